Context: an optimization exercise on an open-source flow, tuned for small area, a short achievable clock period and few clock cycles per item. The choices shown serve that exercise and are no tape-out recipe.
Where RTL was checked, it was by simulation tests only, not by an equivalence proof against the original.
Runs are listed by start time; runs that overlapped did not see each other's results, and the first one shown may already differ from the original design.
Not every run is shown, and edits may drop behaviour that the tests do not exercise.
The RTL of runs 4, 5, 9 to 16 and 18 to 23 was laid out without a check of its function.
Power and IR drop assume default switching activity.

==> flow/design.v <==
`timescale 1ns / 1ps
module simon2share(clk, data_ina, data_inb, data_rdy, cipher_out, Done, Trig);
input clk;
input data_ina, data_inb;
input [1:0] data_rdy;
output [127:0] cipher_out;
output reg Done, Trig;
reg [7:0] counter;
wire [63:0] keya, keyb;
always@(posedge clk)
begin
	if(data_rdy==0) begin
		counter <= 0;
	end
	else if(data_rdy ==3) begin			
		counter <= counter + 1;
	end
end
always @(posedge clk) begin
	if (counter == 1)  
		Trig <= 1;
	else
		Trig <= 0;
	if(data_rdy == 3 && (counter == 135))
		Done <= 1;			
	else
		Done <= 0;
end
p_datapath mydatapath(.clk(clk), .counter(counter), 
							 .data_ina(data_ina), .data_inb(data_inb),
							 .data_rdy(data_rdy), 
							 .key_ina(keya), .key_inb(keyb), 
							 .cipher_out(cipher_out));
p_keysch10 mykeysch_a(.clk(clk), .counter(counter), 
							 .data_in(data_ina), .data_rdy(data_rdy), .key_out(keya));
p_keysch11 mykeysch_b(.clk(clk), .counter(counter), 
							 .data_in(data_inb), .data_rdy(data_rdy), .key_out(keyb));						 
endmodule
module p_datapath
	(clk, counter, data_ina, data_inb, data_rdy,key_ina, key_inb, cipher_out);
input clk, data_ina, data_inb;
input [1:0] data_rdy;
input [7:0] counter;
input [63:0] key_ina, key_inb;	
output [127:0] cipher_out;
wire [63:0] Xout_a, Xout_b, Yout_a, Yout_b;
data_share2 share_a(.clk(clk), .data_rdy(data_rdy), .counter(counter[0]), .data_in(data_ina), 
						 .key_in(key_ina), .X_out(Xout_a), .Y_out(Yout_a), .Y_in(Yout_b));				 
data_share2 share_b(.clk(clk), .data_rdy(data_rdy), .counter(counter[0]), .data_in(data_inb), 
						 .key_in(key_inb), .X_out(Xout_b), .Y_out(Yout_b), .Y_in(Yout_a));
wire [127:0] res1, res2;
reg sel1, sel2;
always @(*) begin
	if (counter == 136) begin
		sel1 <= 1;
		sel2 <= 1;
	end
	else begin		
		sel1 <= 0;
		sel2 <= 0;
	end
end
quick_mux_128 SHARE_A_OUT_MUX_128( .in1({Xout_a, Yout_a}), .in2(128'd0), .out(res1), .sel(sel1) );
quick_mux_128 SHARE_B_OUT_MUX_128( .in1({Xout_b, Yout_b}), .in2(128'd0), .out(res2), .sel(sel2) );
assign cipher_out = res1 ^ res2;
endmodule  
module data_share2(clk, data_rdy, counter, data_in,key_in, X_out, Y_out, Y_in);
input clk, counter, data_in;
input [63:0] key_in;
input [1:0] data_rdy;	
input [63:0] Y_in;
output [63:0] X_out, Y_out;
reg [63:0] X, Y;
wire [63:0] XL1_1, XL2_1, XL8_1;
assign XL1_1 = {X[62:0], X[63]}; 
assign XL2_1 = {X[61:0], X[63:62]}; 
assign XL8_1 = {X[55:0], X[63:56]}; 
wire [63:0] YL1_1, YL8_2;
assign YL1_1 = {Y[62:0], Y[63]}; 
assign YL8_2 = {Y_in[55:0], Y_in[63:56]}; 
wire [63:0] sout1, sout2;
sub1 s1(Y, XL2_1, XL8_1, XL1_1, sout1);
sub1 s2(X, key_in, YL1_1, YL8_2, sout2);
always@(posedge clk)
begin
   if(data_rdy ==1) begin
		{X, Y} <= {data_in, X, Y[63:1]};
	end
	else if(data_rdy ==3) begin			
		if (counter == 1'b0) begin							
			X <= sout1 ;
			Y <= X;
		end
		else begin
			X <= sout2;
		end
	end
end
assign X_out = X;
assign Y_out = Y;
endmodule
module quick_mux_128(in1, in2, out, sel);
input [127:0] in1,in2;
input sel;
output [127:0] out;
assign out = sel?(in1):in2;
endmodule	
module p_keysch10(clk, counter, data_in, data_rdy, key_out);
input clk, data_in;
input [1:0] data_rdy;
input [7:0] counter;
output [63:0] key_out;
reg [63:0] KX, KY;
wire [0:127] Z = {68'b10101111011100000011010010011000101000010001111110010110110011101011, 60'd0};
wire [63:0] c = 64'hfffffffffffffffc;
always@(posedge clk)
begin
	if(data_rdy == 2) begin
		{KX, KY} <= {data_in, KX, KY[63:1]};
	end
	else if(data_rdy == 3) begin
		if(counter[0] == 1'b1) begin
			KX <= c ^ Z[counter[7:1]] ^ KY ^ {KX[2:0],KX[63:3]} ^ {KX[3:0],KX[63:4]};
			KY <= KX;
		end
	end
end
assign key_out = KY ;
endmodule
module p_keysch11(clk, counter, data_in, data_rdy, key_out);
input clk, data_in;
input [1:0] data_rdy;
input [7:0] counter;
output [63:0] key_out;
reg [63:0] KX, KY;
always@(posedge clk)
begin
	if(data_rdy ==2) begin
		{KX, KY} <= {data_in, KX, KY[63:1]};
	end
	else if(data_rdy ==3) begin
		if(counter[0] == 1'b1) begin
			KX <= KY ^ {KX[2:0],KX[63:3]} ^ {KX[3:0],KX[63:4]};
			KY <= KX;
		end
	end
end
assign key_out = KY ;
endmodule
module sub1(i1, i2, i3, i4, o1);
input [63:0] i1, i2, i3, i4;
output [63:0] o1;
wire [63:0] andout;
and4 a1(i3[3:0], i4[3:0], andout[3:0]);
and4 a2(i3[7:4], i4[7:4], andout[7:4]);
and4 a3(i3[11:8], i4[11:8], andout[11:8]);
and4 a4(i3[15:12], i4[15:12], andout[15:12]);
and4 a5(i3[19:16], i4[19:16], andout[19:16]);
and4 a6(i3[23:20], i4[23:20], andout[23:20]);
and4 a7(i3[27:24], i4[27:24], andout[27:24]);
and4 a8(i3[31:28], i4[31:28], andout[31:28]);
and4 a9(i3[35:32], i4[35:32], andout[35:32]);
and4 a10(i3[39:36], i4[39:36], andout[39:36]);
and4 a11(i3[43:40], i4[43:40], andout[43:40]);
and4 a12(i3[47:44], i4[47:44], andout[47:44]);
and4 a13(i3[51:48], i4[51:48], andout[51:48]);
and4 a14(i3[55:52], i4[55:52], andout[55:52]);
and4 a15(i3[59:56], i4[59:56], andout[59:56]);
and4 a16(i3[63:60], i4[63:60], andout[63:60]);
assign o1 = i1 ^ i2 ^ andout;
endmodule
module and4(a1, a2, andout);
input [3:0] a1,a2;
output [3:0] andout;
assign andout = a1 & a2;
endmodule
==> flow/run.sh <==
#!/bin/bash
# synth_recipe.tcl (not shown) runs the flow's synth.tcl, then flattens the netlist and writes it again
# the make line also repeats each setting of config.mk as NAME=value (left out here)
make -C /OpenROAD-flow-scripts/flow DESIGN_CONFIG=/design/flow/config.mk WORK_HOME=/design/flow/orfs CLKGATE_MAP_FILE= SYNTH_SCRIPT=/design/flow/synth_recipe.tcl finish
==> flow/config.mk <==
export PLATFORM = sky130hd
export DESIGN_NAME = simon2share
export DESIGN_NICKNAME = simon2share
export VERILOG_FILES = /design/flow/design.v
export SDC_FILE = /design/flow/constraint.sdc
export NUM_CORES = 4
export LEC_CHECK = 0
export CAP_MARGIN = 20
export CORE_MARGIN = 2
export CORE_UTILIZATION = 45
export SLEW_MARGIN = 20
==> flow/constraint.sdc <==
create_clock -name core_clock -period 4.2 [get_ports {clk}]
set_input_delay 0.8400 -clock core_clock [delete_from_list [all_inputs] [get_ports {clk}]]
set_output_delay 0.8400 -clock core_clock [all_outputs]
set_load 0.01 [all_outputs]
==> results of run 1 <==
[state kept, by name, summed over array words and instances (netlist names)]
signal                count
mydatapath.share_a.X     64
mydatapath.share_a.Y     64
mydatapath.share_b.X     64
mydatapath.share_b.Y     64
mykeysch_a.KX            64
mykeysch_a.KY            64
mykeysch_b.KX            64
mykeysch_b.KY            64
counter                   8
Done                      1
Trig                      1
[per-stage QoR]
| stage | TNS [ps] | total power (W) | cell area, sq um |
|---|---|---|---|
| global placement | 0 | 0.0196 | 35000 |
| floorplan | -510260 | 0.0172 | 33100 |
| finish | 0 | 0.0250 | 37000 |
| global route | 0 | 0.0266 | 37000 |
| detailed placement | 0 | 0.0197 | 35000 |
| CTS | 0 | 0.0251 | 37000 |
[worst min path at each step]
stage,start,endpoint,slack (ps),cells after the start
2_1_floorplan,counter[6],counter[6],520,2
3_3_place_gp,counter[6],counter[6],580,2
3_5_place_dp,counter[6],counter[6],580,2
4_1_cts,counter[6],counter[6],590,2
5_1_grt,counter[6],counter[6],610,2
6_report,counter[6],counter[6],590,2
[per-layer routing]
| metal | track usage | part of all wire | vias to the layer above |
|---|---|---|---|
| met5 | 0 | 0 | - |
| met4 | 0.0620 | 0.025 | 0 |
| met3 | 0.0279 | 0.063 | 134 |
| met2 | 0.380 | 0.47 | 778 |
| met1 | 0.342 | 0.44 | 11320 |
| li1 | - | - | 11220 |
[Yosys cell counts (2+ instances only)]
master and count:
nand3_1 7, a211o_1 2, nor2b_1 3, buf_1 6, and4_1 2, clkbuf_1 211
a32o_1 5, a21oi_1 192, dfxtp_1 10, nand4_1 8, mux2_2 128, o21ai_0 199
nand2b_1 4, xnor2_1 701, nand2_1 841, xor2_1 193, ha_1 10, nor2_4 10
edfxtp_1 512, a31o_2 2, buf_6 13, a31oi_1 2, buf_2 50, mux2i_1 3
inv_1 6, a21boi_0 2, nor2_1 312
[cells by family after synthesis]
group | Yosys count | synth area share
AND/OR/NAND/NOR | 1193 | 0.140
XOR/XNOR | 895 | 0.238
flip-flops | 522 | 0.472
AO/OA/AOI/OAI | 410 | 0.0641
buffers and inverters | 287 | 0.0378
multiplexers | 131 | 0.0446
adder cells (fa/ha/maj) | 10 | 0.00379
[where the power goes]
group | switching, W | internal (W) | leakage [nW]
registers | 0.00317 | 0.00787 | 4.98
clock network | 0.00223 | 0.00316 | 0.985
logic | 0.00395 | 0.00468 | 7.02
[cells in the final DEF, fill, tap and decap left out, types with 7 or more instances in the layout]
cell type          n
dfxtp_1            9
edfxtp_1         512
nand4_1            8
clkbuf_16         60
nor2_4            10
clkbuf_1           9
buf_4             34
nand3_1            7
clkinv_1          12
o21ai_0          199
clkbuf_8           7
ha_1              10
bufinv_16          7
xnor2_1          701
clkinv_2          13
clkdlybuf4s50_1  133
buf_12            18
nand2_1          841
xor2_1           193
nor2_1           312
a21oi_1          192
mux2_2           128
[critical path, stage by stage, from the launching register on]
cell             delay [ps]
dfxtp_1                 430
or3_4                   460
nor2_2                  110
nand4_1                 130
buf_4                   340
nor2_1                  220
clkdlybuf4s50_1         550
[cell type report]
type | instances | area, sq um
Clock inverter | 36 | 362
Timing Repair Buffer | 186 | 1960
Fill cell | 6703 | 35800
Sequential cell | 522 | 15600
Clock buffer | 76 | 1630
Inverter | 6 | 22.5
Multi-Input combinational cell | 2639 | 16200
Tap cell | 959 | 1200
==> results.json, run 1 <==
{
  "outcome": "timing/DRC/antenna clean",
  "fmax_mhz": 262,
  "syn_inst": 3448,
  "detail_route.wirelength_um": 89500,
  "place.port_buffers": 134,
  "worstReg2RegEnd": "mydatapath.share_a.X[34]",
  "clock-skew-final_ps": 12.6,
  "synth_fp_nets": 3463,
  "first_global_vias": 21941,
  "remaining_drc_errors": 0,
  "regToRegStartpoint": "counter[0]",
  "postLayoutSetupSlackWorst_ps": 390,
  "timing.final.max_slew_violations": 0,
  "tritoncts": "yes",
  "cts_buffer_count": 59,
  "post_synth.cell_area_avg_sq_um": 9.58,
  "first_pass_iters": 5,
  "yosysTopAreaCellShare": 0.466,
  "cp.required_ps": 3360,
  "layout.core_utilization": 0.508,
  "max-vdd-ir-drop_mv": 0.374,
  "die_x_um": 275,
  "crit_arrival_ps": 2970,
  "area_delta_synth_final_pct": 12.0,
  "detailedPlacementHpwl_um": 62700,
  "power_leakage_nw": 13.0,
  "die_y_um": 275,
  "total_routing_resource_utilization_after_global_routing": 0.237,
  "setup_violations": 0,
  "critical_path.endpoint_type": "output pin",
  "postCtsSetupBuffers": 0,
  "drv.max_cap_violation_count": 0,
  "grt_overflow": 0,
  "die-area_sq_um": 75600,
  "maximum_number_of_pins_on_one_net_before_global_route_repair": 93,
  "timing.final.crit_share": 0.907,
  "final_net_count": 3429,
  "grt_pass1_wl_um": 138000,
  "wl_per_cell_um": 20.2,
  "timing.hold.worst.class": "reg2reg",
  "start_util": 0.453,
  "hold_buffers": 0,
  "cts-resized-gates": 0,
  "detailroute.via_count": 23452,
  "power_per_cell_area_nw_per_um2": 677,
  "synth-seq-cells": 522,
  "io_pins": 135,
  "hold_violations": 0,
  "synth.cell_area_sq_um": 33000,
  "post-synth-top-area-cell": "edfxtp_1",
  "ffs_w_async_s_r_synth": 0,
  "unrepaired_setup_endpoints_after_global_routing": "no",
  "dr.first_iter.drc_count": 2246,
  "depth_of_the_worst_register_to_register_path": 4,
  "cts.sink_count": 522,
  "number_of_buffers_on_the_longest_clock_path": 3,
  "ys_types": 41,
  "final-instance-count-excl-fill": 4424,
  "fin_worst_hold_slack_ps": 586,
  "clock_tree.htree_level_count": 2,
  "post_drt_via_cell_ratio": 5.30,
  "critical_setup_path_kind": "reg2out",
  "antenna_found_initial": 0,
  "path_clk_slew_ps": 70,
  "yosys_warnings": 5,
  "netlist_top_cells_area": "edfxtp_1 (47%), xnor2_1 (19%), nand2_1 (9.6%)",
  "clock-root-buffer": "clkbuf_16",
  "tightest_slew_ps": 970,
  "ant_nets": 0,
  "rows": 99,
  "synth_enable_flop_cells": 512,
  "worst-path-max-fanout": 61,
  "sequential_element_share_of_the_synthesized_area": 0.472,
  "final_period_minus_worst_setup_slack_ps": 3810,
  "placed_cells": 4312,
  "worst_reg2reg_setup_slack_ps": 1680,
  "dp_worst_setup_slack_ps": 1020,
  "final_layout_size_suffix_gt1_frac": 0.0843,
  "yosys_most_used_dff": "edfxtp_1",
  "num_antenna_cells": 0,
  "core_area_sq_um": 72800,
  "setup.worst_path.start": "counter[4]",
  "gp_congestion": 0.834,
  "max_slew_margin": 0.352,
  "clock_latency_reported_for_the_late_side_of_the_worst_skew_pair_ps": 630,
  "timing.critical_path.to": "cipher_out[30]",
  "timing.critical_path.from_type": "flop"
}
Testbench counts, summed over its fixed seeds: cycles 201,728, encryptions 512.
==> inputs of run 2 (changes only) <==
==> flow/design.v (replaced) <==
`timescale 1ns / 1ps
module simon2share(clk, data_ina, data_inb, data_rdy, cipher_out, Done, Trig);
input clk;
input data_ina, data_inb;
input [1:0] data_rdy;
output [127:0] cipher_out;
output reg Done, Trig;
reg [7:0] counter;     
reg [6:0] ptcnt;       
wire idle  = (data_rdy == 2'd0);
wire ld_pt = (data_rdy == 2'd1);
wire ld_k  = (data_rdy == 2'd2);
wire run   = (data_rdy == 2'd3);
wire ph    = counter[0];
always @(posedge clk) begin
	if (idle)
		counter <= 8'd0;
	else if (run)
		counter <= counter + 8'd1;
end
always @(posedge clk) begin
	if (ld_k)
		ptcnt <= 7'd0;
	else if (ld_pt)
		ptcnt <= ptcnt + 7'd1;
end
always @(posedge clk) begin
	Trig <= (counter == 8'd1);
	Done <= run && (counter == 8'd135);
end
reg [63:0] Xa, Ya, Xb, Yb;
wire [63:0] Xa1 = {Xa[62:0], Xa[63]};
wire [63:0] Xa2 = {Xa[61:0], Xa[63:62]};
wire [63:0] Xa8 = {Xa[55:0], Xa[63:56]};
wire [63:0] Xb1 = {Xb[62:0], Xb[63]};
wire [63:0] Xb2 = {Xb[61:0], Xb[63:62]};
wire [63:0] Xb8 = {Xb[55:0], Xb[63:56]};
wire [63:0] Ya1 = {Ya[62:0], Ya[63]};
wire [63:0] Ya8 = {Ya[55:0], Ya[63:56]};
wire [63:0] Yb1 = {Yb[62:0], Yb[63]};
wire [63:0] Yb8 = {Yb[55:0], Yb[63:56]};
wire [63:0] KYa, KYb;
wire [63:0] sa1 = Ya ^ Xa2 ^ (Xa1 & Xa8);
wire [63:0] sb1 = Yb ^ Xb2 ^ (Xb1 & Xb8);
wire [63:0] sa2 = Xa ^ KYa ^ (Ya1 & Yb8);
wire [63:0] sb2 = Xb ^ KYb ^ (Yb1 & Ya8);
wire y_load = ld_pt && (ptcnt[6] == 1'b0 || ptcnt[5:0] == 6'd0);
always @(posedge clk) begin
	if (run) begin
		if (ph == 1'b0) begin
			Xa <= sa1;
			Xb <= sb1;
		end
		else begin
			Xa <= sa2;
			Xb <= sb2;
		end
	end
	else if (ld_pt) begin
		Xa <= {data_ina, Xa[63:1]};
		Xb <= {data_inb, Xb[63:1]};
	end
	if ((run && ph == 1'b0) || y_load) begin
		Ya <= Xa;
		Yb <= Xb;
	end
end
reg [63:0] KXa, KXb;
reg [63:0] KYa_r, KYb_r;
assign KYa = KYa_r;
assign KYb = KYb_r;
wire [0:127] Z = {68'b10101111011100000011010010011000101000010001111110010110110011101011, 60'd0};
wire [63:0] c = 64'hfffffffffffffffc;
always @(posedge clk) begin
	if (ld_k) begin
		{KXa, KYa_r} <= {data_ina, KXa, KYa_r[63:1]};
		{KXb, KYb_r} <= {data_inb, KXb, KYb_r[63:1]};
	end
	else if (run && ph == 1'b1) begin
		KXa <= c ^ Z[counter[7:1]] ^ KYa_r ^ {KXa[2:0], KXa[63:3]} ^ {KXa[3:0], KXa[63:4]};
		KYa_r <= KXa;
		KXb <= KYb_r ^ {KXb[2:0], KXb[63:3]} ^ {KXb[3:0], KXb[63:4]};
		KYb_r <= KXb;
	end
end
wire [127:0] res_a = Done ? {Xa, Ya} : 128'd0;
wire [127:0] res_b = Done ? {Xb, Yb} : 128'd0;
assign cipher_out = res_a ^ res_b;
endmodule
==> run 2 against run 1 <==
Compared with the run above: sequential cell count increased by 7; setup slack improved by 620 ps; global-route usage down 0.32 points; largest power group unchanged; die area fell by 3.1%; clock-buffer cell count shrank 1; sequential power shrank about 20%; non-clock buffer count fell by 24; still clean on timing, DRC and antenna; synthesized cell count down 3.0%; sequential share of layout area rose by 1.9 points.
==> results.json, run 2 <==
{
  "outcome": "timing/DRC/antenna clean",
  "area_delta_synth_final_pct": 11.7,
  "layout.cell_area.non_filler_sq_um": 35700,
  "final-instance-count-excl-fill": 4288,
  "hold_buffers": 0,
  "grt_overflow": 0,
  "worstReg2RegEnd": "KXa[0]",
  "cp.required_ps": 3360,
  "die_y_um": 271,
  "wl_per_cell_um": 20.2,
  "worst-path-max-fanout": 68,
  "synth.cell_area_sq_um": 32000,
  "detailroute.via_count": 22441,
  "postPlaceCellArea_sq_um": 33900,
  "detailedPlacementHpwl_um": 60100,
  "netlist_top_cells_area": "edfxtp_1 (48%), xnor2_1 (16%), nand2_1 (12%)",
  "first_global_vias": 21593,
  "critical_path.endpoint_type": "output pin",
  "yosys_most_used_dff": "edfxtp_1",
  "setup_total_negative_slack_ps": 0,
  "first_pass_iters": 5,
  "total_routing_resource_utilization_after_global_routing": 0.234,
  "ffs_w_async_s_r_synth": 0,
  "most_frequent_standard_cell_in_the_layout_excluding_fill_and_tap_cells": "nand2_1",
  "dr.first_iter.drc_count": 2127,
  "hold_path.startpoint": "ptcnt[1]",
  "num-fill-cells": 6470,
  "depth_of_the_worst_register_to_register_path": 6,
  "final_net_count": 3319,
  "critical_setup_path_kind": "reg2out",
  "syn_inst": 3346,
  "final_period_minus_worst_setup_slack_ps": 3190,
  "power_per_cell_area_nw_per_um2": 538,
  "die-area_sq_um": 73200,
  "antenna_found_initial": 0,
  "post-synth-top-area-cell": "edfxtp_1",
  "drv.max_cap_violation_count": 0,
  "io_pins": 135,
  "start_util": 0.456,
  "synth.most_common_cell": "nand2_1",
  "min_delay_path_depth": 1,
  "detail_route.wirelength_um": 86600,
  "clock-skew-final_ps": 15.3,
  "die_x_um": 271,
  "ant_nets": 0,
  "yosysTopAreaCellShare": 0.481,
  "synth_commonest_cells": "nand2_1 (980), xnor2_1 (575), edfxtp_1 (512)",
  "timing.critical_path.from_type": "flop",
  "maximum_number_of_pins_on_one_net_before_global_route_repair": 136,
  "grt_pass1_wl_um": 133000,
  "sequential_element_share_of_the_synthesized_area": 0.491,
  "setup_violations": 0,
  "timing.final.crit_share": 0.759,
  "timing.hold.worst.class": "reg2reg",
  "num_antenna_cells": 0,
  "gp_congestion": 0.897,
  "fmax_mhz": 314,
  "clock_tree.htree_level_count": 2,
  "synth_enable_flop_cells": 512,
  "regToRegStartpoint": "counter[2]",
  "unrepaired_setup_endpoints_after_global_routing": "no",
  "yosys_warnings": 1,
  "crit_arrival_ps": 2350,
  "remaining_drc_errors": 0,
  "timing.final.max_slew_violations": 0,
  "cts-resized-gates": 0,
  "max-vdd-ir-drop_mv": 0.331,
  "worst_reg2reg_setup_slack_ps": 2050,
  "path_clk_slew_ps": 60,
  "synth_fp_nets": 3362,
  "tritoncts": "yes",
  "synth-seq-cells": 529,
  "worst_hold_path.endpoint": "ptcnt[1]",
  "max_slew_margin": 0.333,
  "placed_cells": 4181,
  "hold_violations": 0,
  "power_leakage_nw": 13.0,
  "ys_types": 42,
  "cts.sink_count": 529,
  "cts_buffer_count": 59,
  "layout_common_cells": "nand2_1 (978), xnor2_1 (575), edfxtp_1 (512)",
  "core_area_sq_um": 70100,
  "number_of_buffers_on_the_longest_clock_path": 3,
  "post_drt_via_cell_ratio": 5.23,
  "tightest_slew_ps": 1000,
  "postCtsSetupBuffers": 0,
  "post_synth.cell_area_avg_sq_um": 9.56,
  "final_layout_size_suffix_gt1_frac": 0.0355,
  "place.port_buffers": 134,
  "clock_latency_reported_for_the_late_side_of_the_worst_skew_pair_ps": 630,
  "rows": 97,
  "clock-root-buffer": "clkbuf_16"
}
[run 2: changes by cell type after synthesis, sizes merged, moves of 6 or more]
cell    previous run  this run
nor2             323        73
nand2            841       980
o21ai            199       331
and2               0       128
xor2             193       321
mux2             128         1
xnor2            701       575
a21oi            192        68
clkbuf           211       202
dfxtp             10        17
buf               70        64
[run 2: critical path: stages (launching register included)]
cell	delay [ps]
dfxtp_4	670
buf_12	270
and2_1	180
clkdlybuf4s50_1	540
[run 2: kinds of logic after synthesis]
logic type | count (synthesis) | share of synthesized area
buf+inv | 273 | 0.0345
fa+ha+maj | 11 | 0.00430
flops | 529 | 0.491
compound gates | 420 | 0.0680
xor+xnor | 896 | 0.245
mux | 5 | 0.00160
simple gates | 1212 | 0.155
[run 2: cell type report]
class                   count  area [sq um]  share of cell area
flip-flops and latches    529         15700               0.440
multi-input cells        2544         15200               0.426
repair buffers            162          1740              0.0487
clock buffers              75          1540              0.0430
well taps                 940          1180              0.0329
clock inverters            31           327             0.00914
inverters                   7          26.3            0.000735
[run 2: how the worst max path moves through the flow]
stage,from,endpoint,slack [ps],cells past startpoint
finish,Done,cipher_out[17],1010,3
global route,Done,cipher_out[80],830,3
CTS,Done,cipher_out[17],800,2
detailed placement,data_rdy[1],KXb[39],890,5
global placement,data_rdy[1],KXb[1],990,5
floorplan,data_rdy[0],Ya[0],110,4
[run 2: through the flow]
step                      power (W)   util  hold WS [ps]  setup WS, ps
after floorplan              0.0126      -           424           107
after global placement       0.0140  0.483           518           992
after detailed placement     0.0141  0.483           546           889
after CTS                    0.0193  0.509           561           795
after global routing         0.0202  0.509           601           826
final                        0.0192  0.509           565          1010
[run 2: power by group]
part	internal [W]	leakage (nW)	switching (W)
Sequential	0.00717	5.10	0.00169
Combinational	0.00253	6.99	0.00263
Clock	0.00299	0.902	0.00221
[run 2: per-layer routing]
| layer | vias to the layer above | global-route usage | part of all wire |
|---|---|---|---|
| met3 | 121 | 0.0239 | 0.058 |
| met4 | 0 | 0.0631 | 0.024 |
| met1 | 10793 | 0.336 | 0.45 |
| li1 | 10785 | - | - |
| met2 | 742 | 0.379 | 0.47 |
| met5 | - | 0 | 0 |
Testbench counts for the RTL of run 2, summed over its fixed seeds: cycles 201,728, encryptions 512.
==> inputs of run 3 (changes only) <==
--- a/flow/config.mk
+++ b/flow/config.mk
@@ -5,7 +5,9 @@
 export SDC_FILE = /design/flow/constraint.sdc
 export NUM_CORES = 4
 export LEC_CHECK = 0
+export ABC_CLOCK_PERIOD_IN_PS = 2300
 export CAP_MARGIN = 20
 export CORE_MARGIN = 2
 export CORE_UTILIZATION = 45
+export SETUP_SLACK_MARGIN = 1.9
 export SLEW_MARGIN = 20
==> run 3 against run 2 <==
Compared with the run above: clock-buffer cell count down 2; sequential power down 5.6%; synthesized area unchanged; clock skew up 11 ps; largest power group unchanged; critical path type unchanged; register-to-register slack about the same.
==> results.json, run 3 <==
{
  "first_global_vias": 23004,
  "detailedPlacementHpwl_um": 59700,
  "number_of_buffers_on_the_longest_clock_path": 3,
  "fmax_mhz": 389,
  "synth_enable_flop_cells": 512,
  "hold_path.startpoint": "ptcnt[1]",
  "min_delay_path_depth": 1,
  "io_pins": 135,
  "timing.critical_path.from_type": "flop",
  "synth.cell_area_sq_um": 32000,
  "detail_route.wirelength_um": 99500,
  "num-fill-cells": 6178,
  "worst_hold_path.endpoint": "ptcnt[1]",
  "gp_congestion": 0.914,
  "path_clk_slew_ps": 60,
  "netlist_top_cells_area": "edfxtp_1 (48%), xnor2_1 (16%), nand2_1 (12%)",
  "worst-path-max-fanout": 4,
  "cp.required_ps": 3360,
  "antenna_found_initial": 1,
  "total_routing_resource_utilization_after_global_routing": 0.258,
  "hold_buffers": 0,
  "start_util": 0.456,
  "unrepaired_setup_endpoints_after_global_routing": "yes",
  "post_drt_via_cell_ratio": 5.30,
  "timing.hold.worst.class": "reg2reg",
  "core_area_sq_um": 70100,
  "cts_buffer_count": 60,
  "yosys_most_used_dff": "edfxtp_1",
  "tritoncts": "yes",
  "place.port_buffers": 134,
  "regToRegStartpoint": "counter[2]",
  "wl_per_cell_um": 21.6,
  "layout_common_cells": "nand2_1 (976), xnor2_1 (575), edfxtp_1 (512)",
  "syn_inst": 3346,
  "dr.first_iter.drc_count": 2860,
  "ys_types": 42,
  "hold_violations": 0,
  "cts.sink_count": 529,
  "tightest_slew_ps": 1030,
  "power_per_cell_area_nw_per_um2": 510,
  "crit_arrival_ps": 1730,
  "die_y_um": 271,
  "critical_path.endpoint_type": "output pin",
  "final_layout_size_suffix_gt1_frac": 0.195,
  "max_slew_margin": 0.313,
  "synth.most_common_cell": "nand2_1",
  "setup_violations": 0,
  "post-synth-top-area-cell": "edfxtp_1",
  "most_frequent_standard_cell_in_the_layout_excluding_fill_and_tap_cells": "nand2_1",
  "die-area_sq_um": 73200,
  "depth_of_the_worst_register_to_register_path": 6,
  "yosysTopAreaCellShare": 0.481,
  "drv.max_cap_violation_count": 0,
  "max-vdd-ir-drop_mv": 0.300,
  "sequential_element_share_of_the_synthesized_area": 0.491,
  "critical_setup_path_kind": "reg2out",
  "power_leakage_nw": 15.2,
  "yosys_warnings": 1,
  "critPathMostFrequentCell": "buf_6",
  "clock-root-buffer": "clkbuf_16",
  "cp_cell_sequence": "buf_8 -> buf_12 -> buf_6 -> buf_6 -> and2_1 -> buf_2",
  "clock_tree.htree_level_count": 2,
  "clock_latency_reported_for_the_late_side_of_the_worst_skew_pair_ps": 640,
  "timing.critical_path.slowest_cell_delay_ps": 370,
  "rows": 97,
  "grt_overflow": 0,
  "final_net_count": 3634,
  "maximum_number_of_pins_on_one_net_before_global_route_repair": 147,
  "die_x_um": 271,
  "setup_total_negative_slack_ps": 0,
  "ffs_w_async_s_r_synth": 0,
  "detailroute.via_count": 24429,
  "clock-skew-final_ps": 25.8,
  "synth_fp_nets": 3362,
  "timing.final.crit_share": 0.612,
  "first_pass_iters": 6,
  "area_delta_synth_final_pct": 22.1,
  "cp_slowest_cell": "dfxtp_4",
  "cpLargestDelayFamily": "buffers and inverters",
  "post_synth.cell_area_avg_sq_um": 9.56,
  "synth-seq-cells": 529,
  "remaining_drc_errors": 0,
  "timing.final.max_slew_violations": 0,
  "grt_pass1_wl_um": 145000,
  "synth_commonest_cells": "nand2_1 (980), xnor2_1 (575), edfxtp_1 (512)",
  "outcome": "timing/DRC/antenna clean",
  "worstReg2RegEnd": "KXa[0]",
  "timing.critical_path.buf_inv": 5,
  "final_period_minus_worst_setup_slack_ps": 2570,
  "ant_nets": 0,
  "post-layout-total-power_w": 0.0199,
  "worst_reg2reg_setup_slack_ps": 2040
}
[run 3: kinds of logic after synthesis]
group / after synthesis / share of synthesized area
AOI/OAI and AO/OA: 420 / 0.0680
muxes: 5 / 0.00160
adders and majority gates: 11 / 0.00430
and+or+nand+nor: 1212 / 0.155
DFF: 529 / 0.491
xor gates and xnor gates: 896 / 0.245
buffers and inverters: 273 / 0.0345
[run 3: metrics by stage]
step / area, sq um / cells / worst slack, ps / utilization / hold WS [ps]
detailed placement: 33900 / 4183 / 990 / 0.483 / 526
global placement: 33900 / 4183 / 1070 / 0.483 / 519
finish: 39000 / 4605 / 1630 / 0.557 / 540
global route: 39000 / 4605 / 1570 / 0.557 / 580
CTS: 37900 / 4549 / 1300 / 0.541 / 541
floorplan: 32100 / 3346 / 305 / - / 424
[run 3: metal layers]
metal  global-route usage  share of wire  vias to the layer above
li1                     -              -                    11358
met2                0.407           0.45                     1077
met3               0.0348          0.086                      174
met4               0.0820          0.038                        0
met5                    0              0                        -
met1                0.369           0.42                    11820
[run 3: final cells by class]
type	count	area (sq um)	area share
multi-input combinational	2545	15900	0.408
sequential	529	15700	0.403
timing repair buffer	475	4330	0.111
clock buffer	73	1570	0.0403
tap	940	1180	0.0301
clock inverter	35	294	0.00753
inverter	7	28.8	0.000737
antenna	1	2.50	0.0000641
[run 3: worst max path at each step]
stage | startpoint | cells past startpoint | slack (ps) | endpoint
floorplan | data_rdy[1] | 5 | 300 | Ya[0]
global placement | data_rdy[1] | 5 | 1070 | KXa[38]
detailed placement | data_rdy[1] | 6 | 990 | KXb[37]
CTS | Done | 3 | 1300 | cipher_out[103]
global route | Done | 5 | 1570 | cipher_out[38]
finish | Done | 6 | 1630 | cipher_out[115]
[run 3: repair_timing]
item	4_1_cts	5_1_grt
resized for setup	272	412
pin swaps	110	60
setup endpoints to repair	724	280
setup buffers	258	42
cloned	0	13
[run 3: worst reg2reg max path, cell delays in order (launching register included)]
cell	delay (ps)
dfxtp_1	540
inv_1	200
ha_1	240
or4_1	390
a31o_1	240
o311a_1	330
nand3_1	80
[run 3: power by group]
part / internal [W] / total [W] / switching (W)
Combinational: 0.00299 / 0.00642 / 0.00343
Clock: 0.00294 / 0.00516 / 0.00222
Sequential: 0.00716 / 0.00835 / 0.00120
==> inputs of run 4 (changes only) <==
--- a/flow/design.v
+++ b/flow/design.v
@@ -24,9 +24,13 @@
 	else if (ld_pt)
 		ptcnt <= ptcnt + 7'd1;
 end
+reg [2:0] oe;
 always @(posedge clk) begin
 	Trig <= (counter == 8'd1);
-	Done <= run && (counter == 8'd135);
+	Done  <= run && (counter == 8'd135);
+	oe[0] <= run && counter[0] && (counter[7:1] == 7'd67);
+	oe[1] <= run && (counter[3:0] == 4'd7) && (counter[7:4] == 4'd8);
+	oe[2] <= run && (counter[1:0] == 2'd3) && (counter[7:2] == 6'd33);
 end
 reg [63:0] Xa, Ya, Xb, Yb;
 wire [63:0] Xa1 = {Xa[62:0], Xa[63]};
@@ -83,7 +87,8 @@
 		KYb_r <= KXb;
 	end
 end
-wire [127:0] res_a = Done ? {Xa, Ya} : 128'd0;
-wire [127:0] res_b = Done ? {Xb, Yb} : 128'd0;
-assign cipher_out = res_a ^ res_b;
+wire [127:0] xy_a = {Xa, Ya};
+wire [127:0] xy_b = {Xb, Yb};
+wire [127:0] gate = {{32{oe[2]}}, {32{oe[1]}}, {32{oe[0]}}, {32{Done}}};
+assign cipher_out = (xy_a & gate) ^ (xy_b & gate);
 endmodule
--- a/flow/config.mk
+++ b/flow/config.mk
@@ -5,9 +5,11 @@
 export SDC_FILE = /design/flow/constraint.sdc
 export NUM_CORES = 4
 export LEC_CHECK = 0
-export ABC_CLOCK_PERIOD_IN_PS = 2300
+export ABC_AREA = 1
 export CAP_MARGIN = 20
 export CORE_MARGIN = 2
 export CORE_UTILIZATION = 45
+export CTS_CLUSTER_DIAMETER = 80
+export CTS_CLUSTER_SIZE = 24
 export SETUP_SLACK_MARGIN = 1.9
 export SLEW_MARGIN = 20
==> run 4 against run 3 <==
Compared with the run above: power down 27%; sequential power is 11% lower; synthesized area down 2.0%; clock-buffer cell count shrank 37; final cell count rose by 2.5%; largest power group unchanged; setup slack got worse by 120 ps; clock skew about the same; first-iteration DRC count increased by 15%; register-to-register slack improved by 60 ps; critical endpoint is now cipher_out[69]; fmax shrank 4.6%; die area shrank 2.0%.
==> results.json, run 4 <==
{
  "dr.first_iter.drc_count": 3278,
  "detail_route.wirelength_um": 105000,
  "final-instance-count-excl-fill": 4722,
  "io_pins": 135,
  "yosys_warnings": 1,
  "setup_violations": 0,
  "synth.most_common_cell": "nand2_1",
  "power_per_cell_area_nw_per_um2": 387,
  "clock_tree.htree_level_count": 1,
  "timing.critical_path.slowest_cell_delay_ps": 480,
  "area_delta_synth_final_pct": 20.5,
  "ant_nets": 0,
  "timing.final.crit_share": 0.642,
  "post_drt_via_cell_ratio": 5.68,
  "num-fill-cells": 6210,
  "cts_buffer_count": 31,
  "die_x_um": 268,
  "post-synth-top-area-cell": "edfxtp_1",
  "fmax_mhz": 371,
  "critical_setup_path_kind": "reg2out",
  "antenna_found_initial": 0,
  "tightest_slew_ps": 910,
  "maximum_number_of_pins_on_one_net_before_global_route_repair": 136,
  "final_net_count": 3783,
  "final_period_minus_worst_setup_slack_ps": 2700,
  "rows": 96,
  "first_pass_iters": 8,
  "tritoncts": "yes",
  "start_util": 0.455,
  "max_slew_margin": 0.394,
  "ffs_w_async_s_r_synth": 0,
  "drv.max_cap_violation_count": 0,
  "cts.sink_count": 532,
  "worstReg2RegEnd": "Yb[19]",
  "core_area_sq_um": 68800,
  "cpLargestDelayFamily": "buffers and inverters",
  "power_leakage_nw": 15.0,
  "detailroute.via_count": 26831,
  "max-vdd-ir-drop_mv": 0.301,
  "path_clk_slew_ps": 90,
  "synth_commonest_cells": "nand2_1 (794), edfxtp_1 (512), a21oi_1 (333)",
  "synth-seq-cells": 532,
  "netlist_top_cells_area": "edfxtp_1 (49%), nand2_1 (9.5%), xor2_1 (8.0%)",
  "layout_common_cells": "nand2_1 (790), edfxtp_1 (512), buf_4 (289)",
  "yosys_most_used_dff": "edfxtp_1",
  "worst_reg2reg_setup_slack_ps": 2100,
  "remaining_drc_errors": 0,
  "clock-root-buffer": "clkbuf_16",
  "setup_total_negative_slack_ps": 0,
  "post_synth.cell_area_avg_sq_um": 8.97,
  "min_delay_path_depth": 2,
  "sequential_element_share_of_the_synthesized_area": 0.503,
  "clock-skew-final_ps": 25.7,
  "hold_path.startpoint": "ptcnt[2]",
  "clock_latency_reported_for_the_late_side_of_the_worst_skew_pair_ps": 640,
  "detailedPlacementHpwl_um": 62800,
  "yosysTopAreaCellShare": 0.491,
  "total_routing_resource_utilization_after_global_routing": 0.280,
  "grt_pass1_wl_um": 152000,
  "synth_fp_nets": 3510,
  "timing.critical_path.from_type": "flop",
  "timing.critical_path.buf_inv": 4,
  "syn_inst": 3495,
  "outcome": "timing/DRC/antenna clean",
  "worst_hold_path.endpoint": "ptcnt[2]",
  "worst-path-max-fanout": 6,
  "gp_congestion": 0.858,
  "final_layout_size_suffix_gt1_frac": 0.191,
  "timing.final.max_slew_violations": 0,
  "regToRegStartpoint": "ptcnt[1]",
  "most_frequent_standard_cell_in_the_layout_excluding_fill_and_tap_cells": "nand2_1",
  "wl_per_cell_um": 22.3,
  "place.port_buffers": 134,
  "hold_violations": 0,
  "unrepaired_setup_endpoints_after_global_routing": "yes",
  "critical_path.endpoint_type": "output pin",
  "path_depth": 6,
  "first_global_vias": 23901,
  "cp_cell_sequence": "buf_12 -> buf_16 -> buf_6 -> o21ai_2 -> a21oi_2 -> buf_2",
  "placed_cells": 4329,
  "timing.hold.worst.class": "reg2reg",
  "die-area_sq_um": 71800,
  "number_of_buffers_on_the_longest_clock_path": 3,
  "cp.required_ps": 3360,
  "crit_arrival_ps": 1860,
  "cp_slowest_cell": "dfxtp_4",
  "ys_types": 30,
  "grt_overflow": 0,
  "synth.cell_area_sq_um": 31300,
  "synth_enable_flop_cells": 512,
  "depth_of_the_worst_register_to_register_path": 7,
  "die_y_um": 268
}
[run 4: changes by cell type after synthesis, moves of 33 or more]
cell,change
a21oi_1,+265
a31oi_1,+130
and2_1,-128
inv_1,+204
nand2_1,-186
nand3_1,+34
nor2_1,+147
o21ai_0,+125
o21ai_1,-153
o221ai_1,+35
o22ai_1,+69
xnor2_1,-330
xor2_1,-33
[run 4: how the worst max path moves through the flow]
stage               slack, ps        endpoint        start
global route             1470  cipher_out[69]        oe[1]
finish                   1500  cipher_out[69]        oe[1]
CTS                      1500  cipher_out[55]        oe[0]
global placement          930       KYb_r[29]  data_rdy[1]
detailed placement        920         KXb[54]  data_rdy[1]
floorplan                1450          KXa[0]  data_rdy[1]
[run 4: what timing repair did]
action	4_1_cts	5_1_grt
endpoints found under the setup margin	572	179
buffers inserted	287	36
pin swaps	1	0
resized for setup	573	295
hold buffers	0	0
cloned	11	3
[run 4: tightest hold or removal path: cells and delay by family, from the launching register on]
family           cells  cell delay [ps]
flip-flops           1              320
AO/OA/AOI/OAI        1               50
AND/OR/NAND/NOR      1               60
[run 4: kinds of logic (layout without fill, tap and decap cells)]
group           count (synthesis)  in the layout  share of synthesized area
simple gates                 1074           1076                      0.132
buf+inv                       467            760                     0.0585
compound gates                879            879                      0.153
other cells                     0              1                          0
fa+ha+maj                      10             10                    0.00399
flops                         532            532                      0.503
xor+xnor                      533            533                      0.149
[run 4: metrics by stage]
step | cell area [sq um] | util | total power [W] | worst slack [ps] | hold slack (ps)
after global placement | 33200 | 0.482 | 0.0104 | 926 | 455
after global routing | 37800 | 0.549 | 0.0153 | 1470 | 487
after CTS | 36800 | 0.535 | 0.0145 | 1500 | 469
after floorplan | 31400 | - | 0.00953 | 1450 | 424
after detailed placement | 33200 | 0.482 | 0.0104 | 918 | 456
final | 37800 | 0.549 | 0.0146 | 1500 | 468
[run 4: final cells by class]
| cell class | count | area, sq um | share of cell area |
|---|---|---|---|
| clock buffers | 36 | 795 | 0.0210 |
| inverters | 213 | 831 | 0.0220 |
| clock inverters | 19 | 294 | 0.00779 |
| repair buffers | 492 | 4260 | 0.113 |
| flip-flops and latches | 532 | 15800 | 0.418 |
| multi-input cells | 2498 | 14600 | 0.387 |
| well taps | 931 | 1160 | 0.0308 |
| diodes | 1 | 2.50 | 0.0000663 |
[run 4: power by group]
part / total (W) / switching [W] / internal (W)
clock network: 0.00371 / 0.00199 / 0.00173
registers: 0.00746 / 0.000880 / 0.00658
logic: 0.00345 / 0.00197 / 0.00148
[run 4: layer usage]
layer | vias up | part of all wire | GRT usage
li1 | 12430 | - | -
met4 | 0 | 0.038 | 0.101
met5 | - | 0 | 0
met3 | 192 | 0.085 | 0.0329
met2 | 1315 | 0.46 | 0.448
met1 | 12894 | 0.41 | 0.393
==> inputs of run 5 (changes only) <==
--- a/flow/config.mk
+++ b/flow/config.mk
@@ -9,7 +9,5 @@
 export CAP_MARGIN = 20
 export CORE_MARGIN = 2
 export CORE_UTILIZATION = 45
-export CTS_CLUSTER_DIAMETER = 80
-export CTS_CLUSTER_SIZE = 24
 export SETUP_SLACK_MARGIN = 1.9
 export SLEW_MARGIN = 20
==> run 5 against run 4 <==
Compared with the run above: still clean on timing, DRC and antenna; synthesized area did not move; synthesized cell count is the same; routed wire length grew 0.78%; clock skew fell by 1.5 ps; final cell count rose by 0.28%.
==> results.json, run 5 <==
{
  "outcome": "timing/DRC/antenna clean",
  "setup_violations": 0,
  "timing.final.max_slew_violations": 0,
  "first_global_vias": 23923,
  "layout_common_cells": "nand2_1 (791), edfxtp_1 (512), xor2_1 (288)",
  "cp_cell_sequence": "clkbuf_16 -> buf_4 -> o21ai_2 -> a21oi_2 -> buf_2",
  "sequential_element_share_of_the_synthesized_area": 0.503,
  "most_frequent_standard_cell_in_the_layout_excluding_fill_and_tap_cells": "nand2_1",
  "ffs_w_async_s_r_synth": 0,
  "clock-skew-final_ps": 24.2,
  "synth.most_common_cell": "nand2_1",
  "tritoncts": "yes",
  "synth.cell_area_sq_um": 31300,
  "final_layout_size_suffix_gt1_frac": 0.191,
  "multi_input_comb_area_sq_um": 14600,
  "globalRouteMet1Util": 0.389,
  "power_per_cell_area_nw_per_um2": 422,
  "min_delay_path_depth": 2,
  "crit_arrival_ps": 1830,
  "depth_of_the_worst_register_to_register_path": 7,
  "global_route.peak_usage_layer": "met2",
  "wl_per_cell_um": 22.4,
  "timing.critical_path.from_type": "flop",
  "yosys_most_used_dff": "edfxtp_1",
  "critical_path.endpoint_type": "output pin",
  "hold_buffers": 0,
  "start_util": 0.455,
  "post-layout-total-power_w": 0.0161,
  "remaining_drc_errors": 0,
  "cp.required_ps": 3360,
  "yosysTopAreaCellShare": 0.491,
  "yosys_warnings": 1,
  "regToRegStartpoint": "ptcnt[1]",
  "post_drt_via_cell_ratio": 5.68,
  "netlist_top_cells_area": "edfxtp_1 (49%), nand2_1 (9.5%), xor2_1 (8.0%)",
  "die_y_um": 268,
  "fin_worst_hold_slack_ps": 462,
  "max_slew_margin": 0.393,
  "critical_setup_path_kind": "reg2out",
  "hold_violations": 0,
  "cts.sink_count": 532,
  "grtUsageMet3": 0.0422,
  "die-area_sq_um": 71800,
  "maximum_number_of_pins_on_one_net_before_global_route_repair": 136,
  "worst-path-max-fanout": 8,
  "timing.critical_path.slowest_cell_delay_ps": 480,
  "rows": 96,
  "synth_commonest_cells": "nand2_1 (794), edfxtp_1 (512), a21oi_1 (333)",
  "grt_pass1_wl_um": 152000,
  "final-instance-count-excl-fill": 4735,
  "unrepaired_setup_endpoints_after_global_routing": "yes",
  "detail_route.wirelength_um": 106000,
  "synth_enable_flop_cells": 512,
  "clock_tree.htree_level_count": 2,
  "grt_overflow": 0,
  "detailedPlacementHpwl_um": 62800,
  "clock_latency_reported_for_the_late_side_of_the_worst_skew_pair_ps": 630,
  "area.sequential_sq_um": 15800,
  "antenna_found_initial": 0,
  "hold_path.startpoint": "ptcnt[6]",
  "total_routing_resource_utilization_after_global_routing": 0.281,
  "synth-seq-cells": 532,
  "gp_congestion": 0.858,
  "syn_inst": 3495,
  "met2_usage": 0.444,
  "core_area_sq_um": 68800,
  "final_net_count": 3772,
  "synth_fp_nets": 3510,
  "post-synth-top-area-cell": "edfxtp_1",
  "max-vdd-ir-drop_mv": 0.294,
  "worst_reg2reg_setup_slack_ps": 2090,
  "io_pins": 135,
  "cts_buffer_count": 59,
  "first_pass_iters": 9,
  "area_delta_synth_final_pct": 21.8,
  "dr.first_iter.drc_count": 3436,
  "place.port_buffers": 134,
  "tightest_slew_ps": 910,
  "ys_types": 30,
  "timing.final.crit_share": 0.636,
  "power_leakage_nw": 15.2,
  "placed_cells": 4329,
  "post_synth.cell_area_avg_sq_um": 8.97,
  "path_clk_slew_ps": 60,
  "worst_hold_path.endpoint": "ptcnt[6]",
  "detailroute.via_count": 26900,
  "num-fill-cells": 6200,
  "fmax_mhz": 374,
  "drv.max_cap_violation_count": 0,
  "setup_total_negative_slack_ps": 0,
  "final_period_minus_worst_setup_slack_ps": 2670,
  "num_antenna_cells": 0,
  "worstReg2RegEnd": "Ya[36]",
  "cp_slowest_cell": "dfxtp_4",
  "number_of_buffers_on_the_longest_clock_path": 3,
  "ant_nets": 0,
  "clock-root-buffer": "clkbuf_16",
  "die_x_um": 268,
  "timing.hold.worst.class": "reg2reg"
}
==> run 5: cells by family (layout without fill, tap and decap cells) <==
family / after synthesis / in the layout / share of synthesized area
AND/OR/NAND/NOR: 1074 / 1076 / 0.132
buffers and inverters: 467 / 774 / 0.0585
XOR/XNOR: 533 / 533 / 0.149
AO/OA/AOI/OAI: 879 / 879 / 0.153
adder cells (fa/ha/maj): 10 / 10 / 0.00399
flip-flops: 532 / 532 / 0.503
==> run 5: cell type report <==
cell class | count | area share
flip-flops and latches | 532 | 0.414
multi-input cells | 2498 | 0.383
repair buffers | 453 | 0.101
clock buffers | 69 | 0.0397
well taps | 931 | 0.0305
inverters | 213 | 0.0218
clock inverters | 39 | 0.00980
==> run 5: repair_timing <==
item	CTS	global route
setup endpoints to repair	593	133
setup buffers	234	47
cloned	11	6
endpoints found under the hold margin	0	0
resized for setup	471	411
pin swaps	2	0
==> run 5: metrics by stage <==
stage | cell area (sq um) | setup slack [ps] | utilization
finish | 38200 | 1530 | 0.555
global route | 38200 | 1480 | 0.555
CTS | 37300 | 1490 | 0.541
detailed placement | 33200 | 918 | 0.482
global placement | 33200 | 926 | 0.482
floorplan | 31400 | 1450 | -
==> run 5: power by group <==
| part | total, W | internal, W | switching (W) |
|---|---|---|---|
| Combinational | 0.00334 | 0.00144 | 0.00191 |
| Sequential | 0.00752 | 0.00660 | 0.000928 |
| Clock | 0.00525 | 0.00299 | 0.00226 |
| Total | 0.0161 | 0.0110 | 0.00509 |
==> run 5: worst max-delay path by stage <==
| stage | start | to | slack, ps | depth (start not counted) |
|---|---|---|---|---|
| CTS | oe[0] | cipher_out[55] | 1490 | 4 |
| global route | oe[1] | cipher_out[68] | 1480 | 6 |
| detailed placement | data_rdy[1] | KXb[54] | 920 | 8 |
| floorplan | data_rdy[1] | KXa[0] | 1450 | 6 |
| finish | oe[0] | cipher_out[61] | 1530 | 5 |
| global placement | data_rdy[1] | KYb_r[29] | 930 | 6 |
==> run 5: routing by layer <==
| metal | share of wire | vias up | wire length (um) |
|---|---|---|---|
| li1 | - | 12460 | - |
| met4 | 0.048 | 0 | 5080 |
| met1 | 0.41 | 12838 | 43500 |
| met3 | 0.087 | 246 | 9210 |
| met2 | 0.46 | 1356 | 48400 |
| met5 | 0 | - | 0 |
==> run 5: critical path, delay by kind of cell, from the launching register on <==
kind                   cells  cell delay [ps]
buffers and inverters      3              520
DFF                        1              480
AOI/OAI and AO/OA          2              210
==> inputs of run 6 (changes only) <==
--- a/flow/design.v
+++ b/flow/design.v
@@ -24,13 +24,9 @@
 	else if (ld_pt)
 		ptcnt <= ptcnt + 7'd1;
 end
-reg [2:0] oe;
 always @(posedge clk) begin
 	Trig <= (counter == 8'd1);
-	Done  <= run && (counter == 8'd135);
-	oe[0] <= run && counter[0] && (counter[7:1] == 7'd67);
-	oe[1] <= run && (counter[3:0] == 4'd7) && (counter[7:4] == 4'd8);
-	oe[2] <= run && (counter[1:0] == 2'd3) && (counter[7:2] == 6'd33);
+	Done <= run && (counter == 8'd135);
 end
 reg [63:0] Xa, Ya, Xb, Yb;
 wire [63:0] Xa1 = {Xa[62:0], Xa[63]};
@@ -87,8 +83,7 @@
 		KYb_r <= KXb;
 	end
 end
-wire [127:0] xy_a = {Xa, Ya};
-wire [127:0] xy_b = {Xb, Yb};
-wire [127:0] gate = {{32{oe[2]}}, {32{oe[1]}}, {32{oe[0]}}, {32{Done}}};
-assign cipher_out = (xy_a & gate) ^ (xy_b & gate);
+wire [127:0] res_a = Done ? {Xa, Ya} : 128'd0;
+wire [127:0] res_b = Done ? {Xb, Yb} : 128'd0;
+assign cipher_out = res_a ^ res_b;
 endmodule
==> run 6 against run 5 <==
Compared with the run above: largest cell class unchanged; critical path type unchanged; still clean; clock-buffer cell count rose by 14; sequential power rose by 2%; register-to-register slack got worse by 30 ps; sequential share of layout area rose by 2.1 points; critical endpoint is now cipher_out[64]; highest routed layer unchanged; combinational power fell by 14%.
==> results.json, run 6 <==
{
  "setup_total_negative_slack_ps": 0,
  "most_frequent_standard_cell_in_the_layout_excluding_fill_and_tap_cells": "nand2_1",
  "post-synth-top-area-cell": "edfxtp_1",
  "gp_congestion": 0.854,
  "sequential_element_share_of_the_synthesized_area": 0.502,
  "place.port_buffers": 134,
  "multi_input_comb_area_sq_um": 14200,
  "fmax_mhz": 372,
  "unrepaired_setup_endpoints_after_global_routing": "yes",
  "area_delta_synth_final_pct": 15.6,
  "final_period_minus_worst_setup_slack_ps": 2690,
  "core_area_sq_um": 68700,
  "timing.critical_path.slowest_cell_delay_ps": 390,
  "detail_route.wirelength_um": 97000,
  "final_net_count": 3580,
  "worst_reg2reg_setup_slack_ps": 2060,
  "timing.critical_path.from_type": "flop",
  "fin_worst_hold_slack_ps": 474,
  "power_leakage_nw": 14.3,
  "syn_inst": 3481,
  "critical_setup_path_kind": "reg2out",
  "maximum_number_of_pins_on_one_net_before_global_route_repair": 136,
  "timing.final.max_slew_violations": 0,
  "cp.required_ps": 3360,
  "detailroute.via_count": 25457,
  "drv.max_cap_violation_count": 0,
  "dr.first_iter.drc_count": 3105,
  "synth.most_common_cell": "nand2_1",
  "timing.hold.worst.class": "reg2reg",
  "tritoncts": "yes",
  "cp_slowest_cell": "dfxtp_4",
  "start_util": 0.455,
  "timing.critical_path.buf_inv": 4,
  "die-area_sq_um": 71700,
  "detailedPlacementHpwl_um": 62200,
  "max_slew_margin": 0.346,
  "ant_nets": 0,
  "max-vdd-ir-drop_mv": 0.246,
  "placed_cells": 4311,
  "timing.final.crit_share": 0.640,
  "postPlaceCellArea_sq_um": 33100,
  "num_antenna_cells": 0,
  "post_synth.cell_area_avg_sq_um": 8.99,
  "setup_violations": 0,
  "area.sequential_sq_um": 15700,
  "num-fill-cells": 6408,
  "io_pins": 135,
  "antenna_found_initial": 0,
  "first_global_vias": 22909,
  "final-instance-count-excl-fill": 4541,
  "yosys_most_used_dff": "edfxtp_1",
  "power_per_cell_area_nw_per_um2": 441,
  "clock_latency_reported_for_the_late_side_of_the_worst_skew_pair_ps": 600,
  "cp_cell_sequence": "buf_12 -> buf_16 -> buf_12 -> o21ai_4 -> a21oi_2 -> buf_2",
  "number_of_buffers_on_the_longest_clock_path": 3,
  "netlist_top_cells_area": "edfxtp_1 (49%), nand2_1 (9.3%), xor2_1 (7.8%)",
  "synth.cell_area_sq_um": 31300,
  "synth_enable_flop_cells": 512,
  "yosysTopAreaCellShare": 0.491,
  "yosys_warnings": 1,
  "layout.cell_area.non_filler_sq_um": 36200,
  "critical_path.endpoint_type": "output pin",
  "critPathMostFrequentCell": "buf_12",
  "clock_tree.htree_level_count": 3,
  "grt_pass1_wl_um": 142000,
  "crit_arrival_ps": 1850,
  "outcome": "timing/DRC/antenna clean",
  "postLayoutSetupSlackWorst_ps": 1510,
  "clock-root-buffer": "clkbuf_16",
  "clock-skew-final_ps": 24.4,
  "first_pass_iters": 7,
  "synth-seq-cells": 529,
  "layout_common_cells": "nand2_1 (774), edfxtp_1 (512), a21oi_1 (283)",
  "total_routing_resource_utilization_after_global_routing": 0.262,
  "remaining_drc_errors": 0,
  "worst-path-max-fanout": 7,
  "ffs_w_async_s_r_synth": 0,
  "cpLargestDelayFamily": "buffers and inverters",
  "final_layout_size_suffix_gt1_frac": 0.131,
  "grt_overflow": 0,
  "synth_commonest_cells": "nand2_1 (776), edfxtp_1 (512), a21oi_1 (326)",
  "wl_per_cell_um": 21.4,
  "cts_buffer_count": 66,
  "dp_worst_setup_slack_ps": 990,
  "tightest_slew_ps": 981,
  "post_drt_via_cell_ratio": 5.61,
  "hold_violations": 0,
  "rows": 96,
  "path_clk_slew_ps": 60,
  "die_x_um": 268,
  "ys_types": 28,
  "die_y_um": 268,
  "synth_fp_nets": 3497,
  "cts.sink_count": 529
}
## run 6: cell count changes in the layout (fill, tap and decap cells not counted), moves of 10 or more
cell / delta
nand2_1: -17
buf_4: -170
o21ai_2: -24
buf_12: -10
a21oi_1: +25
o21ai_0: +46
a21oi_2: -31
nand3_1: +17
o21ai_4: -15
## run 6: final cells by class
cell class              instances  share of cell area
repair buffers                271              0.0632
clock inverters                31             0.00664
inverters                     216              0.0230
flip-flops and latches        529               0.434
clock buffers                  83              0.0480
well taps                     931              0.0322
multi-input cells            2480               0.392
## run 6: routing by layer
metal	GRT usage	vias up	part of all wire
met5	0	-	0
met4	0.0839	0	0.024
met3	0.0396	146	0.075
met2	0.424	1091	0.47
met1	0.363	12170	0.43
li1	-	12050	-
## run 6: final timing paths
check	from	endpoint	depth (start not counted)
worst max-delay path	Done	cipher_out[64]	6
worst min-delay path	ptcnt[6]	ptcnt[6]	2
worst max register to register	ptcnt[0]	Yb[32]	7
worst min register to register	ptcnt[6]	ptcnt[6]	2
## run 6: timing repair
item | 4_1_cts | 5_1_grt
hold buffers | 0 | 0
pin swaps | 2 | 0
endpoints found under the setup margin | 612 | 160
gates cloned | 7 | 4
resized for setup | 549 | 180
setup buffers | 31 | 74
## run 6: where the power goes
group          switching, W  total [W]  internal [W]  leakage [nW]
Combinational       0.00160    0.00286       0.00126          8.28
Sequential          0.00109    0.00767       0.00657          5.02
Clock               0.00231    0.00542       0.00311         0.964
Total               0.00500     0.0159        0.0109          14.3
## run 6: kinds of logic after synthesis
group,count (synthesis),synth area share
buf+inv,473,0.0601
compound gates,873,0.153
xor+xnor,533,0.149
simple gates,1062,0.131
flops,529,0.502
fa+ha+maj,11,0.00440
## run 6: stage by stage
| step | utilization | total power (W) |
|---|---|---|
| floorplan | - | 0.00952 |
| global placement | 0.482 | 0.0104 |
| detailed placement | 0.482 | 0.0104 |
| CTS | 0.516 | 0.0159 |
| global route | 0.527 | 0.0166 |
| finish | 0.527 | 0.0159 |
## run 6: worst register-to-register path, cell delays in order, from the launching register on
cell and delay (ps):
dfxtp_1 370, inv_1 60, ha_1 180, nand3_1 70
nor3_1 40, o21ai_0 470, nand2_8 270, buf_12 290
Testbench counts for the RTL of run 6, summed over its fixed seeds: cycles 201,728, encryptions 512.
==> inputs of run 7 (changes only) <==
--- a/flow/config.mk
+++ b/flow/config.mk
@@ -8,6 +8,6 @@
 export ABC_AREA = 1
 export CAP_MARGIN = 20
 export CORE_MARGIN = 2
-export CORE_UTILIZATION = 45
-export SETUP_SLACK_MARGIN = 1.9
+export CORE_UTILIZATION = 60
+export SETUP_SLACK_MARGIN = 1.7
 export SLEW_MARGIN = 20
==> run 7 against run 6 <==
Compared with the run above: die area is 25% lower; setup slack worse by 130 ps; largest power group unchanged; sequential share of layout area is 0.076 points lower; highest routed layer unchanged.
==> results.json, run 7 <==
{
  "multi_input_comb_area_sq_um": 14400,
  "timing.critical_path.slowest_cell_delay_ps": 390,
  "timing.critical_path.buf_inv": 5,
  "synth_fp_nets": 3497,
  "syn_inst": 3481,
  "pwr-share-comb": 0.185,
  "grtUsageMet3": 0.0708,
  "power.clock.fraction": 0.338,
  "core_area_sq_um": 51400,
  "tightest_slew_ps": 1010,
  "maximum_number_of_pins_on_one_net_before_global_route_repair": 220,
  "cts_buffer_count": 57,
  "remaining_drc_errors": 0,
  "area_delta_synth_final_pct": 15.9,
  "timing.critical_path.from_type": "flop",
  "num-fill-cells": 3970,
  "timing.hold.worst.class": "reg2reg",
  "synth-seq-cells": 529,
  "ys_types": 28,
  "critPathMostFrequentCell": "buf_12",
  "dr.first_iter.drc_count": 3614,
  "synth_commonest_cells": "nand2_1 (776), edfxtp_1 (512), a21oi_1 (326)",
  "post-layout-total-power_w": 0.0160,
  "detailedPlacementHpwl_um": 61900,
  "hold_buffers": 0,
  "wl_per_cell_um": 23.6,
  "synth.most_common_cell": "nand2_1",
  "sw_frac_of_total": 0.313,
  "timing.final.crit_share": 0.670,
  "first_pass_iters": 6,
  "synth.cell_area_sq_um": 31300,
  "place.port_buffers": 134,
  "final_net_count": 3577,
  "number_of_buffers_on_the_longest_clock_path": 3,
  "die_y_um": 232,
  "cts.sink_count": 529,
  "yosys_most_used_dff": "edfxtp_1",
  "p_switching_w": 0.00503,
  "unrepaired_setup_endpoints_after_global_routing": "yes",
  "io_pins": 135,
  "cpLargestDelayFamily": "buffers and inverters",
  "yosysTopAreaCellShare": 0.491,
  "start_util": 0.609,
  "yosys_warnings": 1,
  "detail_route.wirelength_um": 101000,
  "most_frequent_standard_cell_in_the_layout_excluding_fill_and_tap_cells": "nand2_1",
  "antenna_found_initial": 0,
  "path_clk_slew_ps": 60,
  "first_global_vias": 24302,
  "global_route.peak_usage_layer": "met2",
  "setup_total_negative_slack_ps": 0,
  "worst-path-max-fanout": 8,
  "power_frac_seq": 0.476,
  "die-area_sq_um": 54000,
  "critical_path.endpoint_type": "output pin",
  "cp.required_ps": 3360,
  "clock_latency_reported_for_the_late_side_of_the_worst_skew_pair_ps": 630,
  "power_per_cell_area_nw_per_um2": 443,
  "grt_overflow": 0,
  "die_x_um": 232,
  "sequential_element_share_of_the_synthesized_area": 0.502,
  "critical_setup_path_kind": "reg2out",
  "met2_usage": 0.557,
  "max_slew_margin": 0.325,
  "clock_tree.htree_level_count": 2,
  "post_synth.cell_area_avg_sq_um": 8.99,
  "power_leakage_nw": 14.4,
  "grt_pass1_wl_um": 146000,
  "rows": 83,
  "total_routing_resource_utilization_after_global_routing": 0.357,
  "clock-root-buffer": "clkbuf_16",
  "outcome": "timing/DRC/antenna clean",
  "post_drt_via_cell_ratio": 6.22,
  "max-vdd-ir-drop_mv": 0.361,
  "setup_violations": 0,
  "timing.final.max_slew_violations": 0,
  "hold_violations": 0,
  "drv.max_cap_violation_count": 0,
  "crit_arrival_ps": 1980,
  "layout_common_cells": "nand2_1 (774), edfxtp_1 (512), xor2_1 (279)",
  "gp_congestion": 0.904,
  "area.sequential_sq_um": 15700,
  "synth_enable_flop_cells": 512,
  "ant_nets": 0,
  "final_layout_size_suffix_gt1_frac": 0.141,
  "netlist_top_cells_area": "edfxtp_1 (49%), nand2_1 (9.3%), xor2_1 (7.8%)",
  "final_period_minus_worst_setup_slack_ps": 2820,
  "fmax_mhz": 355,
  "cp_slowest_cell": "dfxtp_4",
  "tritoncts": "yes",
  "ffs_w_async_s_r_synth": 0,
  "globalRouteMet1Util": 0.494,
  "detailroute.via_count": 26705,
  "cp_cell_sequence": "buf_6 -> buf_12 -> buf_12 -> buf_16 -> o21ai_1 -> a21oi_1 -> buf_2",
  "clock-skew-final_ps": 26.3,
  "post-synth-top-area-cell": "edfxtp_1",
  "internal-power_w": 0.0110
}
run 7: worst paths after layout:
| kind | start | endpoint | slack, ps | cells past startpoint |
|---|---|---|---|---|
| worst max-delay path | Done | cipher_out[73] | 1380 | 7 |
| worst max register to register | ptcnt[0] | Yb[30] | 1870 | 7 |
| worst min-delay path | ptcnt[6] | ptcnt[6] | 490 | 2 |
| worst min register to register | ptcnt[6] | ptcnt[6] | 490 | 2 |
run 7: timing repair:
action | in CTS | in global routing
setup buffers | 78 | 24
cloned | 11 | 8
pin swaps | 1 | 2
gates resized for setup | 579 | 221
endpoints found under the setup margin | 195 | 342
run 7: metal layers:
layer | wire length, um | vias up
met3 | 11000 | 278
met2 | 46200 | 1681
met1 | 39900 | 12713
met5 | 0 | -
met4 | 4370 | 0
li1 | - | 12033
run 7: worst reg2reg max path, cell delays in order, from the launching register on:
cell and delay (ps):
dfxtp_1 380, inv_1 60, ha_1 190, nand3_1 80
nor3_1 50, o21ai_1 620, nand2_8 310, buf_12 300
run 7: stage by stage:
step | cell area [sq um] | worst slack [ps] | hold WS [ps] | utilization | instances
after floorplan | 31400 | 1410 | 424 | - | 3481
after global placement | 32800 | 1020 | 462 | 0.638 | 4061
after detailed placement | 32800 | 939 | 478 | 0.638 | 4061
after CTS | 35500 | 1420 | 488 | 0.691 | 4256
after global routing | 36200 | 1340 | 517 | 0.705 | 4288
final | 36200 | 1380 | 494 | 0.705 | 4290
run 7: final cells by class:
| cell class | count | share of cell area |
|---|---|---|
| inverter | 216 | 0.0234 |
| clock inverter | 35 | 0.0116 |
| multi-input combinational | 2482 | 0.396 |
| tap | 680 | 0.0235 |
| timing repair inverter | 1 | 0.000311 |
| clock buffer | 71 | 0.0425 |
| sequential | 529 | 0.434 |
| antenna | 2 | 0.000138 |
| timing repair buffer | 274 | 0.0684 |
run 7: kinds of logic after synthesis:
kind of cell,Yosys count,share of synthesized area
fa+ha+maj,11,0.00440
xor+xnor,533,0.149
buf+inv,473,0.0601
compound gates,873,0.153
simple gates,1062,0.131
flops,529,0.502
run 7: power by group through the flow:
stage	combinational (W)	clock, W	sequential (W)
2_1_floorplan	0.00248	0	0.00704
3_3_place_gp	0.00257	0	0.00772
3_5_place_dp	0.00268	0	0.00772
4_1_cts	0.00286	0.00542	0.00756
5_1_grt	0.00329	0.00561	0.00769
6_report	0.00297	0.00543	0.00764
==> inputs of run 8 (changes only) <==
==> flow/flow/run.sh (new file) <==
#!/bin/bash
# Standard ORFS layout (standard.sh, standard synthesis unchanged) with three changes:
#  - port buffers are plain buf_2 cells instead of the delay cells buffer_ports picks by default;
#  - timing repair may change a cell's footprint (so it can resize those port buffers);
#  - before the placement-stage repair_design, a max fanout of 16 is set so that high-fanout
#    nets get a balanced buffer tree.
set -uo pipefail
here=$(pwd)
bash standard.sh \
  MATCH_CELL_FOOTPRINT=0 \
  "BUFFER_PORTS_ARGS=-buffer_cell sky130_fd_sc_hd__buf_2" \
  PRE_RESIZE_TCL=$here/flow/pre_resize.tcl \
  finish > standard.log 2>&1
status=$?
cp -r orfs/logs orfs_logs 2>/dev/null
exit $status
==> flow/flow/pre_resize.tcl (new file) <==
# Guide repair_design: split high-fanout nets into buffer trees.
set_max_fanout 16 [current_design]
==> flow/standard.sh (new file) <==
#!/bin/bash
# synth_recipe.tcl (not shown) runs the flow's synth.tcl, then flattens the netlist and writes it again
# the make line also repeats each setting of config.mk as NAME=value (left out here)
make -C /OpenROAD-flow-scripts/flow DESIGN_CONFIG=/design/flow/config.mk WORK_HOME=/design/flow/orfs CLKGATE_MAP_FILE= SYNTH_SCRIPT=/design/flow/synth_recipe.tcl "${@:-finish}"
--- a/flow/config.mk
+++ b/flow/config.mk
@@ -8,6 +8,6 @@
 export ABC_AREA = 1
 export CAP_MARGIN = 20
 export CORE_MARGIN = 2
-export CORE_UTILIZATION = 60
-export SETUP_SLACK_MARGIN = 1.7
+export CORE_UTILIZATION = 45
+export SETUP_SLACK_MARGIN = 1.9
 export SLEW_MARGIN = 20
removed: flow/run.sh
==> run 8 against run 7 <==
Compared with the run above: fmax is 1.1% lower; setup slack got worse by 32 ps; sequential cell count is the same; critical path type unchanged.
==> results.json, run 8 <==
{
  "layout_common_cells": "nand2_1 (773), edfxtp_1 (512), xor2_1 (279)",
  "clock_tree.htree_level_count": 2,
  "grt_overflow": 0,
  "outcome": "timing/DRC/antenna clean",
  "synth-seq-cells": 529,
  "final_net_count": 3626,
  "post-synth-top-area-cell": "edfxtp_1",
  "layout.core_utilization": 0.541,
  "fmax_mhz": 351,
  "core_area_sq_um": 68700,
  "post_synth.cell_area_avg_sq_um": 8.99,
  "hold_violations": 0,
  "synth_enable_flop_cells": 512,
  "number_of_buffers_on_the_longest_clock_path": 3,
  "post_drt_via_cell_ratio": 5.67,
  "crit_arrival_ps": 2010,
  "synth_commonest_cells": "nand2_1 (776), edfxtp_1 (512), a21oi_1 (326)",
  "timing.hold.worst.class": "in2reg",
  "die_x_um": 268,
  "clock-skew-final_ps": 17.8,
  "gp_congestion": 0.857,
  "worst-path-max-fanout": 16,
  "num_antenna_cells": 0,
  "die-area_sq_um": 71700,
  "io_pins": 135,
  "remaining_drc_errors": 0,
  "synth_fp_nets": 3497,
  "timing.final.max_slew_violations": 0,
  "path_clk_slew_ps": 60,
  "tritoncts": "yes",
  "synth.area.mux_share": 0,
  "final_layout_size_suffix_gt1_frac": 0.156,
  "critical_path.endpoint_type": "output pin",
  "cts.sink_count": 529,
  "unrepaired_setup_endpoints_after_global_routing": "yes",
  "final-instance-count-excl-fill": 4587,
  "synth.most_common_cell": "nand2_1",
  "cp.required_ps": 3360,
  "netlist_top_cells_area": "edfxtp_1 (49%), nand2_1 (9.3%), xor2_1 (7.8%)",
  "postPlaceCellArea_sq_um": 33700,
  "cp_cell_sequence": "buf_12 -> buf_12 -> buf_12 -> buf_8 -> o21ai_0 -> a21oi_1 -> buf_2",
  "combinational_family_with_the_most_area_after_synthesis": "compound AO/OA/AOI/OAI gates",
  "maximum_number_of_pins_on_one_net_before_global_route_repair": 17,
  "critical_setup_path_kind": "reg2out",
  "total_routing_resource_utilization_after_global_routing": 0.279,
  "num-fill-cells": 6240,
  "timing.critical_path.from_type": "flop",
  "tightest_slew_ps": 870,
  "drv.max_cap_violation_count": 0,
  "max-vdd-ir-drop_mv": 0.361,
  "yosys_warnings": 1,
  "sequential_element_share_of_the_synthesized_area": 0.502,
  "setup_violations": 0,
  "detailedPlacementHpwl_um": 72800,
  "yosysTopAreaCellShare": 0.491,
  "power_leakage_nw": 14.7,
  "area_delta_synth_final_pct": 18.7,
  "syn_inst": 3481,
  "antenna_found_initial": 0,
  "wl_per_cell_um": 22.3,
  "first_pass_iters": 6,
  "timing.critical_path.slowest_cell_delay_ps": 390,
  "max_slew_margin": 0.418,
  "layout.cell_area.non_filler_sq_um": 37100,
  "synth_area_in_xor_xnor": 0.149,
  "cts_buffer_count": 60,
  "synth_compound_area_frac": 0.153,
  "final_period_minus_worst_setup_slack_ps": 2850,
  "placed_cells": 4438,
  "rows": 96,
  "ys_types": 28,
  "grt_pass1_wl_um": 150000,
  "start_util": 0.455,
  "timing.final.crit_share": 0.678,
  "power_per_cell_area_nw_per_um2": 439,
  "clock_latency_reported_for_the_late_side_of_the_worst_skew_pair_ps": 640,
  "place.port_buffers": 134,
  "ffs_w_async_s_r_synth": 0,
  "detailroute.via_count": 25989,
  "most_frequent_standard_cell_in_the_layout_excluding_fill_and_tap_cells": "nand2_1",
  "post_synth_fa_ha_maj_area_fraction": 0.00440,
  "critPathMostFrequentCell": "buf_12",
  "first_global_vias": 23646,
  "ant_nets": 0,
  "yosys_most_used_dff": "edfxtp_1",
  "cp_slowest_cell": "dfxtp_4",
  "postLayoutSetupSlackWorst_ps": 1350,
  "detail_route.wirelength_um": 102000,
  "clock-root-buffer": "clkbuf_16",
  "synth.cell_area_sq_um": 31300,
  "synth_simple_gate_area_frac": 0.131,
  "dr.first_iter.drc_count": 3333,
  "die_y_um": 268,
  "post-layout-total-power_w": 0.0163,
  "dp_worst_setup_slack_ps": -4980
}
[run 8: worst max-delay path, delay by kind of cell (launching register included)]
family	cells	cell delay, ps
buffers and inverters	5	670
flip-flops	1	390
AO/OA/AOI/OAI	2	310
[run 8: cells by family after synthesis]
| kind of cell | after synthesis |
|---|---|
| AO/OA/AOI/OAI | 873 |
| buffers and inverters | 473 |
| flip-flops | 529 |
| adder cells (fa/ha/maj) | 11 |
| AND/OR/NAND/NOR | 1062 |
| XOR/XNOR | 533 |
[run 8: where the power goes]
group	switching [W]	internal [W]	leakage [nW]
Sequential	0.00118	0.00657	5.02
Combinational	0.00166	0.00130	8.72
Clock	0.00225	0.00334	0.996
Total	0.00509	0.0112	14.7
[run 8: timing repair]
item,CTS,global route
gates resized for setup,460,309
pin swaps,1,1
hold buffers,0,0
setup endpoints to repair,1024,602
gates cloned,3,3
setup buffers,17,18
[run 8: cell type report]
| cell class | count | area [sq um] | area share |
|---|---|---|---|
| tap | 931 | 1160 | 0.0314 |
| inverter | 216 | 833 | 0.0224 |
| timing repair buffer | 324 | 2770 | 0.0746 |
| clock buffer | 72 | 1590 | 0.0427 |
| multi-input combinational | 2479 | 14600 | 0.393 |
| clock inverter | 36 | 458 | 0.0123 |
| sequential | 529 | 15700 | 0.423 |
[run 8: worst paths after layout]
check / start / endpoint / slack, ps / cells past startpoint
worst max register to register: counter[0] / Ya[45] / 1950 / 7
worst max-delay path: Done / cipher_out[72] / 1350 / 7
worst min-delay path: data_rdy[0] / Xb[1] / 470 / 1
worst min register to register: ptcnt[2] / ptcnt[2] / 490 / 1
[run 8: metrics by stage]
| stage | TNS (ps) | hold WS, ps |
|---|---|---|
| finish | 0 | 467 |
| global route | 0 | 452 |
| CTS | 0 | 442 |
| detailed placement | -1443130 | 478 |
| global placement | 0 | 474 |
| floorplan | 0 | 424 |
[run 8: routing by layer]
layer,vias to the layer above,wire (um),GRT usage
li1,12155,-,-
met1,12450,43100,0.391
met2,1213,47700,0.447
met3,171,8300,0.0391
met4,0,3200,0.0865
met5,-,0,0
==> inputs of run 9 (changes only) <==
--- a/flow/design.v
+++ b/flow/design.v
@@ -24,9 +24,13 @@
 	else if (ld_pt)
 		ptcnt <= ptcnt + 7'd1;
 end
+reg [2:0] oe;
 always @(posedge clk) begin
 	Trig <= (counter == 8'd1);
-	Done <= run && (counter == 8'd135);
+	Done  <= run && (counter == 8'd135);
+	oe[0] <= run && counter[0] && (counter[7:1] == 7'd67);
+	oe[1] <= run && (counter[3:0] == 4'd7) && (counter[7:4] == 4'd8);
+	oe[2] <= run && (counter[1:0] == 2'd3) && (counter[7:2] == 6'd33);
 end
 reg [63:0] Xa, Ya, Xb, Yb;
 wire [63:0] Xa1 = {Xa[62:0], Xa[63]};
@@ -83,7 +87,8 @@
 		KYb_r <= KXb;
 	end
 end
-wire [127:0] res_a = Done ? {Xa, Ya} : 128'd0;
-wire [127:0] res_b = Done ? {Xb, Yb} : 128'd0;
-assign cipher_out = res_a ^ res_b;
+wire [127:0] xy_a = {Xa, Ya};
+wire [127:0] xy_b = {Xb, Yb};
+wire [127:0] gate = {{32{oe[2]}}, {32{oe[1]}}, {32{oe[0]}}, {32{Done}}};
+assign cipher_out = (xy_a & gate) ^ (xy_b & gate);
 endmodule
==> run 9 against run 8 <==
Compared with the run above: sequential share of layout area down 0.46 points; final area up 1.5%; clock skew is 2.8 ps lower; clock power fell by 4.3%; synthesized area is 0.14% higher; setup slack improved by 170 ps; die area is 0.14% higher; utilization grew 0.71 points; power decreased by 0.70%; highest routed layer unchanged.
==> results.json, run 9 <==
{
  "synth_simple_gate_area_frac": 0.132,
  "path_clk_slew_ps": 60,
  "yosysTopAreaCellShare": 0.491,
  "multi_input_comb_area_sq_um": 14500,
  "timing.hold.worst.class": "reg2reg",
  "num-fill-cells": 6095,
  "core_area_sq_um": 68800,
  "yosys_most_used_dff": "edfxtp_1",
  "timing.final.max_slew_violations": 0,
  "layout_common_cells": "nand2_1 (790), edfxtp_1 (512), xor2_1 (288)",
  "area.sequential_sq_um": 15800,
  "sequential_element_share_of_the_synthesized_area": 0.503,
  "final_net_count": 3718,
  "max_slew_margin": 0.356,
  "timing.critical_path.buf_inv": 5,
  "combinational_family_with_the_most_area_after_synthesis": "compound AO/OA/AOI/OAI gates",
  "clock_tree.htree_level_count": 2,
  "max-vdd-ir-drop_mv": 0.299,
  "io_pins": 135,
  "synth-seq-cells": 532,
  "place.port_buffers": 134,
  "final_layout_size_suffix_gt1_frac": 0.170,
  "yosys_warnings": 1,
  "post-synth-top-area-cell": "edfxtp_1",
  "clock_latency_reported_for_the_late_side_of_the_worst_skew_pair_ps": 630,
  "most_frequent_standard_cell_in_the_layout_excluding_fill_and_tap_cells": "nand2_1",
  "power_leakage_nw": 15.1,
  "dp_worst_setup_slack_ps": -5120,
  "synth_commonest_cells": "nand2_1 (794), edfxtp_1 (512), a21oi_1 (333)",
  "hold_buffers": 0,
  "hold_violations": 0,
  "synth.area.mux_share": 0,
  "setup_total_negative_slack_ps": 0,
  "post_drt_via_cell_ratio": 5.67,
  "unrepaired_setup_endpoints_after_global_routing": "yes",
  "postLayoutSetupSlackWorst_ps": 1520,
  "ffs_w_async_s_r_synth": 0,
  "cpLargestDelayFamily": "buffers and inverters",
  "setup.worst_path.start": "oe[0]",
  "grt_pass1_wl_um": 152000,
  "first_global_vias": 23655,
  "clock-skew-final_ps": 15.0,
  "die-area_sq_um": 71800,
  "syn_inst": 3495,
  "post_synth.cell_area_avg_sq_um": 8.97,
  "setup_violations": 0,
  "critical_path.endpoint_type": "output pin",
  "layout.cell_area.non_filler_sq_um": 37700,
  "postPlaceCellArea_sq_um": 33700,
  "clock-root-buffer": "clkbuf_16",
  "min_delay_path_depth": 2,
  "start_util": 0.455,
  "worst_hold_path.endpoint": "ptcnt[6]",
  "power_per_cell_area_nw_per_um2": 429,
  "post_synth_fa_ha_maj_area_fraction": 0.00399,
  "cts_buffer_count": 59,
  "gp_congestion": 0.863,
  "outcome": "timing/DRC/antenna clean",
  "number_of_buffers_on_the_longest_clock_path": 3,
  "detailroute.via_count": 26545,
  "ant_nets": 0,
  "cp.required_ps": 3360,
  "timing.critical_path.from_type": "flop",
  "grt_overflow": 0,
  "maximum_number_of_pins_on_one_net_before_global_route_repair": 17,
  "synth_area_in_xor_xnor": 0.149,
  "worst-path-max-fanout": 8,
  "detail_route.wirelength_um": 105000,
  "final_period_minus_worst_setup_slack_ps": 2680,
  "regToRegStartpoint": "counter[0]",
  "cp_slowest_cell": "dfxtp_2",
  "antenna_found_initial": 4,
  "worst_reg2reg_setup_slack_ps": 1970,
  "synth.most_common_cell": "nand2_1",
  "remaining_drc_errors": 0,
  "tightest_slew_ps": 964,
  "synth.cell_area_sq_um": 31300,
  "depth_of_the_worst_register_to_register_path": 7,
  "rows": 96,
  "wl_per_cell_um": 22.4,
  "tritoncts": "yes",
  "hold_path.startpoint": "ptcnt[6]",
  "dr.first_iter.drc_count": 3345,
  "worstReg2RegEnd": "Xa[50]",
  "critical_setup_path_kind": "reg2out",
  "layout.core_utilization": 0.548,
  "crit_arrival_ps": 1840,
  "ys_types": 30,
  "detailedPlacementHpwl_um": 73200,
  "area_delta_synth_final_pct": 20.3,
  "netlist_top_cells_area": "edfxtp_1 (49%), nand2_1 (9.5%), xor2_1 (8.0%)",
  "cts.sink_count": 532,
  "drv.max_cap_violation_count": 0,
  "timing.critical_path.slowest_cell_delay_ps": 320,
  "total_routing_resource_utilization_after_global_routing": 0.282,
  "cp_cell_sequence": "buf_6 -> buf_12 -> buf_12 -> buf_6 -> o21ai_2 -> a21oi_1 -> buf_2",
  "synth_enable_flop_cells": 512,
  "fmax_mhz": 373,
  "die_y_um": 268,
  "timing.final.crit_share": 0.638,
  "die_x_um": 268,
  "synth_compound_area_frac": 0.153,
  "first_pass_iters": 6,
  "synth_fp_nets": 3510
}
-- run 9: cell count changes after synthesis, moves of 9 or more --
cell	before	now
nand2_1	776	794
nand3_1	57	40
o21ai_0	293	303
xor2_1	279	288
buf_2	79	64
o21ai_1	13	0
xnor2_1	254	245
clkbuf_1	167	187
-- run 9: cell type report --
cell class,instances,share of cell area
tap,931,0.0309
clock buffer,64,0.0408
timing repair buffer,401,0.0925
inverter,213,0.0218
antenna,2,0.000133
clock inverter,46,0.0106
sequential,532,0.419
multi-input combinational,2496,0.385
-- run 9: worst max-delay path by stage --
stage	endpoint	slack (ps)	cells past startpoint
after global routing	cipher_out[34]	1510	7
final	cipher_out[34]	1520	7
after global placement	KXb[59]	1200	7
after CTS	cipher_out[48]	1540	6
after floorplan	KXa[0]	1450	6
after detailed placement	KXa[15]	-5120	12
-- run 9: worst min-delay path, delay by kind of cell (launching register included) --
family	cells	cell delay, ps
buf+inv	1	60
flops	1	310
compound gates	1	50
-- run 9: kinds of logic (layout without fill, tap and decap cells) --
family,count (synthesis),after routing
xor+xnor,533,533
other cells,0,2
fa+ha+maj,10,10
simple gates,1074,1074
flops,532,532
buf+inv,467,724
compound gates,879,879
-- run 9: layer usage --
metal  track usage  vias to the layer above  wire length, um
li1              -                    12361                -
met1         0.395                    12670            43300
met2         0.452                     1312            49000
met3        0.0378                      202             9100
met4        0.0953                        0             3560
met5             0                        -                0
-- run 9: power by group --
part | internal [W] | total [W] | leakage [nW] | switching, W
Sequential | 0.00660 | 0.00774 | 5.04 | 0.00114
Clock | 0.00305 | 0.00535 | 0.946 | 0.00229
Combinational | 0.00140 | 0.00311 | 9.11 | 0.00170
Total | 0.0111 | 0.0162 | 15.1 | 0.00514
-- run 9: stage by stage --
stage               hold WS [ps]  std cells  power, W
finish                       462       4685    0.0162
CTS                          465       4575    0.0159
detailed placement           458       4449    0.0106
global route                 490       4684    0.0168
floorplan                    424       3495   0.00953
global placement             453       4327    0.0104
-- run 9: what timing repair did --
action | in CTS | in global routing
buffers inserted | 13 | 101
endpoints found under the setup margin | 1025 | 577
cloned | 3 | 7
pin swaps | 0 | 2
gates resized for setup | 486 | 358
==> inputs of run 10 (changes only) <==
--- a/flow/design.v
+++ b/flow/design.v
@@ -24,13 +24,20 @@
 	else if (ld_pt)
 		ptcnt <= ptcnt + 7'd1;
 end
-reg [2:0] oe;
 always @(posedge clk) begin
 	Trig <= (counter == 8'd1);
-	Done  <= run && (counter == 8'd135);
-	oe[0] <= run && counter[0] && (counter[7:1] == 7'd67);
-	oe[1] <= run && (counter[3:0] == 4'd7) && (counter[7:4] == 4'd8);
+	Done <= run && (counter == 8'd135);
+end
+reg [7:0] oe;
+always @(posedge clk) begin
+	oe[0] <= run && (counter == 8'd135);
+	oe[1] <= run && (counter[0:0] == 1'd1) && (counter[7:1] == 7'd67);
 	oe[2] <= run && (counter[1:0] == 2'd3) && (counter[7:2] == 6'd33);
+	oe[3] <= run && (counter[2:0] == 3'd7) && (counter[7:3] == 5'd16);
+	oe[4] <= run && (counter[3:0] == 4'd7) && (counter[7:4] == 4'd8);
+	oe[5] <= run && (counter[4:0] == 5'd7) && (counter[7:5] == 3'd4);
+	oe[6] <= run && (counter[5:0] == 6'd7) && (counter[7:6] == 2'd2);
+	oe[7] <= run && (counter[6:0] == 7'd7) && (counter[7:7] == 1'd1);
 end
 reg [63:0] Xa, Ya, Xb, Yb;
 wire [63:0] Xa1 = {Xa[62:0], Xa[63]};
@@ -89,6 +96,7 @@
 end
 wire [127:0] xy_a = {Xa, Ya};
 wire [127:0] xy_b = {Xb, Yb};
-wire [127:0] gate = {{32{oe[2]}}, {32{oe[1]}}, {32{oe[0]}}, {32{Done}}};
+wire [127:0] gate = {{16{oe[7]}}, {16{oe[6]}}, {16{oe[5]}}, {16{oe[4]}},
+                     {16{oe[3]}}, {16{oe[2]}}, {16{oe[1]}}, {16{oe[0]}}};
 assign cipher_out = (xy_a & gate) ^ (xy_b & gate);
 endmodule
==> flow/run.sh (new file) <==
#!/bin/bash
# synth_recipe.tcl (not shown) runs the flow's synth.tcl, then flattens the netlist and writes it again
# the make line also repeats each setting of config.mk as NAME=value (left out here)
make -C /OpenROAD-flow-scripts/flow DESIGN_CONFIG=/design/flow/config.mk WORK_HOME=/design/flow/orfs CLKGATE_MAP_FILE= SYNTH_SCRIPT=/design/flow/synth_recipe.tcl finish
removed: flow/flow/run.sh
removed: flow/flow/pre_resize.tcl
removed: flow/standard.sh
==> run 10 against run 9 <==
Compared with the run above: still clean on timing, DRC and antenna; worst hold slack improved by 12 ps; power grew 2.8%; clock power is essentially flat; final area grew 4.6%; register-to-register slack improved by 90 ps; clock skew increased by 4.7 ps; global-route usage increased by 0.98 points; final cell count grew 6.1%; sequential cell count grew 4; setup slack gained 120 ps; fmax increased by 4.8%.
==> results.json, run 10 <==
{
  "tightest_slew_ps": 954,
  "timing.critical_path.from_type": "flop",
  "die_y_um": 268,
  "detailedPlacementHpwl_um": 65100,
  "clock-root-buffer": "clkbuf_16",
  "worst-path-max-fanout": 6,
  "clock_tree.htree_level_count": 2,
  "cts.sink_count": 536,
  "hold_buffers": 0,
  "max_slew_margin": 0.364,
  "synth-seq-cells": 536,
  "final_net_count": 4008,
  "ffs_w_async_s_r_synth": 0,
  "first_global_vias": 25522,
  "setup_violations": 0,
  "drv.max_cap_violation_count": 0,
  "die_x_um": 268,
  "timing.hold.worst.class": "reg2reg",
  "clock-skew-final_ps": 19.7,
  "outcome": "timing/DRC/antenna clean",
  "synth_commonest_cells": "nand2_1 (798), edfxtp_1 (512), a21oi_1 (376)",
  "max-vdd-ir-drop_mv": 0.327,
  "power_per_cell_area_nw_per_um2": 422,
  "area_delta_synth_final_pct": 26.0,
  "post-synth-top-area-cell": "edfxtp_1",
  "syn_inst": 3496,
  "final_layout_size_suffix_gt1_frac": 0.232,
  "grt_pass1_wl_um": 159000,
  "cp.required_ps": 3360,
  "min_delay_path_depth": 2,
  "rows": 96,
  "dr.first_iter.drc_count": 3147,
  "path_clk_slew_ps": 60,
  "power_leakage_nw": 16.2,
  "yosysTopAreaCellShare": 0.491,
  "crit_arrival_ps": 1720,
  "maximum_number_of_pins_on_one_net_before_global_route_repair": 141,
  "synth_enable_flop_cells": 512,
  "unrepaired_setup_endpoints_after_global_routing": "yes",
  "worstReg2RegEnd": "KYb_r[35]",
  "fmax_mhz": 391,
  "yosys_most_used_dff": "edfxtp_1",
  "regToRegStartpoint": "counter[0]",
  "timing.final.crit_share": 0.608,
  "final_period_minus_worst_setup_slack_ps": 2560,
  "timing.final.max_slew_violations": 0,
  "hold_violations": 0,
  "die-area_sq_um": 71700,
  "cts_buffer_count": 58,
  "number_of_buffers_on_the_longest_clock_path": 3,
  "grt_overflow": 0,
  "synth_fp_nets": 3513,
  "sequential_element_share_of_the_synthesized_area": 0.506,
  "post_drt_via_cell_ratio": 5.63,
  "antenna_found_initial": 2,
  "first_pass_iters": 6,
  "worst_hold_path.endpoint": "ptcnt[2]",
  "ys_types": 31,
  "fin_worst_hold_slack_ps": 474,
  "start_util": 0.456,
  "place.port_buffers": 134,
  "yosys_warnings": 1,
  "remaining_drc_errors": 0,
  "depth_of_the_worst_register_to_register_path": 3,
  "detail_route.wirelength_um": 108000,
  "synth.cell_area_sq_um": 31300,
  "critical_path.endpoint_type": "output pin",
  "core_area_sq_um": 68700,
  "hold_path.startpoint": "ptcnt[2]",
  "critical_setup_path_kind": "reg2out",
  "post-layout-total-power_w": 0.0166,
  "detailroute.via_count": 27988,
  "layout_common_cells": "nand2_1 (797), edfxtp_1 (512), buf_4 (492)",
  "clock_latency_reported_for_the_late_side_of_the_worst_skew_pair_ps": 630,
  "tritoncts": "yes",
  "io_pins": 135,
  "wl_per_cell_um": 21.6,
  "synth.most_common_cell": "nand2_1",
  "netlist_top_cells_area": "edfxtp_1 (49%), nand2_1 (9.6%), xor2_1 (8.8%)",
  "ant_nets": 0,
  "worst_reg2reg_setup_slack_ps": 2060,
  "total_routing_resource_utilization_after_global_routing": 0.292,
  "post_synth.cell_area_avg_sq_um": 8.95,
  "most_frequent_standard_cell_in_the_layout_excluding_fill_and_tap_cells": "nand2_1",
  "gp_congestion": 0.860,
  "num_antenna_cells": 0
}
[run 10: cell count changes after synthesis, moves of 22 or more]
cell,before,now
xnor2_1,245,201
a21oi_1,333,376
o22ai_1,70,116
o221ai_1,35,8
nor2_1,220,267
inv_1,209,165
o21ai_0,303,270
xor2_1,288,314
nand3_1,40,18
[run 10: worst max-delay path by stage]
stage                                 end  slack (ps)  cells after the start   startpoint
after CTS                  cipher_out[14]        1680                      4        oe[0]
after detailed placement          KXb[10]         890                      8  data_rdy[1]
after global placement            KXb[16]         970                      8  data_rdy[1]
after floorplan                    KXa[0]       -1280                      1  data_rdy[0]
final                     cipher_out[103]        1640                      4        oe[6]
after global routing      cipher_out[103]        1630                      4        oe[6]
[run 10: cells by family after synthesis]
| group | count (synthesis) | synth area share |
|---|---|---|
| AOI/OAI and AO/OA | 908 | 0.156 |
| buffers and inverters | 422 | 0.0532 |
| and+or+nand+nor | 1103 | 0.135 |
| xor gates and xnor gates | 515 | 0.144 |
| adders and majority gates | 12 | 0.00480 |
| DFF | 536 | 0.506 |
[run 10: critical path, stage by stage, from the launching register on]
cell and delay (ps):
dfxtp_4 450, clkbuf_16 190, o21ai_0 100, a21oi_1 180
buf_2 160
[run 10: power by group]
group | leakage [nW] | switching [W] | total [W] | internal, W
logic | 10.2 | 0.00214 | 0.00381 | 0.00167
clock network | 0.950 | 0.00228 | 0.00538 | 0.00310
registers | 5.08 | 0.000808 | 0.00745 | 0.00664
total | 16.2 | 0.00523 | 0.0166 | 0.0114
[run 10: final cells by class]
type	count	area, sq um
inverter	171	672
clock buffer	75	1590
fill	6046	29300
clock inverter	35	369
timing repair buffer	685	5290
timing repair inverter	1	8.76
multi-input combinational	2538	14500
sequential	536	15900
tap	931	1160
[run 10: timing repair]
| action | 4_1_cts | 5_1_grt |
|---|---|---|
| pin swaps | 47 | 24 |
| setup buffers | 480 | 45 |
| gates cloned | 2 | 1 |
| setup endpoints to repair | 297 | 386 |
| endpoints found under the hold margin | 0 | 0 |
| resized for setup | 679 | 188 |
[run 10: metrics by stage]
| step | cells | utilization | TNS [ps] | worst slack [ps] | cell area [sq um] |
|---|---|---|---|---|---|
| 6_report | 4972 | 0.574 | 0 | 1640 | 39400 |
| 3_5_place_dp | 4334 | 0.483 | 0 | 893 | 33200 |
| 3_3_place_gp | 4334 | 0.483 | 0 | 967 | 33200 |
| 2_1_floorplan | 3496 | - | -326480 | -1280 | 31400 |
| 4_1_cts | 4926 | 0.560 | 0 | 1680 | 38500 |
| 5_1_grt | 4972 | 0.574 | 0 | 1630 | 39400 |
[run 10: metal layers]
layer | vias to the layer above | global-route usage | wire, um
met5 | - | 0 | 0
met4 | 0 | 0.0987 | 4040
met3 | 267 | 0.0470 | 9510
met2 | 1337 | 0.458 | 48700
met1 | 13424 | 0.412 | 45300
li1 | 12960 | - | -
==> inputs of run 11 (changes only) <==
--- a/flow/config.mk
+++ b/flow/config.mk
@@ -5,7 +5,6 @@
 export SDC_FILE = /design/flow/constraint.sdc
 export NUM_CORES = 4
 export LEC_CHECK = 0
-export ABC_AREA = 1
 export CAP_MARGIN = 20
 export CORE_MARGIN = 2
 export CORE_UTILIZATION = 45
==> run 11 against run 10 <==
Compared with the run above: worst hold slack better by 53 ps; final area down 2.5%; synthesized area up 2.7%; via count down 11%; global-route usage down 2.7 points; critical endpoint is now cipher_out[83]; largest cell class unchanged; highest routed layer unchanged.
==> results.json, run 11 <==
{
  "outcome": "timing/DRC/antenna clean",
  "num_antenna_cells": 0,
  "yosysTopAreaCellShare": 0.478,
  "drv.max_cap_violation_count": 0,
  "start_util": 0.457,
  "fin_worst_hold_slack_ps": 528,
  "detailroute.via_count": 24921,
  "post-synth-top-area-cell": "edfxtp_1",
  "power.clock.fraction": 0.289,
  "ant_nets": 0,
  "synth-seq-cells": 536,
  "critical_setup_path_kind": "reg2out",
  "die_x_um": 271,
  "hold_path.startpoint": "ptcnt[1]",
  "layout_common_cells": "nand2_1 (980), xnor2_1 (575), edfxtp_1 (512)",
  "syn_inst": 3354,
  "depth_of_the_worst_register_to_register_path": 7,
  "clock_tree.htree_level_count": 3,
  "worst_hold_path.endpoint": "ptcnt[1]",
  "clock_latency_reported_for_the_late_side_of_the_worst_skew_pair_ps": 620,
  "clock-root-buffer": "clkbuf_16",
  "detailedPlacementHpwl_um": 62100,
  "grt_pass1_wl_um": 148000,
  "remaining_drc_errors": 0,
  "critical_path.endpoint_type": "output pin",
  "post_synth.cell_area_avg_sq_um": 9.58,
  "worst_reg2reg_setup_slack_ps": 1990,
  "hold_buffers": 0,
  "final_period_minus_worst_setup_slack_ps": 2500,
  "power_per_cell_area_nw_per_um2": 541,
  "worstReg2RegEnd": "KXa[0]",
  "ffs_w_async_s_r_synth": 0,
  "timing.final.max_slew_violations": 0,
  "timing.critical_path.from_type": "flop",
  "sequential_element_share_of_the_synthesized_area": 0.493,
  "unrepaired_setup_endpoints_after_global_routing": "yes",
  "synth.cell_area_sq_um": 32100,
  "sw_frac_of_total": 0.336,
  "min_delay_path_depth": 1,
  "setup_total_negative_slack_ps": 0,
  "most_frequent_standard_cell_in_the_layout_excluding_fill_and_tap_cells": "nand2_1",
  "worst-path-max-fanout": 2,
  "grt_overflow": 0,
  "first_pass_iters": 6,
  "cp.required_ps": 3360,
  "synth_commonest_cells": "nand2_1 (984), xnor2_1 (575), edfxtp_1 (512)",
  "dr.first_iter.drc_count": 2638,
  "gp_congestion": 0.899,
  "number_of_buffers_on_the_longest_clock_path": 3,
  "synth_fp_nets": 3371,
  "timing.final.crit_share": 0.595,
  "setup_violations": 0,
  "layout.core_utilization": 0.546,
  "yosys_warnings": 1,
  "tritoncts": "yes",
  "internal-power_w": 0.0138,
  "maximum_number_of_pins_on_one_net_before_global_route_repair": 209,
  "pwr-share-comb": 0.306,
  "place.port_buffers": 134,
  "p_switching_w": 0.00699,
  "die-area_sq_um": 73600,
  "synth.most_common_cell": "nand2_1",
  "rows": 97,
  "clock-skew-final_ps": 22.5,
  "hold_violations": 0,
  "power_leakage_nw": 15.2,
  "final_net_count": 3657,
  "post-layout-total-power_w": 0.0208,
  "core_area_sq_um": 70400,
  "crit_arrival_ps": 1660,
  "io_pins": 135,
  "antenna_found_initial": 5,
  "max_slew_margin": 0.321,
  "area_delta_synth_final_pct": 19.7,
  "ys_types": 48,
  "fmax_mhz": 400,
  "max-vdd-ir-drop_mv": 0.280,
  "cts_buffer_count": 66,
  "post_drt_via_cell_ratio": 5.38,
  "tightest_slew_ps": 1020,
  "first_global_vias": 23320,
  "cts.sink_count": 536,
  "path_clk_slew_ps": 60,
  "total_routing_resource_utilization_after_global_routing": 0.265,
  "netlist_top_cells_area": "edfxtp_1 (48%), xnor2_1 (16%), nand2_1 (11%)",
  "die_y_um": 271,
  "yosys_most_used_dff": "edfxtp_1",
  "regToRegStartpoint": "counter[1]",
  "final_layout_size_suffix_gt1_frac": 0.174,
  "num-fill-cells": 6257,
  "wl_per_cell_um": 21.9,
  "detail_route.wirelength_um": 102000,
  "timing.hold.worst.class": "reg2reg",
  "power_frac_seq": 0.405,
  "synth_enable_flop_cells": 512
}
run 11: cell count changes after synthesis, sizes merged, moves of 15 or more:
cell / change
xnor2: +374
a21oi: -309
clkbuf: +33
a31oi: -131
nor2: -194
nand2: +186
o21ai: +57
inv: -161
o22ai: -115
and2: +129
nand3: -15
buf: -24
run 11: how the worst max path moves through the flow:
stage / endpoint / start / slack, ps
after floorplan: Ya[0] / data_rdy[1] / 350
after global placement: KXb[27] / data_rdy[1] / 900
after CTS: cipher_out[64] / Xb[0] / 1700
after detailed placement: KXb[19] / data_rdy[1] / 810
final: cipher_out[83] / Xb[19] / 1700
after global routing: cipher_out[81] / Xb[17] / 1640
run 11: area by class of cell:
type                            instances  area [sq um]  share of cell area
Clock buffer                           86          1870              0.0487
Timing Repair Buffer                  477          3540              0.0920
Clock inverter                         34           374             0.00973
Inverter                                9          41.3             0.00107
Sequential cell                       536         15900               0.413
Tap cell                              940          1180              0.0306
Multi-Input combinational cell       2550         15600               0.405
run 11: worst max-delay path, stage by stage (launching register included):
cell and delay, ps:
edfxtp_1 540, xor2_1 210, and2_1 190, buf_6 120
run 11: power by group through the flow:
stage                     clock, W  sequential (W)  combinational [W]
after floorplan                  0         0.00806            0.00445
after global routing       0.00627         0.00854            0.00695
final                      0.00601         0.00842            0.00638
after CTS                  0.00606         0.00839            0.00611
after detailed placement         0         0.00905            0.00491
after global placement           0         0.00903            0.00481
run 11: cells by family (layout without fill, tap and decap cells):
family / count (synthesis) / after routing / synth area share
mux: 5 / 5 / 0.00164
flops: 536 / 536 / 0.493
fa+ha+maj: 12 / 12 / 0.00467
simple gates: 1218 / 1218 / 0.155
buf+inv: 269 / 606 / 0.0337
compound gates: 418 / 419 / 0.0677
xor+xnor: 896 / 896 / 0.244
run 11: metal layers:
metal,global-route usage,wire [um],part of all wire
met1,0.369,42300,0.42
met2,0.410,45200,0.45
met3,0.0522,10500,0.10
met4,0.0969,3530,0.035
met5,0,0,0
run 11: through the flow:
stage	instances	cell area (sq um)	worst slack [ps]
finish	4632	38500	1700
global route	4632	38500	1640
CTS	4574	37900	1700
detailed placement	4190	34000	809
global placement	4190	34000	903
floorplan	3354	32200	355
run 11: repair_timing:
| item | 4_1_cts | 5_1_grt |
|---|---|---|
| setup buffers | 264 | 55 |
| cloned | 0 | 3 |
| resized for setup | 572 | 28 |
| pin swaps | 192 | 65 |
| setup endpoints to repair | 768 | 245 |
==> inputs of run 12 (changes only) <==
--- a/flow/config.mk
+++ b/flow/config.mk
@@ -8,5 +8,6 @@
 export CAP_MARGIN = 20
 export CORE_MARGIN = 2
 export CORE_UTILIZATION = 45
+export PLACE_DENSITY = 0.47
 export SETUP_SLACK_MARGIN = 1.9
 export SLEW_MARGIN = 20
==> run 12 against run 11 <==
Compared with the run above: final area fell by 0.65%; sequential share of layout area increased by 0.24 points; first-iteration DRC count fell by 7.8%; clock-buffer cell count down 4; utilization down 0.35 points; power is 1.5% lower; clock skew is 3.0 ps higher; die area unchanged; register-to-register slack improved by 80 ps; synthesized area is the same; combinational power shrank 2%; setup slack improved by 4.7 ps; largest cell class unchanged; highest routed layer unchanged.
==> results.json, run 12 <==
{
  "ys_types": 48,
  "worst-path-max-fanout": 2,
  "timing.final.crit_share": 0.594,
  "final_layout_size_suffix_gt1_frac": 0.170,
  "final_period_minus_worst_setup_slack_ps": 2500,
  "clock-skew-final_ps": 25.6,
  "synth_fp_nets": 3371,
  "clock-root-buffer": "clkbuf_16",
  "detail_route.wirelength_um": 104000,
  "post-synth-top-area-cell": "edfxtp_1",
  "antenna_found_initial": 0,
  "io_pins": 135,
  "cts.sink_count": 536,
  "p_switching_w": 0.00696,
  "yosys_warnings": 1,
  "hold_path.startpoint": "ptcnt[1]",
  "cp.required_ps": 3360,
  "syn_inst": 3354,
  "pwr-share-comb": 0.306,
  "area_delta_synth_final_pct": 18.9,
  "most_frequent_standard_cell_in_the_layout_excluding_fill_and_tap_cells": "nand2_1",
  "final_net_count": 3649,
  "grt_overflow": 0,
  "post_synth.cell_area_avg_sq_um": 9.58,
  "timing.critical_path.from_type": "flop",
  "max_slew_margin": 0.320,
  "cts_buffer_count": 67,
  "sw_frac_of_total": 0.340,
  "timing.critical_path.slowest_cell_delay_ps": 500,
  "critical_path.endpoint_type": "output pin",
  "total_routing_resource_utilization_after_global_routing": 0.277,
  "cp_slowest_cell": "edfxtp_1",
  "synth.most_common_cell": "nand2_1",
  "grt_pass1_wl_um": 153000,
  "setup_total_negative_slack_ps": 0,
  "path_clk_slew_ps": 60,
  "synth_enable_flop_cells": 512,
  "maximum_number_of_pins_on_one_net_before_global_route_repair": 147,
  "depth_of_the_worst_register_to_register_path": 7,
  "min_delay_path_depth": 1,
  "crit_arrival_ps": 1660,
  "synth-seq-cells": 536,
  "hold_violations": 0,
  "outcome": "timing/DRC/antenna clean",
  "layout_common_cells": "nand2_1 (980), xnor2_1 (575), edfxtp_1 (512)",
  "post_drt_via_cell_ratio": 5.24,
  "synth_commonest_cells": "nand2_1 (984), xnor2_1 (575), edfxtp_1 (512)",
  "tightest_slew_ps": 1020,
  "clock_latency_reported_for_the_late_side_of_the_worst_skew_pair_ps": 610,
  "synth.cell_area_sq_um": 32100,
  "power_per_cell_area_nw_per_um2": 536,
  "number_of_buffers_on_the_longest_clock_path": 3,
  "die-area_sq_um": 73600,
  "tritoncts": "yes",
  "power_leakage_nw": 15.1,
  "first_global_vias": 23101,
  "power.clock.fraction": 0.282,
  "die_y_um": 271,
  "clock_tree.htree_level_count": 3,
  "internal-power_w": 0.0135,
  "num_antenna_cells": 0,
  "ffs_w_async_s_r_synth": 0,
  "detailroute.via_count": 24212,
  "worstReg2RegEnd": "KXa[0]",
  "dr.first_iter.drc_count": 2431,
  "netlist_top_cells_area": "edfxtp_1 (48%), xnor2_1 (16%), nand2_1 (11%)",
  "cp_cell_sequence": "xor2_1 -> and2_1 -> buf_2",
  "start_util": 0.457,
  "wl_per_cell_um": 22.4,
  "yosysTopAreaCellShare": 0.478,
  "sequential_element_share_of_the_synthesized_area": 0.493,
  "fmax_mhz": 401,
  "drv.max_cap_violation_count": 0,
  "layout.core_utilization": 0.543,
  "critical_setup_path_kind": "reg2out",
  "first_pass_iters": 7,
  "power_frac_seq": 0.412,
  "rows": 97,
  "regToRegStartpoint": "counter[1]",
  "setup_violations": 0,
  "core_area_sq_um": 70400,
  "max-vdd-ir-drop_mv": 0.336,
  "timing.final.max_slew_violations": 0,
  "ant_nets": 0,
  "detailedPlacementHpwl_um": 64300,
  "worst_reg2reg_setup_slack_ps": 2070,
  "timing.hold.worst.class": "reg2reg",
  "unrepaired_setup_endpoints_after_global_routing": "yes",
  "place.port_buffers": 134,
  "die_x_um": 271,
  "gp_congestion": 0.854,
  "worst_hold_path.endpoint": "ptcnt[1]",
  "remaining_drc_errors": 0,
  "yosys_most_used_dff": "edfxtp_1",
  "hold_buffers": 0
}
-- run 12: cell count changes in the layout (fill, tap and decap cells not counted), sizes merged --
cell      change
buf           -7
bufinv        -3
clkbuf        -5
clkinv        +5
clkinvlp      +3
o21a          -1
-- run 12: critical path, delay by kind of cell, from the launching register on --
family	cells	cell delay (ps)
xor+xnor	1	270
buf+inv	1	120
flops	1	500
simple gates	1	160
-- run 12: layer usage --
layer	vias to the layer above	part of all wire	track usage
li1	11437	-	-
met1	11731	0.44	0.397
met2	864	0.45	0.436
met3	180	0.067	0.0318
met4	0	0.038	0.0979
met5	-	0	0
-- run 12: power groups by stage --
stage                     Sequential (W)  Clock, W  Combinational [W]
after floorplan                  0.00806         0            0.00445
after global placement           0.00911         0            0.00487
after detailed placement         0.00910         0            0.00495
after CTS                        0.00844   0.00588            0.00615
after global routing             0.00856   0.00607            0.00692
final                            0.00845   0.00578            0.00626
-- run 12: final cells by class --
type | count | area (sq um)
inverter | 9 | 41.3
timing repair buffer | 469 | 3450
multi-input combinational | 2549 | 15500
fill | 6455 | 32200
sequential | 536 | 15900
clock inverter | 39 | 354
tap | 940 | 1180
clock buffer | 82 | 1800
-- run 12: worst max path at each step --
stage / endpoint / startpoint
2_1_floorplan: Ya[0] / data_rdy[1]
3_3_place_gp: Yb[30] / data_rdy[1]
3_5_place_dp: Yb[28] / data_rdy[1]
4_1_cts: cipher_out[68] / Xb[4]
5_1_grt: cipher_out[72] / Xb[8]
6_report: cipher_out[69] / Xb[5]
-- run 12: cell families after synthesis --
kind of cell | after synthesis | synth area share
DFF | 536 | 0.493
xor gates and xnor gates | 896 | 0.244
adders and majority gates | 12 | 0.00467
buffers and inverters | 269 | 0.0337
muxes | 5 | 0.00164
and+or+nand+nor | 1218 | 0.155
AOI/OAI and AO/OA | 418 | 0.0677
-- run 12: what timing repair did --
| action | CTS | global route |
|---|---|---|
| setup endpoints to repair | 682 | 161 |
| gates resized for setup | 557 | 22 |
| pin swaps | 160 | 74 |
| endpoints found under the hold margin | 0 | 0 |
| gates cloned | 0 | 1 |
| setup buffers | 261 | 47 |
-- run 12: through the flow --
stage / setup WS [ps] / instance area (sq um) / instances / hold slack, ps / power [W]
after global routing: 1670 / 38200 / 4624 / 569 / 0.0216
after detailed placement: 602 / 34000 / 4194 / 523 / 0.0140
final: 1700 / 38200 / 4624 / 540 / 0.0205
after CTS: 1680 / 37700 / 4576 / 540 / 0.0205
after floorplan: 355 / 32200 / 3354 / 424 / 0.0125
after global placement: 686 / 34000 / 4194 / 517 / 0.0140
==> inputs of run 13 (changes only) <==
--- a/flow/config.mk
+++ b/flow/config.mk
@@ -7,7 +7,7 @@
 export LEC_CHECK = 0
 export CAP_MARGIN = 20
 export CORE_MARGIN = 2
-export CORE_UTILIZATION = 45
-export PLACE_DENSITY = 0.47
+export CORE_UTILIZATION = 65
+export PLACE_DENSITY = 0.72
 export SETUP_SLACK_MARGIN = 1.9
 export SLEW_MARGIN = 20
==> run 13 against run 12 <==
Compared with the run above: power decreased by 2.8%; clock-buffer cell count fell by 12; critical path depth did not move; final area is 0.90% lower; critical path type unchanged.
==> results.json, run 13 <==
{
  "outcome": "timing/DRC/antenna clean",
  "cp_cell_sequence": "xor2_1 -> and2_1 -> buf_2",
  "drv.max_cap_violation_count": 0,
  "placed_cells": 3917,
  "detail_route.wirelength_um": 97000,
  "synth_enable_flop_cells": 512,
  "total_routing_resource_utilization_after_global_routing": 0.372,
  "yosysTopAreaCellShare": 0.478,
  "synth-seq-cells": 536,
  "post_synth_fa_ha_maj_area_fraction": 0.00467,
  "most_frequent_standard_cell_in_the_layout_excluding_fill_and_tap_cells": "nand2_1",
  "first_global_vias": 23401,
  "synth.most_common_cell": "nand2_1",
  "io_pins": 135,
  "sequential_element_share_of_the_synthesized_area": 0.493,
  "tightest_slew_ps": 879,
  "dr.first_iter.drc_count": 3364,
  "fin_worst_hold_slack_ps": 563,
  "ant_nets": 0,
  "timing.hold.worst.class": "reg2reg",
  "syn_inst": 3354,
  "cts_buffer_count": 56,
  "final_period_minus_worst_setup_slack_ps": 2490,
  "grt_pass1_wl_um": 142000,
  "die_y_um": 226,
  "max_slew_margin": 0.414,
  "hold_violations": 0,
  "maximum_number_of_pins_on_one_net_before_global_route_repair": 131,
  "rows": 81,
  "yosys_warnings": 1,
  "die_x_um": 226,
  "timing.critical_path.slowest_cell_delay_ps": 530,
  "gp_congestion": 0.922,
  "crit_arrival_ps": 1650,
  "area_delta_synth_final_pct": 17.8,
  "clock_tree.htree_level_count": 2,
  "critical_path.endpoint_type": "output pin",
  "netlist_top_cells_area": "edfxtp_1 (48%), xnor2_1 (16%), nand2_1 (11%)",
  "cts.sink_count": 536,
  "layout_common_cells": "nand2_1 (980), xnor2_1 (575), edfxtp_1 (512)",
  "critical_setup_path_kind": "reg2out",
  "tritoncts": "yes",
  "synth_simple_gate_area_frac": 0.155,
  "antenna_found_initial": 1,
  "remaining_drc_errors": 0,
  "die-area_sq_um": 51200,
  "timing.critical_path.from_type": "flop",
  "path_clk_slew_ps": 60,
  "yosys_most_used_dff": "edfxtp_1",
  "final_net_count": 3673,
  "number_of_buffers_on_the_longest_clock_path": 3,
  "synth_fp_nets": 3371,
  "timing.final.max_slew_violations": 0,
  "setup_violations": 0,
  "max-vdd-ir-drop_mv": 0.420,
  "post_synth.cell_area_avg_sq_um": 9.58,
  "hold_buffers": 0,
  "clock-root-buffer": "clkbuf_16",
  "synth_compound_area_frac": 0.0677,
  "start_util": 0.658,
  "clock_latency_reported_for_the_late_side_of_the_worst_skew_pair_ps": 610,
  "final-instance-count-excl-fill": 4367,
  "detailroute.via_count": 25343,
  "postLayoutSetupSlackWorst_ps": 1710,
  "first_pass_iters": 6,
  "wl_per_cell_um": 22.2,
  "worst-path-max-fanout": 2,
  "timing.final.crit_share": 0.592,
  "cp_slowest_cell": "edfxtp_1",
  "dp_worst_setup_slack_ps": 1180,
  "synth.cell_area_sq_um": 32100,
  "unrepaired_setup_endpoints_after_global_routing": "yes",
  "synth_area_in_xor_xnor": 0.244,
  "post_drt_via_cell_ratio": 5.80,
  "clock-skew-final_ps": 18.0,
  "synth_commonest_cells": "nand2_1 (984), xnor2_1 (575), edfxtp_1 (512)",
  "synth.area.mux_share": 0.00164,
  "cp.required_ps": 3360,
  "detailedPlacementHpwl_um": 57600,
  "core_area_sq_um": 48800,
  "num-fill-cells": 3288,
  "power_leakage_nw": 15.1,
  "grt_overflow": 0,
  "ys_types": 48,
  "fmax_mhz": 402,
  "ffs_w_async_s_r_synth": 0,
  "post-synth-top-area-cell": "edfxtp_1",
  "setup_total_negative_slack_ps": 0,
  "combinational_family_with_the_most_area_after_synthesis": "XOR/XNOR gates",
  "final_layout_size_suffix_gt1_frac": 0.175,
  "power_per_cell_area_nw_per_um2": 526,
  "place.port_buffers": 134
}
-- run 13: cell count changes in the layout (fill, tap and decap cells not counted), sizes merged, moves of 2 or more --
cell      delta
clkbuf      -12
buf         +34
clkinv       -3
clkinvlp     -2
-- run 13: through the flow --
stage / util / instance area (sq um) / total power [W]
floorplan: - / 32200 / 0.0125
global placement: 0.690 / 33700 / 0.0137
detailed placement: 0.690 / 33700 / 0.0139
CTS: 0.759 / 37100 / 0.0195
global route: 0.775 / 37900 / 0.0207
finish: 0.775 / 37900 / 0.0199
-- run 13: worst max-delay path, delay by kind of cell (launching register included) --
family | cells | cell delay [ps]
buffers and inverters | 1 | 130
DFF | 1 | 530
xor gates and xnor gates | 1 | 200
and+or+nand+nor | 1 | 170
-- run 13: final timing paths --
path               from               to  slack [ps]  depth (start not counted)
max reg2reg  counter[2]           KXa[0]        1940                          7
max              Xa[38]  cipher_out[102]        1710                          3
min reg2reg    ptcnt[1]         ptcnt[1]         560                          1
min            ptcnt[1]         ptcnt[1]         560                          1
-- run 13: logic make-up (layout without fill, tap and decap cells) --
| kind of cell | count (synthesis) | after routing |
|---|---|---|
| simple gates | 1218 | 1218 |
| xor+xnor | 896 | 896 |
| flops | 536 | 536 |
| compound gates | 418 | 419 |
| buf+inv | 269 | 616 |
| fa+ha+maj | 12 | 12 |
| mux | 5 | 5 |
| other cells | 0 | 1 |
-- run 13: repair_timing --
item                       CTS  global route
gates resized for setup    546            37
pin swaps                  167            88
setup endpoints to repair  394           266
gates cloned                 2             0
setup buffers              265            78
hold endpoints to repair     0             0
-- run 13: area by class of cell --
cell class	instances	area (sq um)	share of cell area
timing repair buffer	503	3790	0.100
clock buffer	70	1520	0.0401
multi-input combinational	2550	15500	0.409
sequential	536	15900	0.420
inverter	9	45.0	0.00119
tap	664	831	0.0219
clock inverter	34	319	0.00843
antenna	1	2.50	0.0000661
-- run 13: routing by layer --
layer  track usage  wire [um]  share of wire
met1         0.511      37000           0.38
met2         0.578      43800           0.45
met3        0.0793      11800           0.12
met4         0.150       4460          0.046
met5             0          0              0
-- run 13: report_power, final --
group | leakage (nW) | switching, W | internal (W)
logic | 9.06 | 0.00341 | 0.00299
clock network | 0.905 | 0.00217 | 0.00292
registers | 5.16 | 0.00120 | 0.00722
==> inputs of run 14 (changes only) <==
==> flow/flow/run.sh (new file) <==
#!/bin/bash
# Standard ORFS layout (standard.sh, standard synthesis unchanged) with two changes:
#  - port buffers are plain buf_4 cells instead of the delay cells buffer_ports picks by default;
#  - timing repair after CTS may change a cell's footprint (so it can resize those buffers).
# The make output goes to standard.log; each ORFS step keeps its own log under orfs/logs.
set -uo pipefail
bash standard.sh \
  MATCH_CELL_FOOTPRINT=0 \
  "BUFFER_PORTS_ARGS=-buffer_cell sky130_fd_sc_hd__buf_4" \
  finish > standard.log 2>&1
==> flow/standard.sh (new file) <==
#!/bin/bash
# synth_recipe.tcl (not shown) runs the flow's synth.tcl, then flattens the netlist and writes it again
# the make line also repeats each setting of config.mk as NAME=value (left out here)
make -C /OpenROAD-flow-scripts/flow DESIGN_CONFIG=/design/flow/config.mk WORK_HOME=/design/flow/orfs CLKGATE_MAP_FILE= SYNTH_SCRIPT=/design/flow/synth_recipe.tcl "${@:-finish}"
--- a/flow/config.mk
+++ b/flow/config.mk
@@ -7,7 +7,9 @@
 export LEC_CHECK = 0
 export CAP_MARGIN = 20
 export CORE_MARGIN = 2
-export CORE_UTILIZATION = 65
-export PLACE_DENSITY = 0.72
+export CORE_UTILIZATION = 45
+export CTS_CLUSTER_DIAMETER = 80
+export CTS_CLUSTER_SIZE = 24
+export PLACE_DENSITY = 0.47
 export SETUP_SLACK_MARGIN = 1.9
 export SLEW_MARGIN = 20
removed: flow/run.sh
==> run 14 against run 13 <==
Compared with the run above: via count decreased by 5.5%; die area increased by 44%; worst hold slack got worse by 15 ps; sequential power about the same; still clean on timing, DRC and antenna; critical path depth unchanged; setup slack got worse by 30 ps; clock-buffer cell count decreased by 30; clock power decreased by 22%; non-clock buffer count decreased by 29; synthesized area unchanged; sequential share of layout area decreased by 0.20 points; largest power group unchanged; global-route usage decreased by 9.8 points.
==> results.json, run 14 <==
{
  "outcome": "timing/DRC/antenna clean",
  "first_global_vias": 23004,
  "die_y_um": 271,
  "synth.most_common_cell": "nand2_1",
  "clock-skew-final_ps": 26.1,
  "critical_path.endpoint_type": "output pin",
  "io_pins": 135,
  "cp.required_ps": 3360,
  "synth-seq-cells": 536,
  "unrepaired_setup_endpoints_after_global_routing": "yes",
  "clock-root-buffer": "clkbuf_16",
  "maximum_number_of_pins_on_one_net_before_global_route_repair": 134,
  "placed_cells": 4196,
  "dr.first_iter.drc_count": 2259,
  "power_frac_seq": 0.451,
  "synth.cell_area_sq_um": 32100,
  "ffs_w_async_s_r_synth": 0,
  "final_period_minus_worst_setup_slack_ps": 2520,
  "sw_frac_of_total": 0.361,
  "p_switching_w": 0.00674,
  "synth_fp_nets": 3371,
  "post-synth-top-area-cell": "edfxtp_1",
  "timing.final.max_slew_violations": 0,
  "setup_total_negative_slack_ps": 0,
  "timing.hold.worst.class": "reg2reg",
  "timing.critical_path.from_type": "flop",
  "layout_common_cells": "nand2_1 (980), xnor2_1 (575), edfxtp_1 (512)",
  "yosys_most_used_dff": "edfxtp_1",
  "cp_cell_sequence": "xor2_2 -> and2_4 -> buf_6",
  "ant_nets": 0,
  "power_leakage_nw": 14.7,
  "area.sequential_sq_um": 15900,
  "detail_route.wirelength_um": 102000,
  "cp_slowest_cell": "edfxtp_1",
  "wl_per_cell_um": 22.3,
  "first_pass_iters": 5,
  "power.clock.fraction": 0.213,
  "setup_violations": 0,
  "clock_tree.htree_level_count": 2,
  "syn_inst": 3354,
  "die_x_um": 271,
  "critical_setup_path_kind": "reg2out",
  "clock_latency_reported_for_the_late_side_of_the_worst_skew_pair_ps": 590,
  "max_slew_margin": 0.387,
  "yosys_warnings": 1,
  "fmax_mhz": 397,
  "most_frequent_standard_cell_in_the_layout_excluding_fill_and_tap_cells": "nand2_1",
  "final_net_count": 3625,
  "cts.sink_count": 536,
  "place.port_buffers": 134,
  "ys_types": 48,
  "drv.max_cap_violation_count": 0,
  "post-layout-total-power_w": 0.0187,
  "max-vdd-ir-drop_mv": 0.345,
  "rows": 97,
  "final_layout_size_suffix_gt1_frac": 0.178,
  "area_delta_synth_final_pct": 18.4,
  "number_of_buffers_on_the_longest_clock_path": 3,
  "antenna_found_initial": 1,
  "yosysTopAreaCellShare": 0.478,
  "pwr-share-comb": 0.337,
  "worst-path-max-fanout": 2,
  "hold_violations": 0,
  "grt_pass1_wl_um": 152000,
  "timing.final.crit_share": 0.599,
  "post_drt_via_cell_ratio": 5.23,
  "total_routing_resource_utilization_after_global_routing": 0.274,
  "post_synth.cell_area_avg_sq_um": 9.58,
  "timing.critical_path.slowest_cell_delay_ps": 510,
  "tightest_slew_ps": 920,
  "path_clk_slew_ps": 90,
  "internal-power_w": 0.0120,
  "num-fill-cells": 6533,
  "tritoncts": "yes",
  "remaining_drc_errors": 0,
  "grt_overflow": 0,
  "gp_congestion": 0.883,
  "multi_input_comb_area_sq_um": 15700,
  "power_per_cell_area_nw_per_um2": 491,
  "synth_commonest_cells": "nand2_1 (984), xnor2_1 (575), edfxtp_1 (512)",
  "sequential_element_share_of_the_synthesized_area": 0.493,
  "final-instance-count-excl-fill": 4575,
  "synth_enable_flop_cells": 512,
  "detailroute.via_count": 23947,
  "crit_arrival_ps": 1680,
  "start_util": 0.457,
  "core_area_sq_um": 70400,
  "detailedPlacementHpwl_um": 65000,
  "netlist_top_cells_area": "edfxtp_1 (48%), xnor2_1 (16%), nand2_1 (11%)",
  "die-area_sq_um": 73600,
  "cts_buffer_count": 37
}
-- run 14: worst paths after layout --
check	startpoint	end	slack, ps	depth (start not counted)
max	Xb[9]	cipher_out[73]	1680	3
min	ptcnt[1]	ptcnt[1]	550	1
min reg2reg	ptcnt[1]	ptcnt[1]	550	1
max reg2reg	counter[2]	KXa[0]	2020	7
-- run 14: routing by layer --
| metal | global-route usage | vias to the layer above | part of all wire |
|---|---|---|---|
| li1 | - | 11364 | - |
| met1 | 0.392 | 11650 | 0.45 |
| met2 | 0.434 | 792 | 0.46 |
| met3 | 0.0402 | 139 | 0.068 |
| met4 | 0.0737 | 2 | 0.028 |
| met5 | 0 | - | 0.00012 |
-- run 14: power groups by stage --
stage / Clock [W] / Sequential (W) / Combinational (W)
global placement: 0 / 0.00907 / 0.00493
floorplan: 0 / 0.00806 / 0.00445
CTS: 0.00407 / 0.00841 / 0.00616
detailed placement: 0 / 0.00908 / 0.00498
finish: 0.00397 / 0.00842 / 0.00629
global route: 0.00422 / 0.00854 / 0.00695
-- run 14: cell families after synthesis --
kind of cell    after synthesis  synth area share
compound gates              418            0.0677
flops                       536             0.493
simple gates               1218             0.155
fa+ha+maj                    12           0.00467
buf+inv                     269            0.0337
xor+xnor                    896             0.244
mux                           5           0.00164
-- run 14: stage by stage --
step / worst slack [ps] / utilization / cell area (sq um) / hold WS (ps)
2_1_floorplan: 355 / - / 32200 / 424
5_1_grt: 1640 / 0.541 / 38100 / 571
6_report: 1680 / 0.541 / 38100 / 547
4_1_cts: 1690 / 0.531 / 37400 / 541
3_5_place_dp: 1470 / 0.479 / 33700 / 529
3_3_place_gp: 1480 / 0.479 / 33700 / 520
-- run 14: cell type report --
class | instances | share of cell area
Antenna cell | 1 | 0.0000658
Clock buffer | 40 | 0.0249
Clock inverter | 25 | 0.00658
Inverter | 9 | 0.00102
Multi-Input combinational cell | 2550 | 0.412
Sequential cell | 536 | 0.418
Tap cell | 940 | 0.0309
Timing Repair Buffer | 474 | 0.107
-- run 14: worst max-delay path: cells and delay by family, from the launching register on --
family | cells | cell delay, ps
xor gates and xnor gates | 1 | 290
buffers and inverters | 1 | 100
DFF | 1 | 510
and+or+nand+nor | 1 | 190
-- run 14: timing repair --
action	in CTS	in global routing
buffers inserted	257	55
pin swaps	78	48
resized for setup	126	63
endpoints found under the setup margin	130	242
cloned	0	1
hold buffers	0	0
==> inputs of run 15 (changes only) <==
==> flow/run.sh (new file) <==
#!/bin/bash
# synth_recipe.tcl (not shown) runs the flow's synth.tcl, then flattens the netlist and writes it again
# the make line also repeats each setting of config.mk as NAME=value (left out here)
make -C /OpenROAD-flow-scripts/flow DESIGN_CONFIG=/design/flow/config.mk WORK_HOME=/design/flow/orfs CLKGATE_MAP_FILE= SYNTH_SCRIPT=/design/flow/synth_recipe.tcl finish
==> flow/config.mk (replaced) <==
export PLATFORM = sky130hd
export DESIGN_NAME = simon2share
export DESIGN_NICKNAME = simon2share
export VERILOG_FILES = /design/flow/design.v
export SDC_FILE = /design/flow/constraint.sdc
export NUM_CORES = 4
export LEC_CHECK = 0
export CAP_MARGIN = 20
export CORE_ASPECT_RATIO = 0.3
export CORE_MARGIN = 2
export CORE_UTILIZATION = 55
export SETUP_SLACK_MARGIN = 1.9
export SLEW_MARGIN = 20
removed: flow/flow/run.sh
removed: flow/standard.sh
==> run 15 against run 14 <==
Compared with the run above: first-iteration DRC count increased by 74%; power up 4.1%; synthesized area unchanged; sequential share of layout area grew 0.62 points; worst hold slack improved by 17 ps; sequential cell count stayed put; fmax grew 1.6%; critical path depth unchanged; still clean on timing, DRC and antenna; final area shrank 1.5%; final cell count decreased by 3.0%; die area shrank 17%.
==> results.json, run 15 <==
{
  "ys_types": 48,
  "dr.first_iter.drc_count": 3930,
  "timing.final.crit_share": 0.589,
  "post_drt_via_cell_ratio": 5.62,
  "power_leakage_nw": 14.8,
  "layout_common_cells": "nand2_1 (980), xnor2_1 (575), edfxtp_1 (512)",
  "yosys_most_used_dff": "edfxtp_1",
  "first_global_vias": 21995,
  "power_per_cell_area_nw_per_um2": 519,
  "grt_pass1_wl_um": 152000,
  "timing.critical_path.from_type": "flop",
  "max-vdd-ir-drop_mv": 0.327,
  "outcome": "timing/DRC/antenna clean",
  "crit_arrival_ps": 1640,
  "num-fill-cells": 4755,
  "tightest_slew_ps": 1040,
  "final_period_minus_worst_setup_slack_ps": 2480,
  "post-synth-top-area-cell": "edfxtp_1",
  "cts_buffer_count": 45,
  "timing.final.max_slew_violations": 0,
  "first_pass_iters": 5,
  "syn_inst": 3354,
  "timing.hold.worst.class": "reg2reg",
  "synth_enable_flop_cells": 512,
  "start_util": 0.559,
  "layout.core_utilization": 0.652,
  "tritoncts": "yes",
  "unrepaired_setup_endpoints_after_global_routing": "yes",
  "detailroute.via_count": 24940,
  "netlist_top_cells_area": "edfxtp_1 (48%), xnor2_1 (16%), nand2_1 (11%)",
  "remaining_drc_errors": 0,
  "setup.worst_path.start": "Xa[45]",
  "die_x_um": 445,
  "antenna_found_initial": 4,
  "final_net_count": 3641,
  "post-layout-total-power_w": 0.0195,
  "core_area_sq_um": 57500,
  "sequential_element_share_of_the_synthesized_area": 0.493,
  "postPlaceCellArea_sq_um": 33900,
  "cp.required_ps": 3360,
  "gp_congestion": 0.937,
  "fmax_mhz": 404,
  "cts.sink_count": 536,
  "hold_buffers": 0,
  "synth.most_common_cell": "nand2_1",
  "post_synth.cell_area_avg_sq_um": 9.58,
  "most_frequent_standard_cell_in_the_layout_excluding_fill_and_tap_cells": "nand2_1",
  "synth.cell_area_sq_um": 32100,
  "synth_fp_nets": 3371,
  "io_pins": 135,
  "setup_total_negative_slack_ps": 0,
  "layout.cell_area.non_filler_sq_um": 37500,
  "rows": 48,
  "clock-skew-final_ps": 25.2,
  "area.sequential_sq_um": 15900,
  "worst-path-max-fanout": 2,
  "clock_tree.htree_level_count": 2,
  "hold_path.startpoint": "ptcnt[0]",
  "die_y_um": 136,
  "grt_overflow": 0,
  "setup_violations": 0,
  "drv.max_cap_violation_count": 0,
  "wl_per_cell_um": 24.0,
  "critical_path.endpoint_type": "output pin",
  "hold_violations": 0,
  "ant_nets": 0,
  "clock-root-buffer": "clkbuf_16",
  "final_layout_size_suffix_gt1_frac": 0.165,
  "total_routing_resource_utilization_after_global_routing": 0.350,
  "synth-seq-cells": 536,
  "number_of_buffers_on_the_longest_clock_path": 3,
  "maximum_number_of_pins_on_one_net_before_global_route_repair": 155,
  "synth_commonest_cells": "nand2_1 (984), xnor2_1 (575), edfxtp_1 (512)",
  "placed_cells": 4045,
  "multi_input_comb_area_sq_um": 15500,
  "yosys_warnings": 1,
  "place.port_buffers": 134,
  "max_slew_margin": 0.309,
  "clock_latency_reported_for_the_late_side_of_the_worst_skew_pair_ps": 610,
  "regToRegStartpoint": "counter[4]",
  "path_clk_slew_ps": 70,
  "ffs_w_async_s_r_synth": 0,
  "final-instance-count-excl-fill": 4437,
  "detailedPlacementHpwl_um": 69100,
  "yosysTopAreaCellShare": 0.478,
  "detail_route.wirelength_um": 107000,
  "area_delta_synth_final_pct": 16.6,
  "die-area_sq_um": 60700,
  "critical_setup_path_kind": "reg2out"
}
-- run 15: cell count changes in the layout (fill, tap and decap cells not counted), moves of 10 or more --
cell / change
clkbuf_16: +10
xor2_1: +14
xor2_2: -14
and2_1: +36
clkinv_1: +11
buf_4: -48
buf_6: -56
buf_2: +108
and2_4: -36
-- run 15: final timing paths --
| check | to | slack [ps] | cells after the start |
|---|---|---|---|
| worst max-delay path | cipher_out[109] | 1720 | 3 |
| worst min register to register | ptcnt[0] | 560 | 1 |
| worst max register to register | KXa[0] | 2020 | 5 |
| worst min-delay path | ptcnt[0] | 560 | 1 |
-- run 15: per-layer routing --
layer | up-vias | GRT usage | wire, um
met4 | 4 | 0.0416 | 1010
met1 | 11944 | 0.561 | 49500
met2 | 1487 | 0.394 | 36300
met5 | - | 0.0254 | 198
met3 | 84 | 0.191 | 19600
li1 | 11421 | - | -
-- run 15: logic make-up (layout without fill, tap and decap cells) --
logic type,Yosys count,in the layout,share of synthesized area
xor+xnor,896,896,0.244
mux,5,5,0.00164
other cells,0,3,0
flops,536,536,0.493
buf+inv,269,573,0.0337
compound gates,418,419,0.0677
simple gates,1218,1218,0.155
fa+ha+maj,12,12,0.00467
-- run 15: through the flow --
stage	setup slack, ps	hold WS, ps
after global placement	1280	516
after detailed placement	1250	548
after global routing	1670	603
after CTS	1700	564
final	1720	565
after floorplan	355	424
-- run 15: report_power, final --
group / leakage, nW / switching [W] / total (W) / internal, W
sequential: 5.16 / 0.00128 / 0.00849 / 0.00721
combinational: 8.94 / 0.00358 / 0.00654 / 0.00296
clock: 0.706 / 0.00214 / 0.00443 / 0.00229
-- run 15: final cells by class --
class,instances,share of cell area
sequential,536,0.424
tap,775,0.0259
inverter,9,0.00120
clock inverter,29,0.00638
clock buffer,53,0.0320
timing repair buffer,482,0.0973
multi-input combinational,2550,0.413
antenna,3,0.000200
-- run 15: critical path, stage by stage (launching register included) --
cell and delay (ps):
edfxtp_1 490, xor2_2 220, and2_1 170, buf_2 140
-- run 15: timing repair --
action | CTS | global route
resized for setup | 585 | 22
buffers inserted | 260 | 46
setup endpoints to repair | 149 | 549
pin swaps | 129 | 58
cloned | 1 | 0
==> inputs of run 16 (changes only) <==
--- a/flow/design.v
+++ b/flow/design.v
@@ -56,25 +56,16 @@
 wire [63:0] sa2 = Xa ^ KYa ^ (Ya1 & Yb8);
 wire [63:0] sb2 = Xb ^ KYb ^ (Yb1 & Ya8);
 wire y_load = ld_pt && (ptcnt[6] == 1'b0 || ptcnt[5:0] == 6'd0);
+wire selA = run && (ph == 1'b0);
+wire selB = run && (ph == 1'b1);
+wire selS = ld_pt;
+wire selH = !(run || ld_pt);
+wire y_hold = !selA && !y_load;
 always @(posedge clk) begin
-	if (run) begin
-		if (ph == 1'b0) begin
-			Xa <= sa1;
-			Xb <= sb1;
-		end
-		else begin
-			Xa <= sa2;
-			Xb <= sb2;
-		end
-	end
-	else if (ld_pt) begin
-		Xa <= {data_ina, Xa[63:1]};
-		Xb <= {data_inb, Xb[63:1]};
-	end
-	if ((run && ph == 1'b0) || y_load) begin
-		Ya <= Xa;
-		Yb <= Xb;
-	end
+	Xa <= ({64{selA}} & sa1) | ({64{selB}} & sa2) | ({64{selS}} & {data_ina, Xa[63:1]}) | ({64{selH}} & Xa);
+	Xb <= ({64{selA}} & sb1) | ({64{selB}} & sb2) | ({64{selS}} & {data_inb, Xb[63:1]}) | ({64{selH}} & Xb);
+	Ya <= ({64{selA}} & Xa) | ({64{y_load}} & Xa) | ({64{y_hold}} & Ya);
+	Yb <= ({64{selA}} & Xb) | ({64{y_load}} & Xb) | ({64{y_hold}} & Yb);
 end
 reg [63:0] KXa, KXb;
 reg [63:0] KYa_r, KYb_r;
--- a/flow/config.mk
+++ b/flow/config.mk
@@ -6,8 +6,10 @@
 export NUM_CORES = 4
 export LEC_CHECK = 0
 export CAP_MARGIN = 20
-export CORE_ASPECT_RATIO = 0.3
 export CORE_MARGIN = 2
-export CORE_UTILIZATION = 55
+export CORE_UTILIZATION = 65
+export CTS_CLUSTER_DIAMETER = 80
+export CTS_CLUSTER_SIZE = 24
+export PLACE_DENSITY = 0.72
 export SETUP_SLACK_MARGIN = 1.9
 export SLEW_MARGIN = 20
==> run 16 against run 15 <==
Compared with the run above: still clean on timing, DRC and antenna; critical path depth rose by 1; sequential share of layout area decreased by 4.9 points; first-iteration DRC count is 5.4% lower; final area grew 1.5%; non-clock buffer count decreased by 61; fmax grew 6.8%; combinational power is 140% higher; worst hold slack lost 43 ps; largest power group is now combinational cells; highest routed layer unchanged.
==> results.json, run 16 <==
{
  "place.port_buffers": 134,
  "yosys_most_used_dff": "dfxtp_1",
  "first_global_vias": 25956,
  "postLayoutSetupSlackWorst_ps": 1880,
  "final_layout_size_suffix_gt1_frac": 0.266,
  "post_synth.cell_area_avg_sq_um": 9.14,
  "gp_congestion": 0.919,
  "post_drt_via_cell_ratio": 6.30,
  "maximum_number_of_pins_on_one_net_before_global_route_repair": 147,
  "sequential_element_share_of_the_synthesized_area": 0.411,
  "yosysTopAreaCellShare": 0.238,
  "most_frequent_standard_cell_in_the_layout_excluding_fill_and_tap_cells": "nand2_1",
  "setup_violations": 0,
  "remaining_drc_errors": 0,
  "wl_per_cell_um": 24.1,
  "unrepaired_setup_endpoints_after_global_routing": "yes",
  "ant_nets": 0,
  "setup_total_negative_slack_ps": 0,
  "final_net_count": 3709,
  "layout_common_cells": "nand2_1 (729), xnor2_1 (576), a21oi_1 (319)",
  "synth_enable_flop_cells": 256,
  "combinational_family_with_the_most_area_after_synthesis": "XOR/XNOR gates",
  "area_delta_synth_final_pct": 17.8,
  "synth.most_common_cell": "nand2_1",
  "post-layout-total-power_w": 0.0302,
  "ffs_w_async_s_r_synth": 0,
  "clock-skew-final_ps": 26.1,
  "tightest_slew_ps": 993,
  "max_slew_margin": 0.338,
  "synth.cell_area_sq_um": 32300,
  "tritoncts": "yes",
  "netlist_top_cells_area": "edfxtp_1 (24%), dfxtp_1 (17%), xnor2_1 (16%)",
  "grt_pass1_wl_um": 157000,
  "cts_buffer_count": 35,
  "hold_path.startpoint": "ptcnt[0]",
  "clock_latency_reported_for_the_late_side_of_the_worst_skew_pair_ps": 600,
  "total_routing_resource_utilization_after_global_routing": 0.401,
  "final-instance-count-excl-fill": 4383,
  "synth_commonest_cells": "nand2_1 (731), xnor2_1 (576), a21oi_1 (319)",
  "fmax_mhz": 431,
  "synth.area.mux_share": 0.0596,
  "core_area_sq_um": 49000,
  "die_x_um": 227,
  "syn_inst": 3535,
  "synth_area_in_xor_xnor": 0.209,
  "clock-root-buffer": "clkbuf_16",
  "dr.first_iter.drc_count": 3716,
  "max-vdd-ir-drop_mv": 0.390,
  "final_period_minus_worst_setup_slack_ps": 2320,
  "number_of_buffers_on_the_longest_clock_path": 3,
  "ys_types": 50,
  "antenna_found_initial": 2,
  "critical_path.endpoint_type": "output pin",
  "sw_frac_of_total": 0.416,
  "power_leakage_nw": 15.7,
  "path_clk_slew_ps": 90,
  "timing.final.max_slew_violations": 0,
  "cp_cell_sequence": "buf_6 -> xor2_1 -> and2_1 -> buf_2",
  "crit_arrival_ps": 1480,
  "detail_route.wirelength_um": 105000,
  "rows": 81,
  "synth_fp_nets": 3552,
  "cp.required_ps": 3360,
  "min_delay_path_depth": 2,
  "num-fill-cells": 3255,
  "synth-seq-cells": 536,
  "io_pins": 135,
  "detailedPlacementHpwl_um": 60700,
  "critical_setup_path_kind": "reg2out",
  "worst_reg2reg_setup_slack_ps": 2010,
  "outcome": "timing/DRC/antenna clean",
  "timing.hold.worst.class": "reg2reg",
  "drv.max_cap_violation_count": 0,
  "cpLargestDelayFamily": "flip-flops",
  "timing.final.crit_share": 0.552,
  "worst-path-max-fanout": 2,
  "post-synth-top-area-cell": "edfxtp_1",
  "start_util": 0.660,
  "placed_cells": 4052,
  "hold_violations": 0,
  "p_switching_w": 0.0126,
  "regToRegStartpoint": "counter[1]",
  "power_frac_seq": 0.343,
  "dp_worst_setup_slack_ps": 649,
  "die_y_um": 227,
  "worst_hold_path.endpoint": "ptcnt[0]",
  "synth_compound_area_frac": 0.131,
  "power_per_cell_area_nw_per_um2": 793,
  "cts.sink_count": 536,
  "timing.critical_path.slowest_cell_delay_ps": 310,
  "power.clock.fraction": 0.132,
  "yosys_warnings": 1,
  "cp_slowest_cell": "dfxtp_1",
  "depth_of_the_worst_register_to_register_path": 6,
  "first_pass_iters": 6,
  "pwr-share-comb": 0.525,
  "internal-power_w": 0.0176,
  "detailroute.via_count": 27591,
  "grt_overflow": 0,
  "post_synth_fa_ha_maj_area_fraction": 0.00465,
  "timing.critical_path.buf_inv": 2,
  "die-area_sq_um": 51500,
  "timing.critical_path.from_type": "flop",
  "worstReg2RegEnd": "KXa[0]",
  "clock_tree.htree_level_count": 2,
  "synth_simple_gate_area_frac": 0.140
}
-- run 16: cell types whose count changed after synthesis, sizes merged, moves of 126 or more --
cell | before | now
edfxtp | 512 | 256
mux2 | 2 | 130
xor2 | 321 | 194
o21ai | 328 | 83
nor2 | 75 | 203
o211a | 0 | 126
o22ai | 1 | 127
nand2 | 984 | 732
dfxtp | 24 | 280
a21oi | 67 | 319
-- run 16: worst min-delay path, stage by stage (launching register included) --
cell and delay (ps):
dfxtp_1 350, nand2_1 60, o21ai_0 60
-- run 16: worst max path at each step --
| stage | from | depth (start not counted) | endpoint |
|---|---|---|---|
| 6_report | Xa[58] | 4 | cipher_out[122] |
| 5_1_grt | Xa[47] | 3 | cipher_out[111] |
| 3_5_place_dp | data_rdy[1] | 4 | KXb[48] |
| 2_1_floorplan | data_rdy[0] | 6 | KXa[0] |
| 3_3_place_gp | data_rdy[1] | 4 | KXb[48] |
| 4_1_cts | Xa[47] | 3 | cipher_out[111] |
-- run 16: power groups by stage --
stage	Combinational [W]	Sequential [W]	Clock, W
finish	0.0158	0.0104	0.00399
detailed placement	0.00997	0.0114	0
global placement	0.00968	0.0114	0
CTS	0.0150	0.0101	0.00396
global route	0.0167	0.0105	0.00415
floorplan	0.0100	0.00857	0
-- run 16: through the flow --
stage	util	instance area (sq um)	hold slack, ps
6_report	0.778	38100	522
2_1_floorplan	-	32400	478
5_1_grt	0.778	38100	548
3_3_place_gp	0.683	33400	502
4_1_cts	0.771	37700	527
3_5_place_dp	0.683	33400	511
-- run 16: cells by family after synthesis --
logic type                 Yosys count
AOI/OAI and AO/OA                  675
DFF                                536
buffers and inverters              313
and+or+nand+nor                   1098
muxes                              131
adders and majority gates           12
xor gates and xnor gates           770
-- run 16: layout make-up --
class	count	area, sq um	share of cell area
clock inverter	21	249	0.00654
inverter	12	55.1	0.00145
multi-input combinational	2686	18500	0.485
clock buffer	42	997	0.0262
antenna	1	2.50	0.0000657
sequential	536	14300	0.375
timing repair buffer	421	3190	0.0837
tap	664	831	0.0218
-- run 16: metal layers --
layer  vias up  track usage  wire, um  part of all wire
met3       468       0.0771     11800              0.11
met1     13186        0.543     40500              0.38
met4         2        0.187      6380             0.061
li1      12060            -         -                 -
met2      1875        0.622     46800              0.44
met5         -            0        11           0.00010
-- run 16: what timing repair did --
action	4_1_cts	5_1_grt
endpoints found under the hold margin	0	0
setup buffers	261	3
setup endpoints to repair	831	328
pin swaps	53	58
gates resized for setup	1132	50
gates cloned	1	2
hold buffers	0	0
==> inputs of run 17 (changes only) <==
--- a/flow/design.v
+++ b/flow/design.v
@@ -5,19 +5,24 @@
 input [1:0] data_rdy;
 output [127:0] cipher_out;
 output reg Done, Trig;
+reg [1:0] rdy_r;       
+reg ina_r, inb_r;      
 reg [7:0] counter;     
 reg [6:0] ptcnt;       
-wire idle  = (data_rdy == 2'd0);
-wire ld_pt = (data_rdy == 2'd1);
-wire ld_k  = (data_rdy == 2'd2);
-wire run   = (data_rdy == 2'd3);
+always @(posedge clk) begin
+	rdy_r <= data_rdy;
+	ina_r <= data_ina;
+	inb_r <= data_inb;
+end
+wire idle  = (rdy_r == 2'd0);
+wire ld_pt = (rdy_r == 2'd1);
+wire ld_k  = (rdy_r == 2'd2);
+wire run   = (rdy_r == 2'd3);
 wire ph    = counter[0];
-always @(posedge clk) begin
-	if (idle)
-		counter <= 8'd0;
-	else if (run)
-		counter <= counter + 8'd1;
-end
+wire run_now = (data_rdy == 2'd3);
+wire [7:0] counter_next = idle ? 8'd0 : (run ? counter + 8'd1 : counter);
+always @(posedge clk)
+	counter <= counter_next;
 always @(posedge clk) begin
 	if (ld_k)
 		ptcnt <= 7'd0;
@@ -25,19 +30,19 @@
 		ptcnt <= ptcnt + 7'd1;
 end
 always @(posedge clk) begin
-	Trig <= (counter == 8'd1);
-	Done <= run && (counter == 8'd135);
+	Trig <= (counter_next == 8'd1);
+	Done <= run_now && run && (counter == 8'd135);
 end
 reg [7:0] oe;
 always @(posedge clk) begin
-	oe[0] <= run && (counter == 8'd135);
-	oe[1] <= run && (counter[0:0] == 1'd1) && (counter[7:1] == 7'd67);
-	oe[2] <= run && (counter[1:0] == 2'd3) && (counter[7:2] == 6'd33);
-	oe[3] <= run && (counter[2:0] == 3'd7) && (counter[7:3] == 5'd16);
-	oe[4] <= run && (counter[3:0] == 4'd7) && (counter[7:4] == 4'd8);
-	oe[5] <= run && (counter[4:0] == 5'd7) && (counter[7:5] == 3'd4);
-	oe[6] <= run && (counter[5:0] == 6'd7) && (counter[7:6] == 2'd2);
-	oe[7] <= run && (counter[6:0] == 7'd7) && (counter[7:7] == 1'd1);
+	oe[0] <= run_now && run && (counter == 8'd135);
+	oe[1] <= run_now && run && (counter[0:0] == 1'd1) && (counter[7:1] == 7'd67);
+	oe[2] <= run_now && run && (counter[1:0] == 2'd3) && (counter[7:2] == 6'd33);
+	oe[3] <= run_now && run && (counter[2:0] == 3'd7) && (counter[7:3] == 5'd16);
+	oe[4] <= run_now && run && (counter[3:0] == 4'd7) && (counter[7:4] == 4'd8);
+	oe[5] <= run_now && run && (counter[4:0] == 5'd7) && (counter[7:5] == 3'd4);
+	oe[6] <= run_now && run && (counter[5:0] == 6'd7) && (counter[7:6] == 2'd2);
+	oe[7] <= run_now && run && (counter[6:0] == 7'd7) && (counter[7:7] == 1'd1);
 end
 reg [63:0] Xa, Ya, Xb, Yb;
 wire [63:0] Xa1 = {Xa[62:0], Xa[63]};
@@ -62,8 +67,8 @@
 wire selH = !(run || ld_pt);
 wire y_hold = !selA && !y_load;
 always @(posedge clk) begin
-	Xa <= ({64{selA}} & sa1) | ({64{selB}} & sa2) | ({64{selS}} & {data_ina, Xa[63:1]}) | ({64{selH}} & Xa);
-	Xb <= ({64{selA}} & sb1) | ({64{selB}} & sb2) | ({64{selS}} & {data_inb, Xb[63:1]}) | ({64{selH}} & Xb);
+	Xa <= ({64{selA}} & sa1) | ({64{selB}} & sa2) | ({64{selS}} & {ina_r, Xa[63:1]}) | ({64{selH}} & Xa);
+	Xb <= ({64{selA}} & sb1) | ({64{selB}} & sb2) | ({64{selS}} & {inb_r, Xb[63:1]}) | ({64{selH}} & Xb);
 	Ya <= ({64{selA}} & Xa) | ({64{y_load}} & Xa) | ({64{y_hold}} & Ya);
 	Yb <= ({64{selA}} & Xb) | ({64{y_load}} & Xb) | ({64{y_hold}} & Yb);
 end
@@ -75,8 +80,8 @@
 wire [63:0] c = 64'hfffffffffffffffc;
 always @(posedge clk) begin
 	if (ld_k) begin
-		{KXa, KYa_r} <= {data_ina, KXa, KYa_r[63:1]};
-		{KXb, KYb_r} <= {data_inb, KXb, KYb_r[63:1]};
+		{KXa, KYa_r} <= {ina_r, KXa, KYa_r[63:1]};
+		{KXb, KYb_r} <= {inb_r, KXb, KYb_r[63:1]};
 	end
 	else if (run && ph == 1'b1) begin
 		KXa <= c ^ Z[counter[7:1]] ^ KYa_r ^ {KXa[2:0], KXa[63:3]} ^ {KXa[3:0], KXa[63:4]};
==> run 17 against run 16 <==
Compared with the run above: sequential share of layout area grew 1.5 points; largest cell class unchanged; clock skew shrank 5.4 ps; still clean on timing, DRC and antenna; sequential cell count grew 4; largest power group unchanged.
==> results.json, run 17 <==
{
  "clock_tree.htree_level_count": 2,
  "die-area_sq_um": 49700,
  "setup_violations": 0,
  "fin_worst_hold_slack_ps": 521,
  "syn_inst": 3374,
  "clock_latency_reported_for_the_late_side_of_the_worst_skew_pair_ps": 590,
  "grt_overflow": 0,
  "hold_path.startpoint": "ptcnt[5]",
  "power_per_cell_area_nw_per_um2": 724,
  "tightest_slew_ps": 876,
  "worst_reg2reg_setup_slack_ps": 1950,
  "yosys_most_used_dff": "dfxtp_1",
  "most_frequent_standard_cell_in_the_layout_excluding_fill_and_tap_cells": "nand2_1",
  "hold_violations": 0,
  "tritoncts": "yes",
  "multi_input_comb_area_sq_um": 17400,
  "num-fill-cells": 3195,
  "power_leakage_nw": 15.4,
  "antenna_found_initial": 0,
  "rows": 80,
  "netlist_top_cells_area": "edfxtp_1 (25%), dfxtp_1 (18%), xor2_1 (13%)",
  "final_net_count": 3569,
  "setup.worst_path.start": "Ya[19]",
  "synth_area_in_xor_xnor": 0.252,
  "critical_setup_path_kind": "reg2out",
  "critical_path.endpoint_type": "output pin",
  "area.sequential_sq_um": 14400,
  "synth.cell_area_sq_um": 31200,
  "maximum_number_of_pins_on_one_net_before_global_route_repair": 193,
  "die_x_um": 223,
  "path_clk_slew_ps": 100,
  "cts.sink_count": 540,
  "synth.most_common_cell": "nand2_1",
  "ant_nets": 0,
  "post_synth.cell_area_avg_sq_um": 9.24,
  "detailedPlacementHpwl_um": 56800,
  "drv.max_cap_violation_count": 0,
  "core_area_sq_um": 47500,
  "num_antenna_cells": 0,
  "yosys_warnings": 1,
  "outcome": "timing/DRC/antenna clean",
  "worst-path-max-fanout": 2,
  "post_synth_fa_ha_maj_area_fraction": 0.00522,
  "gp_congestion": 0.915,
  "clock-skew-final_ps": 20.6,
  "final_layout_size_suffix_gt1_frac": 0.268,
  "area_delta_synth_final_pct": 17.9,
  "place.port_buffers": 134,
  "first_global_vias": 24784,
  "unrepaired_setup_endpoints_after_global_routing": "yes",
  "wl_per_cell_um": 22.8,
  "yosysTopAreaCellShare": 0.246,
  "ys_types": 43,
  "detailroute.via_count": 25497,
  "dr.first_iter.drc_count": 3988,
  "max-vdd-ir-drop_mv": 0.404,
  "regToRegStartpoint": "rdy_r[0]",
  "cp.required_ps": 3360,
  "synth_commonest_cells": "nand2_1 (974), xor2_1 (451), xnor2_1 (447)",
  "number_of_buffers_on_the_longest_clock_path": 3,
  "timing.final.crit_share": 0.545,
  "cts_buffer_count": 35,
  "start_util": 0.656,
  "total_routing_resource_utilization_after_global_routing": 0.379,
  "remaining_drc_errors": 0,
  "combinational_family_with_the_most_area_after_synthesis": "XOR/XNOR gates",
  "timing.critical_path.from_type": "flop",
  "crit_arrival_ps": 1450,
  "grt_pass1_wl_um": 146000,
  "io_pins": 135,
  "clock-root-buffer": "clkbuf_16",
  "first_pass_iters": 13,
  "synth.area.mux_share": 0.0487,
  "synth_fp_nets": 3392,
  "sequential_element_share_of_the_synthesized_area": 0.429,
  "post-synth-top-area-cell": "edfxtp_1",
  "final_period_minus_worst_setup_slack_ps": 2290,
  "timing.final.max_slew_violations": 0,
  "ffs_w_async_s_r_synth": 0,
  "fmax_mhz": 437,
  "synth_simple_gate_area_frac": 0.160,
  "synth_enable_flop_cells": 256,
  "synth_compound_area_frac": 0.0688,
  "post_drt_via_cell_ratio": 6.08,
  "setup_total_negative_slack_ps": 0,
  "synth-seq-cells": 540,
  "detail_route.wirelength_um": 95500,
  "layout_common_cells": "nand2_1 (973), xnor2_1 (447), xor2_1 (377)",
  "max_slew_margin": 0.416,
  "die_y_um": 223,
  "timing.hold.worst.class": "reg2reg"
}
[run 17: cell count changes in the layout (fill, tap and decap cells not counted), moves of 9 or more]
cell / before / now
nand2_1: 729 / 973
mux2_2: 9 / 129
xor2_1: 107 / 377
and2_4: 15 / 5
xnor2_1: 576 / 447
nor2_1: 202 / 69
o22ai_1: 127 / 2
a222oi_1: 0 / 128
a21oi_1: 319 / 69
and2_1: 113 / 124
o211a_1: 126 / 0
buf_2: 117 / 126
mux2_4: 120 / 1
[run 17: cells by family (layout without fill, tap and decap cells)]
| group | Yosys count | count (layout) |
|---|---|---|
| and+or+nand+nor | 1217 | 1217 |
| xor gates and xnor gates | 898 | 898 |
| DFF | 540 | 540 |
| AOI/OAI and AO/OA | 289 | 289 |
| buffers and inverters | 282 | 485 |
| muxes | 135 | 135 |
| adders and majority gates | 13 | 13 |
[run 17: per-stage QoR]
stage / cells / instance area (sq um) / total power (W) / setup slack [ps] / util
6_report: 4192 / 36800 / 0.0266 / 1910 / 0.773
5_1_grt: 4192 / 36800 / 0.0277 / 1890 / 0.773
4_1_cts: 4188 / 36600 / 0.0259 / 1830 / 0.769
3_5_place_dp: 3866 / 32500 / 0.0190 / 1330 / 0.684
3_3_place_gp: 3866 / 32500 / 0.0187 / 1410 / 0.684
2_1_floorplan: 3374 / 31200 / 0.0165 / 775 / -
[run 17: critical path, cell delays in order, from the launching register on]
cell and delay (ps):
dfxtp_4 380, xor2_2 190, and2_1 160, buf_2 130
[run 17: area by class of cell]
type                            count  area share
Clock inverter                     22     0.00623
Timing Repair Buffer              415      0.0821
Sequential cell                   540       0.391
Tap cell                          615      0.0209
Inverter                            7    0.000783
Clock buffer                       41      0.0264
Multi-Input combinational cell   2552       0.473
[run 17: metal layers]
metal | up-vias | track usage | share of wire
li1 | 11390 | - | -
met2 | 1582 | 0.594 | 0.45
met4 | 0 | 0.178 | 0.050
met5 | - | 0 | 0
met3 | 284 | 0.0715 | 0.11
met1 | 12241 | 0.512 | 0.38
[run 17: path summary, 6_finish.rpt]
check / to / depth (start not counted)
hold / removal: ptcnt[5] / 2
hold reg to reg: ptcnt[5] / 2
setup reg to reg: Xa[1] / 5
setup / recovery: cipher_out[19] / 3
[run 17: repair_timing]
action | CTS | global route
resized for setup | 1113 | 21
endpoints found under the setup margin | 698 | 154
hold endpoints to repair | 0 | 0
hold buffers | 0 | 0
gates cloned | 1 | 0
pin swaps | 50 | 19
buffers inserted | 258 | 4
[run 17: power breakdown]
| part | total, W | internal (W) | switching (W) | leakage (nW) |
|---|---|---|---|---|
| Combinational | 0.0128 | 0.00606 | 0.00673 | 9.88 |
| Clock | 0.00389 | 0.00181 | 0.00208 | 0.590 |
| Sequential | 0.00996 | 0.00796 | 0.00200 | 4.95 |
Testbench counts for the RTL of run 17, summed over its fixed seeds: cycles 202,240, encryptions 512.
==> inputs of run 18 (changes only) <==
==> flow/design.v (replaced) <==
`timescale 1ns / 1ps
module simon2share(clk, data_ina, data_inb, data_rdy, cipher_out, Done, Trig);
input clk;
input data_ina, data_inb;
input [1:0] data_rdy;
output [127:0] cipher_out;
output reg Done, Trig;
reg [1:0] rdy_r;       
reg ina_r, inb_r;      
reg [7:0] counter;     
reg [6:0] ptcnt;       
always @(posedge clk) begin
	rdy_r <= data_rdy;
	ina_r <= data_ina;
	inb_r <= data_inb;
end
wire idle  = (rdy_r == 2'd0);
wire ld_pt = (rdy_r == 2'd1);
wire ld_k  = (rdy_r == 2'd2);
wire run   = (rdy_r == 2'd3);
wire [7:0] counter_next = idle ? 8'd0 : (run ? counter + 8'd1 : counter);
wire [6:0] ptcnt_next   = ld_k ? 7'd0 : (ld_pt ? ptcnt + 7'd1 : ptcnt);
always @(posedge clk) begin
	counter <= counter_next;
	ptcnt   <= ptcnt_next;
end
wire n_pt  = (data_rdy == 2'd1);
wire n_k   = (data_rdy == 2'd2);
wire n_run = (data_rdy == 2'd3);
wire n_ph  = counter_next[0];
wire n_A   = n_run && !n_ph;                        
wire n_B   = n_run && n_ph;                         
wire n_H   = !(n_run || n_pt);                      
wire n_yl  = n_pt && (ptcnt_next[6] == 1'b0 || ptcnt_next[5:0] == 6'd0);   
wire n_YE  = n_A || n_yl;                           
wire n_KE  = n_k || n_B;                            
reg sA_a, sB_a, sS_a, sH_a, yE_a, yH_a, kE_a, kS_a;        
reg sA_bn, sB_bn, sS_bn, sH_bn, yE_bn, yH_bn, kE_bn, kS_bn;  
always @(posedge clk) begin
	sA_a <= n_A;   sB_a <= n_B;   sS_a <= n_pt;  sH_a <= n_H;
	yE_a <= n_YE;  yH_a <= !n_YE; kE_a <= n_KE;  kS_a <= n_k;
	sA_bn <= !n_A;  sB_bn <= !n_B;  sS_bn <= !n_pt; sH_bn <= !n_H;
	yE_bn <= !n_YE; yH_bn <= n_YE;  kE_bn <= !n_KE; kS_bn <= !n_k;
end
wire [0:127] Z = {68'b10101111011100000011010010011000101000010001111110010110110011101011, 60'd0};
reg zr;
always @(posedge clk)
	zr <= Z[counter_next[7:1]];
always @(posedge clk) begin
	Trig <= (counter_next == 8'd1);
	Done <= n_run && run && (counter == 8'd135);
end
reg [7:0] oe;
always @(posedge clk) begin
	oe[0] <= n_run && run && (counter == 8'd135);
	oe[1] <= n_run && run && (counter[0:0] == 1'd1) && (counter[7:1] == 7'd67);
	oe[2] <= n_run && run && (counter[1:0] == 2'd3) && (counter[7:2] == 6'd33);
	oe[3] <= n_run && run && (counter[2:0] == 3'd7) && (counter[7:3] == 5'd16);
	oe[4] <= n_run && run && (counter[3:0] == 4'd7) && (counter[7:4] == 4'd8);
	oe[5] <= n_run && run && (counter[4:0] == 5'd7) && (counter[7:5] == 3'd4);
	oe[6] <= n_run && run && (counter[5:0] == 6'd7) && (counter[7:6] == 2'd2);
	oe[7] <= n_run && run && (counter[6:0] == 7'd7) && (counter[7:7] == 1'd1);
end
reg [63:0] Xa, Ya, Xb, Yb;
wire [63:0] Xa1 = {Xa[62:0], Xa[63]};
wire [63:0] Xa2 = {Xa[61:0], Xa[63:62]};
wire [63:0] Xa8 = {Xa[55:0], Xa[63:56]};
wire [63:0] Xb1 = {Xb[62:0], Xb[63]};
wire [63:0] Xb2 = {Xb[61:0], Xb[63:62]};
wire [63:0] Xb8 = {Xb[55:0], Xb[63:56]};
wire [63:0] Ya1 = {Ya[62:0], Ya[63]};
wire [63:0] Ya8 = {Ya[55:0], Ya[63:56]};
wire [63:0] Yb1 = {Yb[62:0], Yb[63]};
wire [63:0] Yb8 = {Yb[55:0], Yb[63:56]};
reg [63:0] KXa, KXb, KYa, KYb;
wire [63:0] sa1 = Ya ^ Xa2 ^ (Xa1 & Xa8);
wire [63:0] sb1 = Yb ^ Xb2 ^ (Xb1 & Xb8);
wire [63:0] sa2 = Xa ^ KYa ^ (Ya1 & Yb8);
wire [63:0] sb2 = Xb ^ KYb ^ (Yb1 & Ya8);
always @(posedge clk) begin
	Xa <= ({64{sA_a}} & sa1) | ({64{sB_a}} & sa2) | ({64{sS_a}} & {ina_r, Xa[63:1]}) | ({64{sH_a}} & Xa);
	Xb <= ({64{!sA_bn}} & sb1) | ({64{!sB_bn}} & sb2) | ({64{!sS_bn}} & {inb_r, Xb[63:1]}) | ({64{!sH_bn}} & Xb);
	Ya <= ({64{yE_a}} & Xa) | ({64{yH_a}} & Ya);
	Yb <= ({64{!yE_bn}} & Xb) | ({64{!yH_bn}} & Yb);
end
wire [63:0] c = 64'hfffffffffffffffc;
always @(posedge clk) begin
	if (kE_a) begin
		if (kS_a)
			{KXa, KYa} <= {ina_r, KXa, KYa[63:1]};
		else begin
			KXa <= c ^ {63'd0, zr} ^ KYa ^ {KXa[2:0], KXa[63:3]} ^ {KXa[3:0], KXa[63:4]};
			KYa <= KXa;
		end
	end
	if (!kE_bn) begin
		if (!kS_bn)
			{KXb, KYb} <= {inb_r, KXb, KYb[63:1]};
		else begin
			KXb <= KYb ^ {KXb[2:0], KXb[63:3]} ^ {KXb[3:0], KXb[63:4]};
			KYb <= KXb;
		end
	end
end
wire [127:0] xy_a = {Xa, Ya};
wire [127:0] xy_b = {Xb, Yb};
wire [127:0] gate = {{16{oe[7]}}, {16{oe[6]}}, {16{oe[5]}}, {16{oe[4]}},
                     {16{oe[3]}}, {16{oe[2]}}, {16{oe[1]}}, {16{oe[0]}}};
assign cipher_out = (xy_a & gate) ^ (xy_b & gate);
endmodule
==> run 18 against run 17 <==
Compared with the run above: global-route usage shrank 0.23 points; clock skew grew 13 ps; largest cell class unchanged; still clean on timing, DRC and antenna; final area grew 1.6%; die area grew 1.7%; fmax shrank 2.7%; utilization grew 0.61 points; synthesized area grew 1.8%.
==> results.json, run 18 <==
{
  "outcome": "timing/DRC/antenna clean",
  "place.port_buffers": 134,
  "critical_path.endpoint_type": "output pin",
  "final_period_minus_worst_setup_slack_ps": 2350,
  "remaining_drc_errors": 0,
  "ys_types": 53,
  "max_slew_margin": 0.311,
  "maximum_number_of_pins_on_one_net_before_global_route_repair": 72,
  "die_y_um": 225,
  "dp_worst_setup_slack_ps": 1200,
  "timing.critical_path.buf_inv": 1,
  "power.clock.fraction": 0.135,
  "io_pins": 135,
  "rows": 80,
  "timing.final.crit_share": 0.561,
  "p_switching_w": 0.0106,
  "worstReg2RegEnd": "zr",
  "path_clk_slew_ps": 100,
  "internal-power_w": 0.0159,
  "start_util": 0.662,
  "ant_nets": 0,
  "power_leakage_nw": 14.5,
  "wl_per_cell_um": 24.7,
  "clock_tree.htree_level_count": 1,
  "regToRegStartpoint": "counter[0]",
  "grt_pass1_wl_um": 147000,
  "die_x_um": 225,
  "pwr-share-comb": 0.481,
  "critical_setup_path_kind": "reg2out",
  "postLayoutSetupSlackWorst_ps": 1850,
  "first_global_vias": 24382,
  "timing.hold.worst.class": "reg2reg",
  "synth.cell_area_sq_um": 31700,
  "dr.first_iter.drc_count": 3854,
  "ffs_w_async_s_r_synth": 0,
  "synth_commonest_cells": "xnor2_1 (580), nand2_1 (414), xor2_1 (321)",
  "synth_fp_nets": 3102,
  "die-area_sq_um": 50600,
  "cts_buffer_count": 31,
  "fmax_mhz": 425,
  "area_delta_synth_final_pct": 17.7,
  "sequential_element_share_of_the_synthesized_area": 0.431,
  "final_layout_size_suffix_gt1_frac": 0.334,
  "met3_wirelength_um": 11800,
  "drt-met1-wl_um": 36900,
  "synth_enable_flop_cells": 256,
  "number_of_buffers_on_the_longest_clock_path": 3,
  "yosys_most_used_dff": "dfxtp_1",
  "maxUsedRoutingLayer": "met5",
  "worst_hold_path.endpoint": "Xa[9]",
  "synth.most_common_cell": "xnor2_1",
  "antenna_found_initial": 1,
  "syn_inst": 3089,
  "most_frequent_standard_cell_in_the_layout_excluding_fill_and_tap_cells": "xnor2_1",
  "hold_violations": 0,
  "detailroute.via_count": 24880,
  "clock_latency_reported_for_the_late_side_of_the_worst_skew_pair_ps": 640,
  "grt_overflow": 0,
  "yosys_warnings": 1,
  "depth_of_the_worst_register_to_register_path": 12,
  "timing.final.max_slew_violations": 0,
  "cpLargestDelayFamily": "flip-flops",
  "power_frac_seq": 0.384,
  "cp.required_ps": 3360,
  "cp_cell_sequence": "xor2_4 -> and2_1 -> clkbuf_2",
  "unrepaired_setup_endpoints_after_global_routing": "yes",
  "final_net_count": 3304,
  "power_per_cell_area_nw_per_um2": 711,
  "core_area_sq_um": 47900,
  "detail_route.wirelength_um": 97300,
  "yosysTopAreaCellShare": 0.242,
  "worst-path-max-fanout": 2,
  "timing.critical_path.from_type": "flop",
  "clock-root-buffer": "clkbuf_16",
  "post_synth.cell_area_avg_sq_um": 10.3,
  "detailedPlacementHpwl_um": 58600,
  "gp_congestion": 0.942,
  "crit_arrival_ps": 1510,
  "hold_buffers": 0,
  "met2_length_um": 42900,
  "hold_path.startpoint": "sB_a",
  "total_routing_resource_utilization_after_global_routing": 0.377,
  "drv.max_cap_violation_count": 0,
  "setup_total_negative_slack_ps": 0,
  "min_delay_path_depth": 2,
  "clock-skew-final_ps": 33.3,
  "tritoncts": "yes",
  "post_drt_via_cell_ratio": 6.33,
  "setup_violations": 0,
  "worst_reg2reg_setup_slack_ps": 1870,
  "timing.critical_path.slowest_cell_delay_ps": 400,
  "layout_common_cells": "xnor2_1 (580), nand2_1 (413), buf_4 (287)",
  "max-vdd-ir-drop_mv": 0.433,
  "netlist_top_cells_area": "edfxtp_1 (24%), dfxtp_1 (19%), xnor2_1 (16%)",
  "synth-seq-cells": 555,
  "cts.sink_count": 555,
  "post-synth-top-area-cell": "edfxtp_1",
  "sw_frac_of_total": 0.400,
  "cp_slowest_cell": "dfxtp_4",
  "tightest_slew_ps": 1030,
  "first_pass_iters": 10
}
run 18: cell types whose count changed after synthesis, sizes merged, moves of 58 or more:
cell	delta
o221ai	+64
inv	+141
a22oi	+66
a21oi	-62
a22o	+63
xor2	-130
nand2	-560
o22ai	+64
mux2	+125
nor2	-58
a222oi	-64
xnor2	+133
o21ai	-62
run 18: timing repair:
| item | 4_1_cts | 5_1_grt |
|---|---|---|
| setup buffers | 262 | 12 |
| gates resized for setup | 1097 | 62 |
| pin swaps | 137 | 61 |
| setup endpoints to repair | 142 | 110 |
run 18: routing by layer:
layer / global-route usage / up-vias
met5: 0.00978 / -
li1: - / 10791
met1: 0.504 / 12019
met2: 0.586 / 1691
met4: 0.174 / 2
met3: 0.0832 / 377
run 18: worst max path at each step:
stage                startpoint        endpoint  slack (ps)  cells after the start
global placement    data_rdy[0]           oe[1]        1180                      5
CTS                       Xb[0]  cipher_out[64]        1730                      3
finish                    Xb[0]  cipher_out[64]        1850                      3
detailed placement  data_rdy[0]           oe[1]        1200                      5
floorplan                 kE_bn          KXb[0]        1610                      1
global route         counter[0]              zr        1760                     12
run 18: power groups by stage:
stage | clock (W) | sequential, W | combinational (W)
floorplan | 0 | 0.00861 | 0.00815
global placement | 0 | 0.0112 | 0.00764
detailed placement | 0 | 0.0113 | 0.00787
CTS | 0.00361 | 0.00997 | 0.0121
global route | 0.00379 | 0.0103 | 0.0135
finish | 0.00360 | 0.0102 | 0.0128
run 18: cell type report:
| class | instances | area, sq um |
|---|---|---|
| Antenna cell | 1 | 2.50 |
| Clock buffer | 45 | 933 |
| Clock inverter | 13 | 149 |
| Fill cell | 3055 | 10600 |
| Inverter | 148 | 566 |
| Multi-Input combinational cell | 2128 | 17200 |
| Sequential cell | 555 | 14700 |
| Tap cell | 615 | 769 |
| Timing Repair Buffer | 427 | 3070 |
run 18: cell families after synthesis:
| group | after synthesis | share of synthesized area |
|---|---|---|
| AOI/OAI and AO/OA | 365 | 0.0931 |
| xor gates and xnor gates | 901 | 0.249 |
| adders and majority gates | 8 | 0.00315 |
| buffers and inverters | 406 | 0.0492 |
| DFF | 555 | 0.431 |
| muxes | 258 | 0.0914 |
| and+or+nand+nor | 596 | 0.0836 |
run 18: stage by stage:
step	power, W	std cells	cell area (sq um)	util	hold WS [ps]
2_1_floorplan	0.0168	3089	31800	-	448
3_3_place_gp	0.0189	3599	33100	0.691	463
3_5_place_dp	0.0191	3599	33100	0.691	467
4_1_cts	0.0257	3919	36900	0.770	474
5_1_grt	0.0276	3932	37400	0.779	516
6_report	0.0266	3932	37400	0.779	483
run 18: worst min-delay path, stage by stage, from the launching register on:
cell and delay [ps]:
dfxtp_2 360, nand2_1 60, nand2_1 40
==> inputs of run 19 (changes only) <==
--- a/flow/design.v
+++ b/flow/design.v
@@ -45,7 +45,7 @@
 wire [0:127] Z = {68'b10101111011100000011010010011000101000010001111110010110110011101011, 60'd0};
 reg zr;
 always @(posedge clk)
-	zr <= Z[counter_next[7:1]];
+	zr <= Z[counter[7:1]];
 always @(posedge clk) begin
 	Trig <= (counter_next == 8'd1);
 	Done <= n_run && run && (counter == 8'd135);
==> flow/flow/run.sh (new file) <==
#!/bin/bash
# Standard ORFS layout (standard.sh, standard synthesis unchanged) with two changes:
#  - port buffers are plain buf_2 cells instead of the delay cells buffer_ports picks by default;
#  - timing repair after CTS may change a cell's footprint (so it can resize those buffers).
# The make output goes to standard.log; each ORFS step keeps its own log under orfs/logs.
set -uo pipefail
bash standard.sh \
  MATCH_CELL_FOOTPRINT=0 \
  "BUFFER_PORTS_ARGS=-buffer_cell sky130_fd_sc_hd__buf_2" \
  finish > standard.log 2>&1
==> flow/standard.sh (new file) <==
#!/bin/bash
# synth_recipe.tcl (not shown) runs the flow's synth.tcl, then flattens the netlist and writes it again
# the make line also repeats each setting of config.mk as NAME=value (left out here)
make -C /OpenROAD-flow-scripts/flow DESIGN_CONFIG=/design/flow/config.mk WORK_HOME=/design/flow/orfs CLKGATE_MAP_FILE= SYNTH_SCRIPT=/design/flow/synth_recipe.tcl "${@:-finish}"
--- a/flow/config.mk
+++ b/flow/config.mk
@@ -11,5 +11,5 @@
 export CTS_CLUSTER_DIAMETER = 80
 export CTS_CLUSTER_SIZE = 24
 export PLACE_DENSITY = 0.72
-export SETUP_SLACK_MARGIN = 1.9
+export SETUP_SLACK_MARGIN = 1.85
 export SLEW_MARGIN = 20
removed: flow/run.sh
==> run 19 against run 18 <==
Compared with the run above: still clean; critical path depth is the same; routed wire length shrank 12%; via count shrank 7.2%; non-clock buffer count shrank 173; synthesized area shrank 0.63%; sequential share of layout area grew 1.6 points; worst hold slack lost 120 ps; combinational power shrank 24%; power shrank 4.3%; synthesized cell count shrank 1.1%; clock-buffer cell count shrank 3; die area shrank 0.62%; critical endpoint is now cipher_out[98]; highest routed layer is now met4.
==> results.json, run 19 <==
{
  "outcome": "timing/DRC/antenna clean",
  "layout_common_cells": "xnor2_1 (584), nand2_1 (403), xor2_1 (269)",
  "max-vdd-ir-drop_mv": 0.380,
  "clock-skew-final_ps": 22.5,
  "final_layout_size_suffix_gt1_frac": 0.290,
  "timing.critical_path.from_type": "flop",
  "die_y_um": 224,
  "sw_frac_of_total": 0.395,
  "power.clock.fraction": 0.154,
  "timing.final.max_slew_violations": 0,
  "detail_route.wirelength_um": 85500,
  "clock_tree.htree_level_count": 2,
  "detailedPlacementHpwl_um": 58100,
  "synth.cell_area_sq_um": 31500,
  "worst_reg2reg_setup_slack_ps": 1930,
  "critical_path.endpoint_type": "output pin",
  "max_slew_margin": 0.288,
  "synth_commonest_cells": "xnor2_1 (584), nand2_1 (403), xor2_1 (322)",
  "clock_latency_reported_for_the_late_side_of_the_worst_skew_pair_ps": 590,
  "cp_slowest_cell": "dfxtp_4",
  "num_antenna_cells": 0,
  "power_frac_seq": 0.465,
  "core_area_sq_um": 47800,
  "ys_types": 46,
  "start_util": 0.659,
  "place.port_buffers": 134,
  "timing.critical_path.slowest_cell_delay_ps": 440,
  "synth_fp_nets": 3066,
  "setup.worst_path.start": "Xb[34]",
  "wl_per_cell_um": 22.9,
  "cp_cell_sequence": "xor2_1 -> and2_1 -> buf_2",
  "netlist_top_cells_area": "edfxtp_1 (24%), dfxtp_1 (19%), xnor2_1 (16%)",
  "tightest_slew_ps": 1070,
  "final_period_minus_worst_setup_slack_ps": 2340,
  "post-synth-top-area-cell": "edfxtp_1",
  "number_of_buffers_on_the_longest_clock_path": 3,
  "pwr-share-comb": 0.381,
  "dr.first_iter.drc_count": 2730,
  "ffs_w_async_s_r_synth": 0,
  "area_delta_synth_final_pct": 12.5,
  "die_x_um": 224,
  "timing.hold.worst.class": "in2reg",
  "ant_nets": 0,
  "final_net_count": 3102,
  "post_synth.cell_area_avg_sq_um": 10.3,
  "rows": 80,
  "cts.sink_count": 555,
  "synth_enable_flop_cells": 256,
  "gp_congestion": 0.908,
  "most_frequent_standard_cell_in_the_layout_excluding_fill_and_tap_cells": "xnor2_1",
  "synth-seq-cells": 555,
  "crit_arrival_ps": 1500,
  "syn_inst": 3055,
  "sequential_element_share_of_the_synthesized_area": 0.434,
  "post_drt_via_cell_ratio": 6.19,
  "timing.critical_path.to": "cipher_out[98]",
  "antenna_found_initial": 0,
  "internal-power_w": 0.0154,
  "cts_buffer_count": 36,
  "unrepaired_setup_endpoints_after_global_routing": "yes",
  "setup_total_negative_slack_ps": 0,
  "first_global_vias": 22013,
  "critical_setup_path_kind": "reg2out",
  "setup_violations": 0,
  "maximum_number_of_pins_on_one_net_before_global_route_repair": 131,
  "drv.max_cap_violation_count": 0,
  "power_per_cell_area_nw_per_um2": 717,
  "remaining_drc_errors": 0,
  "worstReg2RegEnd": "oe[1]",
  "synth.most_common_cell": "xnor2_1",
  "die-area_sq_um": 50300,
  "grt_overflow": 0,
  "depth_of_the_worst_register_to_register_path": 3,
  "yosysTopAreaCellShare": 0.244,
  "yosys_warnings": 1,
  "hold_violations": 0,
  "power_leakage_nw": 13.4,
  "p_switching_w": 0.0100,
  "timing.final.crit_share": 0.558,
  "fmax_mhz": 427,
  "tritoncts": "yes",
  "clock-root-buffer": "clkbuf_16",
  "yosys_most_used_dff": "dfxtp_1",
  "cp.required_ps": 3360,
  "total_routing_resource_utilization_after_global_routing": 0.330,
  "postPlaceCellArea_sq_um": 32200,
  "first_pass_iters": 10,
  "path_clk_slew_ps": 80,
  "io_pins": 135,
  "layout.cell_area.non_filler_sq_um": 35500,
  "detailroute.via_count": 23087,
  "worst-path-max-fanout": 8,
  "grt_pass1_wl_um": 130000,
  "regToRegStartpoint": "rdy_r[1]"
}
-- run 19: cells by family after synthesis --
logic type / Yosys count / share of synthesized area
AND/OR/NAND/NOR: 579 / 0.0813
AO/OA/AOI/OAI: 350 / 0.0906
adder cells (fa/ha/maj): 6 / 0.00238
multiplexers: 260 / 0.0926
flip-flops: 555 / 0.434
buffers and inverters: 399 / 0.0479
XOR/XNOR: 906 / 0.252
-- run 19: worst max-delay path: cells and delay by family, from the launching register on --
| kind | cells | cell delay, ps |
|---|---|---|
| xor gates and xnor gates | 1 | 220 |
| buffers and inverters | 1 | 120 |
| DFF | 1 | 440 |
| and+or+nand+nor | 1 | 150 |
-- run 19: layout make-up --
type | instances | area, sq um
multi-input cells | 2101 | 16800
flip-flops and latches | 555 | 14500
fillers | 3388 | 12400
repair buffers | 254 | 1600
clock buffers | 42 | 1010
well taps | 615 | 769
inverters | 143 | 541
clock inverters | 22 | 221
-- run 19: repair_timing --
action,CTS,global route
gates cloned,0,0
hold buffers,0,0
gates resized for setup,399,122
setup endpoints to repair,130,158
pin swaps,1,3
buffers inserted,15,85
-- run 19: worst min path at each step --
stage | startpoint | end | slack [ps] | cells after the start
global placement | inb_r | Xb[63] | 490 | 2
global route | data_ina | ina_r | 350 | 1
CTS | data_inb | inb_r | 340 | 1
detailed placement | inb_r | Xb[63] | 510 | 2
floorplan | inb_r | Xb[63] | 450 | 2
finish | data_inb | inb_r | 360 | 1
-- run 19: layer usage --
layer	vias to the layer above	GRT usage	routed length [um]
met3	188	0.0419	7100
met5	-	0	0
met4	0	0.130	3200
met1	11336	0.462	35700
met2	1172	0.524	39500
li1	10391	-	-
-- run 19: power groups by stage --
stage / Clock [W] / Combinational, W / Sequential (W)
floorplan: 0 / 0.00835 / 0.00874
global placement: 0 / 0.00794 / 0.0114
detailed placement: 0 / 0.00815 / 0.0114
CTS: 0.00396 / 0.00863 / 0.0117
global route: 0.00414 / 0.0105 / 0.0120
finish: 0.00393 / 0.00969 / 0.0118
-- run 19: metrics by stage --
step	setup slack, ps	power (W)	instances	hold slack, ps	utilization
after detailed placement	1680	0.0196	3568	512	0.673
after global placement	1690	0.0193	3568	492	0.673
final	1860	0.0254	3732	361	0.741
after CTS	1710	0.0243	3647	339	0.719
after global routing	1830	0.0266	3732	351	0.741
after floorplan	1610	0.0171	3055	448	-
==> inputs of run 20 (changes only) <==
==> flow/run.sh (new file) <==
#!/bin/bash
# synth_recipe.tcl (not shown) runs the flow's synth.tcl, then flattens the netlist and writes it again
# the make line also repeats each setting of config.mk as NAME=value (left out here)
make -C /OpenROAD-flow-scripts/flow DESIGN_CONFIG=/design/flow/config.mk WORK_HOME=/design/flow/orfs CLKGATE_MAP_FILE= SYNTH_SCRIPT=/design/flow/synth_recipe.tcl finish
removed: flow/flow/run.sh
removed: flow/standard.sh
==> run 20 against run 19 <==
Compared with the run above: combinational power up 36%; power up 6.9%; via count up 5.5%; routed wire length up 11%; still clean on timing, DRC and antenna; synthesized area unchanged; final cell count up 4.1%; clock power down 4%; critical path type unchanged; sequential power down 13%.
==> results.json, run 20 <==
{
  "die_x_um": 224,
  "cts_buffer_count": 34,
  "grt_overflow": 0,
  "worst-path-max-fanout": 2,
  "num_antenna_cells": 0,
  "timing.critical_path.from_type": "flop",
  "clock-root-buffer": "clkbuf_16",
  "ys_types": 46,
  "io_pins": 135,
  "first_pass_iters": 7,
  "gp_congestion": 0.932,
  "final_layout_size_suffix_gt1_frac": 0.325,
  "total_routing_resource_utilization_after_global_routing": 0.374,
  "start_util": 0.659,
  "place.port_buffers": 134,
  "num-fill-cells": 3160,
  "rows": 80,
  "area_delta_synth_final_pct": 17.3,
  "detailedPlacementHpwl_um": 58400,
  "die-area_sq_um": 50300,
  "synth_fp_nets": 3066,
  "netlist_top_cells_area": "edfxtp_1 (24%), dfxtp_1 (19%), xnor2_1 (16%)",
  "maximum_number_of_pins_on_one_net_before_global_route_repair": 131,
  "critical_setup_path_kind": "reg2out",
  "synth.cell_area_sq_um": 31500,
  "tightest_slew_ps": 961,
  "number_of_buffers_on_the_longest_clock_path": 3,
  "core_area_sq_um": 47800,
  "ant_nets": 0,
  "syn_inst": 3055,
  "ffs_w_async_s_r_synth": 0,
  "setup_total_negative_slack_ps": 0,
  "synth_commonest_cells": "xnor2_1 (584), nand2_1 (403), xor2_1 (322)",
  "detailroute.via_count": 24352,
  "fmax_mhz": 422,
  "crit_arrival_ps": 1530,
  "synth_enable_flop_cells": 256,
  "most_frequent_standard_cell_in_the_layout_excluding_fill_and_tap_cells": "xnor2_1",
  "yosys_warnings": 1,
  "unrepaired_setup_endpoints_after_global_routing": "yes",
  "synth.most_common_cell": "xnor2_1",
  "hold_buffers": 0,
  "post-layout-total-power_w": 0.0272,
  "final_period_minus_worst_setup_slack_ps": 2370,
  "max_slew_margin": 0.359,
  "cts.sink_count": 555,
  "timing.hold.worst.class": "reg2reg",
  "max-vdd-ir-drop_mv": 0.408,
  "final_net_count": 3255,
  "yosysTopAreaCellShare": 0.244,
  "clock_latency_reported_for_the_late_side_of_the_worst_skew_pair_ps": 590,
  "timing.final.crit_share": 0.565,
  "power_per_cell_area_nw_per_um2": 735,
  "drv.max_cap_violation_count": 0,
  "post_synth.cell_area_avg_sq_um": 10.3,
  "hold_violations": 0,
  "tritoncts": "yes",
  "wl_per_cell_um": 24.5,
  "critical_path.endpoint_type": "output pin",
  "remaining_drc_errors": 0,
  "clock_tree.htree_level_count": 2,
  "post-synth-top-area-cell": "edfxtp_1",
  "timing.final.max_slew_violations": 0,
  "path_clk_slew_ps": 90,
  "clock-skew-final_ps": 35.5,
  "outcome": "timing/DRC/antenna clean",
  "grt_pass1_wl_um": 145000,
  "first_global_vias": 23938,
  "layout.core_utilization": 0.773,
  "power_leakage_nw": 14.2,
  "cp.required_ps": 3360,
  "layout_common_cells": "xnor2_1 (584), nand2_1 (403), buf_4 (267)",
  "dr.first_iter.drc_count": 3660,
  "die_y_um": 224,
  "antenna_found_initial": 1,
  "yosys_most_used_dff": "dfxtp_1",
  "detail_route.wirelength_um": 95200,
  "sequential_element_share_of_the_synthesized_area": 0.434,
  "synth-seq-cells": 555,
  "post_drt_via_cell_ratio": 6.27,
  "setup_violations": 0,
  "fin_worst_hold_slack_ps": 444
}
-- run 20: cell counts after synthesis --
No cell type changed its count.
-- run 20: where the power goes --
part | internal, W | switching [W] | leakage [nW] | total [W]
logic | 0.00641 | 0.00674 | 8.57 | 0.0132
registers | 0.00813 | 0.00215 | 5.07 | 0.0103
clock network | 0.00171 | 0.00205 | 0.551 | 0.00376
-- run 20: path summary, 6_finish.rpt --
check | start | end | slack (ps) | depth (start not counted)
setup / recovery | Xb[18] | cipher_out[82] | 1830 | 3
hold / removal | sB_a | Xa[8] | 440 | 2
setup reg to reg | rdy_r[1] | oe[1] | 1960 | 3
hold reg to reg | sB_a | Xa[8] | 440 | 2
-- run 20: timing repair --
item	4_1_cts	5_1_grt
buffers inserted	244	7
resized for setup	980	84
pin swaps	36	15
hold endpoints to repair	0	0
setup endpoints to repair	130	127
-- run 20: area by class of cell --
class	count	area, sq um	share of cell area
Tap cell	615	769	0.0208
Inverter	143	541	0.0146
Clock inverter	20	200	0.00541
Timing Repair Buffer	409	2920	0.0789
Sequential cell	555	14700	0.397
Clock buffer	41	920	0.0249
Multi-Input combinational cell	2101	17000	0.459
-- run 20: routing by layer --
layer  vias up  track usage  routed length [um]
met1     11775        0.498               36300
li1      10658            -                   -
met5         -            0                   8
met2      1597        0.586               42800
met4         2        0.182                5220
met3       320       0.0779               10900
-- run 20: logic make-up after synthesis --
family          share of synthesized area
mux                                0.0926
flops                               0.434
fa+ha+maj                         0.00238
xor+xnor                            0.252
simple gates                       0.0813
compound gates                     0.0906
buf+inv                            0.0479
-- run 20: through the flow --
stage	setup slack (ps)	instances	cell area, sq um
after global routing	1770	3884	37000
after detailed placement	1300	3572	32900
after global placement	1300	3572	32900
after CTS	1770	3877	37000
final	1830	3884	37000
after floorplan	1610	3055	31500
-- run 20: worst max-delay path, cell delays in order (launching register included) --
cell and delay [ps]:
dfxtp_4 380, xor2_2 180, and2_1 150, clkdlybuf4s15_1 240
==> inputs of run 21 (changes only) <==
==> flow/flow/run.sh (new file) <==
#!/bin/bash
# Standard ORFS layout (standard.sh, standard synthesis unchanged) with two changes:
#  - port buffers are plain buf_2 cells instead of the delay cells buffer_ports picks by default;
#  - timing repair after CTS may change a cell's footprint (so it can resize those buffers).
# The make output goes to standard.log; each ORFS step keeps its own log under orfs/logs.
set -uo pipefail
bash standard.sh \
  MATCH_CELL_FOOTPRINT=0 \
  "BUFFER_PORTS_ARGS=-buffer_cell sky130_fd_sc_hd__buf_2" \
  finish > standard.log 2>&1
==> flow/standard.sh (new file) <==
#!/bin/bash
# synth_recipe.tcl (not shown) runs the flow's synth.tcl, then flattens the netlist and writes it again
# the make line also repeats each setting of config.mk as NAME=value (left out here)
make -C /OpenROAD-flow-scripts/flow DESIGN_CONFIG=/design/flow/config.mk WORK_HOME=/design/flow/orfs CLKGATE_MAP_FILE= SYNTH_SCRIPT=/design/flow/synth_recipe.tcl "${@:-finish}"
--- a/flow/config.mk
+++ b/flow/config.mk
@@ -5,6 +5,7 @@
 export SDC_FILE = /design/flow/constraint.sdc
 export NUM_CORES = 4
 export LEC_CHECK = 0
+export ABC_AREA = 1
 export CAP_MARGIN = 20
 export CORE_MARGIN = 2
 export CORE_UTILIZATION = 65
removed: flow/run.sh
==> run 21 against run 20 <==
Compared with the run above: routed wire length up 15%; sequential power rose by 4%; fmax decreased by 0.12%; critical endpoint is now cipher_out[5].
==> results.json, run 21 <==
{
  "first_global_vias": 27815,
  "layout_common_cells": "nand2_1 (684), inv_1 (414), o21ai_0 (387)",
  "sequential_element_share_of_the_synthesized_area": 0.435,
  "power_leakage_nw": 12.7,
  "area_delta_synth_final_pct": 8.89,
  "cpLargestDelayFamily": "flip-flops",
  "syn_inst": 3949,
  "clock-skew-final_ps": 22.6,
  "ant_nets": 0,
  "place.port_buffers": 134,
  "grt_overflow": 0,
  "ffs_w_async_s_r_synth": 0,
  "fmax_mhz": 421,
  "gp_congestion": 1.01,
  "io_pins": 135,
  "number_of_buffers_on_the_longest_clock_path": 3,
  "postLayoutSetupSlackWorst_ps": 1830,
  "remaining_drc_errors": 0,
  "yosysTopAreaCellShare": 0.244,
  "cp_slowest_cell": "dfxtp_4",
  "post_synth.cell_area_avg_sq_um": 7.97,
  "dp_worst_setup_slack_ps": 1870,
  "timing.critical_path.buf_inv": 2,
  "outcome": "timing/DRC/antenna clean",
  "power_per_cell_area_nw_per_um2": 694,
  "netlist_top_cells_area": "edfxtp_1 (24%), dfxtp_1 (19%), xnor2_1 (11%)",
  "max-vdd-ir-drop_mv": 0.456,
  "first_pass_iters": 9,
  "ys_types": 40,
  "drv.max_cap_violation_count": 0,
  "final_period_minus_worst_setup_slack_ps": 2370,
  "yosys_warnings": 1,
  "clock_tree.htree_level_count": 2,
  "timing.critical_path.from_type": "flop",
  "max_slew_margin": 0.239,
  "synth_commonest_cells": "nand2_1 (684), o21ai_0 (483), inv_1 (415)",
  "timing.critical_path.slowest_cell_delay_ps": 440,
  "synth.most_common_cell": "nand2_1",
  "start_util": 0.659,
  "timing.final.max_slew_violations": 0,
  "hold_violations": 0,
  "tightest_slew_ps": 1140,
  "die_x_um": 224,
  "unrepaired_setup_endpoints_after_global_routing": "yes",
  "setup_total_negative_slack_ps": 0,
  "clock-root-buffer": "clkbuf_16",
  "worst-path-max-fanout": 8,
  "crit_arrival_ps": 1530,
  "path_clk_slew_ps": 100,
  "detailroute.via_count": 30871,
  "most_frequent_standard_cell_in_the_layout_excluding_fill_and_tap_cells": "nand2_1",
  "synth.cell_area_sq_um": 31500,
  "tritoncts": "yes",
  "post-synth-top-area-cell": "edfxtp_1",
  "final_net_count": 3954,
  "setup_violations": 0,
  "core_area_sq_um": 47700,
  "clock_latency_reported_for_the_late_side_of_the_worst_skew_pair_ps": 600,
  "fin_worst_hold_slack_ps": 355,
  "cts_buffer_count": 36,
  "synth_fp_nets": 3960,
  "post-layout-total-power_w": 0.0238,
  "cts.sink_count": 555,
  "detailedPlacementHpwl_um": 77300,
  "placed_cells": 4504,
  "critical_setup_path_kind": "reg2out",
  "maximum_number_of_pins_on_one_net_before_global_route_repair": 129,
  "cp.required_ps": 3360,
  "die_y_um": 224,
  "final-instance-count-excl-fill": 4585,
  "synth-seq-cells": 555,
  "total_routing_resource_utilization_after_global_routing": 0.416,
  "timing.final.crit_share": 0.565,
  "wl_per_cell_um": 23.9,
  "antenna_found_initial": 2,
  "post_drt_via_cell_ratio": 6.73,
  "synth_enable_flop_cells": 256,
  "cp_cell_sequence": "buf_6 -> o21ai_1 -> a21oi_1 -> buf_2",
  "final_layout_size_suffix_gt1_frac": 0.117,
  "timing.hold.worst.class": "in2reg",
  "yosys_most_used_dff": "dfxtp_1",
  "dr.first_iter.drc_count": 5195,
  "rows": 80,
  "grt_pass1_wl_um": 161000,
  "die-area_sq_um": 50200,
  "detail_route.wirelength_um": 110000,
  "critical_path.endpoint_type": "output pin"
}
run 21: area by class of cell:
cell class	count	area [sq um]
Antenna cell	1	2.50
Inverter	424	1600
Multi-Input combinational cell	2759	15700
Tap cell	615	769
Timing Repair Buffer	167	1140
Sequential cell	555	13900
Fill cell	3661	13500
Clock inverter	24	260
Clock buffer	40	947
run 21: power breakdown:
| group | total (W) | internal [W] | switching, W | leakage [nW] |
|---|---|---|---|---|
| Sequential | 0.0107 | 0.00755 | 0.00312 | 4.98 |
| Clock | 0.00399 | 0.00181 | 0.00219 | 0.596 |
| Combinational | 0.00912 | 0.00320 | 0.00592 | 7.13 |
| Total | 0.0238 | 0.0126 | 0.0112 | 12.7 |
run 21: logic make-up after synthesis:
group / Yosys count / synth area share
simple gates: 1243 / 0.167
compound gates: 1116 / 0.207
flops: 555 / 0.435
fa+ha+maj: 6 / 0.00239
buf+inv: 635 / 0.0797
xor+xnor: 394 / 0.110
run 21: routing by layer:
metal | vias to the layer above | GRT usage | part of all wire
met5 | - | 0 | 0
met4 | 0 | 0.223 | 0.061
met3 | 449 | 0.111 | 0.15
met2 | 2528 | 0.607 | 0.42
met1 | 14233 | 0.567 | 0.37
li1 | 13661 | - | -
run 21: path summary, 6_finish.rpt:
| path | startpoint | end | slack (ps) | cells past startpoint |
|---|---|---|---|---|
| max | oe[0] | cipher_out[5] | 1830 | 4 |
| min | data_ina | ina_r | 360 | 1 |
| max reg2reg | sA_bn | Xb[16] | 1990 | 6 |
| min reg2reg | Xa[61] | Xa[61] | 520 | 2 |
run 21: per-stage QoR:
stage | area, sq um | util
after floorplan | 31500 | -
after global placement | 32200 | 0.674
after detailed placement | 32200 | 0.674
after CTS | 33700 | 0.706
after global routing | 34300 | 0.717
final | 34300 | 0.718
run 21: timing repair:
action	in CTS	in global routing
cloned	0	1
endpoints found under the setup margin	129	106
resized for setup	118	207
hold endpoints to repair	0	0
setup buffers	9	6
hold buffers	0	0
==> inputs of run 22 (changes only) <==
--- a/flow/design.v
+++ b/flow/design.v
@@ -34,13 +34,14 @@
 wire n_yl  = n_pt && (ptcnt_next[6] == 1'b0 || ptcnt_next[5:0] == 6'd0);   
 wire n_YE  = n_A || n_yl;                           
 wire n_KE  = n_k || n_B;                            
-reg sA_a, sB_a, sS_a, sH_a, yE_a, yH_a, kE_a, kS_a;        
-reg sA_bn, sB_bn, sS_bn, sH_bn, yE_bn, yH_bn, kE_bn, kS_bn;  
+reg sA_a, sB_a, sS_a, sH_a, kE_a, kS_a;        
+reg sA_bn, sB_bn, sS_bn, sH_bn, kE_bn, kS_bn;  
+reg yE, yH;                                    
 always @(posedge clk) begin
 	sA_a <= n_A;   sB_a <= n_B;   sS_a <= n_pt;  sH_a <= n_H;
-	yE_a <= n_YE;  yH_a <= !n_YE; kE_a <= n_KE;  kS_a <= n_k;
+	yE <= n_YE;    yH <= !n_YE;   kE_a <= n_KE;  kS_a <= n_k;
 	sA_bn <= !n_A;  sB_bn <= !n_B;  sS_bn <= !n_pt; sH_bn <= !n_H;
-	yE_bn <= !n_YE; yH_bn <= n_YE;  kE_bn <= !n_KE; kS_bn <= !n_k;
+	kE_bn <= !n_KE; kS_bn <= !n_k;
 end
 wire [0:127] Z = {68'b10101111011100000011010010011000101000010001111110010110110011101011, 60'd0};
 reg zr;
@@ -80,8 +81,8 @@
 always @(posedge clk) begin
 	Xa <= ({64{sA_a}} & sa1) | ({64{sB_a}} & sa2) | ({64{sS_a}} & {ina_r, Xa[63:1]}) | ({64{sH_a}} & Xa);
 	Xb <= ({64{!sA_bn}} & sb1) | ({64{!sB_bn}} & sb2) | ({64{!sS_bn}} & {inb_r, Xb[63:1]}) | ({64{!sH_bn}} & Xb);
-	Ya <= ({64{yE_a}} & Xa) | ({64{yH_a}} & Ya);
-	Yb <= ({64{!yE_bn}} & Xb) | ({64{!yH_bn}} & Yb);
+	Ya <= ({64{yE}} & Xa) | ({64{yH}} & Ya);
+	Yb <= ({64{yE}} & Xb) | ({64{yH}} & Yb);
 end
 wire [63:0] c = 64'hfffffffffffffffc;
 always @(posedge clk) begin
--- a/flow/config.mk
+++ b/flow/config.mk
@@ -5,7 +5,6 @@
 export SDC_FILE = /design/flow/constraint.sdc
 export NUM_CORES = 4
 export LEC_CHECK = 0
-export ABC_AREA = 1
 export CAP_MARGIN = 20
 export CORE_MARGIN = 2
 export CORE_UTILIZATION = 65
==> run 22 against run 21 <==
Compared with the run above: still clean; synthesized area shrank 0.77%; setup slack better by 27 ps; sequential power rose by about 10%; first-iteration DRC count is 50% lower; critical endpoint is now cipher_out[19]; largest cell class unchanged; largest power group unchanged.
==> results.json, run 22 <==
{
  "outcome": "timing/DRC/antenna clean",
  "total_routing_resource_utilization_after_global_routing": 0.325,
  "yosysTopAreaCellShare": 0.246,
  "pwr-share-comb": 0.377,
  "detail_route.wirelength_um": 82900,
  "timing.critical_path.from_type": "flop",
  "detailedPlacementHpwl_um": 56200,
  "max_slew_margin": 0.311,
  "timing.critical_path.slowest_cell_delay_ps": 440,
  "synth.cell_area_sq_um": 31200,
  "post-synth-top-area-cell": "edfxtp_1",
  "grt_pass1_wl_um": 127000,
  "start_util": 0.657,
  "timing.critical_path.buf_inv": 1,
  "timing.final.crit_share": 0.559,
  "regToRegStartpoint": "counter[0]",
  "most_frequent_standard_cell_in_the_layout_excluding_fill_and_tap_cells": "xnor2_1",
  "maximum_number_of_pins_on_one_net_before_global_route_repair": 129,
  "first_pass_iters": 6,
  "critical_path.endpoint_type": "output pin",
  "cp_cell_sequence": "xor2_1 -> and2_1 -> buf_2",
  "rows": 80,
  "final_net_count": 2971,
  "layout_common_cells": "xnor2_1 (584), nand2_1 (403), xor2_1 (277)",
  "syn_inst": 2927,
  "timing.hold.worst.class": "in2reg",
  "die_x_um": 223,
  "die_y_um": 223,
  "first_global_vias": 21376,
  "core_area_sq_um": 47500,
  "ffs_w_async_s_r_synth": 0,
  "path_clk_slew_ps": 90,
  "wl_per_cell_um": 23.0,
  "max-vdd-ir-drop_mv": 0.414,
  "final-instance-count-excl-fill": 3600,
  "drv.max_cap_violation_count": 0,
  "synth_fp_nets": 2938,
  "number_of_buffers_on_the_longest_clock_path": 3,
  "synth.most_common_cell": "xnor2_1",
  "ys_types": 46,
  "ant_nets": 0,
  "power_frac_seq": 0.473,
  "setup_total_negative_slack_ps": 0,
  "tritoncts": "yes",
  "power_leakage_nw": 13.2,
  "setup_violations": 0,
  "final_layout_size_suffix_gt1_frac": 0.298,
  "yosys_most_used_dff": "dfxtp_1",
  "area_delta_synth_final_pct": 12.2,
  "die-area_sq_um": 49800,
  "detailroute.via_count": 22421,
  "placed_cells": 3436,
  "tightest_slew_ps": 1030,
  "place.port_buffers": 134,
  "io_pins": 135,
  "internal-power_w": 0.0152,
  "power.clock.fraction": 0.150,
  "synth_enable_flop_cells": 256,
  "cp_slowest_cell": "dfxtp_2",
  "clock_latency_reported_for_the_late_side_of_the_worst_skew_pair_ps": 580,
  "synth-seq-cells": 555,
  "cpLargestDelayFamily": "flip-flops",
  "fmax_mhz": 426,
  "worst-path-max-fanout": 5,
  "unrepaired_setup_endpoints_after_global_routing": "yes",
  "final_period_minus_worst_setup_slack_ps": 2350,
  "clock-root-buffer": "clkbuf_16",
  "antenna_found_initial": 1,
  "cts_buffer_count": 34,
  "setup.worst_path.start": "Ya[19]",
  "synth_commonest_cells": "xnor2_1 (584), nand2_1 (403), xor2_1 (322)",
  "post_synth.cell_area_avg_sq_um": 10.7,
  "critical_setup_path_kind": "reg2out",
  "hold_path.startpoint": "data_ina",
  "clock_tree.htree_level_count": 2,
  "remaining_drc_errors": 0,
  "sequential_element_share_of_the_synthesized_area": 0.438,
  "gp_congestion": 0.894,
  "num_antenna_cells": 0,
  "yosys_warnings": 1,
  "cts.sink_count": 555,
  "dr.first_iter.drc_count": 2604,
  "netlist_top_cells_area": "edfxtp_1 (25%), dfxtp_1 (19%), xnor2_1 (16%)",
  "timing.final.max_slew_violations": 0,
  "p_switching_w": 0.00971,
  "grt_overflow": 0,
  "post_drt_via_cell_ratio": 6.23,
  "hold_violations": 0,
  "clock-skew-final_ps": 17.5,
  "sw_frac_of_total": 0.389,
  "cp.required_ps": 3360,
  "power_per_cell_area_nw_per_um2": 713,
  "crit_arrival_ps": 1510
}
-- run 22: layer usage --
| metal | track usage | part of all wire | wire [um] | vias up |
|---|---|---|---|---|
| li1 | - | - | - | 10146 |
| met1 | 0.459 | 0.43 | 35400 | 11003 |
| met2 | 0.513 | 0.46 | 38300 | 1093 |
| met3 | 0.0454 | 0.078 | 6490 | 179 |
| met4 | 0.116 | 0.033 | 2740 | 0 |
| met5 | 0 | 0 | 0 | - |
-- run 22: layout make-up --
type | instances | area, sq um
Inverter | 15 | 60.1
Clock inverter | 19 | 218
Sequential cell | 555 | 14500
Multi-Input combinational cell | 2101 | 16900
Clock buffer | 42 | 923
Tap cell | 615 | 769
Fill cell | 3424 | 12500
Timing Repair Buffer | 253 | 1620
-- run 22: final timing paths --
path               endpoint  slack, ps  cells after the start
max          cipher_out[19]       1850                      3
min                   ina_r        350                      1
max reg2reg            Trig       2090                      6
min reg2reg          Xb[63]        510                      2
-- run 22: power by group through the flow --
stage	Combinational [W]	Sequential (W)	Clock, W
after global routing	0.0102	0.0120	0.00397
after floorplan	0.00820	0.00874	0
final	0.00940	0.0118	0.00375
after CTS	0.00840	0.0117	0.00380
after detailed placement	0.00793	0.0114	0
after global placement	0.00775	0.0114	0
-- run 22: kinds of logic after synthesis --
| kind of cell | synth area share |
|---|---|
| xor gates and xnor gates | 0.254 |
| and+or+nand+nor | 0.0822 |
| DFF | 0.438 |
| AOI/OAI and AO/OA | 0.0966 |
| buffers and inverters | 0.0330 |
| muxes | 0.0936 |
| adders and majority gates | 0.00240 |
-- run 22: stage by stage --
step                total power [W]  setup slack, ps  cell area (sq um)  utilization  hold slack, ps
floorplan                    0.0169             1610              31200            -             448
finish                       0.0250             1850              35000        0.736             351
CTS                          0.0239             1760              34000        0.715             326
detailed placement           0.0193             1880              31900        0.671             495
global route                 0.0261             1810              35000        0.736             342
global placement             0.0191             1900              31900        0.671             484
-- run 22: what timing repair did --
item                       CTS  global route
setup buffers               15            88
setup endpoints to repair  128           102
resized for setup          412            97
pin swaps                    0             2
hold buffers                 0             0
==> inputs of run 23 (changes only) <==
==> flow/flow/run.sh (replaced) <==
#!/bin/bash
# Standard ORFS layout (standard.sh, standard synthesis unchanged) with three changes:
#  - port buffers are plain buf_2 cells instead of the delay cells buffer_ports picks by default;
#  - timing repair after CTS may change a cell's footprint (so it can resize those buffers);
#  - after the placement-stage repair_design, flow/split_out.tcl gives each state register
#    that feeds cipher_out a private net to its output gate (its other loads move behind a buffer).
# The make output goes to standard.log; each ORFS step keeps its own log under orfs/logs.
set -uo pipefail
here=$(pwd)
bash standard.sh \
  MATCH_CELL_FOOTPRINT=0 \
  "BUFFER_PORTS_ARGS=-buffer_cell sky130_fd_sc_hd__buf_2" \
  POST_RESIZE_TCL=$here/flow/split_out.tcl \
  finish > standard.log 2>&1
==> flow/flow/split_out.tcl (new file) <==
# Give each state register that feeds cipher_out a private path to its output
# gate: every other load of the register's net is moved behind a new buffer.
proc reaches_cipher_out {pin depth} {
  set cell [get_cells -of_objects $pin]
  foreach op [get_pins -quiet -of_objects $cell -filter "direction==output"] {
    set net [get_nets -quiet -of_objects $op]
    if {$net eq ""} { continue }
    foreach port [get_ports -quiet -of_objects $net] {
      if {[string match "cipher_out*" [get_full_name $port]]} { return 1 }
    }
    if {$depth > 0} {
      foreach p [get_pins -quiet -of_objects $net -filter "direction==input"] {
        if {[reaches_cipher_out $p [expr {$depth - 1}]]} { return 1 }
      }
    }
  }
  return 0
}
set n_split 0
foreach net [get_nets -quiet {Xa[*] Xb[*] Ya[*] Yb[*]}] {
  set keep {}
  set move {}
  foreach p [get_pins -quiet -of_objects $net -filter "direction==input"] {
    if {[reaches_cipher_out $p 2]} { lappend keep $p } else { lappend move $p }
  }
  if {[llength $keep] > 0 && [llength $move] > 1} {
    insert_buffer -buffer_cell sky130_fd_sc_hd__buf_1 -net $net -load_pins $move
    incr n_split
  }
}
puts "split_out: buffered the internal loads of $n_split output-feeding registers"
==> run 23 against run 22 <==
Compared with the run above: final area shrank 1.8%; via count grew 4.5%; highest routed layer unchanged; routed wire length grew 6.4%; synthesized cell count is the same; first-iteration DRC count grew 17%; clock power grew 5%; non-clock buffer count grew 153; clock-buffer cell count grew 6; global-route usage grew 2.5 points; critical path type unchanged; clock skew grew 3.7 ps; fmax grew 0.73%; power shrank 0.46%; still clean on timing, DRC and antenna; critical endpoint is now cipher_out[67].
==> results.json, run 23 <==
{
  "yosysTopAreaCellShare": 0.246,
  "layout_common_cells": "xnor2_1 (584), nand2_1 (403), xor2_1 (292)",
  "ys_types": 46,
  "syn_inst": 2927,
  "gp_congestion": 0.894,
  "critical_setup_path_kind": "reg2out",
  "wl_per_cell_um": 23.5,
  "setup_violations": 0,
  "detailedPlacementHpwl_um": 63900,
  "path_depth": 3,
  "fmax_mhz": 429,
  "final_layout_size_suffix_gt1_frac": 0.175,
  "antenna_found_initial": 0,
  "first_pass_iters": 9,
  "num-fill-cells": 3522,
  "regToRegStartpoint": "counter[1]",
  "timing.final.max_slew_violations": 0,
  "first_global_vias": 22831,
  "setup.worst_path.start": "Xb[3]",
  "outcome": "timing/DRC/antenna clean",
  "ant_nets": 0,
  "post_synth.cell_area_avg_sq_um": 10.7,
  "clock-root-buffer": "clkbuf_16",
  "cp_slowest_cell": "dfxtp_4",
  "start_util": 0.657,
  "final_period_minus_worst_setup_slack_ps": 2330,
  "grt_pass1_wl_um": 136000,
  "placed_cells": 3692,
  "timing.hold.worst.class": "in2reg",
  "rows": 80,
  "area_delta_synth_final_pct": 10.1,
  "unrepaired_setup_endpoints_after_global_routing": "no",
  "post_drt_via_cell_ratio": 6.24,
  "grt_overflow": 0,
  "number_of_buffers_on_the_longest_clock_path": 3,
  "synth.most_common_cell": "xnor2_1",
  "synth-seq-cells": 555,
  "most_frequent_standard_cell_in_the_layout_excluding_fill_and_tap_cells": "xnor2_1",
  "power_per_cell_area_nw_per_um2": 722,
  "die-area_sq_um": 49800,
  "max-vdd-ir-drop_mv": 0.423,
  "timing.critical_path.from_type": "flop",
  "ffs_w_async_s_r_synth": 0,
  "maximum_number_of_pins_on_one_net_before_global_route_repair": 129,
  "worst_reg2reg_setup_slack_ps": 2010,
  "hold_violations": 0,
  "final_net_count": 3124,
  "setup_total_negative_slack_ps": 0,
  "power_leakage_nw": 12.9,
  "num_antenna_cells": 0,
  "drv.max_cap_violation_count": 0,
  "synth_enable_flop_cells": 256,
  "cts_buffer_count": 34,
  "timing.critical_path.slowest_cell_delay_ps": 370,
  "path_clk_slew_ps": 90,
  "postCtsSetupBuffers": 0,
  "worstReg2RegEnd": "Trig",
  "core_area_sq_um": 47500,
  "total_routing_resource_utilization_after_global_routing": 0.350,
  "synth_commonest_cells": "xnor2_1 (584), nand2_1 (403), xor2_1 (322)",
  "remaining_drc_errors": 0,
  "timing.final.crit_share": 0.555,
  "detailroute.via_count": 23431,
  "post-synth-top-area-cell": "edfxtp_1",
  "clock-skew-final_ps": 21.2,
  "cp.required_ps": 3360,
  "io_pins": 135,
  "netlist_top_cells_area": "edfxtp_1 (25%), dfxtp_1 (19%), xnor2_1 (16%)",
  "final-instance-count-excl-fill": 3754,
  "clock_tree.htree_level_count": 2,
  "dr.first_iter.drc_count": 3047,
  "sequential_element_share_of_the_synthesized_area": 0.438,
  "hold_buffers": 0,
  "tritoncts": "yes",
  "timing.critical_path.buf_inv": 1,
  "yosys_most_used_dff": "dfxtp_1",
  "synth.cell_area_sq_um": 31200,
  "max_slew_margin": 0.316,
  "cpLargestDelayFamily": "flip-flops",
  "place.port_buffers": 134,
  "clock_latency_reported_for_the_late_side_of_the_worst_skew_pair_ps": 580,
  "layout.core_utilization": 0.723,
  "crit_arrival_ps": 1490,
  "yosys_warnings": 1,
  "critical_path.endpoint_type": "output pin",
  "cts.sink_count": 555,
  "multi_input_comb_area_sq_um": 16800,
  "timing.critical_path.to": "cipher_out[67]",
  "synth_fp_nets": 2938,
  "die_y_um": 223,
  "worst-path-max-fanout": 2,
  "tightest_slew_ps": 1020,
  "post-layout-total-power_w": 0.0248,
  "depth_of_the_worst_register_to_register_path": 6,
  "cp_cell_sequence": "xor2_2 -> and2_1 -> buf_2",
  "detail_route.wirelength_um": 88200,
  "die_x_um": 223,
  "area.sequential_sq_um": 13800
}
==> run 23: cell counts after synthesis <==
No cell type changed its count.
==> run 23: cell type report <==
class | instances | area share
Inverter | 15 | 0.00175
Timing Repair Buffer | 406 | 0.0524
Clock buffer | 48 | 0.0305
Sequential cell | 555 | 0.400
Tap cell | 615 | 0.0224
Multi-Input combinational cell | 2101 | 0.488
Clock inverter | 14 | 0.00506
==> run 23: per-layer routing <==
metal  global-route usage  routed length, um
met5                    0                  0
met4                0.140               3600
met1                0.486              35700
met3               0.0632               9060
met2                0.545              39800
==> run 23: worst min-delay path by stage <==
stage	start	to	slack [ps]	cells past startpoint
6_report	data_ina	ina_r	360	1
3_5_place_dp	inb_r	Xb[63]	500	2
5_1_grt	data_inb	inb_r	340	1
2_1_floorplan	inb_r	Xb[63]	450	2
4_1_cts	data_inb	inb_r	330	1
3_3_place_gp	inb_r	Xb[63]	480	2
==> run 23: cell families (layout without fill, tap and decap cells) <==
family,count (synthesis),in the layout,share of synthesized area
flip-flops,555,555,0.438
XOR/XNOR,906,906,0.254
buffers and inverters,271,483,0.0330
AND/OR/NAND/NOR,579,579,0.0822
AO/OA/AOI/OAI,350,350,0.0966
adder cells (fa/ha/maj),6,6,0.00240
multiplexers,260,260,0.0936
==> run 23: power by group <==
part,total (W),internal (W),switching (W)
sequential,0.00930,0.00748,0.00182
clock,0.00394,0.00194,0.00199
combinational,0.0116,0.00524,0.00636
==> run 23: metrics by stage <==
stage / area (sq um) / setup WS (ps) / hold slack (ps)
2_1_floorplan: 31200 / 1610 / 448
3_3_place_gp: 31900 / 1900 / 484
3_5_place_dp: 32800 / 1900 / 499
4_1_cts: 34200 / 1850 / 333
5_1_grt: 34400 / 1850 / 344
6_report: 34400 / 1870 / 358
==> run 23: worst reg2reg max path, delay by kind of cell (launching register included) <==
family                   cells  cell delay, ps
flip-flops                   1             520
XOR/XNOR                     1             180
AND/OR/NAND/NOR              4            1120
adder cells (fa/ha/maj)      1             240
==> run 23: repair_timing <==
action / in CTS / in global routing
setup endpoints to repair: 125 / 41
gates resized for setup: 28 / 50
hold endpoints to repair: 0 / 0
pin swaps: 2 / 8
==> inputs of run 24 (changes only) <==
--- a/flow/design.v
+++ b/flow/design.v
@@ -34,14 +34,15 @@
 wire n_yl  = n_pt && (ptcnt_next[6] == 1'b0 || ptcnt_next[5:0] == 6'd0);   
 wire n_YE  = n_A || n_yl;                           
 wire n_KE  = n_k || n_B;                            
-reg sA_a, sB_a, sS_a, sH_a, kE_a, kS_a;        
-reg sA_bn, sB_bn, sS_bn, sH_bn, kE_bn, kS_bn;  
-reg yE, yH;                                    
+reg sA_a, sB_a, sS_a, sH_a;        
+reg sA_bn, sB_bn, sS_bn, sH_bn;    
+reg yE, yH;                        
+reg kS, kU, kH;                    
 always @(posedge clk) begin
 	sA_a <= n_A;   sB_a <= n_B;   sS_a <= n_pt;  sH_a <= n_H;
-	yE <= n_YE;    yH <= !n_YE;   kE_a <= n_KE;  kS_a <= n_k;
+	yE <= n_YE;    yH <= !n_YE;
+	kS <= n_k;     kU <= n_B;     kH <= !n_KE;
 	sA_bn <= !n_A;  sB_bn <= !n_B;  sS_bn <= !n_pt; sH_bn <= !n_H;
-	kE_bn <= !n_KE; kS_bn <= !n_k;
 end
 wire [0:127] Z = {68'b10101111011100000011010010011000101000010001111110010110110011101011, 60'd0};
 reg zr;
@@ -51,16 +52,16 @@
 	Trig <= (counter_next == 8'd1);
 	Done <= n_run && run && (counter == 8'd135);
 end
-reg [7:0] oe;
+reg [7:0] oe_n;
 always @(posedge clk) begin
-	oe[0] <= n_run && run && (counter == 8'd135);
-	oe[1] <= n_run && run && (counter[0:0] == 1'd1) && (counter[7:1] == 7'd67);
-	oe[2] <= n_run && run && (counter[1:0] == 2'd3) && (counter[7:2] == 6'd33);
-	oe[3] <= n_run && run && (counter[2:0] == 3'd7) && (counter[7:3] == 5'd16);
-	oe[4] <= n_run && run && (counter[3:0] == 4'd7) && (counter[7:4] == 4'd8);
-	oe[5] <= n_run && run && (counter[4:0] == 5'd7) && (counter[7:5] == 3'd4);
-	oe[6] <= n_run && run && (counter[5:0] == 6'd7) && (counter[7:6] == 2'd2);
-	oe[7] <= n_run && run && (counter[6:0] == 7'd7) && (counter[7:7] == 1'd1);
+	oe_n[0] <= !(n_run && run && (counter == 8'd135));
+	oe_n[1] <= !(n_run && run && (counter[0:0] == 1'd1) && (counter[7:1] == 7'd67));
+	oe_n[2] <= !(n_run && run && (counter[1:0] == 2'd3) && (counter[7:2] == 6'd33));
+	oe_n[3] <= !(n_run && run && (counter[2:0] == 3'd7) && (counter[7:3] == 5'd16));
+	oe_n[4] <= !(n_run && run && (counter[3:0] == 4'd7) && (counter[7:4] == 4'd8));
+	oe_n[5] <= !(n_run && run && (counter[4:0] == 5'd7) && (counter[7:5] == 3'd4));
+	oe_n[6] <= !(n_run && run && (counter[5:0] == 6'd7) && (counter[7:6] == 2'd2));
+	oe_n[7] <= !(n_run && run && (counter[6:0] == 7'd7) && (counter[7:7] == 1'd1));
 end
 reg [63:0] Xa, Ya, Xb, Yb;
 wire [63:0] Xa1 = {Xa[62:0], Xa[63]};
@@ -85,27 +86,17 @@
 	Yb <= ({64{yE}} & Xb) | ({64{yH}} & Yb);
 end
 wire [63:0] c = 64'hfffffffffffffffc;
+wire [63:0] kxa_upd = c ^ {63'd0, zr} ^ KYa ^ {KXa[2:0], KXa[63:3]} ^ {KXa[3:0], KXa[63:4]};
+wire [63:0] kxb_upd = KYb ^ {KXb[2:0], KXb[63:3]} ^ {KXb[3:0], KXb[63:4]};
 always @(posedge clk) begin
-	if (kE_a) begin
-		if (kS_a)
-			{KXa, KYa} <= {ina_r, KXa, KYa[63:1]};
-		else begin
-			KXa <= c ^ {63'd0, zr} ^ KYa ^ {KXa[2:0], KXa[63:3]} ^ {KXa[3:0], KXa[63:4]};
-			KYa <= KXa;
-		end
-	end
-	if (!kE_bn) begin
-		if (!kS_bn)
-			{KXb, KYb} <= {inb_r, KXb, KYb[63:1]};
-		else begin
-			KXb <= KYb ^ {KXb[2:0], KXb[63:3]} ^ {KXb[3:0], KXb[63:4]};
-			KYb <= KXb;
-		end
-	end
+	KXa <= ({64{kS}} & {ina_r, KXa[63:1]})   | ({64{kU}} & kxa_upd) | ({64{kH}} & KXa);
+	KYa <= ({64{kS}} & {KXa[0], KYa[63:1]})  | ({64{kU}} & KXa)     | ({64{kH}} & KYa);
+	KXb <= ({64{kS}} & {inb_r, KXb[63:1]})   | ({64{kU}} & kxb_upd) | ({64{kH}} & KXb);
+	KYb <= ({64{kS}} & {KXb[0], KYb[63:1]})  | ({64{kU}} & KXb)     | ({64{kH}} & KYb);
 end
 wire [127:0] xy_a = {Xa, Ya};
 wire [127:0] xy_b = {Xb, Yb};
-wire [127:0] gate = {{16{oe[7]}}, {16{oe[6]}}, {16{oe[5]}}, {16{oe[4]}},
-                     {16{oe[3]}}, {16{oe[2]}}, {16{oe[1]}}, {16{oe[0]}}};
-assign cipher_out = (xy_a & gate) ^ (xy_b & gate);
+wire [127:0] gate_n = {{16{oe_n[7]}}, {16{oe_n[6]}}, {16{oe_n[5]}}, {16{oe_n[4]}},
+                       {16{oe_n[3]}}, {16{oe_n[2]}}, {16{oe_n[1]}}, {16{oe_n[0]}}};
+assign cipher_out = ~gate_n & (xy_a ^ xy_b);
 endmodule
--- a/flow/config.mk
+++ b/flow/config.mk
@@ -5,6 +5,7 @@
 export SDC_FILE = /design/flow/constraint.sdc
 export NUM_CORES = 4
 export LEC_CHECK = 0
+export ABC_AREA = 1
 export CAP_MARGIN = 20
 export CORE_MARGIN = 2
 export CORE_UTILIZATION = 65
==> run 24 against run 23 <==
Compared with the run above: clock skew barely moved; final cell count up 35%; global-route usage grew 11 points; still clean on timing, DRC and antenna; largest power group unchanged; synthesized cell count grew 45%; clock-buffer cell count fell by 13; die area grew 0.34%; sequential share of layout area decreased by 7.6 points; fmax down 4.3%.
==> results.json, run 24 <==
{
  "synth_commonest_cells": "nand2_1 (812), dfxtp_1 (554), inv_1 (482)",
  "start_util": 0.657,
  "cts.sink_count": 554,
  "detailroute.via_count": 33189,
  "tritoncts": "yes",
  "die-area_sq_um": 50000,
  "wl_per_cell_um": 23.6,
  "max_slew_margin": 0.249,
  "timing.critical_path.from_type": "flop",
  "clock_latency_reported_for_the_late_side_of_the_worst_skew_pair_ps": 640,
  "netlist_top_cells_area": "dfxtp_1 (35%), nand2_1 (9.7%), xnor2_1 (8.8%)",
  "ant_nets": 0,
  "maximum_number_of_pins_on_one_net_before_global_route_repair": 83,
  "worst-path-max-fanout": 16,
  "remaining_drc_errors": 0,
  "detailedPlacementHpwl_um": 86400,
  "setup.worst_path.start": "oe_n[3]",
  "yosysTopAreaCellShare": 0.354,
  "total_routing_resource_utilization_after_global_routing": 0.460,
  "regToRegStartpoint": "kH",
  "first_pass_iters": 12,
  "setup_total_negative_slack_ps": 0,
  "dp_worst_setup_slack_ps": 1720,
  "path_clk_slew_ps": 100,
  "critical_setup_path_kind": "reg2out",
  "rows": 80,
  "final_period_minus_worst_setup_slack_ps": 2430,
  "post-layout-total-power_w": 0.0281,
  "area_delta_synth_final_pct": 9.79,
  "max-vdd-ir-drop_mv": 0.503,
  "final_layout_size_suffix_gt1_frac": 0.0821,
  "gp_congestion": 1.00,
  "post-synth-top-area-cell": "dfxtp_1",
  "tightest_slew_ps": 1130,
  "clock_tree.htree_level_count": 1,
  "synth.cell_area_sq_um": 31300,
  "postLayoutSetupSlackWorst_ps": 1770,
  "yosys_warnings": 1,
  "ys_types": 38,
  "final_net_count": 4439,
  "timing.final.max_slew_violations": 0,
  "die_y_um": 224,
  "hold_path.startpoint": "data_ina",
  "hold_violations": 0,
  "setup_violations": 0,
  "cts_buffer_count": 31,
  "synth.most_common_cell": "nand2_1",
  "place.port_buffers": 134,
  "fmax_mhz": 411,
  "ffs_w_async_s_r_synth": 0,
  "syn_inst": 4233,
  "first_global_vias": 29931,
  "outcome": "timing/DRC/antenna clean",
  "critical_path.endpoint_type": "output pin",
  "synth_fp_nets": 4244,
  "drv.max_cap_violation_count": 0,
  "most_frequent_standard_cell_in_the_layout_excluding_fill_and_tap_cells": "nand2_1",
  "core_area_sq_um": 47600,
  "layout.core_utilization": 0.722,
  "sequential_element_share_of_the_synthesized_area": 0.354,
  "detail_route.wirelength_um": 119000,
  "timing.final.crit_share": 0.580,
  "die_x_um": 224,
  "synth_enable_flop_cells": 0,
  "crit_arrival_ps": 1590,
  "synth-seq-cells": 554,
  "io_pins": 135,
  "clock-skew-final_ps": 21.0,
  "post_drt_via_cell_ratio": 6.56,
  "unrepaired_setup_endpoints_after_global_routing": "yes",
  "yosys_most_used_dff": "dfxtp_1",
  "antenna_found_initial": 5,
  "power_leakage_nw": 13.0,
  "number_of_buffers_on_the_longest_clock_path": 3,
  "layout_common_cells": "nand2_1 (812), dfxtp_1 (538), inv_1 (480)",
  "cp.required_ps": 3360,
  "post_synth.cell_area_avg_sq_um": 7.40,
  "grt_pass1_wl_um": 179000,
  "clock-root-buffer": "clkbuf_16",
  "power_per_cell_area_nw_per_um2": 818,
  "timing.hold.worst.class": "in2reg",
  "grt_overflow": 0,
  "num-fill-cells": 4050,
  "dr.first_iter.drc_count": 5396
}
-- run 24: cell types whose count changed after synthesis, moves of 130 or more --
cell / change
mux2_2: -255
inv_1: +469
dfxtp_1: +255
nand2_1: +409
o21ai_0: +314
a21oi_1: +130
nand3_1: +324
edfxtp_1: -256
xnor2_1: -268
xor2_1: -189
-- run 24: cell type report --
type	count	area [sq um]	area share
Multi-Input combinational cell	2939	17600	0.512
Sequential cell	554	11200	0.324
Timing Repair Buffer	412	1960	0.0570
Inverter	490	1850	0.0538
Clock buffer	35	812	0.0236
Tap cell	615	769	0.0224
Clock inverter	17	250	0.00728
Antenna cell	1	2.50	0.0000728
-- run 24: logic make-up (layout without fill, tap and decap cells) --
logic type                 Yosys count  count (layout)  synth area share
other                                0               1                 0
DFF                                554             554             0.354
and+or+nand+nor                   1503            1503             0.222
AOI/OAI and AO/OA                  981             981             0.203
adders and majority gates            6               6           0.00240
xor gates and xnor gates           449             449             0.126
buffers and inverters              740             954            0.0925
-- run 24: per-layer routing --
| layer | vias up | part of all wire | GRT usage |
|---|---|---|---|
| li1 | 14742 | - | - |
| met1 | 15129 | 0.37 | 0.608 |
| met2 | 2684 | 0.41 | 0.684 |
| met3 | 628 | 0.15 | 0.128 |
| met4 | 6 | 0.068 | 0.241 |
| met5 | - | 0.00064 | 0 |
-- run 24: timing repair --
item	4_1_cts	5_1_grt
setup endpoints to repair	128	101
buffers inserted	6	2
hold buffers	0	0
hold endpoints to repair	0	0
resized for setup	55	34
-- run 24: report_power, final --
part | total [W] | internal (W) | switching [W]
logic | 0.0134 | 0.00516 | 0.00824
registers | 0.0110 | 0.00748 | 0.00355
clock network | 0.00370 | 0.00168 | 0.00202
total | 0.0281 | 0.0143 | 0.0138
-- run 24: through the flow --
step,instance area [sq um],cells,hold WS (ps)
floorplan,31300,4233,438
global placement,31900,4746,492
detailed placement,32900,5002,501
CTS,34200,5060,289
global route,34400,5062,300
finish,34400,5063,297
-- run 24: critical path, cell delays in order, from the launching register on --
cell     delay (ps)
dfxtp_4         440
a21oi_1         150
o21a_1          200
buf_2           160
-- run 24: final timing paths --
kind,to,slack [ps],cells past startpoint
setup / recovery,cipher_out[59],1770,3
hold / removal,ina_r,300,1
setup reg to reg,KXa[33],1940,3
hold reg to reg,KYa[3],520,2
Testbench counts for the RTL of run 24, summed over its fixed seeds: cycles 202,240, encryptions 512.
==> inputs of run 25 (changes only) <==
==> flow/flow/run.sh (replaced) <==
#!/bin/bash
# Standard ORFS layout (standard.sh, standard synthesis unchanged) with two changes:
#  - port buffers are plain buf_2 cells instead of the delay cells buffer_ports picks by default;
#  - timing repair after CTS may change a cell's footprint (so it can resize those buffers).
# The make output goes to standard.log; each ORFS step keeps its own log under orfs/logs.
set -uo pipefail
bash standard.sh \
  MATCH_CELL_FOOTPRINT=0 \
  "BUFFER_PORTS_ARGS=-buffer_cell sky130_fd_sc_hd__buf_2" \
  finish > standard.log 2>&1
--- a/flow/config.mk
+++ b/flow/config.mk
@@ -5,7 +5,6 @@
 export SDC_FILE = /design/flow/constraint.sdc
 export NUM_CORES = 4
 export LEC_CHECK = 0
-export ABC_AREA = 1
 export CAP_MARGIN = 20
 export CORE_MARGIN = 2
 export CORE_UTILIZATION = 65
removed: flow/flow/split_out.tcl
==> run 25 against run 24 <==
Compared with the run above: largest cell class unchanged; critical path type unchanged; fmax up 4.4%; sequential cell count unchanged; non-clock buffer count down 248; power up 0.27%; register-to-register slack about the same; setup slack better by 100 ps; final area down 8.9%; die area down 6.5%; final cell count down 26%; clock skew up 1.5 ps; synthesized area down 6.6%; worst hold slack better by 30 ps.
==> results.json, run 25 <==
{
  "wl_per_cell_um": 22.0,
  "synth-seq-cells": 554,
  "num_antenna_cells": 0,
  "post-synth-top-area-cell": "dfxtp_1",
  "ys_types": 48,
  "yosysTopAreaCellShare": 0.379,
  "drv.max_cap_violation_count": 0,
  "worstReg2RegEnd": "zr",
  "worst-path-max-fanout": 8,
  "detailedPlacementHpwl_um": 55100,
  "setup.worst_path.start": "Xb[5]",
  "clock_latency_reported_for_the_late_side_of_the_worst_skew_pair_ps": 620,
  "layout_common_cells": "xnor2_1 (696), nand2_1 (401), a222oi_1 (320)",
  "start_util": 0.660,
  "clock-skew-final_ps": 22.5,
  "path_clk_slew_ps": 90,
  "antenna_found_initial": 0,
  "detailroute.via_count": 24298,
  "cts_buffer_count": 31,
  "multi_input_comb_area_sq_um": 16000,
  "gp_congestion": 0.900,
  "fmax_mhz": 429,
  "regToRegStartpoint": "counter[2]",
  "synth.most_common_cell": "xnor2_1",
  "ant_nets": 0,
  "tightest_slew_ps": 1040,
  "area.sequential_sq_um": 11600,
  "layout.core_utilization": 0.707,
  "outcome": "timing/DRC/antenna clean",
  "io_pins": 135,
  "max-vdd-ir-drop_mv": 0.502,
  "detail_route.wirelength_um": 81900,
  "timing.hold.worst.class": "in2reg",
  "synth_commonest_cells": "xnor2_1 (709), dfxtp_1 (554), nand2_1 (401)",
  "synth_fp_nets": 3253,
  "final_period_minus_worst_setup_slack_ps": 2330,
  "total_routing_resource_utilization_after_global_routing": 0.336,
  "rows": 77,
  "area_delta_synth_final_pct": 7.12,
  "ffs_w_async_s_r_synth": 0,
  "cp.required_ps": 3360,
  "synth.cell_area_sq_um": 29300,
  "post_synth.cell_area_avg_sq_um": 9.02,
  "power_per_cell_area_nw_per_um2": 900,
  "max_slew_margin": 0.304,
  "grt_pass1_wl_um": 129000,
  "netlist_top_cells_area": "dfxtp_1 (38%), xnor2_1 (21%), a222oi_1 (11%)",
  "num-fill-cells": 3491,
  "layout.cell_area.non_filler_sq_um": 31300,
  "cts.sink_count": 554,
  "grt_overflow": 0,
  "timing.final.max_slew_violations": 0,
  "synth_enable_flop_cells": 0,
  "yosys_warnings": 1,
  "crit_arrival_ps": 1490,
  "syn_inst": 3242,
  "sequential_element_share_of_the_synthesized_area": 0.379,
  "number_of_buffers_on_the_longest_clock_path": 3,
  "most_frequent_standard_cell_in_the_layout_excluding_fill_and_tap_cells": "xnor2_1",
  "clock_tree.htree_level_count": 1,
  "setup_violations": 0,
  "final_net_count": 3127,
  "remaining_drc_errors": 0,
  "critical_path.endpoint_type": "output pin",
  "timing.critical_path.from_type": "flop",
  "timing.critical_path.to": "cipher_out[69]",
  "yosys_most_used_dff": "dfxtp_1",
  "die-area_sq_um": 46700,
  "setup_total_negative_slack_ps": 0,
  "final_layout_size_suffix_gt1_frac": 0.163,
  "depth_of_the_worst_register_to_register_path": 5,
  "post_drt_via_cell_ratio": 6.52,
  "first_global_vias": 22626,
  "power_leakage_nw": 13.1,
  "hold_violations": 0,
  "first_pass_iters": 15,
  "unrepaired_setup_endpoints_after_global_routing": "yes",
  "tritoncts": "yes",
  "core_area_sq_um": 44300,
  "worst_reg2reg_setup_slack_ps": 1950,
  "die_x_um": 216,
  "critical_setup_path_kind": "reg2out",
  "place.port_buffers": 134,
  "timing.final.crit_share": 0.555,
  "clock-root-buffer": "clkbuf_16",
  "dr.first_iter.drc_count": 4498,
  "postPlaceCellArea_sq_um": 29600,
  "maximum_number_of_pins_on_one_net_before_global_route_repair": 108,
  "die_y_um": 216
}
[run 25: what timing repair did]
item | in CTS | in global routing
buffers inserted | 0 | 12
gates cloned | 0 | 0
resized for setup | 239 | 112
pin swaps | 0 | 3
setup endpoints to repair | 132 | 103
hold buffers | 0 | 0
[run 25: report_power, final]
part	internal (W)	switching, W
Sequential	0.00791	0.00529
Combinational	0.00682	0.00475
Clock	0.00152	0.00192
[run 25: per-stage QoR]
stage	total power, W	instances	hold slack, ps	setup slack (ps)
6_report	0.0282	3727	327	1870
5_1_grt	0.0298	3727	324	1840
4_1_cts	0.0276	3715	316	1850
3_5_place_dp	0.0238	3663	500	1590
3_3_place_gp	0.0234	3663	450	1650
2_1_floorplan	0.0209	3242	429	2110
[run 25: metal layers]
layer / wire length, um / GRT usage
met5: 0 / 0
met4: 2540 / 0.107
met3: 7520 / 0.0452
met2: 37800 / 0.539
met1: 34100 / 0.469
[run 25: worst min path at each step]
| stage | cells past startpoint | slack (ps) | startpoint | end |
|---|---|---|---|---|
| after floorplan | 1 | 430 | counter[7] | zr |
| after global placement | 1 | 450 | counter[7] | zr |
| after detailed placement | 1 | 500 | counter[7] | zr |
| after CTS | 1 | 320 | data_ina | ina_r |
| after global routing | 1 | 320 | data_inb | inb_r |
| final | 1 | 330 | data_ina | ina_r |
[run 25: cells by family (layout without fill, tap and decap cells)]
| kind of cell | Yosys count | count (layout) | share of synthesized area |
|---|---|---|---|
| simple gates | 576 | 576 | 0.0770 |
| fa+ha+maj | 6 | 6 | 0.00257 |
| compound gates | 604 | 604 | 0.190 |
| flops | 554 | 554 | 0.379 |
| xor+xnor | 901 | 901 | 0.270 |
| buf+inv | 592 | 485 | 0.0772 |
| mux | 9 | 9 | 0.00398 |
[run 25: worst max-delay path, stage by stage, from the launching register on]
cell     delay, ps
dfxtp_4        400
xnor2_1        260
nor2_1          70
buf_2          150
[run 25: area by class of cell]
class | instances | share of cell area
sequential | 554 | 0.371
timing repair buffer | 164 | 0.0298
clock buffer | 33 | 0.0250
multi-input combinational | 2096 | 0.512
tap | 592 | 0.0236
clock inverter | 19 | 0.00647
inverter | 269 | 0.0322
==> inputs of run 26 (changes only) <==
==> flow/flow/run.sh (replaced) <==
#!/bin/bash
# Standard ORFS layout (standard.sh, standard synthesis unchanged) with three changes:
#  - port buffers are plain buf_2 cells instead of the delay cells buffer_ports picks by default;
#  - timing repair after CTS may change a cell's footprint (so it can resize those buffers);
#  - after the placement-stage repair_design, flow/split_out.tcl gives each state register
#    that feeds cipher_out a private net to its output gate (its other loads move behind a buffer).
# The make output goes to standard.log; each ORFS step keeps its own log under orfs/logs.
set -uo pipefail
here=$(pwd)
bash standard.sh \
  MATCH_CELL_FOOTPRINT=0 \
  "BUFFER_PORTS_ARGS=-buffer_cell sky130_fd_sc_hd__buf_2" \
  POST_RESIZE_TCL=$here/flow/split_out.tcl \
  finish > standard.log 2>&1
==> flow/flow/split_out.tcl (new file) <==
# Give each state register that feeds cipher_out a private path to its output
# gate: every other load of the register's net is moved behind a new buffer.
proc reaches_cipher_out {pin depth} {
  set cell [get_cells -of_objects $pin]
  foreach op [get_pins -quiet -of_objects $cell -filter "direction==output"] {
    set net [get_nets -quiet -of_objects $op]
    if {$net eq ""} { continue }
    foreach port [get_ports -quiet -of_objects $net] {
      if {[string match "cipher_out*" [get_full_name $port]]} { return 1 }
    }
    if {$depth > 0} {
      foreach p [get_pins -quiet -of_objects $net -filter "direction==input"] {
        if {[reaches_cipher_out $p [expr {$depth - 1}]]} { return 1 }
      }
    }
  }
  return 0
}
set n_split 0
foreach net [get_nets -quiet {Xa[*] Xb[*] Ya[*] Yb[*]}] {
  set keep {}
  set move {}
  foreach p [get_pins -quiet -of_objects $net -filter "direction==input"] {
    if {[reaches_cipher_out $p 2]} { lappend keep $p } else { lappend move $p }
  }
  if {[llength $keep] > 0 && [llength $move] > 1} {
    insert_buffer -buffer_cell sky130_fd_sc_hd__buf_1 -net $net -load_pins $move
    incr n_split
  }
}
puts "split_out: buffered the internal loads of $n_split output-feeding registers"
==> run 26 against run 25 <==
Compared with the run above: global-route usage rose by 2.9 points; fmax grew 0.51%; worst hold slack improved by 4.4 ps; still clean; final cell count grew 6.5%; highest routed layer is now met5; final area rose by 1.1%; synthesized area did not move; largest power group is now combinational cells; via count up 5.8%; setup slack improved by 12 ps.
==> results.json, run 26 <==
{
  "outcome": "timing/DRC/antenna clean",
  "layout_common_cells": "xnor2_1 (702), dfxtp_1 (530), nand2_1 (401)",
  "yosys_warnings": 1,
  "setup_total_negative_slack_ps": 0,
  "netlist_top_cells_area": "dfxtp_1 (38%), xnor2_1 (21%), a222oi_1 (11%)",
  "timing.critical_path.from_type": "flop",
  "synth.cell_area_sq_um": 29300,
  "multi_input_comb_area_sq_um": 16000,
  "timing.final.max_slew_violations": 0,
  "clock_tree.htree_level_count": 1,
  "power_leakage_nw": 13.3,
  "area_delta_synth_final_pct": 8.31,
  "number_of_buffers_on_the_longest_clock_path": 3,
  "timing.final.crit_share": 0.552,
  "detailedPlacementHpwl_um": 62200,
  "drv.max_cap_violation_count": 0,
  "path_clk_slew_ps": 100,
  "synth_enable_flop_cells": 0,
  "sw_frac_of_total": 0.437,
  "setup_violations": 0,
  "core_area_sq_um": 44300,
  "synth_commonest_cells": "xnor2_1 (709), dfxtp_1 (554), nand2_1 (401)",
  "total_routing_resource_utilization_after_global_routing": 0.364,
  "unrepaired_setup_endpoints_after_global_routing": "no",
  "clock-root-buffer": "clkbuf_16",
  "critical_path.endpoint_type": "output pin",
  "dr.first_iter.drc_count": 4691,
  "internal-power_w": 0.0162,
  "rows": 77,
  "p_switching_w": 0.0125,
  "yosysTopAreaCellShare": 0.379,
  "die_x_um": 216,
  "power.clock.fraction": 0.122,
  "grt_overflow": 0,
  "start_util": 0.660,
  "die-area_sq_um": 46700,
  "final_net_count": 3371,
  "pwr-share-comb": 0.511,
  "critical_setup_path_kind": "reg2out",
  "antenna_found_initial": 2,
  "cts.sink_count": 554,
  "tritoncts": "yes",
  "post_drt_via_cell_ratio": 6.48,
  "crit_arrival_ps": 1480,
  "yosys_most_used_dff": "dfxtp_1",
  "worst-path-max-fanout": 2,
  "timing.hold.worst.class": "in2reg",
  "synth_fp_nets": 3253,
  "wl_per_cell_um": 22.2,
  "power_frac_seq": 0.367,
  "fmax_mhz": 431,
  "final_period_minus_worst_setup_slack_ps": 2320,
  "place.port_buffers": 134,
  "num_antenna_cells": 0,
  "final_layout_size_suffix_gt1_frac": 0.0722,
  "most_frequent_standard_cell_in_the_layout_excluding_fill_and_tap_cells": "xnor2_1",
  "synth-seq-cells": 554,
  "detailroute.via_count": 25713,
  "max-vdd-ir-drop_mv": 0.530,
  "detail_route.wirelength_um": 88000,
  "tightest_slew_ps": 1060,
  "syn_inst": 3242,
  "postCtsSetupBuffers": 0,
  "post-synth-top-area-cell": "dfxtp_1",
  "post-layout-total-power_w": 0.0287,
  "remaining_drc_errors": 0,
  "io_pins": 135,
  "first_global_vias": 24278,
  "hold_violations": 0,
  "ffs_w_async_s_r_synth": 0,
  "hold_buffers": 0,
  "first_pass_iters": 17,
  "max_slew_margin": 0.295,
  "cts_buffer_count": 31,
  "ant_nets": 0,
  "ys_types": 48,
  "synth.most_common_cell": "xnor2_1",
  "maximum_number_of_pins_on_one_net_before_global_route_repair": 108,
  "grt_pass1_wl_um": 138000,
  "power_per_cell_area_nw_per_um2": 907,
  "post_synth.cell_area_avg_sq_um": 9.02,
  "cp.required_ps": 3360,
  "clock-skew-final_ps": 15.1,
  "num-fill-cells": 3536,
  "area.sequential_sq_um": 11200,
  "clock_latency_reported_for_the_late_side_of_the_worst_skew_pair_ps": 620,
  "sequential_element_share_of_the_synthesized_area": 0.379,
  "die_y_um": 216,
  "gp_congestion": 0.900,
  "fin_worst_hold_slack_ps": 331
}
run 26: cell count changes in the layout (fill, tap and decap cells not counted), sizes merged:
cell,before,now
buf,164,408
clkbuf,33,34
clkinvlp,1,2
inv,279,276
run 26: worst max-delay path: stages (launching register included):
cell     delay (ps)
dfxtp_1         480
xnor2_1         180
nor2_1           60
buf_2           140
run 26: power by group through the flow:
stage / combinational, W / clock [W] / sequential (W)
floorplan: 0.0112 / 0 / 0.00968
global placement: 0.0108 / 0 / 0.0126
detailed placement: 0.0142 / 0 / 0.0105
CTS: 0.0143 / 0.00351 / 0.0104
global route: 0.0158 / 0.00369 / 0.0108
finish: 0.0147 / 0.00350 / 0.0105
run 26: stage by stage:
stage          cells   util  setup slack (ps)  cell area [sq um]
3_3_place_gp    3663  0.668              1650              29600
6_report        3970  0.715              1880              31700
2_1_floorplan   3242      -              2110              29300
4_1_cts         3970  0.713              1850              31600
5_1_grt         3970  0.715              1850              31700
3_5_place_dp    3919  0.690              1610              30600
run 26: final cells by class:
type                    instances  area share
multi-input cells            2096       0.504
flip-flops and latches        554       0.352
inverters                     269      0.0319
well taps                     592      0.0234
clock buffers                  34      0.0258
clock inverters                17     0.00628
repair buffers                408      0.0569
run 26: what timing repair did:
item                       in CTS  in global routing
pin swaps                       0                  1
gates resized for setup        12                 17
setup endpoints to repair     132                 43
run 26: path summary, 6_finish.rpt:
| kind | slack [ps] | cells after the start | startpoint | to |
|---|---|---|---|---|
| max | 1880 | 3 | Ya[40] | cipher_out[40] |
| min reg2reg | 510 | 2 | ina_r | Xa[63] |
| max reg2reg | 2030 | 5 | rdy_r[0] | yH |
| min | 330 | 1 | data_inb | inb_r |
run 26: logic make-up after synthesis:
logic type / Yosys count / synth area share
XOR/XNOR: 901 / 0.270
adder cells (fa/ha/maj): 6 / 0.00257
multiplexers: 9 / 0.00398
AND/OR/NAND/NOR: 576 / 0.0770
AO/OA/AOI/OAI: 604 / 0.190
buffers and inverters: 592 / 0.0772
flip-flops: 554 / 0.379
run 26: routing by layer:
metal / vias to the layer above / GRT usage / wire length, um
li1: 11457 / - / -
met3: 269 / 0.0707 / 10200
met1: 12326 / 0.494 / 34600
met4: 2 / 0.144 / 3710
met2: 1659 / 0.573 / 39500
met5: - / 0 / 18
==> inputs of run 27 (changes only) <==
==> flow/flow/run.sh (replaced) <==
#!/bin/bash
# Standard ORFS layout (standard.sh, standard synthesis unchanged) with two changes:
#  - port buffers are plain buf_2 cells instead of the delay cells buffer_ports picks by default;
#  - timing repair after CTS may change a cell's footprint (so it can resize those buffers).
# The make output goes to standard.log; each ORFS step keeps its own log under orfs/logs.
set -uo pipefail
bash standard.sh \
  MATCH_CELL_FOOTPRINT=0 \
  "BUFFER_PORTS_ARGS=-buffer_cell sky130_fd_sc_hd__buf_2" \
  finish > standard.log 2>&1
--- a/flow/config.mk
+++ b/flow/config.mk
@@ -11,5 +11,5 @@
 export CTS_CLUSTER_DIAMETER = 80
 export CTS_CLUSTER_SIZE = 24
 export PLACE_DENSITY = 0.72
-export SETUP_SLACK_MARGIN = 1.85
+export SETUP_SLACK_MARGIN = 2.0
 export SLEW_MARGIN = 20
removed: flow/flow/split_out.tcl
==> run 27 against run 26 <==
Compared with the run above: still clean; routed wire length rose by 16%; clock power about the same; sequential cell count did not move; clock skew is 16 ps higher; fmax shrank 1.8%.
==> results.json, run 27 <==
{
  "ant_nets": 0,
  "yosysTopAreaCellShare": 0.379,
  "antenna_found_initial": 3,
  "core_area_sq_um": 44300,
  "die_x_um": 216,
  "synth.cell_area_sq_um": 29300,
  "tritoncts": "yes",
  "final_layout_size_suffix_gt1_frac": 0.274,
  "post_drt_via_cell_ratio": 6.82,
  "synth-seq-cells": 554,
  "tightest_slew_ps": 1080,
  "timing.final.crit_share": 0.562,
  "clock_latency_reported_for_the_late_side_of_the_worst_skew_pair_ps": 650,
  "grt_pass1_wl_um": 147000,
  "power_leakage_nw": 15.1,
  "first_pass_iters": 13,
  "crit_arrival_ps": 1520,
  "yosys_most_used_dff": "dfxtp_1",
  "max_slew_margin": 0.277,
  "internal-power_w": 0.0188,
  "timing.hold.worst.class": "in2reg",
  "maximum_number_of_pins_on_one_net_before_global_route_repair": 108,
  "cts.sink_count": 554,
  "worst-path-max-fanout": 2,
  "critical_path.endpoint_type": "output pin",
  "cp_slowest_cell": "dfxtp_4",
  "most_frequent_standard_cell_in_the_layout_excluding_fill_and_tap_cells": "xnor2_1",
  "timing.critical_path.from_type": "flop",
  "outcome": "timing/DRC/antenna clean",
  "netlist_top_cells_area": "dfxtp_1 (38%), xnor2_1 (21%), a222oi_1 (11%)",
  "post-layout-total-power_w": 0.0331,
  "dr.first_iter.drc_count": 5913,
  "detailedPlacementHpwl_um": 55100,
  "fmax_mhz": 423,
  "ffs_w_async_s_r_synth": 0,
  "synth_fp_nets": 3253,
  "ys_types": 48,
  "total_routing_resource_utilization_after_global_routing": 0.393,
  "detail_route.wirelength_um": 102000,
  "unrepaired_setup_endpoints_after_global_routing": "yes",
  "gp_congestion": 0.900,
  "place.port_buffers": 134,
  "number_of_buffers_on_the_longest_clock_path": 3,
  "post-synth-top-area-cell": "dfxtp_1",
  "timing.critical_path.slowest_cell_delay_ps": 380,
  "p_switching_w": 0.0143,
  "first_global_vias": 24875,
  "cp_cell_sequence": "xnor2_2 -> nor2_2 -> buf_2",
  "synth_enable_flop_cells": 0,
  "clock_tree.htree_level_count": 1,
  "placed_cells": 3663,
  "area_delta_synth_final_pct": 21.9,
  "hold_violations": 0,
  "rows": 77,
  "detailroute.via_count": 27234,
  "clock-root-buffer": "clkbuf_16",
  "clock-skew-final_ps": 31.0,
  "sw_frac_of_total": 0.431,
  "final-instance-count-excl-fill": 3991,
  "critical_setup_path_kind": "reg2out",
  "hold_buffers": 0,
  "synth_commonest_cells": "xnor2_1 (709), dfxtp_1 (554), nand2_1 (401)",
  "cts_buffer_count": 31,
  "drv.max_cap_violation_count": 0,
  "die-area_sq_um": 46700,
  "syn_inst": 3242,
  "power_frac_seq": 0.366,
  "power_per_cell_area_nw_per_um2": 928,
  "setup_violations": 0,
  "synth.most_common_cell": "xnor2_1",
  "wl_per_cell_um": 25.5,
  "remaining_drc_errors": 0,
  "post_synth.cell_area_avg_sq_um": 9.02,
  "setup_total_negative_slack_ps": 0,
  "io_pins": 135,
  "timing.final.max_slew_violations": 0,
  "power.clock.fraction": 0.106,
  "cp.required_ps": 3360,
  "layout_common_cells": "xnor2_1 (588), nand2_1 (401), a222oi_1 (320)",
  "final_net_count": 3390,
  "grt_overflow": 0,
  "sequential_element_share_of_the_synthesized_area": 0.379,
  "final_period_minus_worst_setup_slack_ps": 2360,
  "start_util": 0.660,
  "die_y_um": 216,
  "path_clk_slew_ps": 110,
  "max-vdd-ir-drop_mv": 0.584,
  "pwr-share-comb": 0.528,
  "yosys_warnings": 1
}
-- run 27: cell counts after synthesis --
Identical to the previous run, type by type.
-- run 27: power by group through the flow --
stage	Combinational, W	Clock [W]	Sequential [W]
floorplan	0.0112	0	0.00968
global placement	0.0108	0	0.0126
detailed placement	0.0111	0	0.0127
CTS	0.0158	0.00346	0.0116
global route	0.0184	0.00369	0.0124
finish	0.0175	0.00351	0.0121
-- run 27: cell families after synthesis --
kind of cell,synth area share
compound gates,0.190
xor+xnor,0.270
fa+ha+maj,0.00257
buf+inv,0.0772
flops,0.379
mux,0.00398
simple gates,0.0770
-- run 27: per-stage QoR --
| stage | instance area (sq um) | hold slack [ps] | worst slack, ps | util |
|---|---|---|---|---|
| after CTS | 34300 | 316 | 1920 | 0.774 |
| after global placement | 29600 | 450 | 1650 | 0.668 |
| after global routing | 35700 | 323 | 1700 | 0.805 |
| after floorplan | 29300 | 429 | 2110 | - |
| after detailed placement | 29600 | 500 | 1590 | 0.668 |
| final | 35700 | 326 | 1840 | 0.805 |
-- run 27: critical path: cells and delay by family (launching register included) --
kind          cells  cell delay [ps]
xor+xnor          1              280
flops             1              380
simple gates      1               70
buf+inv           1              140
-- run 27: area by class of cell --
class / count / area (sq um)
Fill cell: 2682 / 8650
Timing Repair Buffer: 427 / 3240
Clock inverter: 19 / 203
Inverter: 269 / 1010
Multi-Input combinational cell: 2096 / 17600
Antenna cell: 1 / 2.50
Clock buffer: 33 / 783
Tap cell: 592 / 741
Sequential cell: 554 / 12100
-- run 27: what timing repair did --
action	CTS	global route
buffers inserted	246	29
gates cloned	0	0
resized for setup	643	174
pin swaps	32	61
setup endpoints to repair	139	131
endpoints found under the hold margin	0	0
-- run 27: worst paths after layout --
path                                  from        endpoint  slack [ps]  cells after the start
worst max-delay path                Ya[46]  cipher_out[46]        1840                      3
worst min-delay path              data_ina           ina_r         330                      1
worst max register to register          kU         KYa[47]        2020                      3
worst min register to register  counter[7]              zr         510                      1
-- run 27: metal layers --
metal / vias to the layer above / routed length (um) / GRT usage
met3: 484 / 13000 / 0.0856
met5: - / 0 / 0
met2: 2087 / 45200 / 0.622
met4: 0 / 6890 / 0.173
li1: 11521 / - / -
met1: 13142 / 36900 / 0.517
==> inputs of run 28 (changes only) <==
--- a/flow/design.v
+++ b/flow/design.v
@@ -52,16 +52,24 @@
 	Trig <= (counter_next == 8'd1);
 	Done <= n_run && run && (counter == 8'd135);
 end
-reg [7:0] oe_n;
+reg [7:0] oe_a, oe_bn;
 always @(posedge clk) begin
-	oe_n[0] <= !(n_run && run && (counter == 8'd135));
-	oe_n[1] <= !(n_run && run && (counter[0:0] == 1'd1) && (counter[7:1] == 7'd67));
-	oe_n[2] <= !(n_run && run && (counter[1:0] == 2'd3) && (counter[7:2] == 6'd33));
-	oe_n[3] <= !(n_run && run && (counter[2:0] == 3'd7) && (counter[7:3] == 5'd16));
-	oe_n[4] <= !(n_run && run && (counter[3:0] == 4'd7) && (counter[7:4] == 4'd8));
-	oe_n[5] <= !(n_run && run && (counter[4:0] == 5'd7) && (counter[7:5] == 3'd4));
-	oe_n[6] <= !(n_run && run && (counter[5:0] == 6'd7) && (counter[7:6] == 2'd2));
-	oe_n[7] <= !(n_run && run && (counter[6:0] == 7'd7) && (counter[7:7] == 1'd1));
+	oe_a[0]  <= n_run && run && (counter == 8'd135);
+	oe_a[1]  <= n_run && run && (counter[0:0] == 1'd1) && (counter[7:1] == 7'd67);
+	oe_a[2]  <= n_run && run && (counter[1:0] == 2'd3) && (counter[7:2] == 6'd33);
+	oe_a[3]  <= n_run && run && (counter[2:0] == 3'd7) && (counter[7:3] == 5'd16);
+	oe_a[4]  <= n_run && run && (counter[3:0] == 4'd7) && (counter[7:4] == 4'd8);
+	oe_a[5]  <= n_run && run && (counter[4:0] == 5'd7) && (counter[7:5] == 3'd4);
+	oe_a[6]  <= n_run && run && (counter[5:0] == 6'd7) && (counter[7:6] == 2'd2);
+	oe_a[7]  <= n_run && run && (counter[6:0] == 7'd7) && (counter[7:7] == 1'd1);
+	oe_bn[0] <= !(n_run && run && (counter == 8'd135));
+	oe_bn[1] <= !(n_run && run && (counter[0:0] == 1'd1) && (counter[7:1] == 7'd67));
+	oe_bn[2] <= !(n_run && run && (counter[1:0] == 2'd3) && (counter[7:2] == 6'd33));
+	oe_bn[3] <= !(n_run && run && (counter[2:0] == 3'd7) && (counter[7:3] == 5'd16));
+	oe_bn[4] <= !(n_run && run && (counter[3:0] == 4'd7) && (counter[7:4] == 4'd8));
+	oe_bn[5] <= !(n_run && run && (counter[4:0] == 5'd7) && (counter[7:5] == 3'd4));
+	oe_bn[6] <= !(n_run && run && (counter[5:0] == 6'd7) && (counter[7:6] == 2'd2));
+	oe_bn[7] <= !(n_run && run && (counter[6:0] == 7'd7) && (counter[7:7] == 1'd1));
 end
 reg [63:0] Xa, Ya, Xb, Yb;
 wire [63:0] Xa1 = {Xa[62:0], Xa[63]};
@@ -96,7 +104,9 @@
 end
 wire [127:0] xy_a = {Xa, Ya};
 wire [127:0] xy_b = {Xb, Yb};
-wire [127:0] gate_n = {{16{oe_n[7]}}, {16{oe_n[6]}}, {16{oe_n[5]}}, {16{oe_n[4]}},
-                       {16{oe_n[3]}}, {16{oe_n[2]}}, {16{oe_n[1]}}, {16{oe_n[0]}}};
-assign cipher_out = ~gate_n & (xy_a ^ xy_b);
+wire [127:0] gate_a  = {{16{oe_a[7]}}, {16{oe_a[6]}}, {16{oe_a[5]}}, {16{oe_a[4]}},
+                        {16{oe_a[3]}}, {16{oe_a[2]}}, {16{oe_a[1]}}, {16{oe_a[0]}}};
+wire [127:0] gate_bn = {{16{oe_bn[7]}}, {16{oe_bn[6]}}, {16{oe_bn[5]}}, {16{oe_bn[4]}},
+                        {16{oe_bn[3]}}, {16{oe_bn[2]}}, {16{oe_bn[1]}}, {16{oe_bn[0]}}};
+assign cipher_out = (xy_a & gate_a) ^ (xy_b & ~gate_bn);
 endmodule
--- a/flow/config.mk
+++ b/flow/config.mk
@@ -11,5 +11,5 @@
 export CTS_CLUSTER_DIAMETER = 80
 export CTS_CLUSTER_SIZE = 24
 export PLACE_DENSITY = 0.72
-export SETUP_SLACK_MARGIN = 2.0
+export SETUP_SLACK_MARGIN = 1.85
 export SLEW_MARGIN = 20
==> run 28 against run 27 <==
Compared with the run above: via count decreased by 6.0%; critical path type unchanged; non-clock buffer count decreased by 224; sequential share of layout area increased by 1.4 points; largest cell class unchanged; first-iteration DRC count decreased by 30%; setup slack got worse by 100 ps; final area decreased by 5.9%; sequential power increased by 7%; synthesized cell count increased by 5.0%; clock skew decreased by 12 ps.
==> results.json, run 28 <==
{
  "total_routing_resource_utilization_after_global_routing": 0.345,
  "cp_slowest_cell": "dfxtp_4",
  "area.sequential_sq_um": 11900,
  "timing.critical_path.buf_inv": 2,
  "post_synth.cell_area_avg_sq_um": 8.92,
  "gp_congestion": 0.916,
  "synth-seq-cells": 561,
  "worst_hold_path.endpoint": "ina_r",
  "sw_frac_of_total": 0.414,
  "critical_path.endpoint_type": "output pin",
  "synth_commonest_cells": "xnor2_1 (709), dfxtp_1 (561), nand2_1 (527)",
  "clock-root-buffer": "clkbuf_16",
  "antenna_found_initial": 1,
  "layout.cell_area.non_filler_sq_um": 33600,
  "yosys_most_used_dff": "dfxtp_1",
  "ffs_w_async_s_r_synth": 0,
  "area_delta_synth_final_pct": 10.5,
  "internal-power_w": 0.0161,
  "start_util": 0.655,
  "layout.core_utilization": 0.724,
  "depth_of_the_worst_register_to_register_path": 5,
  "worstReg2RegEnd": "Trig",
  "tightest_slew_ps": 1090,
  "power_frac_seq": 0.475,
  "detailedPlacementHpwl_um": 58400,
  "die_y_um": 220,
  "number_of_buffers_on_the_longest_clock_path": 3,
  "postPlaceCellArea_sq_um": 30700,
  "detailroute.via_count": 25589,
  "most_frequent_standard_cell_in_the_layout_excluding_fill_and_tap_cells": "xnor2_1",
  "core_area_sq_um": 46400,
  "drv.max_cap_violation_count": 0,
  "worst_reg2reg_setup_slack_ps": 1980,
  "synth_enable_flop_cells": 0,
  "num-fill-cells": 3485,
  "place.port_buffers": 134,
  "die_x_um": 220,
  "sequential_element_share_of_the_synthesized_area": 0.370,
  "grt_pass1_wl_um": 134000,
  "power_leakage_nw": 14.1,
  "yosys_warnings": 1,
  "critical_setup_path_kind": "reg2out",
  "dr.first_iter.drc_count": 4120,
  "multi_input_comb_area_sq_um": 17400,
  "yosysTopAreaCellShare": 0.370,
  "ant_nets": 0,
  "rows": 79,
  "cts.sink_count": 561,
  "unrepaired_setup_endpoints_after_global_routing": "yes",
  "final_period_minus_worst_setup_slack_ps": 2460,
  "detail_route.wirelength_um": 88200,
  "power.clock.fraction": 0.133,
  "regToRegStartpoint": "counter[0]",
  "cts_buffer_count": 34,
  "timing.final.max_slew_violations": 0,
  "die-area_sq_um": 48500,
  "timing.final.crit_share": 0.587,
  "grt_overflow": 0,
  "netlist_top_cells_area": "dfxtp_1 (37%), xnor2_1 (20%), a222oi_1 (11%)",
  "crit_arrival_ps": 1620,
  "final_layout_size_suffix_gt1_frac": 0.196,
  "final_net_count": 3323,
  "io_pins": 135,
  "setup_total_negative_slack_ps": 0,
  "fmax_mhz": 406,
  "path_depth": 4,
  "clock_latency_reported_for_the_late_side_of_the_worst_skew_pair_ps": 570,
  "first_pass_iters": 17,
  "outcome": "timing/DRC/antenna clean",
  "ys_types": 57,
  "layout_common_cells": "xnor2_1 (682), nand2_1 (517), a222oi_1 (320)",
  "hold_path.startpoint": "data_ina",
  "remaining_drc_errors": 0,
  "synth_fp_nets": 3417,
  "max_slew_margin": 0.272,
  "timing.critical_path.slowest_cell_delay_ps": 420,
  "worst-path-max-fanout": 8,
  "cpLargestDelayFamily": "flip-flops",
  "tritoncts": "yes",
  "pwr-share-comb": 0.392,
  "cp_cell_sequence": "buf_12 -> nor2b_2 -> xnor2_1 -> buf_2",
  "timing.hold.worst.class": "in2reg",
  "max-vdd-ir-drop_mv": 0.561,
  "cp.required_ps": 3360,
  "post-synth-top-area-cell": "dfxtp_1",
  "synth.cell_area_sq_um": 30400,
  "p_switching_w": 0.0114,
  "syn_inst": 3405,
  "hold_violations": 0,
  "min_delay_path_depth": 1,
  "post_drt_via_cell_ratio": 6.50,
  "timing.critical_path.from_type": "flop",
  "setup_violations": 0,
  "clock-skew-final_ps": 18.8,
  "clock_tree.htree_level_count": 2,
  "wl_per_cell_um": 22.4,
  "path_clk_slew_ps": 90,
  "num_antenna_cells": 0,
  "synth.most_common_cell": "xnor2_1",
  "power_per_cell_area_nw_per_um2": 817,
  "maximum_number_of_pins_on_one_net_before_global_route_repair": 88,
  "first_global_vias": 23698
}
## run 28: cell type report
type                            instances  share of cell area
Clock buffer                           39              0.0268
Clock inverter                         17             0.00540
Inverter                              274              0.0307
Multi-Input combinational cell       2237               0.519
Sequential cell                       561               0.354
Tap cell                              607              0.0226
Timing Repair Buffer                  203              0.0418
## run 28: how the worst max path moves through the flow
stage / start / endpoint / slack [ps]
finish: oe_bn[5] / cipher_out[90] / 1740
global route: oe_bn[5] / cipher_out[90] / 1700
CTS: oe_a[1] / cipher_out[16] / 1760
detailed placement: rdy_r[1] / oe_bn[0] / 1760
global placement: rdy_r[1] / oe_bn[0] / 1800
floorplan: oe_a[0] / cipher_out[10] / 2170
## run 28: repair_timing
| item | in CTS | in global routing |
|---|---|---|
| buffers inserted | 12 | 40 |
| hold buffers | 0 | 0 |
| endpoints found under the hold margin | 0 | 0 |
| setup endpoints to repair | 137 | 119 |
| resized for setup | 376 | 183 |
| pin swaps | 8 | 28 |
| gates cloned | 0 | 0 |
## run 28: kinds of logic (layout without fill, tap and decap cells)
| logic type | Yosys count | after routing | synth area share |
|---|---|---|---|
| adders and majority gates | 7 | 7 | 0.00288 |
| muxes | 3 | 3 | 0.000988 |
| and+or+nand+nor | 711 | 711 | 0.103 |
| xor gates and xnor gates | 904 | 904 | 0.261 |
| DFF | 561 | 561 | 0.370 |
| AOI/OAI and AO/OA | 612 | 612 | 0.185 |
| buffers and inverters | 607 | 533 | 0.0776 |
## run 28: stage by stage
| stage | setup WS [ps] | hold WS, ps | std cells | total power, W |
|---|---|---|---|---|
| finish | 1740 | 363 | 3938 | 0.0274 |
| global route | 1700 | 347 | 3938 | 0.0289 |
| CTS | 1760 | 339 | 3898 | 0.0268 |
| detailed placement | 1760 | 504 | 3830 | 0.0227 |
| global placement | 1800 | 498 | 3830 | 0.0223 |
| floorplan | 2170 | 452 | 3405 | 0.0199 |
## run 28: metal layers
| metal | wire length [um] | GRT usage | vias to the layer above |
|---|---|---|---|
| met3 | 8010 | 0.0551 | 270 |
| li1 | - | - | 11548 |
| met1 | 35700 | 0.464 | 12300 |
| met2 | 40200 | 0.546 | 1469 |
| met4 | 4220 | 0.154 | 2 |
| met5 | 13 | 0 | - |
## run 28: power groups by stage
stage,Combinational (W),Sequential [W],Clock [W]
3_5_place_dp,0.0100,0.0126,0
2_1_floorplan,0.0103,0.00961,0
6_report,0.0107,0.0130,0.00366
5_1_grt,0.0118,0.0133,0.00388
4_1_cts,0.0103,0.0128,0.00368
3_3_place_gp,0.00975,0.0125,0
Testbench counts for the RTL of run 28, summed over its fixed seeds: cycles 202,240, encryptions 512.
==> inputs of run 29 (changes only) <==
--- a/flow/design.v
+++ b/flow/design.v
@@ -52,24 +52,16 @@
 	Trig <= (counter_next == 8'd1);
 	Done <= n_run && run && (counter == 8'd135);
 end
-reg [7:0] oe_a, oe_bn;
+reg [7:0] oe_n;
 always @(posedge clk) begin
-	oe_a[0]  <= n_run && run && (counter == 8'd135);
-	oe_a[1]  <= n_run && run && (counter[0:0] == 1'd1) && (counter[7:1] == 7'd67);
-	oe_a[2]  <= n_run && run && (counter[1:0] == 2'd3) && (counter[7:2] == 6'd33);
-	oe_a[3]  <= n_run && run && (counter[2:0] == 3'd7) && (counter[7:3] == 5'd16);
-	oe_a[4]  <= n_run && run && (counter[3:0] == 4'd7) && (counter[7:4] == 4'd8);
-	oe_a[5]  <= n_run && run && (counter[4:0] == 5'd7) && (counter[7:5] == 3'd4);
-	oe_a[6]  <= n_run && run && (counter[5:0] == 6'd7) && (counter[7:6] == 2'd2);
-	oe_a[7]  <= n_run && run && (counter[6:0] == 7'd7) && (counter[7:7] == 1'd1);
-	oe_bn[0] <= !(n_run && run && (counter == 8'd135));
-	oe_bn[1] <= !(n_run && run && (counter[0:0] == 1'd1) && (counter[7:1] == 7'd67));
-	oe_bn[2] <= !(n_run && run && (counter[1:0] == 2'd3) && (counter[7:2] == 6'd33));
-	oe_bn[3] <= !(n_run && run && (counter[2:0] == 3'd7) && (counter[7:3] == 5'd16));
-	oe_bn[4] <= !(n_run && run && (counter[3:0] == 4'd7) && (counter[7:4] == 4'd8));
-	oe_bn[5] <= !(n_run && run && (counter[4:0] == 5'd7) && (counter[7:5] == 3'd4));
-	oe_bn[6] <= !(n_run && run && (counter[5:0] == 6'd7) && (counter[7:6] == 2'd2));
-	oe_bn[7] <= !(n_run && run && (counter[6:0] == 7'd7) && (counter[7:7] == 1'd1));
+	oe_n[0] <= !(n_run && run && (counter == 8'd135));
+	oe_n[1] <= !(n_run && run && (counter[0:0] == 1'd1) && (counter[7:1] == 7'd67));
+	oe_n[2] <= !(n_run && run && (counter[1:0] == 2'd3) && (counter[7:2] == 6'd33));
+	oe_n[3] <= !(n_run && run && (counter[2:0] == 3'd7) && (counter[7:3] == 5'd16));
+	oe_n[4] <= !(n_run && run && (counter[3:0] == 4'd7) && (counter[7:4] == 4'd8));
+	oe_n[5] <= !(n_run && run && (counter[4:0] == 5'd7) && (counter[7:5] == 3'd4));
+	oe_n[6] <= !(n_run && run && (counter[5:0] == 6'd7) && (counter[7:6] == 2'd2));
+	oe_n[7] <= !(n_run && run && (counter[6:0] == 7'd7) && (counter[7:7] == 1'd1));
 end
 reg [63:0] Xa, Ya, Xb, Yb;
 wire [63:0] Xa1 = {Xa[62:0], Xa[63]};
@@ -104,9 +96,7 @@
 end
 wire [127:0] xy_a = {Xa, Ya};
 wire [127:0] xy_b = {Xb, Yb};
-wire [127:0] gate_a  = {{16{oe_a[7]}}, {16{oe_a[6]}}, {16{oe_a[5]}}, {16{oe_a[4]}},
-                        {16{oe_a[3]}}, {16{oe_a[2]}}, {16{oe_a[1]}}, {16{oe_a[0]}}};
-wire [127:0] gate_bn = {{16{oe_bn[7]}}, {16{oe_bn[6]}}, {16{oe_bn[5]}}, {16{oe_bn[4]}},
-                        {16{oe_bn[3]}}, {16{oe_bn[2]}}, {16{oe_bn[1]}}, {16{oe_bn[0]}}};
-assign cipher_out = (xy_a & gate_a) ^ (xy_b & ~gate_bn);
+wire [127:0] gate_n = {{16{oe_n[7]}}, {16{oe_n[6]}}, {16{oe_n[5]}}, {16{oe_n[4]}},
+                       {16{oe_n[3]}}, {16{oe_n[2]}}, {16{oe_n[1]}}, {16{oe_n[0]}}};
+assign cipher_out = (xy_a & ~gate_n) ^ (xy_b & ~gate_n);
 endmodule
==> run 29 against run 28 <==
Compared with the run above: synthesized area shrank 3.8%; sequential power is essentially flat; global-route usage shrank 1.3 points; clock-buffer cell count shrank 3; combinational power grew 6%; power grew 1.0%; via count shrank 6.1%; critical path type unchanged; critical endpoint is now cipher_out[11]; largest cell class unchanged.
==> results.json, run 29 <==
{
  "final-instance-count-excl-fill": 3709,
  "final_layout_size_suffix_gt1_frac": 0.151,
  "antenna_found_initial": 0,
  "internal-power_w": 0.0161,
  "fin_worst_hold_slack_ps": 327,
  "synth_enable_flop_cells": 0,
  "path_clk_slew_ps": 100,
  "p_switching_w": 0.0116,
  "crit_arrival_ps": 1500,
  "cts_buffer_count": 29,
  "power_per_cell_area_nw_per_um2": 891,
  "synth-seq-cells": 554,
  "power_frac_seq": 0.474,
  "post-synth-top-area-cell": "dfxtp_1",
  "hold_violations": 0,
  "hold_path.startpoint": "data_ina",
  "clock_latency_reported_for_the_late_side_of_the_worst_skew_pair_ps": 610,
  "syn_inst": 3242,
  "first_pass_iters": 15,
  "hold_buffers": 0,
  "min_delay_path_depth": 1,
  "most_frequent_standard_cell_in_the_layout_excluding_fill_and_tap_cells": "xnor2_1",
  "dr.first_iter.drc_count": 4021,
  "number_of_buffers_on_the_longest_clock_path": 3,
  "timing.final.max_slew_violations": 0,
  "yosysTopAreaCellShare": 0.379,
  "power_leakage_nw": 13.0,
  "die_x_um": 216,
  "ys_types": 45,
  "num_antenna_cells": 0,
  "core_area_sq_um": 44300,
  "timing.final.crit_share": 0.556,
  "worst_reg2reg_setup_slack_ps": 1920,
  "ant_nets": 0,
  "yosys_most_used_dff": "dfxtp_1",
  "area.sequential_sq_um": 11600,
  "layout.core_utilization": 0.701,
  "rows": 77,
  "detailedPlacementHpwl_um": 54900,
  "placed_cells": 3664,
  "detailroute.via_count": 24021,
  "clock-skew-final_ps": 29.5,
  "total_routing_resource_utilization_after_global_routing": 0.332,
  "first_global_vias": 22523,
  "grt_overflow": 0,
  "synth_fp_nets": 3253,
  "cts.sink_count": 554,
  "fmax_mhz": 428,
  "gp_congestion": 0.905,
  "sw_frac_of_total": 0.420,
  "yosys_warnings": 1,
  "wl_per_cell_um": 21.7,
  "maximum_number_of_pins_on_one_net_before_global_route_repair": 163,
  "layout_common_cells": "xnor2_1 (703), nand2_1 (402), a222oi_1 (320)",
  "outcome": "timing/DRC/antenna clean",
  "tritoncts": "yes",
  "worst_hold_path.endpoint": "ina_r",
  "critical_path.endpoint_type": "output pin",
  "area_delta_synth_final_pct": 6.27,
  "io_pins": 135,
  "postCtsSetupBuffers": 0,
  "tightest_slew_ps": 1130,
  "worstReg2RegEnd": "Trig",
  "remaining_drc_errors": 0,
  "drv.max_cap_violation_count": 0,
  "timing.hold.worst.class": "in2reg",
  "post_synth.cell_area_avg_sq_um": 9.02,
  "post_drt_via_cell_ratio": 6.48,
  "power.clock.fraction": 0.118,
  "cp.required_ps": 3360,
  "final_period_minus_worst_setup_slack_ps": 2340,
  "regToRegStartpoint": "counter[2]",
  "num-fill-cells": 3519,
  "pwr-share-comb": 0.408,
  "max-vdd-ir-drop_mv": 0.436,
  "setup_total_negative_slack_ps": 0,
  "critical_setup_path_kind": "reg2out",
  "synth.cell_area_sq_um": 29200,
  "netlist_top_cells_area": "dfxtp_1 (38%), xnor2_1 (21%), a222oi_1 (11%)",
  "place.port_buffers": 134,
  "start_util": 0.660,
  "unrepaired_setup_endpoints_after_global_routing": "yes",
  "clock-root-buffer": "clkbuf_16",
  "die-area_sq_um": 46700,
  "multi_input_comb_area_sq_um": 16000,
  "sequential_element_share_of_the_synthesized_area": 0.379,
  "synth.most_common_cell": "xnor2_1",
  "clock_tree.htree_level_count": 1,
  "timing.critical_path.from_type": "flop",
  "depth_of_the_worst_register_to_register_path": 6,
  "grt_pass1_wl_um": 127000,
  "worst-path-max-fanout": 5,
  "max_slew_margin": 0.247,
  "detail_route.wirelength_um": 80400,
  "ffs_w_async_s_r_synth": 0,
  "die_y_um": 216,
  "setup_violations": 0,
  "final_net_count": 3114,
  "synth_commonest_cells": "xnor2_1 (708), dfxtp_1 (554), nand2_1 (402)"
}
-- run 29: changes by cell type in the layout (fill, tap and decap cells not counted), moves of 9 or more --
cell | before | now
nor2_1 | 8 | 137
nand2_1 | 517 | 402
dfxtp_4 | 129 | 69
dfxtp_2 | 138 | 197
nor2b_1 | 58 | 1
nor2b_2 | 38 | 0
buf_4 | 47 | 12
nor2b_4 | 34 | 0
xnor2_2 | 27 | 3
xnor2_1 | 682 | 703
buf_12 | 13 | 4
-- run 29: what timing repair did --
| item | 4_1_cts | 5_1_grt |
|---|---|---|
| endpoints found under the setup margin | 134 | 104 |
| resized for setup | 208 | 120 |
| hold endpoints to repair | 0 | 0 |
-- run 29: worst max-delay path by stage --
stage | cells past startpoint | from | end | slack [ps]
floorplan | 4 | data_rdy[1] | yH | 2250
global placement | 3 | rdy_r[0] | oe_n[6] | 1630
detailed placement | 3 | rdy_r[0] | oe_n[6] | 1540
CTS | 3 | Yb[38] | cipher_out[38] | 1850
global route | 6 | counter[2] | Trig | 1820
finish | 3 | Yb[11] | cipher_out[11] | 1860
-- run 29: power groups by stage --
stage | combinational [W] | clock, W | sequential [W]
2_1_floorplan | 0.0112 | 0 | 0.00967
3_3_place_gp | 0.0108 | 0 | 0.0126
3_5_place_dp | 0.0110 | 0 | 0.0127
4_1_cts | 0.0112 | 0.00331 | 0.0128
5_1_grt | 0.0124 | 0.00350 | 0.0135
6_report | 0.0113 | 0.00328 | 0.0131
-- run 29: routing by layer --
| layer | vias up | wire length (um) | track usage |
|---|---|---|---|
| met5 | - | 0 | 0 |
| met4 | 0 | 2480 | 0.106 |
| met3 | 146 | 7080 | 0.0421 |
| met2 | 1264 | 36800 | 0.527 |
| met1 | 11669 | 34000 | 0.469 |
| li1 | 10942 | - | - |
-- run 29: final cells by class --
| class | count | share of cell area |
|---|---|---|
| clock buffers | 36 | 0.0252 |
| inverters | 270 | 0.0326 |
| flip-flops and latches | 554 | 0.373 |
| repair buffers | 150 | 0.0271 |
| clock inverters | 9 | 0.00407 |
| well taps | 592 | 0.0238 |
| multi-input cells | 2098 | 0.514 |
-- run 29: logic make-up (layout without fill, tap and decap cells) --
group | count (synthesis) | in the layout | share of synthesized area
AND/OR/NAND/NOR | 578 | 578 | 0.0771
adder cells (fa/ha/maj) | 6 | 6 | 0.00257
multiplexers | 8 | 8 | 0.00364
flip-flops | 554 | 554 | 0.379
buffers and inverters | 590 | 465 | 0.0766
XOR/XNOR | 902 | 902 | 0.270
AO/OA/AOI/OAI | 604 | 604 | 0.191
-- run 29: per-stage QoR --
stage / instance area [sq um] / power [W] / setup slack (ps)
after floorplan: 29200 / 0.0208 / 2250
after global placement: 29600 / 0.0234 / 1630
after detailed placement: 29600 / 0.0237 / 1540
after CTS: 30800 / 0.0272 / 1850
after global routing: 31100 / 0.0293 / 1820
final: 31100 / 0.0277 / 1860
-- run 29: worst max-delay path: stages (launching register included) --
cell and delay, ps:
dfxtp_1 530, xnor2_1 180, nor2_1 60, buf_2 140
Testbench counts for the RTL of run 29, summed over its fixed seeds: cycles 202,240, encryptions 512.
==> inputs of run 30 (changes only) <==
--- a/flow/config.mk
+++ b/flow/config.mk
@@ -11,5 +11,5 @@
 export CTS_CLUSTER_DIAMETER = 80
 export CTS_CLUSTER_SIZE = 24
 export PLACE_DENSITY = 0.72
-export SETUP_SLACK_MARGIN = 1.85
+export SETUP_SLACK_MARGIN = 1.9
 export SLEW_MARGIN = 20
==> run 30 against run 29 <==
Compared with the run above: still clean on timing, DRC and antenna; final cell count rose by 1.9%; utilization rose by 2.5 points; clock-buffer cell count is the same; via count increased by 1.8%; synthesized cell count unchanged; setup slack better by 47 ps; combinational power increased by 8%.
==> results.json, run 30 <==
{
  "synth.most_common_cell": "xnor2_1",
  "cts.sink_count": 554,
  "setup_violations": 0,
  "timing.critical_path.buf_inv": 1,
  "clock-root-buffer": "clkbuf_16",
  "synth_enable_flop_cells": 0,
  "max-vdd-ir-drop_mv": 0.439,
  "crit_arrival_ps": 1450,
  "tightest_slew_ps": 1120,
  "num-fill-cells": 3373,
  "wl_per_cell_um": 21.7,
  "outcome": "timing/DRC/antenna clean",
  "hold_violations": 0,
  "clock_tree.htree_level_count": 1,
  "detailroute.via_count": 24454,
  "post_synth.cell_area_avg_sq_um": 9.02,
  "critical_setup_path_kind": "reg2out",
  "dp_worst_setup_slack_ps": 1540,
  "grt_overflow": 0,
  "post_drt_via_cell_ratio": 6.47,
  "detail_route.wirelength_um": 82100,
  "ys_types": 45,
  "timing.critical_path.from_type": "flop",
  "tritoncts": "yes",
  "yosysTopAreaCellShare": 0.379,
  "detailedPlacementHpwl_um": 54900,
  "total_routing_resource_utilization_after_global_routing": 0.334,
  "gp_congestion": 0.905,
  "cp.required_ps": 3360,
  "synth_commonest_cells": "xnor2_1 (708), dfxtp_1 (554), nand2_1 (402)",
  "die-area_sq_um": 46700,
  "setup_total_negative_slack_ps": 0,
  "drv.max_cap_violation_count": 0,
  "place.port_buffers": 134,
  "num_antenna_cells": 0,
  "synth-seq-cells": 554,
  "number_of_buffers_on_the_longest_clock_path": 3,
  "critical_path.endpoint_type": "output pin",
  "ant_nets": 0,
  "area_delta_synth_final_pct": 9.99,
  "cp_slowest_cell": "dfxtp_2",
  "dr.first_iter.drc_count": 4144,
  "clock_latency_reported_for_the_late_side_of_the_worst_skew_pair_ps": 610,
  "fmax_mhz": 437,
  "max_slew_margin": 0.256,
  "antenna_found_initial": 0,
  "cts_buffer_count": 29,
  "io_pins": 135,
  "final_layout_size_suffix_gt1_frac": 0.187,
  "postLayoutSetupSlackWorst_ps": 1910,
  "cp_cell_sequence": "xnor2_1 -> nor2_1 -> buf_2",
  "netlist_top_cells_area": "dfxtp_1 (38%), xnor2_1 (21%), a222oi_1 (11%)",
  "die_y_um": 216,
  "maximum_number_of_pins_on_one_net_before_global_route_repair": 163,
  "first_global_vias": 22615,
  "timing.critical_path.slowest_cell_delay_ps": 380,
  "ffs_w_async_s_r_synth": 0,
  "yosys_most_used_dff": "dfxtp_1",
  "timing.final.crit_share": 0.545,
  "timing.final.max_slew_violations": 0,
  "final_net_count": 3185,
  "synth_fp_nets": 3253,
  "most_frequent_standard_cell_in_the_layout_excluding_fill_and_tap_cells": "xnor2_1",
  "timing.hold.worst.class": "in2reg",
  "yosys_warnings": 1,
  "core_area_sq_um": 44300,
  "cpLargestDelayFamily": "flip-flops",
  "fin_worst_hold_slack_ps": 324,
  "post-synth-top-area-cell": "dfxtp_1",
  "clock-skew-final_ps": 25.0,
  "power_per_cell_area_nw_per_um2": 891,
  "layout_common_cells": "xnor2_1 (665), nand2_1 (402), a222oi_1 (320)",
  "final_period_minus_worst_setup_slack_ps": 2290,
  "rows": 77,
  "unrepaired_setup_endpoints_after_global_routing": "yes",
  "first_pass_iters": 13,
  "hold_buffers": 0,
  "die_x_um": 216,
  "remaining_drc_errors": 0,
  "worst-path-max-fanout": 5,
  "syn_inst": 3242,
  "path_clk_slew_ps": 100,
  "sequential_element_share_of_the_synthesized_area": 0.379,
  "start_util": 0.660,
  "power_leakage_nw": 13.6,
  "grt_pass1_wl_um": 128000,
  "synth.cell_area_sq_um": 29200
}
run 30: area by class of cell:
cell class                      count  area, sq um  area share
Multi-Input combinational cell   2098        16300       0.506
Tap cell                          592          741      0.0230
Clock inverter                      9          126     0.00393
Timing Repair Buffer              221         1390      0.0433
Clock buffer                       36          782      0.0243
Sequential cell                   554        11800       0.368
Inverter                          270         1010      0.0315
run 30: power by group:
group	internal (W)	switching, W
combinational	0.00725	0.00496
clock	0.00147	0.00182
sequential	0.00805	0.00512
total	0.0168	0.0119
run 30: timing repair:
item | CTS | global route
buffers inserted | 8 | 63
gates resized for setup | 335 | 133
setup endpoints to repair | 137 | 99
pin swaps | 4 | 6
cloned | 0 | 0
run 30: worst register-to-register path, cell delays in order, from the launching register on:
cell and delay [ps]:
dfxtp_2 670, mux2i_1 290, o2bb2ai_2 90, or3_1 380, or3_1 340, o221a_1 240
run 30: cell families after synthesis:
group / Yosys count / synth area share
AOI/OAI and AO/OA: 604 / 0.191
xor gates and xnor gates: 902 / 0.270
adders and majority gates: 6 / 0.00257
buffers and inverters: 590 / 0.0766
DFF: 554 / 0.379
muxes: 8 / 0.00364
and+or+nand+nor: 578 / 0.0771
run 30: routing by layer:
layer | routed length [um] | global-route usage | up-vias
li1 | - | - | 11096
met1 | 34500 | 0.473 | 11913
met2 | 38000 | 0.529 | 1306
met3 | 7220 | 0.0421 | 139
met4 | 2400 | 0.108 | 0
met5 | 0 | 0 | -
run 30: worst paths after layout:
| check | from | to | slack (ps) | depth (start not counted) |
|---|---|---|---|---|
| max | Ya[53] | cipher_out[53] | 1910 | 3 |
| min | data_ina | ina_r | 320 | 1 |
| max reg2reg | rdy_r[0] | yH | 2090 | 5 |
| min reg2reg | counter[7] | zr | 500 | 1 |
run 30: stage by stage:
| stage | cell area (sq um) | utilization | total power [W] | instances |
|---|---|---|---|---|
| 6_report | 32200 | 0.726 | 0.0287 | 3780 |
| 5_1_grt | 32200 | 0.726 | 0.0303 | 3780 |
| 4_1_cts | 31200 | 0.703 | 0.0276 | 3717 |
| 3_5_place_dp | 29600 | 0.668 | 0.0237 | 3664 |
| 3_3_place_gp | 29600 | 0.668 | 0.0234 | 3664 |
| 2_1_floorplan | 29200 | - | 0.0208 | 3242 |
==> inputs of run 31 (changes only) <==
--- a/flow/config.mk
+++ b/flow/config.mk
@@ -7,9 +7,9 @@
 export LEC_CHECK = 0
 export CAP_MARGIN = 20
 export CORE_MARGIN = 2
-export CORE_UTILIZATION = 65
+export CORE_UTILIZATION = 75
 export CTS_CLUSTER_DIAMETER = 80
 export CTS_CLUSTER_SIZE = 24
-export PLACE_DENSITY = 0.72
-export SETUP_SLACK_MARGIN = 1.9
+export PLACE_DENSITY = 0.8
+export SETUP_SLACK_MARGIN = 1.85
 export SLEW_MARGIN = 20
==> run 31 against run 30 <==
Compared with the run above: clock power hardly changed; sequential cell count stayed put; worst hold slack better by 4.9 ps; routed wire length is 0.72% lower; sequential power hardly changed; first-iteration DRC count is 4.6% higher.
==> results.json, run 31 <==
{
  "outcome": "timing/DRC/antenna clean",
  "area_delta_synth_final_pct": 6.07,
  "remaining_drc_errors": 0,
  "ant_nets": 0,
  "final-instance-count-excl-fill": 3642,
  "rows": 72,
  "synth.cell_area_sq_um": 29200,
  "tritoncts": "yes",
  "critical_path.endpoint_type": "output pin",
  "max_slew_margin": 0.293,
  "yosys_most_used_dff": "dfxtp_1",
  "power_per_cell_area_nw_per_um2": 901,
  "num-fill-cells": 2615,
  "first_global_vias": 22932,
  "die_y_um": 201,
  "setup_violations": 0,
  "start_util": 0.758,
  "worst-path-max-fanout": 8,
  "detailedPlacementHpwl_um": 54500,
  "clock-skew-final_ps": 21.8,
  "maximum_number_of_pins_on_one_net_before_global_route_repair": 91,
  "final_net_count": 3118,
  "fmax_mhz": 425,
  "timing.final.crit_share": 0.560,
  "most_frequent_standard_cell_in_the_layout_excluding_fill_and_tap_cells": "xnor2_1",
  "gp_congestion": 0.952,
  "synth_commonest_cells": "xnor2_1 (708), dfxtp_1 (554), nand2_1 (402)",
  "cp.required_ps": 3360,
  "clock_tree.htree_level_count": 1,
  "synth_fp_nets": 3253,
  "layout_common_cells": "xnor2_1 (700), nand2_1 (402), a222oi_1 (320)",
  "max-vdd-ir-drop_mv": 0.525,
  "first_pass_iters": 20,
  "syn_inst": 3242,
  "dr.first_iter.drc_count": 4335,
  "hold_violations": 0,
  "number_of_buffers_on_the_longest_clock_path": 3,
  "setup_total_negative_slack_ps": 0,
  "critical_setup_path_kind": "reg2out",
  "final_layout_size_suffix_gt1_frac": 0.153,
  "antenna_found_initial": 0,
  "post-synth-top-area-cell": "dfxtp_1",
  "synth.most_common_cell": "xnor2_1",
  "wl_per_cell_um": 22.4,
  "hold_buffers": 0,
  "yosys_warnings": 1,
  "cts.sink_count": 554,
  "post_drt_via_cell_ratio": 6.74,
  "detailroute.via_count": 24553,
  "synth_enable_flop_cells": 0,
  "detail_route.wirelength_um": 81500,
  "io_pins": 135,
  "place.port_buffers": 134,
  "area.sequential_sq_um": 11600,
  "placed_cells": 3591,
  "synth-seq-cells": 554,
  "unrepaired_setup_endpoints_after_global_routing": "no",
  "final_period_minus_worst_setup_slack_ps": 2350,
  "depth_of_the_worst_register_to_register_path": 6,
  "die-area_sq_um": 40600,
  "power_leakage_nw": 13.0,
  "grt_overflow": 0,
  "timing.final.max_slew_violations": 0,
  "drv.max_cap_violation_count": 0,
  "core_area_sq_um": 38600,
  "cts_buffer_count": 30,
  "yosysTopAreaCellShare": 0.379,
  "total_routing_resource_utilization_after_global_routing": 0.385,
  "sequential_element_share_of_the_synthesized_area": 0.379,
  "ys_types": 45,
  "min_delay_path_depth": 1,
  "post_synth.cell_area_avg_sq_um": 9.02,
  "tightest_slew_ps": 1060,
  "timing.critical_path.from_type": "flop",
  "clock_latency_reported_for_the_late_side_of_the_worst_skew_pair_ps": 610,
  "die_x_um": 201,
  "timing.hold.worst.class": "in2reg",
  "path_clk_slew_ps": 90,
  "netlist_top_cells_area": "dfxtp_1 (38%), xnor2_1 (21%), a222oi_1 (11%)",
  "clock-root-buffer": "clkbuf_16",
  "multi_input_comb_area_sq_um": 16000,
  "ffs_w_async_s_r_synth": 0,
  "crit_arrival_ps": 1510,
  "grt_pass1_wl_um": 128000
}
run 31: cell counts after synthesis:
Identical to the previous run, type by type.
run 31: layout make-up:
type | count | share of cell area
clock buffers | 35 | 0.0261
flip-flops and latches | 554 | 0.373
repair buffers | 153 | 0.0278
inverters | 270 | 0.0328
clock inverters | 13 | 0.00448
well taps | 518 | 0.0209
multi-input cells | 2098 | 0.515
diodes | 1 | 0.0000807
run 31: timing repair:
item / in CTS / in global routing
pin swaps: 0 / 1
buffers inserted: 0 / 2
setup endpoints to repair: 128 / 118
gates resized for setup: 185 / 127
run 31: critical path, stage by stage (launching register included):
cell and delay [ps]:
dfxtp_2 450, xnor2_1 90, nor2_1 180, buf_2 170
run 31: final timing paths:
| path | endpoint | slack (ps) | startpoint |
|---|---|---|---|
| worst min-delay path | ina_r | 330 | data_ina |
| worst max-delay path | cipher_out[65] | 1850 | Xb[1] |
| worst max register to register | Trig | 1990 | counter[0] |
| worst min register to register | zr | 510 | counter[7] |
run 31: metrics by stage:
step                      hold slack [ps]  setup WS [ps]  power (W)  cell area (sq um)   util
after global placement                462           1490     0.0233              29500  0.766
final                                 328           1850     0.0279              31000  0.804
after CTS                             313           1800     0.0273              30700  0.797
after global routing                  310           1830     0.0294              31000  0.804
after floorplan                       435           2250     0.0208              29200      -
after detailed placement              466           1880     0.0237              29500  0.766
run 31: report_power, final:
group | leakage [nW] | total [W] | switching [W] | internal, W
sequential | 4.67 | 0.0131 | 0.00526 | 0.00787
combinational | 7.90 | 0.0115 | 0.00479 | 0.00670
clock | 0.466 | 0.00332 | 0.00184 | 0.00148
run 31: routing by layer:
layer  global-route usage  vias up  part of all wire  routed length [um]
met2                0.621     1614              0.46               37500
met3               0.0510      227              0.10                8310
met5                    0        -                 0                   0
met4                0.161        0             0.041                3330
li1                     -    10975                 -                   -
met1                0.522    11737              0.40               32400
run 31: cell families (layout without fill, tap and decap cells):
logic type / after synthesis / after routing / synth area share
other cells: 0 / 1 / 0
buf+inv: 590 / 471 / 0.0766
compound gates: 604 / 604 / 0.191
mux: 8 / 8 / 0.00364
fa+ha+maj: 6 / 6 / 0.00257
xor+xnor: 902 / 902 / 0.270
flops: 554 / 554 / 0.379
simple gates: 578 / 578 / 0.0771

==> what the ideal ports hide <==
No port has a modelled driver above. Below, the same layouts with a new extraction and two added sets of constraints. Step 1 assumes that a clkbuf_16 drives the clock port and a buf_2 every other input. Step 2 adds t to the input delays and takes it off the output delays; t is the mean of the earliest and latest rising clock arrival at the registers after step 1. Input paths then give back, and output paths get back, about the clock's delay inside the block. a / b / c = no drivers / after step 1 / after step 2; a / b = the first two.
run	shift t [ns]	setup WS [ns]	worst setup path after step 2	worst slew at a driven data input, ns	pins driven straight from the clock port
run 1	0.688	0.390 / 0.325 / 0.998	input to register	0.04	1
run 2	0.677	1.011 / 0.955 / 0.872	input to register	0.04	1
run 3	0.687	1.628 / 1.568 / 1.435	input to register	0.04	1
run 4	0.689	1.505 / 1.440 / 1.390	input to register	0.04	1
run 5	0.681	1.529 / 1.466 / 1.416	input to register	0.05	1
run 6	0.651	1.511 / 1.451 / 1.347	input to register	0.05	1
run 7	0.684	1.384 / 1.320 / 1.446	input to register	0.04	1
run 8	0.689	1.352 / 1.293 / 1.251	input to register	0.05	1
run 9	0.685	1.522 / 1.456 / 1.274	input to register	0.05	1
run 10	0.689	1.645 / 1.580 / 1.633	input to register	0.04	1
run 11	0.667	1.699 / 1.635 / 1.366	input to register	0.04	1
run 12	0.670	1.704 / 1.636 / 1.466	input to register	0.05	1
run 13	0.663	1.714 / 1.655 / 1.334	input to register	0.05	1
run 14	0.649	1.684 / 1.618 / 1.485	input to register	0.06	1
run 15	0.671	1.724 / 1.653 / 1.297	input to register	0.04	1
run 16	0.657	1.882 / 1.819 / 1.294	input to register	0.03	1
run 17	0.642	1.910 / 1.850 / 1.849	input to register	0.03	1
run 18	0.688	1.845 / 1.783 / 1.336	input to register	0.04	1
run 19	0.639	1.857 / 1.796 / 1.699	input to register	0.05	1
run 20	0.631	1.829 / 1.771 / 1.255	input to register	0.03	1
run 21	0.639	1.826 / 1.771 / 1.936	input to register	0.03	1
run 22	0.636	1.854 / 1.795 / 1.912	input to register	0.03	1
run 23	0.631	1.871 / 1.813 / 1.915	input to register	0.03	1
run 24	0.694	1.766 / 1.706 / 1.631	input to register	0.03	1
run 25	0.671	1.869 / 1.809 / 1.919	input to register	0.03	1
run 26	0.673	1.881 / 1.819 / 1.902	input to register	0.04	1
run 27	0.688	1.838 / 1.777 / 1.904	input to register	0.03	1
run 28	0.624	1.736 / 1.674 / 1.889	input to register	0.03	1
run 29	0.655	1.865 / 1.805 / 1.922	register to register	0.03	1
run 30	0.657	1.912 / 1.854 / 1.933	input to register	0.03	1
run 31	0.665	1.849 / 1.789 / 1.991	register to register	0.04	1
After both steps every run listed still meets setup and hold. The setup slack of run 16, which loses most, moves by -0.063 ns with the drivers and by -0.588 ns with both steps.
